Context: an optimization exercise on an open-source flow, tuned for small area. The choices shown serve that exercise and are no tape-out recipe.
RTL that was checked went through simulation tests only; none was proved equivalent to the original.
Order is by start time. A run may have started before the one above it ended, and the first run may already hold edits.
Not every run is shown, and edits may drop behaviour that the tests do not exercise.
No functional check of the RTL was part of run 13.
The flow treats the clock pin as an ideal source, which a real chip does not have.
Power and IR drop assume default switching activity.

$ cat config.mk
export PLATFORM = sky130hd
export DESIGN_NAME = counter
export DESIGN_NICKNAME = counter
export VERILOG_FILES = /design/flow/design.v
export SDC_FILE = /design/flow/constraint.sdc
export NUM_CORES = 4
export LEC_CHECK = 0
export CAP_MARGIN = 20
export CORE_MARGIN = 2
export CORE_UTILIZATION = 40
export SLEW_MARGIN = 20
$ cat constraint.sdc
create_clock -name core_clock -period 45.0 [get_ports {clk}]
set_input_delay 9.0000 -clock core_clock [delete_from_list [all_inputs] [get_ports {clk}]]
set_output_delay 9.0000 -clock core_clock [all_outputs]
set_load 0.01 [all_outputs]
$ cat design.v
`timescale 1ns / 1ps
module binarytodecimal(
    input [15:0] count, 
    output reg [6:0] digit0,
    output reg [6:0] digit1,
    output reg [6:0] digit2,
    output reg [6:0] digit3
    );
    reg [3:0] mydigit0;
    reg [3:0] mydigit1;
    reg [3:0] mydigit2;
    reg [3:0] mydigit3;
    always@(count)
        begin
        mydigit0 = count%10;
        mydigit1 = (count%100-count%10)/10;
        mydigit2 = (count%1000-count%100)/100;
        mydigit3 = (count%10000)/1000;
          case(mydigit0)
            4'b0000 : digit0 = 7'b0000001;
            4'b0001 : digit0 = 7'b1001111;
            4'b0010 : digit0 = 7'b0010010;
            4'b0011 : digit0 = 7'b0000110;
            4'b0100 : digit0 = 7'b1001100;
            4'b0101 : digit0 = 7'b0100100;
            4'b0110 : digit0 = 7'b0100000;
            4'b0111 : digit0 = 7'b0001111;
            4'b1000 : digit0 = 7'b0000000;
            4'b1001 : digit0 = 7'b0000100;
            4'b1010 : digit0 = 7'b0001000;
            4'b1011 : digit0 = 7'b1100000;
            4'b1100 : digit0 = 7'b0110001;
            4'b1101 : digit0 = 7'b1000010;
            4'b1110 : digit0 = 7'b0110000;
            4'b1111 : digit0 = 7'b0111000;
            endcase
        case(mydigit1)
            4'b0000 : digit1 = 7'b0000001;
            4'b0001 : digit1 = 7'b1001111;
            4'b0010 : digit1 = 7'b0010010;
            4'b0011 : digit1 = 7'b0000110;
            4'b0100 : digit1 = 7'b1001100;
            4'b0101 : digit1 = 7'b0100100;
            4'b0110 : digit1 = 7'b0100000;
            4'b0111 : digit1 = 7'b0001111;
            4'b1000 : digit1 = 7'b0000000;
            4'b1001 : digit1 = 7'b0000100;
            4'b1010 : digit1 = 7'b0001000;
            4'b1011 : digit1 = 7'b1100000;
            4'b1100 : digit1 = 7'b0110001;
            4'b1101 : digit1 = 7'b1000010;
            4'b1110 : digit1 = 7'b0110000;
            4'b1111 : digit1 = 7'b0111000;
            endcase
         case(mydigit2)
            4'b0000 : digit2 = 7'b0000001;
            4'b0001 : digit2 = 7'b1001111;
            4'b0010 : digit2 = 7'b0010010;
            4'b0011 : digit2 = 7'b0000110;
            4'b0100 : digit2 = 7'b1001100;
            4'b0101 : digit2 = 7'b0100100;
            4'b0110 : digit2 = 7'b0100000;
            4'b0111 : digit2 = 7'b0001111;
            4'b1000 : digit2 = 7'b0000000;
            4'b1001 : digit2 = 7'b0000100;
            4'b1010 : digit2 = 7'b0001000;
            4'b1011 : digit2 = 7'b1100000;
            4'b1100 : digit2 = 7'b0110001;
            4'b1101 : digit2 = 7'b1000010;
            4'b1110 : digit2 = 7'b0110000;
            4'b1111 : digit2 = 7'b0111000;
            endcase
           case(mydigit3)
            4'b0000 : digit3 = 7'b0000001;
            4'b0001 : digit3 = 7'b1001111;
            4'b0010 : digit3 = 7'b0010010;
            4'b0011 : digit3 = 7'b0000110;
            4'b0100 : digit3 = 7'b1001100;
            4'b0101 : digit3 = 7'b0100100;
            4'b0110 : digit3 = 7'b0100000;
            4'b0111 : digit3 = 7'b0001111;
            4'b1000 : digit3 = 7'b0000000;
            4'b1001 : digit3 = 7'b0000100;
            4'b1010 : digit3 = 7'b0001000;
            4'b1011 : digit3 = 7'b1100000;
            4'b1100 : digit3 = 7'b0110001;
            4'b1101 : digit3 = 7'b1000010;
            4'b1110 : digit3 = 7'b0110000;
            4'b1111 : digit3 = 7'b0111000;
            endcase
    end
endmodule
`timescale 1ns / 1ps
module clkdiv(
    input clk,
    input rst,
    output reg clk_out
    );
   reg [6:0] COUNT;  
    always @(posedge clk)
    begin
            if (rst)
            begin
                COUNT <= 0;
                clk_out <= 0;
                end
            else if (COUNT < 7'd99)
            begin
                COUNT <= COUNT+1;
                clk_out <= 0;
                end
            else
                begin
                clk_out <= 1;
                COUNT <= 0;
                end
                end
    endmodule
`timescale 1ns / 1ps
module clkdivdisplayme(
    input clk,
    input rst,
    output clk_out
    );
   reg [2:0] COUNT;  
    assign clk_out = COUNT[2];
    always @(posedge clk)
    begin
        if (rst)
            COUNT <= 0;
        else
            COUNT <= COUNT+1;
    end
    endmodule
`timescale 1ns / 1ps
module display_timer(
    input [6:0] digit0,
    input [6:0] digit1,
    input [6:0] digit2,
    input [6:0] digit3,
    input clk,
    input rst,
    input display_clk,
    output reg [6:0] sseg,
    output reg [3:0] an,
    output reg dp
    );
    reg [1:0] timer_state;
    reg[1:0] timer_next_state;
    reg display_clk_q;
    always@(posedge clk) begin
    if (rst) begin
        display_clk_q <= 1'b0;
        timer_state <= 2'b00;
        end
    else begin
        display_clk_q <= display_clk;
        if (display_clk && !display_clk_q)
            timer_state <= timer_next_state;
        end
    end
    always@(*) begin
    case(timer_state) 
        2'b00: timer_next_state = 2'b01;
        2'b01: timer_next_state = 2'b10;
        2'b10: timer_next_state = 2'b11;
        2'b11: timer_next_state = 2'b00;
        endcase
        end
    always@(*) begin
        case(timer_state)
            2'b00 : begin sseg = digit0; 
                    an = 4'b1110;
                    dp = 1'b1;
                    end
            2'b01 : begin sseg = digit1;
                    an = 4'b1101;
                    dp = 1'b1;
                    end
            2'b10 : begin sseg = digit2;
                    an = 4'b1011;
                    dp = 1'b0;
                    end
            2'b11 : begin sseg = digit3;
                    an = 4'b0111;
                    dp = 1'b1;
                    end
        endcase
        end
endmodule
`timescale 1ns / 1ps
module counter(
    input clk,
    input sys_rst,
    input startbutton,
    input reset,
    input [1:0] select,
    input [3:0] loadmeMSD,
    input [3:0] loadmeLSD,
    output wire [6:0] sseg,
    output wire [3:0] an,
    output wire dp
    );
    reg [3:0] next_state;
    wire slow_clk;
    reg [15:0] count;
    reg [3:0] state;
    wire [6:0] digit0;
    wire [6:0] digit1;
    wire [6:0] digit2;
    wire [6:0] digit3;
    binarytodecimal bd(.count(count), .digit0(digit0), .digit1(digit1), .digit2(digit2), .digit3(digit3));
    wire display_clk;
    clkdiv c5(.clk(clk), .rst(sys_rst), .clk_out(slow_clk));
    clkdivdisplayme c6(.clk(clk), .rst(sys_rst), .clk_out(display_clk));
    display_timer mytime(.clk(clk), .rst(sys_rst), .display_clk(display_clk), .digit0(digit0), .digit1(digit1), .digit2(digit2), .digit3(digit3), .sseg(sseg), .an(an), .dp(dp));
    localparam [3:0] State_Start = 0,
                     State_Countup_NoLoad = 1,
                     State_Countup_YesLoad = 2,
                     State_Countdown_NoLoad = 3,
                     State_Countdown_YesLoad = 4,
                     State_Countup_Work = 5,
                     State_Countdown_Work = 6,
                     State_Stop_Countup = 7,
                     State_Countup_Wait = 8,
                     State_Countdown_Wait = 9,
                     State_Stop_FromUp_Wait = 10,
                     State_Stop_FromDown_Wait = 11,
                     State_Stop_ToUp_Wait = 12,
                     State_Stop_ToDown_Wait = 13,
                     State_Stop_Countdown = 14;
    always@(posedge clk) begin
        if (sys_rst)
        state <= State_Start;
        else if (slow_clk)
        state <= next_state;
        end
    always@(posedge clk) begin
        if (sys_rst)
        count <= 0;
        else if (slow_clk)
        case(state)
        State_Countup_NoLoad: count <= 0;
        State_Countup_Work: begin
        if(count != 9999)
            count <= count+1;
            end
        State_Countdown_NoLoad: count <= 9999;
        State_Countdown_Work: begin
         if(count != 0)
         count <= count-1;
         end
        State_Countup_YesLoad: count <= loadmeMSD*1000 + loadmeLSD*100;
        State_Countdown_YesLoad: count <= loadmeMSD*1000 + loadmeLSD*100;
        default: begin
            end
            endcase
            end
    always@(*) begin
        next_state = state;
        case(state)
        State_Start:
        begin
            if(select == 2'b00)
                begin
                next_state = State_Countup_NoLoad;
                end
            else if (select == 2'b01)
                begin
                next_state = State_Countup_YesLoad;
                end
            else if (select == 2'b10)
                begin
                next_state = State_Countdown_NoLoad;
                end
            else if (select == 2'b11)
                begin
                next_state = State_Countdown_YesLoad;
                end
            end
          State_Countup_NoLoad: begin
                if((startbutton == 1'b1) && (reset != 1))
                    next_state = State_Countup_Wait;
                else if((startbutton == 1'b0) && (reset != 1))
                    next_state = State_Countup_NoLoad;
                else if((reset == 1))
                    next_state = State_Start;
                end
          State_Countup_YesLoad: begin
            if((startbutton == 1'b1) && (reset != 1)) 
                next_state = State_Countup_Wait;
            else if((startbutton == 1'b0) && (reset != 1)) 
                next_state = State_Countup_YesLoad;
            else if(reset == 1)
                next_state = State_Start;
             end
           State_Countup_Wait: begin
                if(startbutton == 1'b0)
                    next_state = State_Countup_Work;
                else
                    next_state = State_Countup_Wait;
                end  
         State_Countdown_NoLoad: begin
                if((startbutton == 1'b1) && (reset != 1))
                    next_state = State_Countdown_Wait;
                else if((startbutton == 1'b0) && (reset != 1)) 
                    next_state = State_Countdown_NoLoad;
                else if(reset == 1)
                    next_state = State_Start;
                end
         State_Countdown_YesLoad: begin
                if((startbutton == 1'b1) && (reset != 1))
                    next_state = State_Countdown_Wait;
                else if ((startbutton == 1'b0) && (reset != 1))
                    next_state = State_Countdown_YesLoad;
                else if(reset == 1)
                    next_state = State_Start;
                end
        State_Countdown_Wait: begin
                if(startbutton == 1'b0)
                    next_state = State_Countdown_Work;
                else
                    next_state = State_Countdown_Wait;
                end  
         State_Countup_Work: begin
                if(((count != 16'd9999) && (startbutton == 0)) && (reset != 1)) begin
                    next_state = State_Countup_Work;
                    end
                else if(((count == 16'd9999) || (startbutton == 1)) && (reset != 1))
                    next_state = State_Stop_FromUp_Wait;  
                else if(reset == 1)
                    next_state = State_Start;
                end
          State_Countdown_Work: begin
                if( ((count != 16'd0) && (startbutton == 0)) && (reset != 1)) begin
                    next_state = State_Countdown_Work;
                    end
                else if(((count == 16'd0) || (startbutton == 1))&& (reset != 1))
                    next_state = State_Stop_FromDown_Wait;  
                else if(reset == 1)
                    next_state = State_Start;  
                end
         State_Stop_FromUp_Wait: begin
                if(startbutton == 0)
                    next_state = State_Stop_Countup;
                else
                    next_state = State_Stop_FromUp_Wait;
            end
         State_Stop_FromDown_Wait: begin
                if(startbutton == 0)
                    next_state = State_Stop_Countdown;
                else
                    next_state = State_Stop_FromDown_Wait;
            end
         State_Stop_ToUp_Wait: begin
                if(startbutton == 0)
                    next_state = State_Countup_Work;
                else
                    next_state = State_Stop_ToUp_Wait;
         end
         State_Stop_ToDown_Wait: begin
                if(startbutton == 0)
                    next_state = State_Countdown_Work;
                else
                    next_state = State_Stop_ToDown_Wait;
         end          
        State_Stop_Countup: begin
            if((reset != 1) && (startbutton == 0))
                next_state = State_Stop_Countup;
            else if((reset != 1) && (startbutton == 1))
                    next_state = State_Stop_ToUp_Wait;
            else if(reset == 1)
                next_state = State_Start;
          end
          State_Stop_Countdown: begin
            if((reset != 1) && (startbutton == 0))
                next_state = State_Stop_Countdown;
            else if((reset != 1) && (startbutton == 1))
                    next_state = State_Stop_ToDown_Wait;
            else if(reset == 1)
                next_state = State_Start;
              end      
         default: begin
         next_state = State_Start;
         end
            endcase
        end
endmodule
$ cat run.sh
#!/bin/bash
# synth_recipe.tcl (not shown) runs the flow's synth.tcl, then flattens the netlist and writes it again
# the make line also repeats each setting of config.mk as NAME=value (left out here)
make -C /OpenROAD-flow-scripts/flow DESIGN_CONFIG=/design/flow/config.mk WORK_HOME=/design/flow/orfs CLKGATE_MAP_FILE= SYNTH_SCRIPT=/design/flow/synth_recipe.tcl finish
==> impl_metrics.csv, run 1 <==
group,metric,value,unit
outcome,status,"complete, no violations",
cts,clockRootBuffer,"clkbuf_16",
die,placementRows,100,
logic_synthesis,syn_area_per_cell,6.77,sq um
worst_setup_path,cp_num_buf_inv,8,
drt,ant_nets,0,
cts,clkLatencyLatePin,0.32,ns
worst_setup_path,cp-start-kind,"flop",
worst_setup_path,r2r_cells,21,
timing,setup_tns,0,ns
die,core,74300,sq um
drt,first_pass_iters,6,
hold_path,holdPathEnd,"c6.COUNT[0]",
worst_setup_path,cp-end-kind,"output port",
finish,layout_commonest_cell,"nor2_1",
cts,cts.clk_slew.worst_paths,0.06,ns
timing,fin_crit_sh,94.3,%
cts,htreeDepth,2,
timing,finalMaxSlewViolations,0,
grt,grt_use_met3,1.93,%
die,dieWidth,278,um
worst_setup_path,crit_fanout,41,
logic_synthesis,yosys_warnings,5,
worst_setup_path,max_stage_delay,0.73,ns
grt,grtUsageMet1,32.9,%
worst_setup_path,cp.required,36.00,ns
grt,grt_pass1_vias,30000,
logic_synthesis,synth_largest_area_cell,"xnor2_1",
die,start_util,40.3,%
logic_synthesis,synth.top_cell.area_share,6.84,%
grt,grt_pass1_wl,154,mm
worst_setup_path,reg2reg_from,"state[1]",
timing,fin_crit,42.44,ns
finish,fillers,7784,
finish,drive_above_1_share,8.57,%
timing,final_hold_viol_count,0,
drt,routedWlPerCell,17.9,um
timing,finClkSkew,0.0245,ns
finish,final-seq-area,682,sq um
drt,via_per_inst,6.45,
finish,nNetsFinal,4469,
timing,rsz0062_at_grt,"false",
timing,worst_slew_pin_slew,1.06,ns
die,die_area,77100,sq um
worst_setup_path,critPathKind,"reg -> out",
drt,wirelength,94.3,mm
hold_path,hp-class,"reg -> reg",
timing,setup_violations,0,
grt,grt_use_met2,36.4,%
finish,area_delta_synth_final,4.38,%
logic_synthesis,seq_area_frac_synth,2.27,%
drt,drc,0,
hold_path,whs_path_depth,1,
logic_synthesis,synth_ff_type,"dfxtp_1",
logic_synthesis,synth-edff-count,0,
logic_synthesis,ys_seq_elements,34,
grt,grt_usage,22.9,%
logic_synthesis,async_flop_share,0,%
worst_setup_path,slowest_stage,"or4_1",
logic_synthesis,synthCells,4426,
worst_setup_path,crit_family,"compound AO/OA/AOI/OAI gates",
die,die_h,278,um
drt,vias,34000,
cts,cts-buffers-inserted,5,
grt,grt_start_max_net_pins,43,
placement,place_congestion,0.959,
worst_setup_path,worst_path_most_repeated_cell,"nor2_1",
timing,relSlewSlack,28.9,%
worst_setup_path,reg2reg_to,"count[15]",
finish,final_cell_mix,"nor2_1, nand2_1, a21oi_1",
finish,multi_input_area,27800,sq um
cts,clock_path_buffers,2,
hold_path,hold_start,"c6.COUNT[0]",
timing,fmax,0.0236,GHz
flow_run,maxCapViolCount,0,
placement,io_buffers,25,
cts,cts_tree,"done",
logic_synthesis,synth_cell_types,165,
drt,drt_iter0_drc,3301,
worst_setup_path,arrival,33.44,ns
logic_synthesis,syn-cell-area,30000,sq um
logic_synthesis,yosys-top-cells-area,"xnor2_1, ha_1, a21oi_1, nor2_1, nand2_1",
grt,grt_antenna_before_repair,0,
worst_setup_path,rrSetupSlack,39.88,ns
worst_setup_path,crit_cells,115,
finish,n_antenna_cell,0,
placement,hpwl,73.1,mm
grt,top_usage_layer,"met2",
grt,grt_overflow,0,
cts,cts.sinks,34,
die,io_pins,26,
-- flip-flops by register name (all words and copies together), names as in the netlist --
register	cells
count	16
c5.COUNT	7
state	4
c6.COUNT	3
mytime.timer_state	2
c5.clk_out	1
mytime.display_clk_q	1
-- synth_stat cells, types with 46 or more instances --
| cell | instances |
|---|---|
| nor2_1 | 422 |
| nand2_1 | 360 |
| a21oi_1 | 355 |
| o21ai_0 | 235 |
| xnor2_1 | 234 |
| nor3_1 | 168 |
| inv_1 | 162 |
| ha_1 | 151 |
| clkbuf_1 | 149 |
| nand3_1 | 147 |
| a21o_1 | 96 |
| and2_1 | 80 |
| o211ai_1 | 80 |
| xor2_1 | 80 |
| mux2i_1 | 71 |
| a31oi_1 | 69 |
| o21ai_1 | 63 |
| nand4_1 | 58 |
| a211oi_1 | 57 |
| o21a_1 | 56 |
| buf_2 | 52 |
| nor4_1 | 52 |
| or3_1 | 50 |
| and3_1 | 46 |
-- metrics by stage --
step | instance area, sq um | setup slack (ns) | hold WS [ns] | instances | util, %
finish | 31300 | 2.56 | 0.432 | 5264 | 42.1
global route | 31300 | 0.00593 | 0.443 | 5264 | 42.1
CTS | 31100 | 1.39 | 0.438 | 5255 | 41.8
detailed placement | 30900 | 1.87 | 0.429 | 5247 | 41.5
global placement | 30900 | 2.51 | 0.412 | 5247 | 41.5
floorplan | 30000 | 7.35 | 0.399 | 4428 | -
-- worst max path at each step --
stage / from / endpoint / slack [ns]
2_1_floorplan: count[12] / sseg[3] / 7.35
3_3_place_gp: count[14] / sseg[3] / 2.51
6_report: count[14] / sseg[1] / 2.56
4_1_cts: count[14] / sseg[3] / 1.39
5_1_grt: count[11] / sseg[0] / 0.006
3_5_place_dp: count[14] / sseg[3] / 1.87
-- worst register-to-register path: cells and delay by family (launching register included) --
family	cells	cell delay [ns]
buffers and inverters	1	0.31
AND/OR/NAND/NOR	2	0.77
flip-flops	1	0.74
adder cells (fa/ha/maj)	1	0.37
AO/OA/AOI/OAI	16	2.62
XOR/XNOR	1	0.18
-- cell type report --
| class | instances | share of cell area [%] |
|---|---|---|
| Tap cell | 969 | 3.88 |
| Clock buffer | 5 | 0.400 |
| Clock inverter | 3 | 0.220 |
| Timing Repair Buffer | 89 | 2.34 |
| Multi-Input combinational cell | 3989 | 88.9 |
| Inverter | 175 | 2.11 |
| Sequential cell | 34 | 2.18 |
-- logic make-up (layout without fill, tap and decap cells) --
| family | Yosys count | count (layout) | synth area share, % |
|---|---|---|---|
| AO/OA/AOI/OAI | 1723 | 1723 | 42.7 |
| XOR/XNOR | 325 | 325 | 9.89 |
| adder cells (fa/ha/maj) | 196 | 196 | 8.17 |
| buffers and inverters | 405 | 272 | 5.48 |
| flip-flops | 34 | 34 | 2.27 |
| multiplexers | 111 | 111 | 4.15 |
| other | 1 | 3 | 0.0125 |
| AND/OR/NAND/NOR | 1631 | 1631 | 27.3 |
-- layer usage --
metal / vias to the layer above / part of all wire, %
met3: 138 / 5.8
met5: - / 0
met4: 0 / 2.6
li1: 16800 / -
met1: 15900 / 48
met2: 1161 / 44
-- repair_timing --
item / 4_1_cts / 5_1_grt
endpoints found under the hold margin: 0 / 0
gates resized for setup: 0 / 22
endpoints found under the setup margin: 0 / 7
hold buffers: 0 / 0
buffers inserted: 0 / 9
Power of run 1 is not shown: default switching activity piles up to over one toggle a cycle in this logic, so the estimate is an artifact.
==> run 2: changes to the inputs <==
==> design.v (replaced) <==
`timescale 1ns / 1ps
module counter(
    input clk,
    input sys_rst,
    input startbutton,
    input reset,
    input [1:0] select,
    input [3:0] loadmeMSD,
    input [3:0] loadmeLSD,
    output reg [6:0] sseg,
    output reg [3:0] an,
    output reg dp
    );
    reg [4:0] scan;
    reg [4:0] div25;
    wire tick = div25[4] & div25[3] & div25[0] & scan[1] & scan[0];
    always @(posedge clk) begin
        if (sys_rst) begin
            scan  <= 5'd3;
            div25 <= 5'd0;
        end else begin
            scan  <= scan + 5'd1;
            div25 <= (div25[4] & div25[3] & div25[0]) ? 5'd1 : div25 + 5'd1;
        end
    end
    localparam [2:0] P_START = 3'd0,
                     P_NOLOAD = 3'd1,
                     P_LOAD = 3'd2,
                     P_WAITWORK = 3'd3,
                     P_WORK = 3'd4,
                     P_WAITSTOP = 3'd5,
                     P_STOP = 3'd6;
    reg [2:0] phase;
    reg down;
    reg [3:0] d0, d1, d2, d3;    
    reg [2:0] q;                 
    wire d0_9 = d0[3] & d0[0];
    wire d1_9 = d1[3] & d1[0];
    wire d2_9 = d2[3] & d2[0];
    wire d3_9 = d3[3] & d3[0];
    wire d0_0 = d0 == 4'd0;
    wire d1_0 = d1 == 4'd0;
    wire d2_0 = d2 == 4'd0;
    wire d3_0 = d3 == 4'd0;
    wire q_0 = q == 3'd0;
    wire all9 = d0_9 & d1_9 & d2_9 & d3_9;
    wire all0 = d0_0 & d1_0 & d2_0 & d3_0;
    wire limit = down ? (q_0 & all0) : (q_0 & all9);
    reg [2:0] phase_n;
    reg down_n;
    always @(*) begin
        phase_n = phase;
        down_n = down;
        case (phase)
            P_START: begin
                down_n = select[1];
                phase_n = select[0] ? P_LOAD : P_NOLOAD;
            end
            P_NOLOAD, P_LOAD, P_STOP: begin
                if (reset) phase_n = P_START;
                else if (startbutton) phase_n = P_WAITWORK;
            end
            P_WAITWORK: if (!startbutton) phase_n = P_WORK;
            P_WORK: begin
                if (reset) phase_n = P_START;
                else if (limit || startbutton) phase_n = P_WAITSTOP;
            end
            P_WAITSTOP: if (!startbutton) phase_n = P_STOP;
            default: phase_n = P_START;
        endcase
    end
    always @(posedge clk) begin
        if (sys_rst) begin
            phase <= P_START;
            down <= 1'b0;
        end else if (tick) begin
            phase <= phase_n;
            down <= down_n;
        end
    end
    wire lsd_hi = loadmeLSD >= 4'd10;
    wire [3:0] ld2 = lsd_hi ? loadmeLSD - 4'd10 : loadmeLSD;
    wire [4:0] t = loadmeMSD + lsd_hi;
    wire msd_hi = t >= 5'd10;
    wire [4:0] ld3 = msd_hi ? t - 5'd10 : t;
    wire wrap = q[2] & q[1] & (d3 == 4'd5) & (d2 == 4'd5) & (d1 == 4'd3) & (d0 == 4'd5);
    always @(posedge clk) begin
        if (sys_rst) begin
            d0 <= 4'd0; d1 <= 4'd0; d2 <= 4'd0; d3 <= 4'd0; q <= 3'd0;
        end else if (tick) begin
            case (phase)
                P_NOLOAD: begin
                    q <= 3'd0;
                    if (down) begin
                        d0 <= 4'd9; d1 <= 4'd9; d2 <= 4'd9; d3 <= 4'd9;
                    end else begin
                        d0 <= 4'd0; d1 <= 4'd0; d2 <= 4'd0; d3 <= 4'd0;
                    end
                end
                P_LOAD: begin
                    q <= {2'b00, msd_hi};
                    d3 <= ld3[3:0]; d2 <= ld2; d1 <= 4'd0; d0 <= 4'd0;
                end
                P_WORK: if (!limit) begin
                    if (!down) begin
                        if (wrap) begin
                            d0 <= 4'd0; d1 <= 4'd0; d2 <= 4'd0; d3 <= 4'd0; q <= 3'd0;
                        end else begin
                            d0 <= d0_9 ? 4'd0 : d0 + 4'd1;
                            if (d0_9) begin
                                d1 <= d1_9 ? 4'd0 : d1 + 4'd1;
                                if (d1_9) begin
                                    d2 <= d2_9 ? 4'd0 : d2 + 4'd1;
                                    if (d2_9) begin
                                        d3 <= d3_9 ? 4'd0 : d3 + 4'd1;
                                        if (d3_9) q <= q + 3'd1;
                                    end
                                end
                            end
                        end
                    end else begin
                        d0 <= d0_0 ? 4'd9 : d0 - 4'd1;
                        if (d0_0) begin
                            d1 <= d1_0 ? 4'd9 : d1 - 4'd1;
                            if (d1_0) begin
                                d2 <= d2_0 ? 4'd9 : d2 - 4'd1;
                                if (d2_0) begin
                                    d3 <= d3_0 ? 4'd9 : d3 - 4'd1;
                                    if (d3_0) q <= 3'd0;
                                end
                            end
                        end
                    end
                end
                default: ;
            endcase
        end
    end
    reg [3:0] dig;
    always @(*) begin
        case (scan[4:3])
            2'd0: begin dig = d0; an = 4'b1110; dp = 1'b1; end
            2'd1: begin dig = d1; an = 4'b1101; dp = 1'b1; end
            2'd2: begin dig = d2; an = 4'b1011; dp = 1'b0; end
            default: begin dig = d3; an = 4'b0111; dp = 1'b1; end
        endcase
        case (dig)
            4'd0: sseg = 7'b0000001;
            4'd1: sseg = 7'b1001111;
            4'd2: sseg = 7'b0010010;
            4'd3: sseg = 7'b0000110;
            4'd4: sseg = 7'b1001100;
            4'd5: sseg = 7'b0100100;
            4'd6: sseg = 7'b0100000;
            4'd7: sseg = 7'b0001111;
            4'd8: sseg = 7'b0000000;
            default: sseg = 7'b0000100;
        endcase
    end
endmodule
--- a/config.mk
+++ b/config.mk
@@ -5,6 +5,7 @@
 export SDC_FILE = /design/flow/constraint.sdc
 export NUM_CORES = 4
 export LEC_CHECK = 0
+export ABC_AREA = 1
 export CAP_MARGIN = 20
 export CORE_MARGIN = 2
 export CORE_UTILIZATION = 40
==> impl_metrics.csv, run 2 <==
group,metric,value,unit
cts,cts_tree,"done",
die,dieWidth,90.6,um
timing,relSlewSlack,53.4,%
placement,place_congestion,0.876,
die,core,7250,sq um
cts,cts_setup_buffers,0,
drt,dr_wl_met3,431,um
finish,design_area,3410,sq um
logic_synthesis,synth_ff_type,"dfxtp_1",
placement,hpwl,5.81,mm
cts,clock_path_buffers,2,
finish,drive_above_1_share,6.37,%
worst_setup_path,setup.worst_path.end,"sseg[2]",
worst_setup_path,arrival,2.55,ns
flow_run,maxCapViolCount,0,
cts,cts-buffers-inserted,5,
logic_synthesis,synth_largest_area_cell,"dfxtp_1",
drt,drc,0,
logic_synthesis,syn-cell-area,3000,sq um
outcome,status,"complete, no violations",
die,die_area,8200,sq um
placement,placed_area,3300,sq um
finish,layout_commonest_cell,"nand2_1",
finish,reg.largest.list,"div25 (5), scan (5)",
drt,highest_layer,"met4",
logic_synthesis,ys_seq_elements,33,
timing,setup_tns,0,ns
cts,ctsHoldBuffers,0,
worst_setup_path,critPathLaunch,"scan[3]",
timing,layout_setup_ws,33.45,ns
logic_synthesis,seq_area_frac_synth,22.0,%
worst_setup_path,cp-end-kind,"output port",
grt,grt_start_max_net_pins,21,
cts,clockRootBuffer,"clkbuf_8",
grt,grt_antenna_before_repair,0,
grt,grt_usage,19.2,%
logic_synthesis,syn_area_per_cell,6.24,sq um
drt,wirelength,7.61,mm
worst_setup_path,reg2reg_to,"d2[2]",
worst_setup_path,cp-start-kind,"flop",
timing,setup_violations,0,
drt,first_pass_iters,4,
logic_synthesis,yosys_warnings,1,
power,total_power,67.0,uW
timing,finClkSkew,0.0112,ns
worst_setup_path,r2r_cells,8,
logic_synthesis,synthCells,480,
drt,wl_met2,3.38,mm
logic_synthesis,async_flop_share,0,%
finish,fin_cells,601,
logic_synthesis,synth_most_common_cell,"nand2_1",
hold_path,hold_start,"scan[0]",
worst_setup_path,reg2reg_from,"down",
cts,cts.sinks,33,
power,cellPowerDensity,19.6,nW/um^2
finish,n_antenna_cell,0,
placement,dp_cells,593,
worst_setup_path,cp.required,36.00,ns
logic_synthesis,synth-edff-count,0,
die,die_h,90.6,um
timing,rsz0062_at_grt,"false",
power,peakVddDrop,0.0117,mV
hold_path,hp-class,"reg -> reg",
grt,grt_pass1_wl,13.2,mm
drt,routedWlPerCell,12.7,um
grt,grt_pass1_vias,2872,
finish,nNetsFinal,541,
drt,drt_iter0_drc,153,
placement,io_buffers,25,
drt,via_per_inst,5.12,
grt,grt_overflow,0,
cts,htreeDepth,2,
timing,fin_crit_sh,25.7,%
die,start_util,41.3,%
finish,area_delta_synth_final,13.9,%
logic_synthesis,synth.top_cell.area_share,22.0,%
die,io_pins,26,
cts,cts.clk_slew.worst_paths,0.08,ns
finish,final_cell_mix,"nand2_1, inv_1, nor2_1",
cts,cts_resized,0,
drt,met1_length,3.74,mm
placement,place_ws,33.71,ns
power,leakage,0.00158,uW
timing,fmax,0.0865,GHz
cts,clkLatencyLatePin,0.29,ns
finish,fillers,765,
timing,finalMaxSlewViolations,0,
logic_synthesis,synth_cell_types,37,
die,placementRows,31,
worst_setup_path,crit_fanout,9,
logic_synthesis,synth_commonest_cells,"nand2_1, inv_1, nor2_1",
timing,worst_slew_pin_slew,0.698,ns
timing,final_hold_viol_count,0,
logic_synthesis,yosys-top-cells-area,"dfxtp_1, nand2_1, ha_1, inv_1, nand3_1",
drt,vias,3075,
worst_setup_path,rrSetupSlack,42.62,ns
timing,fin_crit,11.55,ns
worst_setup_path,critPathKind,"reg -> out",
drt,ant_nets,0,
## run 2: cell types whose count changed after synthesis, sizes merged, moves of 125 or more
| cell | previous run | this run |
|---|---|---|
| clkbuf | 150 | 3 |
| a21oi | 365 | 36 |
| nand2 | 363 | 116 |
| o21ai | 310 | 38 |
| nor2 | 433 | 58 |
| ha | 151 | 26 |
| nor3 | 179 | 2 |
| xnor2 | 242 | 6 |
## run 2: per-layer routing
metal | GRT usage, % | vias up
li1 | - | 1616
met1 | 25.5 | 1376
met2 | 32.6 | 74
met3 | 2.67 | 9
met4 | 5.00 | 0
met5 | 0 | -
## run 2: final cells by class
cell class	instances	area (sq um)	area share [%]
Timing Repair Buffer	25	250	7.33
Inverter	68	260	7.63
Multi-Input combinational cell	368	2000	58.6
Clock inverter	1	30.0	0.880
Sequential cell	33	661	19.4
Tap cell	99	124	3.63
Clock buffer	7	86.3	2.53
## run 2: critical path, stage by stage, from the launching register on
cell             delay (ns)
dfxtp_1                0.48
inv_1                  0.15
nand2_1                0.12
o221ai_1               0.12
o21ai_0                0.20
inv_1                  0.15
ha_1                   0.20
inv_1                  0.06
o21ai_0                0.07
o21ai_0                0.16
clkdlybuf4s50_1        0.55
## run 2: cell families (layout without fill, tap and decap cells)
family | count (synthesis) | in the layout | synth area share [%]
xor gates and xnor gates | 11 | 11 | 3.21
and+or+nand+nor | 235 | 235 | 34.9
DFF | 33 | 33 | 22.0
adders and majority gates | 26 | 26 | 10.9
AOI/OAI and AO/OA | 96 | 96 | 17.8
buffers and inverters | 79 | 101 | 11.2
## run 2: power by group
group / switching (uW) / leakage, uW / internal (uW) / total, uW
Clock: 11.9 / 0.0000585 / 18.1 / 30.0
Combinational: 3.31 / 0.00125 / 3.11 / 6.42
Sequential: 0.759 / 0.000267 / 29.9 / 30.7
Total: 16.0 / 0.00158 / 51.1 / 67.0
## run 2: worst min path at each step
stage               endpoint  slack [ns]  cells after the start
global route         scan[0]        0.48                      1
detailed placement   scan[0]        0.42                      1
floorplan            scan[0]        0.40                      1
global placement     scan[0]        0.41                      1
CTS                  scan[0]        0.45                      1
finish               scan[0]        0.45                      1
## run 2: through the flow
step                hold WS (ns)  util, %
floorplan                  0.396        -
global placement           0.415     45.4
detailed placement         0.423     45.4
CTS                        0.448     47.0
global route               0.481     47.0
finish                     0.445     47.0
==> run 3: changes to the inputs <==
==> design.v (replaced) <==
`timescale 1ns / 1ps
module counter(
    input clk,
    input sys_rst,
    input startbutton,
    input reset,
    input [1:0] select,
    input [3:0] loadmeMSD,
    input [3:0] loadmeLSD,
    output [6:0] sseg,
    output [3:0] an,
    output dp
    );
    reg [4:0] scan;
    reg [4:0] div;
    wire div_fb = ~((div[3] & div[4]) | (div[1] & div[2] & div[4]) | (div[1] & ~div[2] & ~div[3] & ~div[4]));
    wire div_end = div[4] & ~div[3] & ~div[2] & ~div[1];       
    wire tick = div_end & scan[1] & scan[0];
    always @(posedge clk) begin
        if (sys_rst) begin
            scan <= 5'd3;
            div  <= 5'd0;
        end else begin
            scan <= scan + 5'd1;
            div  <= {div[3:0], div_fb};
        end
    end
    localparam [2:0] P_START = 3'd0,
                     P_NOLOAD = 3'd1,
                     P_LOAD = 3'd2,
                     P_WAITWORK = 3'd3,
                     P_WORK = 3'd4,
                     P_WAITSTOP = 3'd5,
                     P_STOP = 3'd6;
    reg [2:0] phase;
    reg dir;                     
    reg cmpl;                    
    reg [3:0] c0, c1, c2, c3;
    reg [2:0] s;
    wire c0_9 = c0[3] & c0[0];
    wire c1_9 = c1[3] & c1[0];
    wire c2_9 = c2[3] & c2[0];
    wire c3_9 = c3[3] & c3[0];
    wire s_0 = ~s[2] & ~s[1] & ~s[0];
    wire limit = s_0 & c0_9 & c1_9 & c2_9 & c3_9;
    reg [2:0] phase_n;
    always @(*) begin
        phase_n = phase;
        case (phase)
            P_START: phase_n = select[0] ? P_LOAD : P_NOLOAD;
            P_NOLOAD, P_LOAD, P_STOP: begin
                if (reset) phase_n = P_START;
                else if (startbutton) phase_n = P_WAITWORK;
            end
            P_WAITWORK: if (!startbutton) phase_n = P_WORK;
            P_WORK: begin
                if (reset) phase_n = P_START;
                else if (limit || startbutton) phase_n = P_WAITSTOP;
            end
            P_WAITSTOP: if (!startbutton) phase_n = P_STOP;
            default: phase_n = P_START;
        endcase
    end
    always @(posedge clk) begin
        if (sys_rst)
            phase <= P_START;
        else if (tick)
            phase <= phase_n;
    end
    always @(posedge clk)
        if (tick && phase == P_START)
            dir <= select[1];
    always @(posedge clk) begin
        if (sys_rst)
            cmpl <= 1'b0;
        else if (tick && (phase == P_NOLOAD || phase == P_LOAD))
            cmpl <= dir;
    end
    wire lsd_hi = loadmeLSD[3] & (loadmeLSD[2] | loadmeLSD[1]);
    wire [3:0] l2 = lsd_hi ? loadmeLSD - 4'd10 : loadmeLSD;
    wire [4:0] t = loadmeMSD + lsd_hi;
    wire hi = t >= 5'd10;
    wire [3:0] l3 = hi ? t[3:0] - 4'd10 : t[3:0];
    wire [3:0] k2 = dir ? 4'd9 - l2 : l2;
    wire [3:0] k3 = dir ? 4'd9 - l3 : l3;
    wire wrap = s[2] & s[1] & ~s[0] & c3[2] & c3[0] & c2[2] & c2[0] & c1[1] & c1[0] & c0[2] & c0[0];
    wire work = tick & (phase == P_WORK) & ~limit;
    wire clr = sys_rst | (tick & (phase == P_NOLOAD)) | (work & wrap);
    wire load = tick & (phase == P_LOAD);
    wire e0 = work;
    wire e1 = e0 & c0_9;
    wire e2 = e1 & c1_9;
    wire e3 = e2 & c2_9;
    wire es = e3 & c3_9;
    function [3:0] tog(input [3:0] x, input e);
        tog = {e & x[0] & (x[3] | (x[2] & x[1])), e & x[0] & x[1], e & x[0] & ~x[3], e};
    endfunction
    wire [3:0] n0 = c0 ^ tog(c0, e0);
    wire [3:0] n1 = c1 ^ tog(c1, e1);
    wire [3:0] n2 = c2 ^ tog(c2, e2);
    wire [3:0] n3 = c3 ^ tog(c3, e3);
    wire [2:0] ns = s ^ {es & s[1] & s[0], es & s[0], es};
    always @(posedge clk) begin
        c0 <= clr ? 4'd0 : load ? {dir, 2'b00, dir} : n0;
        c1 <= clr ? 4'd0 : load ? {dir, 2'b00, dir} : n1;
        c2 <= clr ? 4'd0 : load ? k2 : n2;
        c3 <= clr ? 4'd0 : load ? k3 : n3;
        s  <= clr ? 3'd0 : load ? {dir & hi, dir & hi, hi} : ns;
    end
    wire [1:0] pos = scan[4:3];
    assign an = {~(pos[1] & pos[0]), ~(pos[1] & ~pos[0]), ~(~pos[1] & pos[0]), ~(~pos[1] & ~pos[0])};
    assign dp = ~(pos[1] & ~pos[0]);
    wire [3:0] x = pos[1] ? (pos[0] ? c3 : c2) : (pos[0] ? c1 : c0);
    wire [3:0] d = cmpl ? {~(x[3] | x[2] | x[1]), x[2] ^ x[1], x[1], ~x[0]} : x;
    assign sseg[6] = (~d[3] & ~d[2] & ~d[1] & d[0]) | (d[2] & ~d[1] & ~d[0]);
    assign sseg[5] = d[2] & (d[1] ^ d[0]);
    assign sseg[4] = ~d[2] & d[1] & ~d[0];
    assign sseg[3] = (~d[3] & ~d[2] & ~d[1] & d[0]) | (d[2] & ~d[1] & ~d[0]) | (d[2] & d[1] & d[0]);
    assign sseg[2] = d[0] | (d[2] & ~d[1]);
    assign sseg[1] = (~d[2] & d[1]) | (~d[3] & ~d[2] & d[0]) | (d[1] & d[0]);
    assign sseg[0] = (~d[3] & ~d[2] & ~d[1]) | (d[2] & d[1] & d[0]);
endmodule
==> flow/run.sh (new file) <==
#!/bin/bash
# Layout flow: the standard flow (standard.sh) with
#  - a synthesis that differs from the standard one only in its technology
#    mapping: ABC runs an area-oriented script and yosys's extract_fa is
#    skipped (registers, their names and cell types are unchanged);
#  - port buffers of the smallest buffer cell;
#  - clock tree synthesis without dummy loads.
set -euo pipefail
W=$PWD
{
  echo 'proc synth {args} { yosys synth -nofsm -noshare {*}$args }'
  echo 'proc extract_fa {args} { puts "extract_fa skipped" }'
  echo "proc abc {args} {"
  echo "  set i [lsearch -exact \$args -script]"
  echo "  if {\$i >= 0} { set args [lreplace \$args [expr {\$i+1}] [expr {\$i+1}] $W/flow/area.abc] }"
  echo "  yosys abc {*}\$args"
  echo "}"
  tail -n +2 synth_recipe.tcl
} > my_synth.tcl
bash standard.sh SYNTH_SCRIPT=$W/my_synth.tcl \
  "BUFFER_PORTS_ARGS=-buffer_cell sky130_fd_sc_hd__buf_1" \
  "CTS_ARGS=-sink_clustering_enable -repair_clock_nets -dont_use_dummy_load -buf_list {sky130_fd_sc_hd__clkbuf_2 sky130_fd_sc_hd__clkbuf_4 sky130_fd_sc_hd__clkbuf_8}" \
  finish > standard.log 2>&1
==> flow/area.abc (new file) <==
strash
dch -f
amap
topo
==> standard.sh (new file) <==
#!/bin/bash
# synth_recipe.tcl (not shown) runs the flow's synth.tcl, then flattens the netlist and writes it again
# the make line also repeats each setting of config.mk as NAME=value (left out here)
make -C /OpenROAD-flow-scripts/flow DESIGN_CONFIG=/design/flow/config.mk WORK_HOME=/design/flow/orfs CLKGATE_MAP_FILE= SYNTH_SCRIPT=/design/flow/synth_recipe.tcl "${@:-finish}"
removed: run.sh
==> impl_metrics.csv, run 3 <==
group,metric,value,unit
hold_path,hp-class,"reg -> reg",
logic_synthesis,yosys.area_share.adder,0,%
grt,grt_pass1_vias,1766,
placement,io_buffers,25,
worst_setup_path,cp_num_buf_inv,3,
logic_synthesis,synth_compound_area_share,26.8,%
finish,multi_input_area,1080,sq um
worst_setup_path,worst_path_most_repeated_cell,"nor2_1",
grt,grt_start_max_net_pins,16,
cts,clock_path_buffers,2,
logic_synthesis,synthCells,282,
placement,hpwl,3.41,mm
finish,design_area,2150,sq um
worst_setup_path,arrival,2.64,ns
die,io_pins,26,
power,leakage,0.000699,uW
worst_setup_path,cp.required,36.00,ns
drt,drc,0,
drt,via_per_inst,5.40,
die,placementRows,25,
power,peakVddDrop,0.0147,mV
die,die_h,73.2,um
worst_setup_path,path_cells,"clkinv_1, nand2_1, o22ai_1, nor2_1, clkinv_1, nor2_1, a21oi_1, o21ai_0, nor2_1, o21a_1, or2_0, buf_1",
finish,area_delta_synth_final,12.0,%
finish,fillers,507,
die,start_util,41.1,%
logic_synthesis,yosys-top-cells-area,"dfxtp_1, nor2_1, clkinv_1, o21ai_0, a21oi_1",
cts,cts.clk_slew.worst_paths,0.07,ns
drt,wirelength,4.46,mm
logic_synthesis,yosys_warnings,1,
logic_synthesis,synth_simple_gate_area_share,28.9,%
drt,routedWlPerCell,12.2,um
logic_synthesis,synth-edff-count,1,
grt,grt_overflow,0,
placement,placed_area,2080,sq um
die,core,4660,sq um
flow_run,maxCapViolCount,0,
timing,worst_slew_pin_slew,0.770,ns
logic_synthesis,synth_commonest_cells,"nor2_1, clkinv_1, dfxtp_1",
cts,cts-buffers-inserted,5,
timing,fin_crit_sh,25.9,%
logic_synthesis,ys_seq_elements,34,
logic_synthesis,synth_most_common_cell,"nor2_1",
placement,place_ws,33.52,ns
cts,ctsHoldBuffers,0,
timing,rsz0062_at_grt,"false",
logic_synthesis,synth_ff_type,"dfxtp_1",
logic_synthesis,synth_cell_types,34,
logic_synthesis,synth.top_cell.area_share,34.5,%
finish,final_cell_mix,"nor2_1, clkinv_1, dfxtp_1",
logic_synthesis,seq_area_frac_synth,36.0,%
timing,layout_setup_ws,33.36,ns
logic_synthesis,syn-cell-area,1920,sq um
timing,fin_crit,11.64,ns
finish,final-seq-area,691,sq um
power,cellPowerDensity,27.2,nW/um^2
cts,cts_resized,0,
finish,layout_commonest_cell,"nor2_1",
outcome,status,"complete, no violations",
timing,finClkSkew,0.0120,ns
finish,drive_above_1_share,1.92,%
logic_synthesis,async_flop_share,0,%
worst_setup_path,cp-start-kind,"flop",
finish,reg.largest.list,"div (5), scan (5)",
drt,first_pass_iters,4,
drt,drt_iter0_drc,102,
worst_setup_path,crit_family,"simple AND/OR/NAND/NOR gates",
cts,clockRootBuffer,"clkbuf_8",
logic_synthesis,synthXorXnorAreaFrac,0.457,%
worst_setup_path,crit_fanout,7,
finish,n_antenna_cell,0,
drt,vias,1975,
logic_synthesis,synth_largest_area_cell,"dfxtp_1",
cts,cts_tree,"done",
finish,nNetsFinal,328,
cts,cts.sinks,34,
timing,finalMaxSlewViolations,0,
logic_synthesis,synth.area.mux_share,0,%
timing,final_hold_viol_count,0,
worst_setup_path,critPathKind,"reg -> out",
timing,setup_tns,0,ns
worst_setup_path,cp-end-kind,"output port",
placement,place_congestion,0.857,
cts,htreeDepth,2,
timing,setup_violations,0,
cts,cts_setup_buffers,0,
timing,relSlewSlack,48.3,%
logic_synthesis,syn_area_per_cell,6.80,sq um
worst_setup_path,max_stage_delay,0.40,ns
die,die_area,5360,sq um
die,dieWidth,73.2,um
logic_synthesis,synth_top_family_by_area,"simple AND/OR/NAND/NOR gates",
grt,grt_antenna_before_repair,0,
grt,grt_usage,18.1,%
cts,clkLatencyLatePin,0.28,ns
drt,ant_nets,0,
worst_setup_path,slowest_stage,"dfxtp_1",
timing,fmax,0.0859,GHz
grt,grt_pass1_wl,7.62,mm
timing,whs,0.402,ns
## run 3: cell types whose count changed in the layout (fill, tap and decap cells not counted), moves of 15 or more
cell             previous run  this run
ha_1                       26         0
nor2_1                     51        71
inv_1                      63         0
a21oi_1                    36        18
nand2_1                   111        20
nand3_1                    47         3
clkdlybuf4s50_1            25         0
o21ai_0                    37        22
clkinv_1                    1        38
buf_1                       0        25
## run 3: final timing paths
path,endpoint,slack (ns),cells past startpoint,start
setup / recovery,sseg[3],33.36,12,scan[3]
hold / removal,scan[0],0.40,1,scan[0]
setup reg to reg,c0[2],41.49,11,c0[3]
hold reg to reg,scan[0],0.40,1,scan[0]
## run 3: through the flow
step	cells	util [%]	total power, uW
floorplan	282	-	36.8
global placement	361	44.6	39.0
detailed placement	361	44.6	39.1
CTS	366	46.1	59.3
global route	366	46.1	61.5
finish	366	46.1	58.3
## run 3: worst register-to-register path: cells and delay by family (launching register included)
family                 cells  cell delay [ns]
and+or+nand+nor            8             2.22
buffers and inverters      2             0.57
AOI/OAI and AO/OA          1             0.21
DFF                        1             0.41
## run 3: power breakdown
| group | total (uW) | internal [uW] | switching [uW] |
|---|---|---|---|
| logic | 7.19 | 2.48 | 4.71 |
| clock network | 19.9 | 9.96 | 9.95 |
| registers | 31.2 | 30.8 | 0.399 |
## run 3: metal layers
layer	vias to the layer above	part of all wire [%]	global-route usage (%)	wire length (um)
met5	-	0	0	0
met4	0	1.3	5.97	60
met3	9	4.4	4.97	197
met2	32	45	28.3	2000
met1	878	49	23.9	2200
li1	1056	-	-	-
## run 3: cell type report
class	instances	area share (%)
multi-input cells	209	50.1
flip-flops and latches	34	32.2
inverters	38	6.64
repair buffers	26	4.72
clock buffers	5	3.21
well taps	54	3.15
## run 3: logic make-up (layout without fill, tap and decap cells)
logic type,after synthesis,in the layout
AO/OA/AOI/OAI,81,81
buffers and inverters,39,69
flip-flops,34,34
XOR/XNOR,1,1
AND/OR/NAND/NOR,127,127
==> run 4: changes to the inputs <==
--- a/flow/run.sh
+++ b/flow/run.sh
@@ -19,5 +19,5 @@
 } > my_synth.tcl
 bash standard.sh SYNTH_SCRIPT=$W/my_synth.tcl \
   "BUFFER_PORTS_ARGS=-buffer_cell sky130_fd_sc_hd__buf_1" \
-  "CTS_ARGS=-sink_clustering_enable -repair_clock_nets -dont_use_dummy_load -buf_list {sky130_fd_sc_hd__clkbuf_2 sky130_fd_sc_hd__clkbuf_4 sky130_fd_sc_hd__clkbuf_8}" \
+  "CTS_ARGS=-sink_clustering_enable -repair_clock_nets -dont_use_dummy_load -buf_list sky130_fd_sc_hd__clkbuf_4" \
   finish > standard.log 2>&1
==> impl_metrics.csv, run 4 <==
group,metric,value,unit
logic_synthesis,synth_ff_type,"dfxtp_1",
power,leakage,0.000686,uW
drt,via_per_inst,5.43,
worst_setup_path,cp-start-kind,"flop",
power,power_frac_clock,27.6,%
cts,cts-buffers-inserted,5,
timing,final_hold_viol_count,0,
cts,clkLatencyLatePin,0.33,ns
timing,fmax,0.0855,GHz
die,dieWidth,73.2,um
placement,place_congestion,0.857,
drt,routedWlPerCell,12.1,um
die,die_area,5360,sq um
power,p_seq_share,58.8,%
timing,fin_crit_sh,26.0,%
grt,grt_usage,18.1,%
grt,grt_overflow,0,
finish,area_delta_synth_final,10.4,%
flow_run,maxCapViolCount,0,
logic_synthesis,ys_seq_elements,34,
cts,ctsHoldBuffers,0,
logic_synthesis,synth_commonest_cells,"nor2_1, clkinv_1, dfxtp_1",
logic_synthesis,async_flop_share,0,%
grt,grt_start_max_net_pins,16,
cts,cts.sinks,34,
worst_setup_path,arrival,2.70,ns
logic_synthesis,synthCells,282,
placement,io_buffers,25,
timing,worst_slew_pin_slew,0.734,ns
cts,cts_resized,0,
power,cellPowerDensity,25.1,nW/um^2
logic_synthesis,synth.top_cell.area_share,34.5,%
finish,drive_above_1_share,1.92,%
drt,first_pass_iters,4,
die,io_pins,26,
worst_setup_path,crit_family,"simple AND/OR/NAND/NOR gates",
finish,layout_commonest_cell,"nor2_1",
logic_synthesis,yosys-top-cells-area,"dfxtp_1, nor2_1, clkinv_1, o21ai_0, a21oi_1",
placement,hpwl,3.41,mm
power,p_int,38.5,uW
worst_setup_path,crit_fanout,7,
worst_setup_path,worst_path_most_repeated_cell,"nor2_1",
drt,drc,0,
finish,design_area,2120,sq um
power,power_switching,14.6,uW
cts,htreeDepth,2,
finish,n_antenna_cell,0,
die,start_util,41.1,%
worst_setup_path,rrSetupSlack,41.51,ns
timing,finalMaxSlewViolations,0,
drt,drt_iter0_drc,78,
grt,grt_pass1_wl,7.64,mm
finish,reg.largest.list,"div (5), scan (5)",
finish,nNetsFinal,328,
die,die_h,73.2,um
power,p_sw_share,27.4,%
grt,grt_antenna_before_repair,0,
power,comb_power_share,13.5,%
hold_path,hold_start,"scan[0]",
worst_setup_path,cp-end-kind,"output port",
worst_setup_path,max_stage_delay,0.42,ns
logic_synthesis,synth-edff-count,1,
cts,cts_setup_buffers,0,
timing,relSlewSlack,50.7,%
worst_setup_path,reg2reg_to,"c0[2]",
timing,rsz0062_at_grt,"false",
drt,wirelength,4.44,mm
power,peakVddDrop,0.0135,mV
drt,vias,1989,
logic_synthesis,yosys_warnings,1,
logic_synthesis,synth_cell_types,34,
die,core,4660,sq um
cts,cts.clk_slew.worst_paths,0.11,ns
grt,grt_pass1_vias,1753,
finish,fillers,512,
logic_synthesis,synth_most_common_cell,"nor2_1",
logic_synthesis,syn_area_per_cell,6.80,sq um
worst_setup_path,r2r_cells,11,
worst_setup_path,path_cells,"clkinv_1, nand2_1, o22ai_1, nor2_1, clkinv_1, nor2_1, a21oi_1, o21ai_0, nor2_1, o21a_1, or2_0, buf_1",
logic_synthesis,syn-cell-area,1920,sq um
die,placementRows,25,
hold_path,whs_path_depth,1,
placement,placed_area,2080,sq um
worst_setup_path,reg2reg_from,"c0[3]",
drt,ant_nets,0,
worst_setup_path,cp.required,36.00,ns
hold_path,holdPathEnd,"scan[0]",
timing,finClkSkew,0.0206,ns
cts,clock_path_buffers,2,
logic_synthesis,synth_largest_area_cell,"dfxtp_1",
logic_synthesis,seq_area_frac_synth,36.0,%
hold_path,hp-class,"reg -> reg",
outcome,status,"complete, no violations",
cts,clockRootBuffer,"clkbuf_4",
worst_setup_path,critPathKind,"reg -> out",
timing,setup_tns,0,ns
worst_setup_path,cp_num_buf_inv,3,
finish,final_cell_mix,"nor2_1, clkinv_1, dfxtp_1",
timing,setup_violations,0,
worst_setup_path,slowest_stage,"dfxtp_1",
timing,fin_crit,11.70,ns
cts,cts_tree,"done",
[run 4: cell count changes in the layout (fill, tap and decap cells not counted)]
cell	delta
clkbuf_4	+5
clkbuf_8	-5
[run 4: worst register-to-register path, delay by kind of cell (launching register included)]
family / cells / cell delay (ns)
AOI/OAI and AO/OA: 1 / 0.21
DFF: 1 / 0.40
and+or+nand+nor: 8 / 2.21
buffers and inverters: 2 / 0.57
[run 4: cells by family (layout without fill, tap and decap cells)]
kind of cell / after synthesis / after routing / synth area share [%]
AND/OR/NAND/NOR: 127 / 127 / 28.9
AO/OA/AOI/OAI: 81 / 81 / 26.8
buffers and inverters: 39 / 69 / 7.83
flip-flops: 34 / 34 / 36.0
XOR/XNOR: 1 / 1 / 0.457
[run 4: worst max path at each step]
stage                             from  endpoint  slack, ns  cells after the start
after floorplan                scan[3]   sseg[3]      33.79                     10
after global placement    loadmeLSD[3]     c3[3]      33.67                     17
after detailed placement  loadmeLSD[3]     c3[3]      33.52                     17
after CTS                      scan[3]   sseg[3]      33.30                     12
after global routing           scan[3]   sseg[3]      32.91                     11
final                          scan[3]   sseg[3]      33.30                     12
[run 4: per-stage QoR]
| stage | std cells | power [uW] | setup WS (ns) | hold slack, ns | util [%] |
|---|---|---|---|---|---|
| 5_1_grt | 366 | 56.5 | 32.91 | 0.453 | 45.4 |
| 2_1_floorplan | 282 | 36.8 | 33.79 | 0.367 | - |
| 4_1_cts | 366 | 54.0 | 33.30 | 0.415 | 45.4 |
| 6_report | 366 | 53.1 | 33.30 | 0.411 | 45.4 |
| 3_3_place_gp | 361 | 39.0 | 33.67 | 0.377 | 44.6 |
| 3_5_place_dp | 361 | 39.1 | 33.52 | 0.384 | 44.6 |
[run 4: per-layer routing]
metal	part of all wire, %	vias to the layer above	track usage (%)
li1	-	1058	-
met1	49	891	24.1
met2	45	30	28.2
met3	5.1	10	4.97
met4	1.5	0	5.97
met5	0	-	0
[run 4: area by class of cell]
| class | count | area, sq um | share of cell area, % |
|---|---|---|---|
| clock buffer | 5 | 37.5 | 1.77 |
| inverter | 38 | 143 | 6.74 |
| multi-input combinational | 209 | 1080 | 50.9 |
| sequential | 34 | 691 | 32.6 |
| tap | 54 | 67.6 | 3.19 |
| timing repair buffer | 26 | 101 | 4.79 |
[run 4: power by group through the flow]
stage,clock (uW),sequential (uW),combinational [uW]
floorplan,0,31.8,5.02
global placement,0,31.9,7.10
detailed placement,0,31.9,7.18
CTS,15.5,31.2,7.22
global route,16.8,31.3,8.31
finish,14.7,31.2,7.19
==> run 5: changes to the inputs <==
--- a/flow/run.sh
+++ b/flow/run.sh
@@ -19,5 +19,5 @@
 } > my_synth.tcl
 bash standard.sh SYNTH_SCRIPT=$W/my_synth.tcl \
   "BUFFER_PORTS_ARGS=-buffer_cell sky130_fd_sc_hd__buf_1" \
-  "CTS_ARGS=-sink_clustering_enable -repair_clock_nets -dont_use_dummy_load -buf_list sky130_fd_sc_hd__clkbuf_4" \
+  "CTS_ARGS=-sink_clustering_enable -repair_clock_nets -dont_use_dummy_load -buf_list sky130_fd_sc_hd__clkbuf_8 -sink_clustering_size 50 -sink_clustering_max_diameter 1000" \
   finish > standard.log 2>&1
==> impl_metrics.csv, run 5 <==
group,metric,value,unit
logic_synthesis,synth_top_family_by_area,"simple AND/OR/NAND/NOR gates",
drt,drc,0,
worst_setup_path,critPathKind,"reg -> out",
die,start_util,41.1,%
logic_synthesis,synth.area.mux_share,0,%
drt,routedWlPerCell,12.2,um
timing,finClkSkew,0.0120,ns
cts,cts_resized,0,
hold_path,holdPathEnd,"scan[0]",
placement,io_buffers,25,
timing,fin_crit_sh,25.9,%
drt,first_pass_iters,4,
die,dieWidth,73.2,um
timing,setup_tns,0,ns
logic_synthesis,synth_cell_types,34,
die,placementRows,25,
die,io_pins,26,
logic_synthesis,synth_largest_area_cell,"dfxtp_1",
worst_setup_path,reg2reg_from,"c0[3]",
finish,layout_commonest_cell,"nor2_1",
worst_setup_path,crit_fanout,7,
finish,drive_above_1_share,1.92,%
finish,nNetsFinal,328,
worst_setup_path,r2r_cells,11,
finish,design_area,2150,sq um
power,cellPowerDensity,27.2,nW/um^2
grt,grt_overflow,0,
finish,reg.largest.list,"div (5), scan (5)",
timing,final_hold_viol_count,0,
placement,hpwl,3.41,mm
drt,ant_nets,0,
hold_path,hp-class,"reg -> reg",
worst_setup_path,rrSetupSlack,41.49,ns
logic_synthesis,synth_most_common_cell,"nor2_1",
drt,via_per_inst,5.40,
logic_synthesis,ys_seq_elements,34,
cts,ctsHoldBuffers,0,
timing,layout_setup_ws,33.36,ns
logic_synthesis,synth.top_cell.area_share,34.5,%
worst_setup_path,arrival,2.64,ns
timing,finalMaxSlewViolations,0,
logic_synthesis,yosys_warnings,1,
finish,final_cell_mix,"nor2_1, clkinv_1, dfxtp_1",
timing,setup_violations,0,
cts,cts.clk_slew.worst_paths,0.07,ns
timing,fin_crit,11.64,ns
cts,cts-buffers-inserted,5,
cts,cts_tree,"done",
drt,wirelength,4.46,mm
hold_path,hold_start,"scan[0]",
worst_setup_path,cp-end-kind,"output port",
logic_synthesis,syn_area_per_cell,6.80,sq um
logic_synthesis,synth_commonest_cells,"nor2_1, clkinv_1, dfxtp_1",
worst_setup_path,cp-start-kind,"flop",
logic_synthesis,yosys-top-cells-area,"dfxtp_1, nor2_1, clkinv_1, o21ai_0, a21oi_1",
die,die_h,73.2,um
power,peakVddDrop,0.0147,mV
finish,fillers,507,
die,core,4660,sq um
placement,place_congestion,0.857,
cts,cts_setup_buffers,0,
timing,rsz0062_at_grt,"false",
cts,htreeDepth,2,
cts,clock_path_buffers,2,
drt,vias,1975,
finish,fin_cells,366,
logic_synthesis,yosys.area_share.adder,0,%
grt,grt_antenna_before_repair,0,
timing,worst_slew_pin_slew,0.770,ns
logic_synthesis,synthCells,282,
finish,n_antenna_cell,0,
placement,dp_cells,361,
grt,grt_pass1_vias,1766,
logic_synthesis,async_flop_share,0,%
cts,clockRootBuffer,"clkbuf_8",
placement,place_ws,33.52,ns
worst_setup_path,reg2reg_to,"c0[2]",
finish,area_delta_synth_final,12.0,%
worst_setup_path,cp.required,36.00,ns
logic_synthesis,syn-cell-area,1920,sq um
grt,grt_pass1_wl,7.62,mm
logic_synthesis,synth_ff_type,"dfxtp_1",
grt,grt_usage,18.1,%
power,leakage,0.000699,uW
logic_synthesis,synth_simple_gate_area_share,28.9,%
logic_synthesis,synthXorXnorAreaFrac,0.457,%
logic_synthesis,synth-edff-count,1,
timing,relSlewSlack,48.3,%
drt,drt_iter0_drc,102,
flow_run,maxCapViolCount,0,
hold_path,whs_path_depth,1,
logic_synthesis,seq_area_frac_synth,36.0,%
cts,cts.sinks,34,
finish,utilization,46.1,%
grt,grt_start_max_net_pins,16,
cts,clkLatencyLatePin,0.28,ns
placement,placed_area,2080,sq um
timing,fmax,0.0859,GHz
die,die_area,5360,sq um
logic_synthesis,synth_compound_area_share,26.8,%
outcome,status,"complete, no violations",
## run 5: cell counts after synthesis
No cell type changed its count.
## run 5: kinds of logic after synthesis
group | Yosys count
XOR/XNOR | 1
AND/OR/NAND/NOR | 127
flip-flops | 34
AO/OA/AOI/OAI | 81
buffers and inverters | 39
## run 5: stage by stage
stage                     total power, uW  hold slack, ns
after CTS                            59.3           0.404
after floorplan                      36.8           0.367
after detailed placement             39.1           0.384
after global placement               39.0           0.377
after global routing                 61.5           0.442
final                                58.3           0.402
## run 5: routing by layer
metal | vias to the layer above | routed length, um | share of wire (%) | track usage, %
met5 | - | 0 | 0 | 0
met4 | 0 | 60 | 1.3 | 5.97
met3 | 9 | 197 | 4.4 | 4.97
met2 | 32 | 2000 | 45 | 28.3
met1 | 878 | 2200 | 49 | 23.9
li1 | 1056 | - | - | -
## run 5: worst max-delay path, cell delays in order (launching register included)
cell	delay (ns)
dfxtp_1	0.40
clkinv_1	0.15
nand2_1	0.20
o22ai_1	0.12
nor2_1	0.19
clkinv_1	0.21
nor2_1	0.19
a21oi_1	0.07
o21ai_0	0.23
nor2_1	0.08
o21a_1	0.18
or2_0	0.20
buf_1	0.12
## run 5: power breakdown
part           internal [uW]  total [uW]  switching, uW
combinational           2.48        7.19           4.71
clock                   9.96        19.9           9.95
sequential              30.8        31.2          0.399
## run 5: area by class of cell
class | instances | area, sq um | area share, %
Clock buffer | 5 | 68.8 | 3.21
Inverter | 38 | 143 | 6.64
Multi-Input combinational cell | 209 | 1080 | 50.1
Sequential cell | 34 | 691 | 32.2
Tap cell | 54 | 67.6 | 3.15
Timing Repair Buffer | 26 | 101 | 4.72
## run 5: worst max path at each step
stage,from,to,depth (start not counted)
after floorplan,scan[3],sseg[3],10
after detailed placement,loadmeLSD[3],c3[3],17
after global routing,scan[3],sseg[3],11
after CTS,scan[3],sseg[3],12
final,scan[3],sseg[3],12
after global placement,loadmeLSD[3],c3[3],17
==> run 6: changes to the inputs <==
--- a/design.v
+++ b/design.v
@@ -27,11 +27,11 @@
     end
     localparam [2:0] P_START = 3'd0,
                      P_NOLOAD = 3'd1,
-                     P_LOAD = 3'd2,
-                     P_WAITWORK = 3'd3,
-                     P_WORK = 3'd4,
-                     P_WAITSTOP = 3'd5,
-                     P_STOP = 3'd6;
+                     P_LOAD = 3'd7,
+                     P_WAITWORK = 3'd2,
+                     P_WORK = 3'd3,
+                     P_WAITSTOP = 3'd6,
+                     P_STOP = 3'd5;
     reg [2:0] phase;
     reg dir;                     
     reg cmpl;                    
--- a/flow/run.sh
+++ b/flow/run.sh
@@ -19,5 +19,5 @@
 } > my_synth.tcl
 bash standard.sh SYNTH_SCRIPT=$W/my_synth.tcl \
   "BUFFER_PORTS_ARGS=-buffer_cell sky130_fd_sc_hd__buf_1" \
-  "CTS_ARGS=-sink_clustering_enable -repair_clock_nets -dont_use_dummy_load -buf_list sky130_fd_sc_hd__clkbuf_8 -sink_clustering_size 50 -sink_clustering_max_diameter 1000" \
+  "CTS_ARGS=-sink_clustering_enable -repair_clock_nets -dont_use_dummy_load -buf_list sky130_fd_sc_hd__clkbuf_4" \
   finish > standard.log 2>&1
==> flow/area.abc (replaced) <==
strash
&get -n
&deepsyn -J 20 -T 120
&put
dch -f
amap
topo
==> impl_metrics.csv, run 6 <==
group,metric,value,unit
logic_synthesis,yosys.area_share.adder,0,%
drt,via_per_inst,5.46,
finish,fillers,467,
drt,drc,0,
worst_setup_path,cp-end-kind,"output port",
timing,whs,0.415,ns
logic_synthesis,ys_seq_elements,34,
power,leakage,0.000642,uW
drt,routedWlPerCell,12.3,um
finish,reg.largest.list,"div (5), scan (5)",
cts,clockRootBuffer,"clkbuf_4",
finish,area_delta_synth_final,10.3,%
logic_synthesis,synthCells,263,
drt,drt_iter0_drc,115,
die,start_util,41.8,%
cts,cts_tree,"done",
finish,final_cell_mix,"nor2_1, clkinv_1, dfxtp_1",
logic_synthesis,synth.area.mux_share,0,%
power,p_seq_share,59.6,%
logic_synthesis,synth-edff-count,1,
die,core,4380,sq um
logic_synthesis,synth_simple_gate_area_share,29.2,%
placement,io_buffers,25,
drt,wirelength,4.24,mm
logic_synthesis,synth_top_family_by_area,"simple AND/OR/NAND/NOR gates",
cts,cts.clk_slew.worst_paths,0.11,ns
grt,grt_pass1_vias,1676,
timing,final_hold_viol_count,0,
grt,grt_overflow,0,
grt,grt_usage,18.3,%
timing,worst_slew_pin_slew,0.890,ns
logic_synthesis,syn_area_per_cell,6.97,sq um
finish,nNetsFinal,308,
logic_synthesis,syn-cell-area,1830,sq um
timing,setup_violations,0,
die,die_h,71.7,um
timing,finalMaxSlewViolations,0,
finish,n_antenna_cell,0,
finish,drive_above_1_share,1.71,%
logic_synthesis,seq_area_frac_synth,37.7,%
worst_setup_path,cp-start-kind,"flop",
worst_setup_path,cp.required,36.00,ns
power,p_sw_share,27.2,%
timing,fin_crit_sh,25.6,%
die,io_pins,26,
cts,cts-buffers-inserted,5,
cts,htreeDepth,2,
die,dieWidth,71.7,um
timing,finClkSkew,0.0192,ns
logic_synthesis,synth_cell_types,36,
logic_synthesis,yosys_warnings,1,
logic_synthesis,synth_commonest_cells,"nor2_1, clkinv_1, dfxtp_1",
cts,cts.sinks,34,
grt,grt_pass1_wl,7.47,mm
die,placementRows,24,
hold_path,hp-class,"reg -> reg",
cts,ctsHoldBuffers,0,
worst_setup_path,crit_fanout,6,
power,power_frac_clock,27.3,%
logic_synthesis,synthXorXnorAreaFrac,0,%
logic_synthesis,synth_ff_type,"dfxtp_1",
drt,first_pass_iters,4,
logic_synthesis,async_flop_share,0,%
logic_synthesis,synth.top_cell.area_share,36.0,%
timing,setup_tns,0,ns
placement,place_congestion,0.900,
power,cellPowerDensity,26.2,nW/um^2
cts,cts_setup_buffers,0,
logic_synthesis,synth_compound_area_share,25.4,%
timing,rsz0062_at_grt,"false",
timing,fmax,0.0868,GHz
power,peakVddDrop,0.0174,mV
drt,vias,1877,
die,die_area,5140,sq um
power,comb_power_share,13.1,%
drt,ant_nets,0,
finish,layout_commonest_cell,"nor2_1",
grt,grt_start_max_net_pins,14,
cts,clkLatencyLatePin,0.34,ns
timing,fin_crit,11.52,ns
worst_setup_path,critPathKind,"reg -> out",
power,total_power,53.0,uW
power,p_int,38.6,uW
logic_synthesis,synth_largest_area_cell,"dfxtp_1",
power,power_switching,14.5,uW
cts,cts_resized,0,
logic_synthesis,yosys-top-cells-area,"dfxtp_1, nor2_1, clkinv_1, nand2_1, o21ai_0",
grt,grt_antenna_before_repair,0,
outcome,status,"complete, no violations",
flow_run,maxCapViolCount,0,
cts,clock_path_buffers,2,
worst_setup_path,arrival,2.52,ns
placement,hpwl,3.38,mm
logic_synthesis,synth_most_common_cell,"nor2_1",
timing,relSlewSlack,40.1,%
## run 6: power groups by stage
| stage | Sequential [uW] | Clock [uW] | Combinational, uW |
|---|---|---|---|
| 4_1_cts | 31.6 | 14.8 | 7.02 |
| 3_5_place_dp | 32.3 | 0 | 7.02 |
| 3_3_place_gp | 32.3 | 0 | 6.93 |
| 6_report | 31.6 | 14.5 | 6.96 |
| 2_1_floorplan | 32.1 | 0 | 4.74 |
| 5_1_grt | 31.7 | 16.7 | 8.15 |
## run 6: final cells by class
cell class                 count  area, sq um  share of cell area [%]
timing repair buffer          25         93.8                    4.64
tap                           52         65.1                    3.22
multi-input combinational    192         1000                    49.5
sequential                    34          691                    34.1
inverter                      36          135                    6.68
clock buffer                   5         37.5                    1.86
## run 6: final timing paths
kind	cells past startpoint	to	from	slack [ns]
setup reg to reg	11	s[2]	scan[0]	41.49
hold reg to reg	1	scan[0]	scan[0]	0.41
setup / recovery	10	sseg[3]	scan[3]	33.48
hold / removal	1	scan[0]	scan[0]	0.41
## run 6: per-stage QoR
step                setup WS, ns  utilization [%]  cell area, sq um  cells
global placement           33.92             45.3              1990    339
finish                     33.48             46.1              2020    344
floorplan                  34.06                -              1830    263
detailed placement         33.86             45.3              1990    339
CTS                        33.46             46.1              2020    344
global route               33.07             46.1              2020    344
## run 6: metal layers
metal | up-vias | track usage (%) | share of wire, %
met4 | 0 | 5.03 | 1.4
met3 | 9 | 3.94 | 3.6
li1 | 998 | - | -
met5 | - | 0 | 0
met2 | 36 | 29.6 | 46
met1 | 834 | 24.6 | 49
## run 6: cells by family (layout without fill, tap and decap cells)
kind of cell	after synthesis	after routing
buf+inv	37	66
compound gates	70	70
simple gates	122	122
flops	34	34
## run 6: critical path, stage by stage, from the launching register on
cell and delay [ns]:
dfxtp_1 0.37, clkinv_1 0.14, nand2_1 0.19, nor2_1 0.06, a31oi_1 0.15, o221ai_1 0.18, a2111oi_0 0.55, nand2_1 0.13
o21ai_0 0.12, or2_0 0.14, buf_1 0.15
==> run 7: changes to the inputs <==
--- a/flow/run.sh
+++ b/flow/run.sh
@@ -1,7 +1,8 @@
 #!/bin/bash
 # Layout flow: the standard flow (standard.sh) with
 #  - a synthesis that differs from the standard one only in its technology
-#    mapping: ABC runs an area-oriented script and yosys's extract_fa is
+#    mapping: ABC runs an area-oriented script, arithmetic is not mapped
+#    to Kogge-Stone adders, and yosys's extract_fa is
 #    skipped (registers, their names and cell types are unchanged);
 #  - port buffers of the smallest buffer cell;
 #  - clock tree synthesis without dummy loads.
@@ -17,7 +18,7 @@
   echo "}"
   tail -n +2 synth_recipe.tcl
 } > my_synth.tcl
-bash standard.sh SYNTH_SCRIPT=$W/my_synth.tcl \
+bash standard.sh SYNTH_SCRIPT=$W/my_synth.tcl SYNTH_OPERATIONS_ARGS=-noshare \
   "BUFFER_PORTS_ARGS=-buffer_cell sky130_fd_sc_hd__buf_1" \
   "CTS_ARGS=-sink_clustering_enable -repair_clock_nets -dont_use_dummy_load -buf_list sky130_fd_sc_hd__clkbuf_4" \
   finish > standard.log 2>&1
==> flow/area.abc (replaced) <==
strash
&get -n
&deepsyn -J 20 -T 120
&put
dch -f
amap
strash
&get -n
&deepsyn -J 20 -T 120
&put
dch -f
amap
==> impl_metrics.csv, run 7 <==
group,metric,value,unit
outcome,status,"complete, no violations",
logic_synthesis,async_flop_share,0,%
placement,place_ws,33.88,ns
worst_setup_path,rrSetupSlack,41.61,ns
cts,clockRootBuffer,"clkbuf_4",
hold_path,hold_start,"scan[0]",
timing,layout_setup_ws,33.54,ns
timing,setup_violations,0,
worst_setup_path,cp-start-kind,"flop",
finish,final_cell_mix,"nor2_1, clkinv_1, dfxtp_1",
logic_synthesis,syn_area_per_cell,7.09,sq um
worst_setup_path,reg2reg_from,"div[3]",
timing,worst_slew_pin_slew,0.652,ns
logic_synthesis,yosys_warnings,1,
drt,drc,0,
die,die_h,70.3,um
worst_setup_path,cp_num_buf_inv,3,
drt,wirelength,4.05,mm
cts,cts.sinks,34,
timing,fmax,0.0872,GHz
drt,via_per_inst,5.20,
die,start_util,40.9,%
worst_setup_path,max_stage_delay,0.37,ns
worst_setup_path,critPathKind,"reg -> out",
drt,drt_iter0_drc,82,
timing,finalMaxSlewViolations,0,
die,die_area,4940,sq um
cts,cts.clk_slew.worst_paths,0.10,ns
finish,multi_input_area,917,sq um
cts,clkLatencyLatePin,0.33,ns
drt,ant_nets,0,
finish,area_delta_synth_final,10.7,%
finish,reg.largest.list,"div (5), scan (5)",
worst_setup_path,slowest_stage,"dfxtp_1",
hold_path,holdPathEnd,"scan[0]",
timing,relSlewSlack,56.2,%
logic_synthesis,seq_area_frac_synth,39.3,%
worst_setup_path,path_cells,"clkinv_1, nand2_1, o22ai_1, a311oi_1, nor2_1, a21oi_1, clkinv_1, o21ai_0, o21ai_0, nor2_1, buf_1",
grt,grt_pass1_vias,1599,
logic_synthesis,yosys-top-cells-area,"dfxtp_1, nor2_1, clkinv_1, o21ai_0, nand2_1",
logic_synthesis,synth.area.mux_share,0,%
finish,nNetsFinal,293,
power,peakVddDrop,0.00928,mV
timing,rsz0062_at_grt,"false",
timing,fin_crit_sh,25.5,%
worst_setup_path,crit_family,"compound AO/OA/AOI/OAI gates",
die,placementRows,24,
logic_synthesis,synth_commonest_cells,"nor2_1, clkinv_1, dfxtp_1",
logic_synthesis,synthCells,248,
finish,layout_commonest_cell,"nor2_1",
timing,fin_crit,11.46,ns
drt,routedWlPerCell,12.3,um
die,core,4290,sq um
hold_path,hp-class,"reg -> reg",
power,cellPowerDensity,26.5,nW/um^2
logic_synthesis,synthXorXnorAreaFrac,0.498,%
logic_synthesis,synth_most_common_cell,"nor2_1",
logic_synthesis,synth.top_cell.area_share,37.6,%
worst_setup_path,crit_fanout,6,
cts,ctsHoldBuffers,0,
finish,final-seq-area,691,sq um
logic_synthesis,synth_cell_types,32,
drt,first_pass_iters,4,
worst_setup_path,cp.required,36.00,ns
cts,cts-buffers-inserted,5,
cts,htreeDepth,2,
grt,grt_overflow,0,
timing,finClkSkew,0.0228,ns
grt,grt_start_max_net_pins,14,
power,leakage,0.000644,uW
worst_setup_path,cp-end-kind,"output port",
worst_setup_path,r2r_cells,19,
placement,place_congestion,0.812,
drt,vias,1712,
cts,cts_resized,0,
placement,hpwl,3.18,mm
finish,n_antenna_cell,0,
cts,cts_tree,"done",
logic_synthesis,synth-edff-count,1,
logic_synthesis,synth_largest_area_cell,"dfxtp_1",
logic_synthesis,synth_simple_gate_area_share,25.1,%
cts,clock_path_buffers,2,
finish,fillers,486,
hold_path,whs_path_depth,1,
finish,drive_above_1_share,1.81,%
timing,setup_tns,0,ns
timing,final_hold_viol_count,0,
logic_synthesis,yosys.area_share.adder,0,%
grt,grt_antenna_before_repair,0,
logic_synthesis,syn-cell-area,1760,sq um
grt,grt_pass1_wl,7.24,mm
die,dieWidth,70.3,um
worst_setup_path,arrival,2.46,ns
cts,cts_setup_buffers,0,
logic_synthesis,synth_top_family_by_area,"compound AO/OA/AOI/OAI gates",
grt,grt_usage,18.3,%
worst_setup_path,reg2reg_to,"s[2]",
logic_synthesis,synth_ff_type,"dfxtp_1",
logic_synthesis,synth_compound_area_share,26.6,%
logic_synthesis,ys_seq_elements,34,
die,io_pins,26,
placement,io_buffers,25,
flow_run,maxCapViolCount,0,
## run 7: cell count changes after synthesis, sizes merged, moves of 3 or more
| cell | before | now |
|---|---|---|
| a31oi | 3 | 6 |
| nor2 | 58 | 41 |
| nor3 | 10 | 7 |
| o21ai | 16 | 25 |
| o22ai | 10 | 6 |
| o31ai | 3 | 6 |
| o32ai | 2 | 5 |
## run 7: per-layer routing
layer / GRT usage, % / up-vias / part of all wire [%]
met3: 4.47 / 7 / 4.0
met2: 27.7 / 40 / 42
met5: 0 / - / 0
met4: 7.05 / 0 / 1.7
met1: 25.1 / 738 / 52
li1: - / 927 / -
## run 7: layout make-up
type | count | area share [%]
timing repair buffer | 25 | 4.82
tap | 52 | 3.34
multi-input combinational | 175 | 47.1
sequential | 34 | 35.5
clock buffer | 5 | 1.93
inverter | 38 | 7.33
## run 7: kinds of logic after synthesis
logic type / Yosys count
AND/OR/NAND/NOR: 101
AO/OA/AOI/OAI: 73
buffers and inverters: 39
flip-flops: 34
XOR/XNOR: 1
## run 7: worst max path at each step
stage                   end  startpoint  slack (ns)  cells past startpoint
floorplan           sseg[6]     scan[3]       34.05                     10
global placement    sseg[6]     scan[4]       33.90                     11
detailed placement  sseg[6]     scan[3]       33.88                     11
CTS                 sseg[6]     scan[3]       33.49                     11
global route        sseg[6]     scan[3]       33.17                     11
finish              sseg[6]     scan[3]       33.54                     11
## run 7: where the power goes
part | switching [uW] | internal (uW) | leakage, uW
combinational | 3.70 | 1.95 | 0.000344
clock | 9.25 | 5.21 | 0.0000230
sequential | 0.515 | 30.9 | 0.000277
total | 13.5 | 38.1 | 0.000644
## run 7: through the flow
stage | cell area [sq um] | cells | util (%) | hold WS, ns | total power [uW]
final | 1950 | 329 | 45.3 | 0.405 | 51.5
after global routing | 1950 | 329 | 45.3 | 0.446 | 54.5
after CTS | 1950 | 329 | 45.3 | 0.408 | 52.1
after detailed placement | 1910 | 324 | 44.5 | 0.384 | 37.8
after global placement | 1910 | 324 | 44.5 | 0.384 | 37.7
after floorplan | 1760 | 248 | - | 0.371 | 35.8
## run 7: worst reg2reg max path, stage by stage, from the launching register on
cell and delay (ns):
dfxtp_1 0.33, clkinv_1 0.06, nand3_1 0.08, nor3_1 0.34
nand2_1 0.15, nor2_1 0.16, nand3_1 0.12, clkinv_1 0.12
nand2_1 0.08, nor2_1 0.27, nand2_1 0.12, nor2_1 0.14
clkinv_1 0.12, nor2b_1 0.32, and3_1 0.29, nand2_1 0.11
nor2_1 0.16, o21ai_0 0.10, a21oi_1 0.14, or2_0 0.12
==> run 8: changes to the inputs <==
--- a/design.v
+++ b/design.v
@@ -68,7 +68,7 @@
             phase <= phase_n;
     end
     always @(posedge clk)
-        if (tick && phase == P_START)
+        if (phase == P_START)
             dir <= select[1];
     always @(posedge clk) begin
         if (sys_rst)
--- a/flow/run.sh
+++ b/flow/run.sh
@@ -5,7 +5,8 @@
 #    to Kogge-Stone adders, and yosys's extract_fa is
 #    skipped (registers, their names and cell types are unchanged);
 #  - port buffers of the smallest buffer cell;
-#  - clock tree synthesis without dummy loads.
+#  - the clock tree: two clkbuf_8, each driving half of the flip-flops,
+#    inserted before CTS (flow/clkbuf.tcl), so TritonCTS adds nothing.
 set -euo pipefail
 W=$PWD
 {
@@ -20,5 +21,6 @@
 } > my_synth.tcl
 bash standard.sh SYNTH_SCRIPT=$W/my_synth.tcl SYNTH_OPERATIONS_ARGS=-noshare \
   "BUFFER_PORTS_ARGS=-buffer_cell sky130_fd_sc_hd__buf_1" \
+  PRE_CTS_TCL=$W/flow/clkbuf.tcl \
   "CTS_ARGS=-sink_clustering_enable -repair_clock_nets -dont_use_dummy_load -buf_list sky130_fd_sc_hd__clkbuf_4" \
   finish > standard.log 2>&1
==> flow/clkbuf.tcl (new file) <==
# Clock distribution for a small design: the clock port drives N clock
# buffers, each driving the flip-flops nearest to it (flops split into N
# groups by x position), in place of TritonCTS's H-tree.
set nbuf 2
set cell sky130_fd_sc_hd__clkbuf_8
set block [ord::get_db_block]
set sinks {}
foreach it [$block getITerms] {
  set m [[$it getInst] getMaster]
  if {[$it isInputSignal] || 1} {
    set mt [$it getMTerm]
    if {[$mt getName] eq "CLK" && [[$it getNet] getName] eq "clk"} {
      set xy [$it getAvgXY]
      lappend sinks [list [lindex $xy 1] [lindex $xy 2] [[$it getInst] getName]]
    }
  }
}
set sinks [lsort -real -index 0 $sinks]
set n [llength $sinks]
puts "clock sinks: $n"
for {set g 0} {$g < $nbuf} {incr g} {
  set lo [expr {$g * $n / $nbuf}]
  set hi [expr {($g + 1) * $n / $nbuf - 1}]
  set pins {}; set sx 0; set sy 0
  foreach s [lrange $sinks $lo $hi] {
    lappend pins [get_pins "[lindex $s 2]/CLK"]
    set sx [expr {$sx + [lindex $s 0]}]; set sy [expr {$sy + [lindex $s 1]}]
  }
  set k [llength $pins]
  set dbu [$block getDbUnitsPerMicron]
  set loc [list [expr {$sx / $k / double($dbu)}] [expr {$sy / $k / double($dbu)}]]
  insert_buffer -buffer_cell $cell -net clk -load_pins $pins -location $loc -buffer_name clkbuf_g$g
}
==> impl_metrics.csv, run 8 <==
group,metric,value,unit
finish,fillers,484,
grt,grt_usage,18.0,%
logic_synthesis,synth_most_common_cell,"nor2_1",
worst_setup_path,cp-end-kind,"output port",
die,core,4320,sq um
cts,cts_setup_buffers,0,
cts,cts_tree,"done",
finish,n_antenna_cell,0,
power,leakage,0.000666,uW
placement,hpwl,3.26,mm
grt,grt_antenna_before_repair,0,
drt,vias,1799,
placement,io_buffers,25,
logic_synthesis,synth_ff_type,"dfxtp_1",
cts,cts_resized,0,
logic_synthesis,synth.top_cell.area_share,37.3,%
timing,setup_violations,0,
timing,fmax,0.0835,GHz
finish,area_delta_synth_final,13.9,%
logic_synthesis,synth_largest_area_cell,"dfxtp_1",
timing,setup_tns,0,ns
die,start_util,41.0,%
outcome,status,"complete, no violations",
logic_synthesis,syn-cell-area,1770,sq um
timing,fin_crit_sh,26.6,%
logic_synthesis,synthCells,246,
power,peakVddDrop,0.0165,mV
die,die_area,4980,sq um
drt,wirelength,4.21,mm
finish,nNetsFinal,297,
die,die_h,70.6,um
timing,finClkSkew,0.0118,ns
drt,drt_iter0_drc,79,
drt,via_per_inst,5.40,
timing,rsz0062_at_grt,"false",
die,io_pins,26,
drt,routedWlPerCell,12.6,um
drt,ant_nets,0,
grt,grt_pass1_wl,7.26,mm
logic_synthesis,seq_area_frac_synth,39.0,%
cts,cts.clk_slew.worst_paths,0.10,ns
cts,clkLatencyLatePin,0.63,ns
placement,place_congestion,0.836,
worst_setup_path,rrSetupSlack,42.03,ns
logic_synthesis,synth_cell_types,35,
logic_synthesis,syn_area_per_cell,7.20,sq um
timing,relSlewSlack,61.0,%
worst_setup_path,crit_fanout,7,
drt,drc,0,
logic_synthesis,ys_seq_elements,34,
finish,drive_above_1_share,3.91,%
timing,final_hold_viol_count,0,
drt,first_pass_iters,4,
power,cellPowerDensity,30.1,nW/um^2
timing,fin_crit,11.98,ns
timing,finalMaxSlewViolations,0,
finish,layout_commonest_cell,"nor2_1",
grt,grt_overflow,0,
flow_run,maxCapViolCount,0,
grt,grt_start_max_net_pins,15,
logic_synthesis,yosys-top-cells-area,"dfxtp_1, nor2_1, clkinv_1, o21ai_0, nand2_1",
logic_synthesis,async_flop_share,0,%
logic_synthesis,yosys_warnings,1,
finish,reg.largest.list,"div (5), scan (5)",
worst_setup_path,arrival,2.98,ns
die,placementRows,24,
finish,final_cell_mix,"nor2_1, clkinv_1, dfxtp_1",
cts,ctsHoldBuffers,0,
worst_setup_path,cp-start-kind,"flop",
hold_path,hp-class,"reg -> reg",
worst_setup_path,critPathKind,"reg -> out",
timing,layout_setup_ws,33.02,ns
timing,worst_slew_pin_slew,0.571,ns
worst_setup_path,cp.required,36.00,ns
die,dieWidth,70.6,um
logic_synthesis,synth_commonest_cells,"nor2_1, clkinv_1, dfxtp_1",
placement,place_ws,33.68,ns
finish,utilization,46.7,%
logic_synthesis,synth-edff-count,1,
grt,grt_pass1_vias,1651,
## run 8: worst paths after layout
check / from / to / cells after the start
max reg2reg: c3[0] / c2[3] / 10
min reg2reg: scan[0] / scan[0] / 1
min: scan[0] / scan[0] / 1
max: scan[3] / sseg[3] / 10
## run 8: cells by family after synthesis
group                  after synthesis  synth area share [%]
AO/OA/AOI/OAI                       76                  28.3
XOR/XNOR                             1                 0.494
buffers and inverters               35                  7.63
flip-flops                          34                  39.0
AND/OR/NAND/NOR                    100                  24.6
## run 8: final cells by class, clock buffers not listed
class / count / area [sq um] / share of cell area [%]
Inverter: 34 / 128 / 6.32
Multi-Input combinational cell: 177 / 946 / 46.9
Sequential cell: 34 / 691 / 34.2
Tap cell: 52 / 65.1 / 3.22
Timing Repair Buffer: 25 / 93.8 / 4.65
## run 8: worst max-delay path: stages (launching register included)
cell and delay (ns):
dfxtp_1 0.37, clkinv_1 0.18, nand2_1 0.18, o22ai_1 0.10
a311oi_1 0.45, a21oi_1 0.20, o21ai_0 0.28, o22ai_1 0.13
o21ai_0 0.24, clkinv_1 0.09, buf_1 0.13
## run 8: power by group
part / internal, uW / switching, uW
registers: 30.9 / 0.480
clock network: 12.9 / 11.0
logic: 1.90 / 3.67
total: 45.6 / 15.2
## run 8: per-stage QoR
| step | cells | power, uW | cell area, sq um | hold WS (ns) |
|---|---|---|---|---|
| finish | 333 | 60.8 | 2020 | 0.404 |
| detailed placement | 322 | 37.6 | 1920 | 0.384 |
| floorplan | 246 | 35.8 | 1770 | 0.367 |
| global placement | 322 | 37.6 | 1920 | 0.380 |
| CTS | 333 | 61.7 | 2020 | 0.408 |
| global route | 333 | 64.8 | 2020 | 0.445 |
## run 8: per-layer routing
layer / wire length, um / GRT usage (%) / vias to the layer above
li1: - / - / 954
met2: 1820 / 28.0 / 39
met5: 0 / 0 / -
met4: 27 / 6.29 / 0
met1: 2160 / 24.3 / 804
met3: 208 / 4.70 / 2
==> run 9: changes to the inputs <==
--- a/flow/run.sh
+++ b/flow/run.sh
@@ -22,5 +22,5 @@
 bash standard.sh SYNTH_SCRIPT=$W/my_synth.tcl SYNTH_OPERATIONS_ARGS=-noshare \
   "BUFFER_PORTS_ARGS=-buffer_cell sky130_fd_sc_hd__buf_1" \
   PRE_CTS_TCL=$W/flow/clkbuf.tcl \
-  "CTS_ARGS=-sink_clustering_enable -repair_clock_nets -dont_use_dummy_load -buf_list sky130_fd_sc_hd__clkbuf_4" \
+  "CTS_ARGS=-sink_clustering_enable -repair_clock_nets -dont_use_dummy_load -buf_list sky130_fd_sc_hd__clkbuf_8" \
   finish > standard.log 2>&1
==> impl_metrics.csv, run 9 <==
group,metric,value,unit
logic_synthesis,yosys_warnings,1,
drt,first_pass_iters,4,
worst_setup_path,reg2reg_to,"c2[3]",
logic_synthesis,synth_most_common_cell,"nor2_1",
cts,cts_resized,0,
worst_setup_path,max_stage_delay,0.45,ns
hold_path,hp-class,"reg -> reg",
power,power_switching,12.3,uW
timing,finalMaxSlewViolations,0,
die,die_area,4980,sq um
worst_setup_path,path_cells,"clkinv_1, nand2_1, o22ai_1, a311oi_1, a21oi_1, o21ai_0, o22ai_1, o21ai_0, clkinv_1, buf_1",
hold_path,holdPathEnd,"scan[0]",
finish,drive_above_1_share,0.735,%
worst_setup_path,arrival,2.51,ns
timing,fin_crit_sh,25.6,%
placement,hpwl,3.26,mm
cts,cts_setup_buffers,0,
worst_setup_path,cp.required,36.00,ns
finish,layout_commonest_cell,"nor2_1",
die,start_util,41.0,%
finish,final-seq-area,691,sq um
worst_setup_path,cp-end-kind,"output port",
logic_synthesis,async_flop_share,0,%
cts,ctsHoldBuffers,0,
placement,placed_area,1920,sq um
timing,worst_slew_pin_slew,0.568,ns
die,io_pins,26,
drt,via_per_inst,5.45,
finish,utilization,45.1,%
worst_setup_path,cp_num_buf_inv,3,
finish,n_antenna_cell,0,
finish,final_cell_mix,"nor2_1, clkinv_1, dfxtp_1",
power,cellPowerDensity,25.3,nW/um^2
drt,ant_nets,0,
timing,setup_tns,0,ns
timing,rsz0062_at_grt,"false",
timing,relSlewSlack,61.2,%
worst_setup_path,slowest_stage,"a311oi_1",
timing,finClkSkew,0.00320,ns
grt,grt_antenna_before_repair,0,
timing,final_hold_viol_count,0,
worst_setup_path,critPathKind,"reg -> out",
placement,io_buffers,25,
power,peakVddDrop,0.0150,mV
grt,grt_pass1_vias,1540,
drt,drc,0,
logic_synthesis,synth_ff_type,"dfxtp_1",
outcome,status,"complete, no violations",
timing,fmax,0.0869,GHz
hold_path,whs_path_depth,1,
grt,grt_usage,16.5,%
drt,drt_iter0_drc,83,
placement,dp_cells,322,
hold_path,hold_start,"scan[0]",
logic_synthesis,synthCells,246,
timing,setup_violations,0,
worst_setup_path,rrSetupSlack,42.02,ns
finish,fin_cells,324,
drt,routedWlPerCell,12.7,um
power,leakage,0.000624,uW
placement,place_congestion,0.836,
power,comb_power_share,11.3,%
worst_setup_path,r2r_cells,10,
logic_synthesis,synth_largest_area_cell,"dfxtp_1",
die,placementRows,24,
power,p_int,36.9,uW
grt,grt_pass1_wl,7.04,mm
finish,design_area,1950,sq um
drt,wirelength,4.13,mm
logic_synthesis,synth_cell_types,35,
finish,multi_input_area,946,sq um
grt,grt_start_max_net_pins,18,
die,core,4320,sq um
drt,vias,1765,
finish,area_delta_synth_final,10.1,%
grt,grt_overflow,0,
worst_setup_path,crit_fanout,6,
logic_synthesis,synth.top_cell.area_share,37.3,%
logic_synthesis,ys_seq_elements,34,
logic_synthesis,seq_area_frac_synth,39.0,%
power,p_seq_share,63.6,%
logic_synthesis,syn_area_per_cell,7.20,sq um
worst_setup_path,crit_family,"compound AO/OA/AOI/OAI gates",
worst_setup_path,cp-start-kind,"flop",
finish,nNetsFinal,288,
cts,clkLatencyLatePin,0.16,ns
power,p_sw_share,25.0,%
logic_synthesis,synth_commonest_cells,"nor2_1, clkinv_1, dfxtp_1",
cts,cts.clk_slew.worst_paths,0.11,ns
flow_run,maxCapViolCount,0,
die,dieWidth,70.6,um
worst_setup_path,reg2reg_from,"c3[0]",
finish,fillers,490,
logic_synthesis,yosys-top-cells-area,"dfxtp_1, nor2_1, clkinv_1, o21ai_0, nand2_1",
logic_synthesis,syn-cell-area,1770,sq um
die,die_h,70.6,um
timing,fin_crit,11.51,ns
power,power_frac_clock,25.0,%
finish,reg.largest.list,"div (5), scan (5)",
logic_synthesis,synth-edff-count,1,
## run 9: cell counts after synthesis
Identical to the previous run, type by type.
## run 9: stage by stage
stage	total power (uW)	hold WS, ns	setup WS (ns)
floorplan	35.8	0.367	33.83
global placement	37.6	0.380	33.77
detailed placement	37.6	0.384	33.68
CTS	46.3	0.384	33.69
global route	51.7	0.448	33.12
finish	49.3	0.407	33.49
## run 9: cell families after synthesis
logic type	share of synthesized area [%]
simple gates	24.6
compound gates	28.3
buf+inv	7.63
flops	39.0
xor+xnor	0.494
## run 9: worst max path at each step
stage	from	endpoint	slack, ns	depth (start not counted)
2_1_floorplan	scan[4]	sseg[6]	33.83	10
3_3_place_gp	scan[4]	sseg[3]	33.77	10
3_5_place_dp	scan[4]	sseg[3]	33.68	10
4_1_cts	scan[4]	sseg[3]	33.69	10
5_1_grt	scan[4]	sseg[3]	33.12	10
6_report	scan[4]	sseg[3]	33.49	10
## run 9: cell type report, clock buffers not listed
type	count	share of cell area [%]
inverters	34	6.54
flip-flops and latches	34	35.4
repair buffers	25	4.81
multi-input cells	177	48.5
well taps	52	3.34
## run 9: routing by layer
layer / up-vias / share of wire, % / global-route usage, %
met1: 792 / 51 / 23.9
met5: - / 0 / 0
met2: 34 / 43 / 28.3
li1: 936 / - / -
met3: 3 / 5.2 / 1.28
met4: 0 / 0.70 / 1.05
## run 9: power by group through the flow
stage / Combinational, uW / Sequential (uW) / Clock [uW]
3_5_place_dp: 5.58 / 32.0 / 0
2_1_floorplan: 3.84 / 31.9 / 0
4_1_cts: 5.60 / 32.0 / 8.64
3_3_place_gp: 5.53 / 32.0 / 0
6_report: 5.58 / 31.3 / 12.3
5_1_grt: 6.47 / 31.4 / 13.8
## run 9: worst reg2reg max path, stage by stage, from the launching register on
cell	delay [ns]
dfxtp_1	0.41
nand2_1	0.09
or3_1	0.30
nor3_1	0.30
clkinv_1	0.14
nand3_1	0.25
o41ai_1	0.13
nor2_1	0.36
clkinv_1	0.45
a211o_1	0.40
o41ai_1	0.06
==> run 10: changes to the inputs <==
==> flow/area.abc (replaced) <==
strash
&get -n
&deepsyn -J 20 -T 120
&dch -f
&nf -R 1000
&put
strash
&get -n
&deepsyn -J 20 -T 120
&put
dch -f
amap
==> impl_metrics.csv, run 10 <==
group,metric,value,unit
power,cellPowerDensity,25.8,nW/um^2
timing,setup_violations,0,
die,dieWidth,70.2,um
worst_setup_path,cp.required,36.00,ns
timing,fin_crit,11.17,ns
timing,finClkSkew,0.00281,ns
worst_setup_path,path_cells,"clkinv_1, nand2_1, o22ai_1, nor2_1, clkinv_1, nand2_1, a21oi_1, o21ai_0, nand2_1, o21ai_0, clkinv_1, buf_1",
finish,multi_input_area,945,sq um
hold_path,hp-class,"reg -> reg",
logic_synthesis,synth_most_common_cell,"nor2_1",
die,io_pins,26,
timing,finalMaxSlewViolations,0,
finish,reg.largest.list,"div (5), scan (5)",
placement,io_buffers,25,
flow_run,maxCapViolCount,0,
drt,wirelength,3.95,mm
worst_setup_path,max_stage_delay,0.36,ns
worst_setup_path,reg2reg_to,"s[2]",
grt,grt_antenna_before_repair,0,
timing,rsz0062_at_grt,"false",
power,leakage,0.000640,uW
logic_synthesis,synth.top_cell.area_share,37.6,%
die,die_area,4930,sq um
timing,final_hold_viol_count,0,
finish,final-seq-area,691,sq um
grt,grt_start_max_net_pins,18,
grt,grt_usage,17.0,%
finish,utilization,45.0,%
die,die_h,70.2,um
logic_synthesis,synth_commonest_cells,"nor2_1, dfxtp_1, clkinv_1",
timing,worst_slew_pin_slew,0.704,ns
die,placementRows,24,
die,start_util,40.9,%
logic_synthesis,synthCells,249,
hold_path,whs_path_depth,1,
die,core,4290,sq um
timing,fin_crit_sh,24.8,%
logic_synthesis,synth-edff-count,1,
worst_setup_path,critPathKind,"reg -> out",
drt,first_pass_iters,4,
placement,hpwl,3.20,mm
finish,drive_above_1_share,0.727,%
worst_setup_path,arrival,2.17,ns
logic_synthesis,synth_cell_types,32,
worst_setup_path,reg2reg_from,"div[3]",
finish,fillers,453,
drt,drc,0,
logic_synthesis,yosys-top-cells-area,"dfxtp_1, nor2_1, clkinv_1, o21ai_0, nand2_1",
finish,nNetsFinal,291,
timing,relSlewSlack,52.9,%
grt,grt_overflow,0,
worst_setup_path,cp-start-kind,"flop",
logic_synthesis,ys_seq_elements,34,
worst_setup_path,slowest_stage,"dfxtp_1",
finish,layout_commonest_cell,"nor2_1",
drt,routedWlPerCell,12.1,um
worst_setup_path,cp-end-kind,"output port",
logic_synthesis,syn_area_per_cell,7.05,sq um
logic_synthesis,async_flop_share,0,%
placement,place_congestion,0.848,
cts,ctsHoldBuffers,0,
cts,cts_setup_buffers,0,
hold_path,holdPathEnd,"scan[0]",
worst_setup_path,crit_family,"simple AND/OR/NAND/NOR gates",
grt,grt_pass1_wl,7.09,mm
cts,cts.clk_slew.worst_paths,0.10,ns
drt,via_per_inst,5.24,
cts,cts_resized,0,
worst_setup_path,r2r_cells,18,
worst_setup_path,critPathLaunch,"scan[3]",
timing,setup_tns,0,ns
drt,ant_nets,0,
logic_synthesis,syn-cell-area,1760,sq um
logic_synthesis,seq_area_frac_synth,39.3,%
hold_path,hold_start,"scan[0]",
outcome,status,"complete, no violations",
cts,clkLatencyLatePin,0.16,ns
grt,grt_pass1_vias,1581,
finish,final_cell_mix,"nor2_1, dfxtp_1, clkinv_1",
drt,drt_iter0_drc,101,
worst_setup_path,crit_fanout,6,
drt,vias,1715,
worst_setup_path,rrSetupSlack,41.52,ns
worst_setup_path,cp_num_buf_inv,4,
power,peakVddDrop,0.0208,mV
logic_synthesis,synth_ff_type,"dfxtp_1",
finish,area_delta_synth_final,10.2,%
logic_synthesis,yosys_warnings,1,
logic_synthesis,synth_largest_area_cell,"dfxtp_1",
timing,fmax,0.0895,GHz
finish,n_antenna_cell,0,
==> run 10: final cells by class, clock buffers not listed <==
class	count	share of cell area (%)
Sequential cell	34	35.7
Multi-Input combinational cell	184	48.8
Tap cell	52	3.36
Inverter	30	5.82
Timing Repair Buffer	25	4.85
==> run 10: cell families (layout without fill, tap and decap cells) <==
| kind of cell | Yosys count | after routing | share of synthesized area [%] |
|---|---|---|---|
| buffers and inverters | 31 | 57 | 6.84 |
| AO/OA/AOI/OAI | 75 | 75 | 26.7 |
| flip-flops | 34 | 34 | 39.3 |
| AND/OR/NAND/NOR | 109 | 109 | 27.1 |
==> run 10: worst max path at each step <==
stage / endpoint / cells past startpoint / slack [ns]
final: sseg[3] / 12 / 33.83
after global routing: sseg[3] / 12 / 33.49
after CTS: c3[2] / 9 / 33.92
after detailed placement: c3[2] / 9 / 33.92
after global placement: c3[2] / 9 / 33.97
after floorplan: c3[2] / 8 / 34.21
==> run 10: per-stage QoR <==
| step | cell area (sq um) | worst slack, ns | total power [uW] | hold slack (ns) | cells |
|---|---|---|---|---|---|
| 2_1_floorplan | 1760 | 34.21 | 36.8 | 0.371 | 249 |
| 6_report | 1930 | 33.83 | 50.0 | 0.408 | 327 |
| 3_3_place_gp | 1910 | 33.97 | 39.0 | 0.383 | 325 |
| 5_1_grt | 1930 | 33.49 | 53.2 | 0.458 | 327 |
| 4_1_cts | 1930 | 33.92 | 47.7 | 0.385 | 327 |
| 3_5_place_dp | 1910 | 33.92 | 39.0 | 0.385 | 325 |
==> run 10: power by group <==
| part | internal, uW | switching [uW] | leakage, uW | total (uW) |
|---|---|---|---|---|
| clock | 4.14 | 7.49 | 0.0000144 | 11.6 |
| combinational | 2.40 | 4.57 | 0.000348 | 6.97 |
| sequential | 30.9 | 0.503 | 0.000278 | 31.4 |
| total | 37.4 | 12.6 | 0.000640 | 50.0 |
==> run 10: routing by layer <==
metal	vias up	track usage, %	routed length [um]
met4	0	0.855	16
li1	944	-	-
met1	739	25.4	2040
met5	-	0	0
met3	2	1.30	141
met2	30	28.1	1760
==> run 11: changes to the inputs <==
==> flow/run.sh (replaced) <==
#!/bin/bash
# Layout flow: the standard flow (standard.sh) with
#  - a synthesis that differs from the standard one only in its technology
#    mapping of the combinational logic: arithmetic is not mapped to
#    Kogge-Stone adders, yosys's extract_fa is skipped, and ABC maps with
#    several area-oriented scripts, keeping the smallest result
#    (flow/abc_portfolio.tcl); registers, their names and cell types are
#    those of the standard synthesis;
#  - port buffers of the smallest buffer cell;
#  - the clock tree: two clkbuf_8, each driving half of the flip-flops,
#    inserted before CTS (flow/clkbuf.tcl), so TritonCTS adds nothing.
set -euo pipefail
W=$PWD
export FLOW_FLOW_DIR=$W/flow
{
  echo 'proc synth {args} { yosys synth -nofsm -noshare {*}$args }'
  echo 'proc extract_fa {args} { puts "extract_fa skipped" }'
  echo "source $W/flow/abc_portfolio.tcl"
  tail -n +2 synth_recipe.tcl
} > my_synth.tcl
bash standard.sh SYNTH_SCRIPT=$W/my_synth.tcl SYNTH_OPERATIONS_ARGS=-noshare \
  "BUFFER_PORTS_ARGS=-buffer_cell sky130_fd_sc_hd__buf_1" \
  PRE_CTS_TCL=$W/flow/clkbuf.tcl \
  "CTS_ARGS=-sink_clustering_enable -repair_clock_nets -dont_use_dummy_load -buf_list sky130_fd_sc_hd__clkbuf_8" \
  finish > standard.log 2>&1
==> flow/abc_p1.script (new file) <==
strash
&get -n
&deepsyn -J 20 -T 120
&put
dch -f
amap
strash
&get -n
&deepsyn -J 20 -T 120
&put
dch -f
amap
==> flow/abc_p2.script (new file) <==
strash
&get -n
&deepsyn -J 20 -T 120
&dch -f
&nf -R 1000
&put
==> flow/abc_p3.script (new file) <==
strash
&get -n
&deepsyn -J 20 -T 120
&dch -f
&nf -R 1000
&put
strash
&get -n
&deepsyn -J 20 -T 120
&put
dch -f
amap
==> flow/abc_p4.script (new file) <==
strash
&get -n
&deepsyn -J 20 -T 120
&dch -f
&nf -R 1000
&put
strash
&get -n
&deepsyn -J 20 -T 120
&put
dch -f
amap
strash
&get -n
&deepsyn -J 20 -T 120
&put
dch -f
amap
==> flow/abc_p5.script (new file) <==
strash
&get -n
&deepsyn -J 20 -T 120 -S 1
&put
dch -f
amap
strash
&get -n
&deepsyn -J 20 -T 120 -S 1
&put
dch -f
amap
==> flow/abc_p6.script (new file) <==
strash
&get -n
&deepsyn -J 20 -T 120 -S 2
&put
dch -f
amap
strash
&get -n
&deepsyn -J 20 -T 120 -S 2
&put
dch -f
amap
==> flow/abc_p7.script (new file) <==
strash
&get -n
&deepsyn -J 20 -T 120 -S 1
&dch -f
&nf -R 1000
&put
strash
&get -n
&deepsyn -J 20 -T 120 -S 1
&put
dch -f
amap
==> flow/abc_p8.script (new file) <==
strash
&get -n
&deepsyn -J 20 -T 120 -S 2
&dch -f
&nf -R 1000
&put
strash
&get -n
&deepsyn -J 20 -T 120 -S 2
&put
dch -f
amap
==> flow/abc_portfolio.tcl (new file) <==
# Technology mapping with a small portfolio of ABC scripts: each script in
# flow/abc_*.script maps the same netlist, and the smallest result (by the
# liberty area of its cells) is kept. Only the combinational mapping differs
# between the candidates; flip-flops are mapped before this step.
proc abc {args} {
  set scripts [lsort [glob -directory $::env(FLOW_FLOW_DIR) abc_*.script]]
  set i [lsearch -exact $args -script]
  set j [lsearch -exact $args -liberty]
  set lib [lindex $args [expr {$j + 1}]]
  yosys design -save pre_abc
  set best_area 1e18
  set best ""
  foreach s $scripts {
    yosys design -load pre_abc
    set a [lreplace $args [expr {$i + 1}] [expr {$i + 1}] $s]
    yosys abc {*}$a
    set st [yosys tee -q -s result.string stat -liberty $lib]
    if {![regexp {Chip area for module '[^']*': ([0-9.]+)} $st -> area]} {
      error "abc portfolio: no area for $s"
    }
    puts "abc portfolio: $s area $area"
    if {$area < $best_area} {
      set best_area $area
      set best $s
      yosys design -save best_abc
    }
  }
  yosys design -load best_abc
  puts "abc portfolio: kept $best area $best_area"
}
removed: flow/area.abc
==> impl_metrics.csv, run 11 <==
group,metric,value,unit
logic_synthesis,synth_ff_type,"dfxtp_1",
worst_setup_path,cp.required,36.00,ns
timing,relSlewSlack,46.9,%
placement,io_buffers,25,
drt,met1_length,1.99,mm
drt,drc,0,
cts,cts_resized,0,
placement,hpwl,3.18,mm
timing,fin_crit,11.29,ns
power,cellPowerDensity,26.2,nW/um^2
drt,drt_iter0_drc,131,
logic_synthesis,yosys-top-cells-area,"dfxtp_1, nor2_1, o21ai_0, clkinv_1, nand2_1",
finish,fin_cells,318,
drt,routedWlPerCell,12.7,um
cts,clkLatencyLatePin,0.16,ns
worst_setup_path,reg2reg_from,"scan[0]",
worst_setup_path,crit_fanout,7,
drt,dr_wl_met3,252,um
timing,fmax,0.0886,GHz
cts,ctsHoldBuffers,0,
logic_synthesis,ys_seq_elements,34,
die,placementRows,24,
finish,layout_commonest_cell,"nor2_1",
placement,place_congestion,0.799,
timing,finalMaxSlewViolations,0,
worst_setup_path,critPathLaunch,"scan[3]",
timing,setup_tns,0,ns
grt,grt_usage,16.8,%
finish,reg.largest.list,"div (5), scan (5)",
finish,nNetsFinal,282,
finish,n_antenna_cell,0,
cts,cts_setup_buffers,0,
finish,final_cell_mix,"nor2_1, dfxtp_1, clkinv_1",
logic_synthesis,synth.top_cell.area_share,37.9,%
outcome,status,"complete, no violations",
die,die_h,70.0,um
drt,wirelength,4.04,mm
placement,dp_cells,316,
die,core,4260,sq um
logic_synthesis,synth-edff-count,1,
die,start_util,40.9,%
timing,fin_crit_sh,25.1,%
logic_synthesis,seq_area_frac_synth,39.6,%
logic_synthesis,syn-cell-area,1740,sq um
timing,setup_violations,0,
die,die_area,4900,sq um
drt,vias,1752,
grt,grt_start_max_net_pins,18,
logic_synthesis,synth_largest_area_cell,"dfxtp_1",
drt,ant_nets,0,
grt,grt_overflow,0,
logic_synthesis,synth_most_common_cell,"nor2_1",
logic_synthesis,synth_cell_types,35,
worst_setup_path,arrival,2.29,ns
drt,first_pass_iters,4,
power,leakage,0.000646,uW
cts,cts.clk_slew.worst_paths,0.10,ns
drt,wl_met2,1.77,mm
die,dieWidth,70.0,um
logic_synthesis,async_flop_share,0,%
logic_synthesis,synth_commonest_cells,"nor2_1, dfxtp_1, clkinv_1",
logic_synthesis,yosys_warnings,1,
timing,final_hold_viol_count,0,
timing,worst_slew_pin_slew,0.789,ns
die,io_pins,26,
finish,drive_above_1_share,0.752,%
worst_setup_path,cp-end-kind,"output port",
drt,via_per_inst,5.51,
worst_setup_path,cp-start-kind,"flop",
hold_path,hold_start,"scan[0]",
finish,area_delta_synth_final,10.3,%
flow_run,maxCapViolCount,0,
logic_synthesis,syn_area_per_cell,7.26,sq um
drt,highest_layer,"met4",
grt,grt_pass1_wl,7.13,mm
grt,grt_antenna_before_repair,0,
timing,finClkSkew,0.00486,ns
power,peakVddDrop,0.0206,mV
logic_synthesis,synthCells,240,
timing,rsz0062_at_grt,"false",
grt,grt_pass1_vias,1596,
hold_path,hp-class,"reg -> reg",
worst_setup_path,critPathKind,"reg -> out",
==> run 11: cell count changes after synthesis, moves of 2 or more <==
| cell | change |
|---|---|
| a21oi_1 | -2 |
| clkinv_1 | -2 |
| nand3_1 | -2 |
| nor2_1 | -7 |
| nor3_1 | -4 |
| nor4_1 | +2 |
| o32ai_1 | +2 |
==> run 11: layer usage <==
| layer | track usage (%) | up-vias |
|---|---|---|
| met2 | 29.5 | 49 |
| met3 | 1.73 | 3 |
| li1 | - | 919 |
| met4 | 1.28 | 0 |
| met5 | 0 | - |
| met1 | 23.2 | 781 |
==> run 11: report_power, final <==
part | switching (uW) | total [uW] | internal, uW | leakage [uW]
logic | 4.63 | 7.15 | 2.52 | 0.000354
registers | 0.488 | 31.4 | 30.9 | 0.000278
clock network | 7.69 | 11.8 | 4.14 | 0.0000144
==> run 11: critical path: stages (launching register included) <==
cell      delay (ns)
dfxtp_1         0.36
clkinv_1        0.13
nand2_1         0.20
o22ai_1         0.11
nor2_1          0.35
clkinv_1        0.16
nand2_1         0.11
a21oi_1         0.04
o21ai_0         0.09
o31ai_1         0.11
o21ai_0         0.24
clkinv_1        0.09
buf_1           0.13
==> run 11: area by class of cell, clock buffers not listed <==
class,count,area (sq um)
fill,467,2340
inverter,28,105
multi-input combinational,177,940
sequential,34,691
tap,52,65.1
timing repair buffer,25,93.8
==> run 11: path summary, 6_finish.rpt <==
path,end,slack (ns),cells after the start
worst max-delay path,sseg[3],33.71,12
worst min-delay path,scan[0],0.41,1
worst max register to register,s[2],41.45,16
worst min register to register,scan[0],0.41,1
==> run 11: logic make-up (layout without fill, tap and decap cells) <==
group / count (synthesis) / in the layout / synth area share (%)
AO/OA/AOI/OAI: 78 / 78 / 28.9
AND/OR/NAND/NOR: 99 / 99 / 25.1
flip-flops: 34 / 34 / 39.6
buffers and inverters: 29 / 55 / 6.46
==> run 11: per-stage QoR <==
stage / utilization, % / hold WS [ns] / total power [uW] / instance area, sq um / setup slack [ns]
floorplan: - / 0.371 / 36.9 / 1740 / 34.08
global placement: 44.4 / 0.385 / 39.1 / 1890 / 33.88
detailed placement: 44.4 / 0.389 / 39.2 / 1890 / 33.87
CTS: 45.1 / 0.390 / 47.9 / 1920 / 33.87
global route: 45.1 / 0.436 / 53.6 / 1920 / 33.41
finish: 45.1 / 0.414 / 50.3 / 1920 / 33.71
==> run 12: changes to the inputs <==
==> flow/abc_b1s0.script (new file) <==
strash
&get -n
&deepsyn -J 20 -T 120
&put
dch -f
amap
strash
&get -n
&deepsyn -J 20 -T 120
&put
dch -f
amap
==> flow/abc_b1s1.script (new file) <==
strash
&get -n
&deepsyn -J 20 -T 120 -S 1
&put
dch -f
amap
strash
&get -n
&deepsyn -J 20 -T 120 -S 1
&put
dch -f
amap
==> flow/abc_b1s2.script (new file) <==
strash
&get -n
&deepsyn -J 20 -T 120 -S 2
&put
dch -f
amap
strash
&get -n
&deepsyn -J 20 -T 120 -S 2
&put
dch -f
amap
==> flow/abc_b1s3.script (new file) <==
strash
&get -n
&deepsyn -J 20 -T 120 -S 3
&put
dch -f
amap
strash
&get -n
&deepsyn -J 20 -T 120 -S 3
&put
dch -f
amap
==> flow/abc_b2s0.script (new file) <==
strash
&get -n
&deepsyn -J 20 -T 120
&dch -f
&nf -R 1000
&put
==> flow/abc_b2s1.script (new file) <==
strash
&get -n
&deepsyn -J 20 -T 120 -S 1
&dch -f
&nf -R 1000
&put
==> flow/abc_b2s2.script (new file) <==
strash
&get -n
&deepsyn -J 20 -T 120 -S 2
&dch -f
&nf -R 1000
&put
==> flow/abc_b2s3.script (new file) <==
strash
&get -n
&deepsyn -J 20 -T 120 -S 3
&dch -f
&nf -R 1000
&put
==> flow/abc_b3s0.script (new file) <==
strash
&get -n
&deepsyn -J 20 -T 120
&dch -f
&nf -R 1000
&put
strash
&get -n
&deepsyn -J 20 -T 120
&put
dch -f
amap
==> flow/abc_b3s1.script (new file) <==
strash
&get -n
&deepsyn -J 20 -T 120 -S 1
&dch -f
&nf -R 1000
&put
strash
&get -n
&deepsyn -J 20 -T 120 -S 1
&put
dch -f
amap
==> flow/abc_b3s2.script (new file) <==
strash
&get -n
&deepsyn -J 20 -T 120 -S 2
&dch -f
&nf -R 1000
&put
strash
&get -n
&deepsyn -J 20 -T 120 -S 2
&put
dch -f
amap
==> flow/abc_b3s3.script (new file) <==
strash
&get -n
&deepsyn -J 20 -T 120 -S 3
&dch -f
&nf -R 1000
&put
strash
&get -n
&deepsyn -J 20 -T 120 -S 3
&put
dch -f
amap
==> flow/abc_b4s0.script (new file) <==
strash
&get -n
&deepsyn -J 20 -T 120
&dch -f
&nf -R 1000
&put
strash
&get -n
&deepsyn -J 20 -T 120
&put
dch -f
amap
strash
&get -n
&deepsyn -J 20 -T 120
&put
dch -f
amap
==> flow/abc_b4s1.script (new file) <==
strash
&get -n
&deepsyn -J 20 -T 120 -S 1
&dch -f
&nf -R 1000
&put
strash
&get -n
&deepsyn -J 20 -T 120 -S 1
&put
dch -f
amap
strash
&get -n
&deepsyn -J 20 -T 120 -S 1
&put
dch -f
amap
==> flow/abc_b4s2.script (new file) <==
strash
&get -n
&deepsyn -J 20 -T 120 -S 2
&dch -f
&nf -R 1000
&put
strash
&get -n
&deepsyn -J 20 -T 120 -S 2
&put
dch -f
amap
strash
&get -n
&deepsyn -J 20 -T 120 -S 2
&put
dch -f
amap
==> flow/abc_b4s3.script (new file) <==
strash
&get -n
&deepsyn -J 20 -T 120 -S 3
&dch -f
&nf -R 1000
&put
strash
&get -n
&deepsyn -J 20 -T 120 -S 3
&put
dch -f
amap
strash
&get -n
&deepsyn -J 20 -T 120 -S 3
&put
dch -f
amap
removed: flow/abc_p1.script
removed: flow/abc_p2.script
removed: flow/abc_p3.script
removed: flow/abc_p4.script
removed: flow/abc_p5.script
removed: flow/abc_p6.script
removed: flow/abc_p7.script
removed: flow/abc_p8.script
==> impl_metrics.csv, run 12 <==
group,metric,value,unit
logic_synthesis,synthCells,240,
timing,fin_crit_sh,25.1,%
grt,grt_overflow,0,
finish,utilization,45.1,%
logic_synthesis,synth_commonest_cells,"nor2_1, dfxtp_1, clkinv_1",
finish,nNetsFinal,282,
drt,wirelength,4.04,mm
timing,whs,0.414,ns
flow_run,maxCapViolCount,0,
logic_synthesis,synth_ff_type,"dfxtp_1",
drt,first_pass_iters,4,
timing,layout_setup_ws,33.71,ns
drt,drt_iter0_drc,131,
power,power_switching,12.8,uW
worst_setup_path,path_cells,"clkinv_1, nand2_1, o22ai_1, nor2_1, clkinv_1, nand2_1, a21oi_1, o21ai_0, o31ai_1, o21ai_0, clkinv_1, buf_1",
hold_path,whs_path_depth,1,
die,dieWidth,70.0,um
worst_setup_path,crit_family,"simple AND/OR/NAND/NOR gates",
logic_synthesis,ys_seq_elements,34,
timing,relSlewSlack,46.9,%
timing,final_hold_viol_count,0,
worst_setup_path,r2r_cells,16,
cts,cts_resized,0,
hold_path,hp-class,"reg -> reg",
finish,reg.largest.list,"div (5), scan (5)",
finish,n_antenna_cell,0,
logic_synthesis,seq_area_frac_synth,39.6,%
timing,setup_tns,0,ns
timing,fmax,0.0886,GHz
worst_setup_path,worst_path_most_repeated_cell,"clkinv_1",
placement,place_congestion,0.799,
logic_synthesis,syn_area_per_cell,7.26,sq um
worst_setup_path,rrSetupSlack,41.45,ns
die,io_pins,26,
power,peakVddDrop,0.0206,mV
cts,cts.clk_slew.worst_paths,0.10,ns
outcome,status,"complete, no violations",
logic_synthesis,yosys-top-cells-area,"dfxtp_1, nor2_1, o21ai_0, clkinv_1, nand2_1",
die,core,4260,sq um
worst_setup_path,reg2reg_to,"s[2]",
drt,via_per_inst,5.51,
drt,ant_nets,0,
logic_synthesis,synth-edff-count,1,
logic_synthesis,yosys_warnings,1,
drt,drc,0,
hold_path,hold_start,"scan[0]",
timing,rsz0062_at_grt,"false",
power,cellPowerDensity,26.2,nW/um^2
power,p_int,37.5,uW
finish,drive_above_1_share,0.752,%
worst_setup_path,arrival,2.29,ns
drt,vias,1752,
power,power_frac_clock,23.5,%
grt,grt_usage,16.8,%
worst_setup_path,critPathKind,"reg -> out",
grt,grt_antenna_before_repair,0,
power,comb_power_share,14.2,%
logic_synthesis,synth_most_common_cell,"nor2_1",
worst_setup_path,cp.required,36.00,ns
placement,io_buffers,25,
power,leakage,0.000646,uW
worst_setup_path,max_stage_delay,0.36,ns
worst_setup_path,slowest_stage,"dfxtp_1",
cts,cts_setup_buffers,0,
timing,worst_slew_pin_slew,0.789,ns
hold_path,holdPathEnd,"scan[0]",
cts,clkLatencyLatePin,0.16,ns
logic_synthesis,synth_largest_area_cell,"dfxtp_1",
die,start_util,40.9,%
die,die_area,4900,sq um
worst_setup_path,crit_fanout,7,
timing,fin_crit,11.29,ns
power,total_power,50.3,uW
power,p_sw_share,25.4,%
worst_setup_path,cp_num_buf_inv,4,
worst_setup_path,reg2reg_from,"scan[0]",
logic_synthesis,syn-cell-area,1740,sq um
worst_setup_path,cp-start-kind,"flop",
timing,finalMaxSlewViolations,0,
placement,place_ws,33.87,ns
finish,final_cell_mix,"nor2_1, dfxtp_1, clkinv_1",
drt,routedWlPerCell,12.7,um
placement,hpwl,3.18,mm
cts,ctsHoldBuffers,0,
finish,layout_commonest_cell,"nor2_1",
logic_synthesis,async_flop_share,0,%
die,die_h,70.0,um
worst_setup_path,cp-end-kind,"output port",
power,p_seq_share,62.3,%
die,placementRows,24,
grt,grt_pass1_vias,1596,
grt,grt_pass1_wl,7.13,mm
timing,setup_violations,0,
grt,grt_start_max_net_pins,18,
logic_synthesis,synth.top_cell.area_share,37.9,%
finish,area_delta_synth_final,10.3,%
logic_synthesis,synth_cell_types,35,
timing,finClkSkew,0.00486,ns
run 12: per-stage QoR:
| step | cell area, sq um | cells |
|---|---|---|
| 6_report | 1920 | 318 |
| 5_1_grt | 1920 | 318 |
| 4_1_cts | 1920 | 318 |
| 3_5_place_dp | 1890 | 316 |
| 3_3_place_gp | 1890 | 316 |
| 2_1_floorplan | 1740 | 240 |
run 12: layout make-up, clock buffers not listed:
cell class | instances | area (sq um)
Fill cell | 467 | 2340
Inverter | 28 | 105
Multi-Input combinational cell | 177 | 940
Sequential cell | 34 | 691
Tap cell | 52 | 65.1
Timing Repair Buffer | 25 | 93.8
run 12: worst max-delay path by stage:
| stage | start | end | slack, ns | cells past startpoint |
|---|---|---|---|---|
| 2_1_floorplan | scan[4] | sseg[6] | 34.08 | 8 |
| 3_3_place_gp | scan[3] | sseg[3] | 33.88 | 12 |
| 3_5_place_dp | scan[3] | sseg[3] | 33.87 | 12 |
| 4_1_cts | scan[3] | sseg[3] | 33.87 | 12 |
| 5_1_grt | scan[3] | sseg[3] | 33.41 | 12 |
| 6_report | scan[3] | sseg[3] | 33.71 | 12 |
run 12: per-layer routing:
metal | vias to the layer above | GRT usage, % | part of all wire, %
met5 | - | 0 | 0
met4 | 0 | 1.28 | 0.59
met3 | 3 | 1.73 | 6.2
met2 | 49 | 29.5 | 44
met1 | 781 | 23.2 | 49
li1 | 919 | - | -
run 12: kinds of logic (layout without fill, tap and decap cells):
kind of cell / after synthesis / count (layout) / share of synthesized area, %
compound gates: 78 / 78 / 28.9
simple gates: 99 / 99 / 25.1
buf+inv: 29 / 55 / 6.46
flops: 34 / 34 / 39.6
run 12: power groups by stage:
stage	Combinational [uW]	Clock [uW]	Sequential, uW
floorplan	4.95	0	31.9
global placement	7.11	0	32.0
detailed placement	7.18	0	32.0
CTS	7.20	8.64	32.0
global route	8.18	14.0	31.5
finish	7.15	11.8	31.4
==> run 13: changes to the inputs <==
--- a/design.v
+++ b/design.v
@@ -33,16 +33,16 @@
                      P_WAITSTOP = 3'd6,
                      P_STOP = 3'd5;
     reg [2:0] phase;
-    reg dir;                     
     reg cmpl;                    
     reg [3:0] c0, c1, c2, c3;
     reg [2:0] s;
+    wire dir = s[2];             
     wire c0_9 = c0[3] & c0[0];
     wire c1_9 = c1[3] & c1[0];
     wire c2_9 = c2[3] & c2[0];
     wire c3_9 = c3[3] & c3[0];
-    wire s_0 = ~s[2] & ~s[1] & ~s[0];
-    wire limit = s_0 & c0_9 & c1_9 & c2_9 & c3_9;
+    wire s_z = ~s[1] & ~s[0];    
+    wire limit = s_z & c0_9 & c1_9 & c2_9 & c3_9;
     reg [2:0] phase_n;
     always @(*) begin
         phase_n = phase;
@@ -67,9 +67,6 @@
         else if (tick)
             phase <= phase_n;
     end
-    always @(posedge clk)
-        if (phase == P_START)
-            dir <= select[1];
     always @(posedge clk) begin
         if (sys_rst)
             cmpl <= 1'b0;
@@ -83,10 +80,11 @@
     wire [3:0] l3 = hi ? t[3:0] - 4'd10 : t[3:0];
     wire [3:0] k2 = dir ? 4'd9 - l2 : l2;
     wire [3:0] k3 = dir ? 4'd9 - l3 : l3;
-    wire wrap = s[2] & s[1] & ~s[0] & c3[2] & c3[0] & c2[2] & c2[0] & c1[1] & c1[0] & c0[2] & c0[0];
+    wire wrap = ~cmpl & s[2] & ~s[1] & s[0] & c3[2] & c3[0] & c2[2] & c2[0] & c1[1] & c1[0] & c0[2] & c0[0];
     wire work = tick & (phase == P_WORK) & ~limit;
     wire clr = sys_rst | (tick & (phase == P_NOLOAD)) | (work & wrap);
     wire load = tick & (phase == P_LOAD);
+    wire start = tick & (phase == P_START);
     wire e0 = work;
     wire e1 = e0 & c0_9;
     wire e2 = e1 & c1_9;
@@ -99,13 +97,18 @@
     wire [3:0] n1 = c1 ^ tog(c1, e1);
     wire [3:0] n2 = c2 ^ tog(c2, e2);
     wire [3:0] n3 = c3 ^ tog(c3, e3);
-    wire [2:0] ns = s ^ {es & s[1] & s[0], es & s[0], es};
+    wire [2:0] ns = s ^ {es & (~s[2] | s[1]), es & s[0] & ~s[2], es & s[2]};
     always @(posedge clk) begin
         c0 <= clr ? 4'd0 : load ? {dir, 2'b00, dir} : n0;
         c1 <= clr ? 4'd0 : load ? {dir, 2'b00, dir} : n1;
         c2 <= clr ? 4'd0 : load ? k2 : n2;
         c3 <= clr ? 4'd0 : load ? k3 : n3;
-        s  <= clr ? 3'd0 : load ? {dir & hi, dir & hi, hi} : ns;
+    end
+    wire s_wrap = work & wrap;   
+    always @(posedge clk) begin
+        s[2] <= start ? select[1] : ~s_wrap & ns[2];
+        s[1] <= ~(start | load) & ns[1];
+        s[0] <= ~(start | s_wrap) & (load ? hi : ns[0]);
     end
     wire [1:0] pos = scan[4:3];
     assign an = {~(pos[1] & pos[0]), ~(pos[1] & ~pos[0]), ~(~pos[1] & pos[0]), ~(~pos[1] & ~pos[0])};
==> impl_metrics.csv, run 13 <==
group,metric,value,unit
outcome,status,"complete, no violations",
grt,grt_pass1_wl,6.75,mm
timing,rsz0062_at_grt,"false",
drt,drt_iter0_drc,114,
finish,n_antenna_cell,0,
logic_synthesis,synth_cell_types,36,
grt,grt_antenna_before_repair,0,
worst_setup_path,critPathKind,"reg -> out",
flow_run,maxCapViolCount,0,
finish,final_cell_mix,"nor2_1, dfxtp_1, clkinv_1",
worst_setup_path,crit_fanout,5,
logic_synthesis,ys_seq_elements,33,
drt,drc,0,
worst_setup_path,cp-start-kind,"flop",
drt,via_per_inst,5.48,
die,start_util,42.6,%
die,die_area,4900,sq um
logic_synthesis,yosys_warnings,1,
finish,nNetsFinal,289,
die,dieWidth,70.0,um
logic_synthesis,synth_most_common_cell,"nor2_1",
grt,grt_pass1_vias,1522,
placement,place_congestion,0.801,
power,peakVddDrop,0.0143,mV
timing,setup_violations,0,
logic_synthesis,yosys-top-cells-area,"dfxtp_1, nor2_1, clkinv_1, o21ai_0, nand2_1",
worst_setup_path,arrival,2.17,ns
timing,finalMaxSlewViolations,0,
finish,layout_commonest_cell,"nor2_1",
logic_synthesis,synthCells,247,
drt,wirelength,3.97,mm
drt,ant_nets,0,
power,total_power,51.8,uW
logic_synthesis,seq_area_frac_synth,37.9,%
logic_synthesis,synth_commonest_cells,"nor2_1, dfxtp_1, clkinv_1",
die,io_pins,26,
worst_setup_path,rrSetupSlack,41.85,ns
worst_setup_path,r2r_cells,13,
placement,placed_area,1890,sq um
drt,first_pass_iters,4,
die,placementRows,23,
power,leakage,0.000643,uW
worst_setup_path,setup.worst_path.end,"sseg[1]",
placement,hpwl,3.13,mm
cts,cts_resized,0,
logic_synthesis,async_flop_share,0,%
grt,grt_overflow,0,
hold_path,hp-class,"reg -> reg",
drt,routedWlPerCell,12.3,um
logic_synthesis,syn_area_per_cell,7.05,sq um
cts,ctsHoldBuffers,0,
cts,cts.clk_slew.worst_paths,0.10,ns
logic_synthesis,synth-edff-count,0,
worst_setup_path,cp-end-kind,"output port",
timing,worst_slew_pin_slew,0.706,ns
finish,fillers,433,
finish,design_area,1920,sq um
die,die_h,70.0,um
grt,grt_usage,15.7,%
placement,io_buffers,25,
cts,cts_setup_buffers,0,
drt,vias,1770,
logic_synthesis,synth_largest_area_cell,"dfxtp_1",
worst_setup_path,reg2reg_to,"s[1]",
power,cellPowerDensity,27.0,nW/um^2
timing,finClkSkew,0.00400,ns
logic_synthesis,synth_ff_type,"dfxtp_1",
finish,reg.largest.list,"div (5), scan (5)",
logic_synthesis,syn-cell-area,1740,sq um
cts,clkLatencyLatePin,0.16,ns
finish,area_delta_synth_final,10.1,%
die,core,4090,sq um
timing,relSlewSlack,51.7,%
worst_setup_path,cp.required,36.00,ns
timing,final_hold_viol_count,0,
worst_setup_path,critPathLaunch,"scan[4]",
logic_synthesis,synth.top_cell.area_share,37.9,%
timing,fin_crit_sh,24.8,%
timing,fin_crit,11.17,ns
finish,drive_above_1_share,0.733,%
grt,grt_start_max_net_pins,18,
timing,fmax,0.0895,GHz
timing,setup_tns,0,ns
worst_setup_path,reg2reg_from,"div[3]",
[run 13: cell count changes after synthesis, sizes merged, moves of 2 or more]
cell    previous run  this run
a21oi             12        10
o21a               0         3
nor2b              4         7
nand3              6         3
a21o               2         0
nor2              43        53
and3               4         2
or2                3         6
o221ai             4         1
nor3               3         8
clkinv            28        30
nand2             27        23
[run 13: layout make-up, clock buffers not listed]
cell class              count  area [sq um]  share of cell area (%)
inverters                  30           113                    5.87
multi-input cells         183           961                    50.1
flip-flops and latches     33           661                    34.4
well taps                  50          62.6                    3.26
repair buffers             25          93.8                    4.89
[run 13: routing by layer]
metal	GRT usage, %	wire [um]	vias up
li1	-	-	929
met1	23.5	2050	793
met2	25.9	1710	46
met3	1.15	175	2
met4	1.07	29	0
met5	0	0	-
[run 13: worst max-delay path, cell delays in order, from the launching register on]
cell,delay (ns)
dfxtp_1,0.40
clkinv_1,0.10
nand2_1,0.16
o22ai_1,0.10
nor2_1,0.16
nor2_1,0.05
a2111oi_0,0.56
nor2_1,0.14
o21ai_0,0.18
buf_1,0.17
[run 13: power by group]
group,total (uW),internal (uW),switching (uW),leakage [uW]
Clock,11.7,4.14,7.55,0.0000144
Sequential,31.0,30.1,0.943,0.000268
Combinational,9.11,3.25,5.86,0.000360
Total,51.8,37.5,14.4,0.000643
[run 13: logic make-up (layout without fill, tap and decap cells)]
family,count (synthesis),in the layout,synth area share [%]
simple gates,110,110,27.9
compound gates,73,73,27.2
buf+inv,31,57,6.90
flops,33,33,37.9
[run 13: metrics by stage]
step	worst slack [ns]	hold slack [ns]	utilization, %	instances
4_1_cts	34.07	0.388	46.9	323
6_report	33.83	0.411	46.9	323
3_3_place_gp	34.11	0.386	46.3	321
3_5_place_dp	34.07	0.388	46.3	321
5_1_grt	33.60	0.460	46.9	323
2_1_floorplan	34.11	0.372	-	247
[run 13: worst min path at each step]
| stage | from | slack, ns | to | depth (start not counted) |
|---|---|---|---|---|
| CTS | scan[0] | 0.39 | scan[0] | 1 |
| finish | scan[0] | 0.41 | scan[0] | 1 |
| floorplan | scan[0] | 0.37 | scan[0] | 1 |
| global route | scan[0] | 0.46 | scan[0] | 1 |
| global placement | scan[0] | 0.39 | scan[0] | 1 |
| detailed placement | scan[0] | 0.39 | scan[0] | 1 |
==> run 14: changes to the inputs <==
--- a/design.v
+++ b/design.v
@@ -27,11 +27,11 @@
     end
     localparam [2:0] P_START = 3'd0,
                      P_NOLOAD = 3'd1,
-                     P_LOAD = 3'd7,
+                     P_LOAD = 3'd3,
                      P_WAITWORK = 3'd2,
-                     P_WORK = 3'd3,
-                     P_WAITSTOP = 3'd6,
-                     P_STOP = 3'd5;
+                     P_WORK = 3'd6,
+                     P_WAITSTOP = 3'd4,
+                     P_STOP = 3'd7;
     reg [2:0] phase;
     reg cmpl;                    
     reg [3:0] c0, c1, c2, c3;
==> impl_metrics.csv, run 14 <==
group,metric,value,unit
logic_synthesis,synth.top_cell.area_share,38.5,%
grt,grt_usage,16.9,%
timing,relSlewSlack,59.3,%
finish,nNetsFinal,281,
cts,clkLatencyLatePin,0.16,ns
drt,first_pass_iters,4,
power,comb_power_share,17.0,%
timing,rsz0062_at_grt,"false",
timing,finalMaxSlewViolations,0,
hold_path,hp-class,"reg -> reg",
flow_run,maxCapViolCount,0,
drt,wirelength,4.14,mm
worst_setup_path,critPathLaunch,"scan[3]",
die,dieWidth,69.5,um
placement,place_congestion,0.793,
timing,finClkSkew,0.0131,ns
timing,setup_violations,0,
cts,ctsHoldBuffers,0,
cts,cts.clk_slew.worst_paths,0.11,ns
worst_setup_path,cp.required,36.00,ns
power,cellPowerDensity,27.1,nW/um^2
worst_setup_path,crit_fanout,7,
logic_synthesis,yosys-top-cells-area,"dfxtp_1, nor2_1, clkinv_1, o21ai_0, o22ai_1",
worst_setup_path,cp-start-kind,"flop",
finish,layout_commonest_cell,"nor2_1",
outcome,status,"complete, no violations",
power,p_sw_share,27.4,%
drt,drc,0,
placement,dp_cells,313,
hold_path,hold_start,"scan[0]",
logic_synthesis,async_flop_share,0,%
power,peakVddDrop,0.0233,mV
logic_synthesis,synth_ff_type,"dfxtp_1",
die,io_pins,26,
die,die_area,4840,sq um
cts,cts_resized,0,
drt,drt_iter0_drc,130,
grt,grt_pass1_vias,1516,
timing,fin_crit,11.20,ns
die,placementRows,23,
logic_synthesis,syn-cell-area,1720,sq um
die,die_h,69.5,um
drt,routedWlPerCell,13.1,um
logic_synthesis,ys_seq_elements,33,
drt,vias,1711,
timing,fin_crit_sh,24.9,%
drt,ant_nets,0,
drt,via_per_inst,5.43,
finish,fin_cells,315,
power,p_int,37.2,uW
logic_synthesis,yosys_warnings,1,
power,leakage,0.000641,uW
die,core,4060,sq um
logic_synthesis,synthCells,239,
logic_synthesis,synth_commonest_cells,"nor2_1, dfxtp_1, clkinv_1",
logic_synthesis,synth_largest_area_cell,"dfxtp_1",
worst_setup_path,arrival,2.20,ns
finish,n_antenna_cell,0,
worst_setup_path,cp-end-kind,"output port",
finish,drive_above_1_share,0.755,%
logic_synthesis,syn_area_per_cell,7.19,sq um
cts,cts_setup_buffers,0,
placement,hpwl,3.34,mm
placement,io_buffers,25,
power,power_frac_clock,23.0,%
finish,area_delta_synth_final,10.3,%
logic_synthesis,synth-edff-count,0,
power,power_switching,14.1,uW
worst_setup_path,reg2reg_from,"c3[3]",
timing,setup_tns,0,ns
die,start_util,42.3,%
timing,final_hold_viol_count,0,
grt,grt_pass1_wl,7.04,mm
timing,fmax,0.0893,GHz
finish,final_cell_mix,"nor2_1, dfxtp_1, clkinv_1",
grt,grt_start_max_net_pins,18,
grt,grt_antenna_before_repair,0,
finish,reg.largest.list,"div (5), scan (5)",
worst_setup_path,critPathKind,"reg -> out",
logic_synthesis,synth_most_common_cell,"nor2_1",
logic_synthesis,seq_area_frac_synth,38.5,%
grt,grt_overflow,0,
timing,worst_slew_pin_slew,0.603,ns
power,p_seq_share,60.0,%
logic_synthesis,synth_cell_types,35,
## run 14: per-stage QoR
step	power, uW	hold slack, ns	utilization (%)	instance area, sq um	setup WS (ns)
after floorplan	37.3	0.371	-	1720	34.29
after global placement	40.1	0.384	46.0	1870	34.06
after detailed placement	40.2	0.383	46.0	1870	34.03
after CTS	48.7	0.383	46.7	1890	34.01
after global routing	54.0	0.418	46.7	1890	33.53
final	51.3	0.403	46.7	1890	33.80
## run 14: metal layers
| metal | routed length, um | GRT usage (%) | vias up |
|---|---|---|---|
| met4 | 19 | 0.654 | 0 |
| met5 | 0 | 0 | - |
| met1 | 2130 | 25.3 | 754 |
| met2 | 1790 | 28.2 | 32 |
| met3 | 200 | 0.872 | 2 |
| li1 | - | - | 923 |
## run 14: layout make-up, clock buffers not listed
class | count | area, sq um
flip-flops and latches | 33 | 661
multi-input cells | 175 | 937
inverters | 30 | 113
fillers | 422 | 2160
well taps | 50 | 62.6
repair buffers | 25 | 93.8
## run 14: power groups by stage
stage,sequential [uW],clock [uW],combinational [uW]
after floorplan,31.2,0,6.12
after global placement,31.4,0,8.64
after detailed placement,31.4,0,8.76
after CTS,31.4,8.51,8.79
after global routing,30.9,13.1,9.92
final,30.8,11.8,8.72
## run 14: kinds of logic after synthesis
kind of cell    Yosys count  synth area share [%]
simple gates             99                  25.5
flops                    33                  38.5
compound gates           76                  29.1
buf+inv                  31                  6.99
## run 14: worst paths after layout
kind         endpoint  slack, ns  cells past startpoint
max           sseg[6]      33.80                     11
min           scan[0]       0.40                      1
max reg2reg     c2[2]      41.61                     10
min reg2reg   scan[0]       0.40                      1
## run 14: worst max-delay path: stages (launching register included)
cell and delay (ns):
dfxtp_1 0.37, clkinv_1 0.13, nand2_1 0.20, o22ai_1 0.11
nor2_1 0.33, nor2_1 0.14, o21ai_0 0.15, o21ai_0 0.12
nor2_1 0.15, a21oi_1 0.08, nor2_1 0.10, buf_1 0.15
==> run 15: changes to the inputs <==
--- a/design.v
+++ b/design.v
@@ -26,12 +26,12 @@
         end
     end
     localparam [2:0] P_START = 3'd0,
-                     P_NOLOAD = 3'd1,
-                     P_LOAD = 3'd3,
-                     P_WAITWORK = 3'd2,
-                     P_WORK = 3'd6,
-                     P_WAITSTOP = 3'd4,
-                     P_STOP = 3'd7;
+                     P_NOLOAD = 3'd3,
+                     P_LOAD = 3'd7,
+                     P_WAITWORK = 3'd4,
+                     P_WORK = 3'd5,
+                     P_WAITSTOP = 3'd1,
+                     P_STOP = 3'd2;
     reg [2:0] phase;
     reg cmpl;                    
     reg [3:0] c0, c1, c2, c3;
==> impl_metrics.csv, run 15 <==
group,metric,value,unit
outcome,status,"complete, no violations",
logic_synthesis,synth_ff_type,"dfxtp_1",
timing,finClkSkew,0.00475,ns
power,power_switching,16.4,uW
grt,grt_overflow,0,
timing,fmax,0.0894,GHz
power,power_frac_clock,21.6,%
logic_synthesis,synth_most_common_cell,"nor2_1",
cts,cts_resized,0,
logic_synthesis,synth_simple_gate_area_share,28.3,%
die,io_pins,26,
worst_setup_path,max_stage_delay,0.37,ns
power,p_sw_share,29.8,%
die,placementRows,23,
logic_synthesis,synth_cell_types,30,
drt,via_per_inst,5.49,
cts,clkLatencyLatePin,0.16,ns
placement,hpwl,3.06,mm
logic_synthesis,seq_area_frac_synth,38.7,%
logic_synthesis,synth.area.mux_share,0,%
power,p_seq_share,58.1,%
finish,n_antenna_cell,0,
worst_setup_path,cp-start-kind,"flop",
logic_synthesis,synth_compound_area_share,26.2,%
worst_setup_path,arrival,2.18,ns
timing,fin_crit_sh,24.9,%
logic_synthesis,synth.top_cell.area_share,38.7,%
placement,dp_cells,314,
finish,layout_commonest_cell,"nor2_1",
drt,ant_nets,0,
logic_synthesis,synth_top_family_by_area,"simple AND/OR/NAND/NOR gates",
logic_synthesis,async_flop_share,0,%
worst_setup_path,cp.required,36.00,ns
finish,drive_above_1_share,0.752,%
power,p_int,38.8,uW
drt,routedWlPerCell,12.5,um
timing,rsz0062_at_grt,"false",
grt,grt_usage,16.1,%
logic_synthesis,yosys-top-cells-area,"dfxtp_1, nor2_1, nand2_1, clkinv_1, o22ai_1",
logic_synthesis,synthXorXnorAreaFrac,0,%
finish,nNetsFinal,282,
grt,grt_start_max_net_pins,18,
timing,fin_crit,11.18,ns
drt,vias,1736,
worst_setup_path,path_cells,"clkinv_1, nand2_1, o22ai_1, nor2_1, clkinv_1, o21ai_0, clkinv_1, o221ai_1, o22ai_1, nor2b_1, buf_1",
drt,drt_iter0_drc,73,
timing,finalMaxSlewViolations,0,
timing,worst_slew_pin_slew,0.630,ns
worst_setup_path,slowest_stage,"dfxtp_1",
power,total_power,55.2,uW
die,core,4060,sq um
logic_synthesis,synth_commonest_cells,"nor2_1, dfxtp_1, nand2_1",
timing,setup_tns,0,ns
timing,relSlewSlack,57.6,%
worst_setup_path,cp_num_buf_inv,4,
cts,cts_setup_buffers,0,
die,dieWidth,69.3,um
drt,drc,0,
hold_path,hp-class,"reg -> reg",
placement,place_congestion,0.843,
flow_run,maxCapViolCount,0,
worst_setup_path,cp-end-kind,"output port",
drt,first_pass_iters,4,
grt,grt_pass1_wl,6.75,mm
die,die_area,4810,sq um
timing,final_hold_viol_count,0,
logic_synthesis,ys_seq_elements,33,
finish,fin_cells,316,
power,peakVddDrop,0.0190,mV
power,cellPowerDensity,29.3,nW/um^2
finish,final_cell_mix,"nor2_1, dfxtp_1, nand2_1",
logic_synthesis,syn_area_per_cell,7.12,sq um
grt,grt_pass1_vias,1486,
cts,cts.clk_slew.worst_paths,0.11,ns
logic_synthesis,syn-cell-area,1710,sq um
finish,fillers,446,
worst_setup_path,worst_path_most_repeated_cell,"clkinv_1",
logic_synthesis,synth-edff-count,0,
finish,reg.largest.list,"div (5), scan (5)",
worst_setup_path,critPathKind,"reg -> out",
drt,wirelength,3.95,mm
placement,io_buffers,25,
finish,utilization,46.4,%
worst_setup_path,rrSetupSlack,41.83,ns
die,die_h,69.3,um
power,comb_power_share,20.3,%
logic_synthesis,synthCells,240,
logic_synthesis,yosys.area_share.adder,0,%
logic_synthesis,yosys_warnings,1,
power,leakage,0.000632,uW
cts,ctsHoldBuffers,0,
grt,grt_antenna_before_repair,0,
finish,area_delta_synth_final,10.3,%
logic_synthesis,synth_largest_area_cell,"dfxtp_1",
worst_setup_path,crit_family,"compound AO/OA/AOI/OAI gates",
timing,setup_violations,0,
worst_setup_path,crit_fanout,6,
die,start_util,42.1,%
[run 15: cell types whose count changed after synthesis, sizes merged, moves of 3 or more]
| cell | before | now |
|---|---|---|
| nor2 | 47 | 40 |
| o32ai | 2 | 9 |
| o31ai | 6 | 0 |
| nand2 | 19 | 30 |
| nor3 | 11 | 14 |
| a211oi | 4 | 1 |
[run 15: power by group through the flow]
stage | registers (uW) | logic (uW) | clock network, uW
2_1_floorplan | 32.2 | 8.19 | 0
3_3_place_gp | 32.8 | 11.2 | 0
3_5_place_dp | 32.8 | 11.3 | 0
4_1_cts | 32.8 | 11.3 | 8.51
5_1_grt | 32.4 | 12.8 | 13.6
6_report | 32.1 | 11.2 | 11.9
[run 15: cell type report, clock buffers not listed]
| type | instances | area, sq um | share of cell area, % |
|---|---|---|---|
| Multi-Input combinational cell | 177 | 931 | 49.4 |
| Sequential cell | 33 | 661 | 35.1 |
| Inverter | 29 | 109 | 5.78 |
| Timing Repair Buffer | 25 | 93.8 | 4.98 |
| Tap cell | 50 | 62.6 | 3.32 |
[run 15: per-stage QoR]
step	hold slack [ns]	setup WS [ns]	cell area (sq um)
2_1_floorplan	0.372	34.17	1710
5_1_grt	0.434	33.59	1880
3_5_place_dp	0.389	34.03	1860
6_report	0.416	33.82	1880
4_1_cts	0.388	34.02	1880
3_3_place_gp	0.384	34.12	1860
[run 15: kinds of logic (layout without fill, tap and decap cells)]
group	Yosys count	after routing
AO/OA/AOI/OAI	69	69
buffers and inverters	30	56
flip-flops	33	33
AND/OR/NAND/NOR	108	108
[run 15: worst register-to-register path: stages (launching register included)]
cell and delay [ns]:
dfxtp_1 0.33, clkinv_1 0.07, nand3_1 0.08, or3_1 0.42
nor3_1 0.46, and3_1 0.34, nand2_1 0.13, nor2_1 0.19
nand2_1 0.14, nor2_1 0.19, nand2_1 0.10, clkinv_1 0.08
nand2_1 0.06, clkinv_1 0.09, nand2_1 0.08, o311a_1 0.14
nor4_1 0.17
[run 15: worst paths after layout]
check / startpoint / to / cells past startpoint
min: scan[0] / scan[0] / 1
max: scan[3] / sseg[6] / 11
max reg2reg: div[3] / s[0] / 16
min reg2reg: scan[0] / scan[0] / 1
[run 15: per-layer routing]
| layer | wire length [um] | global-route usage (%) |
|---|---|---|
| met5 | 0 | 0 |
| met4 | 55 | 1.74 |
| met3 | 234 | 1.45 |
| met2 | 1660 | 26.1 |
| met1 | 1990 | 24.1 |

separate check: timing with driven ports:
The results above use ideal ports. As a check the final layouts listed here were re-extracted and re-timed, cells and wires unchanged.
Step 1 (the two cells are an assumption about what drives the block):
set clk [get_ports {clk}]
set_driving_cell -lib_cell sky130_fd_sc_hd__clkbuf_16 $clk
set_driving_cell -lib_cell sky130_fd_sc_hd__buf_2 [delete_from_list [all_inputs] $clk]
Step 2 moves the port delays by t, midway between the first and last clock arrival at a register: inputs arrive t later, outputs are due t later. That takes back most of the time a late clock gives input paths.
Three values: ideal, step 1, step 2; two values: the first two.
| run | t (ns) | setup WS [ns] | worst setup path after step 2 | worst slew at a driven data input, ns |
|---|---|---|---|---|
| run 1 | 0.356 | 2.562 / 2.515 / 2.871 | register to output | 0.03 |
| run 2 | 0.308 | 33.446 / 33.418 / 33.700 | input to register | 0.03 |
| run 3 | 0.302 | 33.364 / 33.338 / 33.443 | input to register | 0.03 |
| run 4 | 0.348 | 33.301 / 33.277 / 33.452 | input to register | 0.03 |
| run 5 | 0.302 | 33.364 / 33.338 / 33.443 | input to register | 0.03 |
| run 6 | 0.352 | 33.477 / 33.453 / 33.805 | register to output | 0.03 |
| run 7 | 0.349 | 33.537 / 33.511 / 33.860 | register to output | 0.03 |
| run 8 | 0.655 | 33.019 / 32.993 / 33.648 | register to output | 0.03 |
| run 9 | 0.199 | 33.490 / 33.454 / 33.652 | register to output | 0.03 |
| run 10 | 0.192 | 33.830 / 33.796 / 33.886 | input to register | 0.03 |
| run 11 | 0.193 | 33.712 / 33.676 / 33.869 | register to output | 0.03 |
| run 12 | 0.193 | 33.712 / 33.676 / 33.869 | register to output | 0.03 |
| run 13 | 0.194 | 33.827 / 33.791 / 33.985 | register to output | 0.03 |
| run 14 | 0.192 | 33.800 / 33.766 / 33.958 | register to output | 0.03 |
| run 15 | 0.195 | 33.816 / 33.781 / 33.975 | register to output | 0.03 |
After both steps setup and hold are still met in every run listed.
